What follows belongs to an exercise in optimizing a design on an open flow for small area and a short achievable clock period; a production flow would make more cautious choices.
At most, simulation tests tie the RTL to the original design; equivalence was not proved.
Order is by start time. A run may have started before the one above it ended, and the first run may already hold edits.
Some runs may be left out. An edit can pass the tests and still lose a function that they never use.
For runs 3, 4, 9, 14, 16, 23 and 24, only the layout was checked, not whether the RTL still works.
The clock cells of runs 18 to 28 come from the design's own scripts or RTL, not from TritonCTS.
The flow treats the clock pin as an ideal source. Dropping or thinning the clock tree relies on that and would not hold on a real chip.
Power figures rest on the tool's default switching activity, not on a simulated workload.

**design.v**
```verilog
`timescale 1ns / 1ps
module gen_register( clk, rst, data_in, data_out, write_en  );
	parameter WORD_SIZE = 32 ; 
	input wire clk, rst, write_en;
	input wire [WORD_SIZE-1:0] data_in;
	output reg [WORD_SIZE-1:0] data_out;	
always @ (posedge rst or posedge clk ) begin
	if ( rst ) begin
		data_out <= { WORD_SIZE {1'b0} };
	end else begin
		if(write_en)
			data_out <= data_in;
	end
end
endmodule
`timescale 1ns / 1ps
module fp_adder_stage1#(parameter FP_SIZE = 32,parameter FRAC_SIZE = 23)
		(
		N1,
		N2,
		significand_1,
		shifted_significand_2,
		exponent_1,
		exponent_2,
		exponent_difference,
		sign_bit,
		num_1,
		num_2
    );
	input wire [FP_SIZE-1:0] N1;
	input wire [FP_SIZE-1:0] N2;
	output reg [(FP_SIZE-FRAC_SIZE-1)-1:0] exponent_1;
	output reg [(FP_SIZE-FRAC_SIZE-1)-1:0] exponent_2;
	output reg [(FP_SIZE-FRAC_SIZE-1)-1:0] exponent_difference;
	output reg [FRAC_SIZE:0] significand_1;
	output reg [FRAC_SIZE:0] shifted_significand_2;
	output reg sign_bit;
	output reg [FP_SIZE-1:0] num_1;  
	output reg [FP_SIZE-1:0] num_2;  
	reg [FRAC_SIZE:0] significand_2;
	 always@(*)begin
		significand_2='d0;
		if (N2[30:23] > N1[30:23]) begin
			num_1=N2;
			num_2=N1;
		end else begin
			num_1=N1;
			num_2=N2;
		end
		exponent_1 = num_1[30:23];
		exponent_2 = num_2[30:23];
		significand_1[22:0]=num_1[22:0];
		significand_2[22:0]=num_2[22:0];
		if (exponent_1 == 'd0) begin
			significand_1[23] = 1'b0;
		end else begin
			significand_1[23] = 1'b1;
		end
		if (exponent_2 == 'd0) begin
			significand_2[23] = 1'b0;
		end else begin
			significand_2[23] = 1'b1;
		end
		exponent_difference = $signed(exponent_1) - $signed(exponent_2);
		if(exponent_difference[7]==1'b1)begin
			exponent_difference=~exponent_difference;
			exponent_difference=exponent_difference+8'b00000001;
		end
		shifted_significand_2 = significand_2 >> exponent_difference;
		if (shifted_significand_2>significand_1) begin
			sign_bit=num_2[FP_SIZE-1];
		end else begin
			sign_bit=num_1[FP_SIZE-1];
		end
		if (num_1[FP_SIZE-1] != num_2[FP_SIZE-1]) begin
			shifted_significand_2 = ~ shifted_significand_2;
			shifted_significand_2 = shifted_significand_2 + 'd1;
		end
	 end
endmodule
`timescale 1ns / 1ps
module fp_adder_stage2#(parameter FP_SIZE = 32,parameter FRAC_SIZE = 23)
(
	num_1,
	num_2,
	exponent_1,
	exponent_2,
	significand_1,
	significand_2,
	result_significand,
	carryout);
	input wire [FP_SIZE-1:0] num_1;
	input wire [FP_SIZE-1:0] num_2;
	input wire [(FP_SIZE-FRAC_SIZE-1)-1:0] exponent_1;
	input wire [(FP_SIZE-FRAC_SIZE-1)-1:0] exponent_2;
	input wire [FRAC_SIZE:0] significand_1;
	input wire [FRAC_SIZE:0] significand_2;
	output reg [FRAC_SIZE:0] result_significand;
	output reg carryout;
	always@(*) begin
		carryout='d0;
		{carryout,result_significand} = {1'b0, significand_1} + {1'b0, significand_2};
		if((num_1[FP_SIZE-1] != num_2[FP_SIZE-1]) && result_significand[FRAC_SIZE]==1'b1 && carryout==1'b0) begin
			result_significand=~result_significand;
			result_significand=result_significand+24'd1;
		end
	end
endmodule
`timescale 1ns / 1ps
module fp_adder_stage3#(parameter FP_SIZE = 32,parameter FRAC_SIZE = 23)
(
		num_1,
		num_2,
		carryout,
		sign_bit,
		exponent_1,
		significand,
		result,
		zero
    );
	input wire [FP_SIZE-1:0] num_1;
	input wire [FP_SIZE-1:0] num_2;
	output reg [FP_SIZE-1:0] result;
	input wire [FRAC_SIZE:0] significand;
	input wire [(FP_SIZE-FRAC_SIZE-1)-1:0] exponent_1;
	input wire carryout;
	input wire sign_bit;
	output reg zero;
	integer i; 
	reg [FRAC_SIZE:0] c_significand;
	reg [(FP_SIZE-FRAC_SIZE-1)-1:0] left_shift;
	reg [(FP_SIZE-FRAC_SIZE-1)-1:0] exponent;
	always@(*) begin
		zero=1'b1;  
		left_shift='d0;
		exponent='d0;
		c_significand=significand;
		if ((num_1[FP_SIZE-1]==num_2[FP_SIZE-1]) && carryout==1'b1) begin
			c_significand=c_significand>>1;
			c_significand[FRAC_SIZE]=1'b1;
			left_shift=-'d1;
			zero=1'b0;
		end else begin
			for(i=0;i<=24;i=i+1) begin
				if(c_significand[FRAC_SIZE]!=1'b1) begin 
					c_significand=c_significand<<1;
					left_shift=left_shift+'d1;
				end else begin
					zero=1'b0;
				end
			end
		end
		c_significand[FRAC_SIZE]=sign_bit;  
		if (zero) begin
			exponent='d0;
		end else begin 
			exponent=exponent_1-left_shift;
		end
		if (zero) begin
			result='d0;
		end else begin
			result={c_significand[FRAC_SIZE],exponent,c_significand[FRAC_SIZE-1:0]};
		end
	end
endmodule
`timescale 1ns / 1ps
module FP_Adder 
	#(
		parameter FP_SIZE = 32,
		parameter FRAC_SIZE = 23,
		parameter EXP_SIZE = 8
	)
	(
		input clk,
		input rst,
		input enable,
		input[FP_SIZE-1:0]  N1,
		input[FP_SIZE-1:0]  N2,
		input wire valid,
		output reg[FP_SIZE-1:0] result
	);
	wire [FRAC_SIZE:0] stg1_significand_1;
	wire [FRAC_SIZE:0] stg1_significand_2;
	wire [(FP_SIZE-FRAC_SIZE-1)-1:0] stg1_exponent_1;
	wire [(FP_SIZE-FRAC_SIZE-1)-1:0] stg1_exponent_2;
	wire [(FP_SIZE-FRAC_SIZE-1)-1:0] stg1_exponent_difference;
	wire stg1_sign_bit;
	wire [FP_SIZE-1:0] stg1_num_1;
	wire [FP_SIZE-1:0] stg1_num_2;
	reg [FP_SIZE-1:0] c_N1;
	reg [FP_SIZE-1:0] c_N2;
	wire[FRAC_SIZE:0] stg2_result_significand;
	wire stg2_carryout;
	wire [FP_SIZE-1:0] stg3_result;
	wire stg3_zero;
		wire [23:0] rb11_out;	 
		wire [23:0] rb12_out;	 
		wire [7:0] 	rb13_out;	 
		wire [7:0] 	rb14_out;	 
		wire [7:0] 	rb15_out;	 
		wire [31:0] rb16_out;	 
		wire [31:0] rb17_out;	 
		wire 			rb18_out;	 
		wire [31:0] rb21_out; 	 
		wire [31:0] rb22_out;	 
		wire [23:0] rb23_out;	 
		wire 			rb24_out;	 
		wire 			rb25_out;	 
		wire [7:0] rb26_out;		 
		wire [31:0] rb31_out;	 
		wire 			rb32_out;	 
	always@(*) begin
		if(valid) begin
			c_N1 = N1;
			c_N2 = N2;
		end else begin
			c_N1='d0;
			c_N2='d0;
		end
	end
	fp_adder_stage1 #(FP_SIZE,FRAC_SIZE) stage_1 
		(
		.N1(c_N1),
		.N2(c_N2),
		.significand_1(stg1_significand_1),
		.shifted_significand_2(stg1_significand_2),
		.exponent_1(stg1_exponent_1),
		.exponent_2(stg1_exponent_2),
		.exponent_difference(stg1_exponent_difference),
		.sign_bit(stg1_sign_bit),
		.num_1(stg1_num_1),
		.num_2(stg1_num_2)
    );
	gen_register #(24) rb11 (.clk(clk),
									.rst(rst),
									.write_en(enable),
									.data_in(stg1_significand_1),
									.data_out(rb11_out));
	gen_register #(24) rb12 (.clk(clk),
									.rst(rst),
									.write_en(enable),
									.data_in(stg1_significand_2),
									.data_out(rb12_out));
	gen_register #(8) rb13 (.clk(clk),
									.rst(rst),
									.write_en(enable),
									.data_in(stg1_exponent_1),
									.data_out(rb13_out));
	gen_register #(8) rb14 (.clk(clk),
									.rst(rst),
									.write_en(enable),
									.data_in(stg1_exponent_2),
									.data_out(rb14_out));
	gen_register #(8) rb15 (.clk(clk),
									.rst(rst),
									.write_en(enable),
									.data_in(stg1_exponent_difference),
									.data_out(rb15_out));
	gen_register #(32) rb16 (.clk(clk),
									.rst(rst),
									.write_en(enable),
									.data_in(stg1_num_1),
									.data_out(rb16_out));
	gen_register #(32) rb17 (.clk(clk),
									.rst(rst),
									.write_en(enable),
									.data_in(stg1_num_2),
									.data_out(rb17_out));
	gen_register #(1) rb18 (.clk(clk),
									.rst(rst),
									.write_en(enable),
									.data_in(stg1_sign_bit),
									.data_out(rb18_out));
	 fp_adder_stage2 #(FP_SIZE,FRAC_SIZE) stage_2
	 (
	 .num_1(rb16_out),
		.num_2(rb17_out),
		.exponent_1(rb13_out),
		.exponent_2(rb14_out),
		.significand_1(rb11_out),
		.significand_2(rb12_out),
		.result_significand(stg2_result_significand),
		.carryout(stg2_carryout));
	gen_register #(32) rb21 (.clk(clk),
									.rst(rst),
									.write_en(enable),
									.data_in(rb16_out),
									.data_out(rb21_out));
	gen_register #(32) rb22 (.clk(clk),
									.rst(rst),
									.write_en(enable),
									.data_in(rb17_out),
									.data_out(rb22_out));
	gen_register #(24) rb23 (.clk(clk),
									.rst(rst),
									.write_en(enable),
									.data_in(stg2_result_significand),
									.data_out(rb23_out));
	gen_register #(1) rb24 (.clk(clk),
									.rst(rst),
									.write_en(enable),
									.data_in(rb18_out),
									.data_out(rb24_out));
	gen_register #(1) rb25 (.clk(clk),
									.rst(rst),
									.write_en(enable),
									.data_in(stg2_carryout),
									.data_out(rb25_out));
	gen_register #(8) rb26(.clk(clk),
									.rst(rst),
									.write_en(enable),
									.data_in(rb13_out),
									.data_out(rb26_out));
	fp_adder_stage3 #(FP_SIZE,FRAC_SIZE) stage3
	(
		.num_1(rb21_out),
		.num_2(rb22_out),
		.carryout(rb25_out),
		.sign_bit(rb24_out),
		.exponent_1(rb26_out),
		.significand(rb23_out),
		.result(stg3_result),
		.zero(stg3_zero)
    );
	gen_register #(32) rb31(.clk(clk),
									.rst(rst),
									.write_en(enable),
									.data_in(stg3_result),
									.data_out(rb31_out));
	gen_register #(1) rb32(.clk(clk),
									.rst(rst),
									.write_en(enable),
									.data_in(stg3_zero),
									.data_out(rb32_out));
	always@(posedge clk or posedge rst) begin
		if(rst) begin
			result<='d0;
		end else begin
			result<=rb31_out;
		end
	end
endmodule 
```
**run.sh**
```bash
#!/bin/bash
# synth_recipe.tcl (not shown) runs the flow's synth.tcl, then flattens the netlist and writes it again
# the make line also repeats each setting of config.mk as NAME=value (left out here)
make -C /OpenROAD-flow-scripts/flow DESIGN_CONFIG=/design/flow/config.mk WORK_HOME=/design/flow/orfs CLKGATE_MAP_FILE= SYNTH_SCRIPT=/design/flow/synth_recipe.tcl finish
```
**config.mk**
```make
export PLATFORM = sky130hd
export DESIGN_NAME = FP_Adder
export DESIGN_NICKNAME = FP_Adder
export VERILOG_FILES = /design/flow/design.v
export SDC_FILE = /design/flow/constraint.sdc
export NUM_CORES = 4
export LEC_CHECK = 0
export CAP_MARGIN = 20
export CORE_MARGIN = 2
export CORE_UTILIZATION = 40
export SLEW_MARGIN = 20
```
**constraint.sdc**
```tcl
create_clock -name core_clock -period 16.0 [get_ports {clk}]
set_input_delay 3.2000 -clock core_clock [delete_from_list [all_inputs] [get_ports {clk}]]
set_output_delay 3.2000 -clock core_clock [all_outputs]
set_load 0.01 [all_outputs]
```
==> flow_summary.json, run 1 <==
{
  "outcome": "complete, no violations",
  "path_class": "register to register",
  "portBuffers": 99,
  "tns_ns": 0,
  "crit_slowest_cell": "dfrtp_4",
  "rr_worst_depth": 73,
  "endpoint_kind": "register",
  "drive_gt1_frac": 0.111,
  "finalMaxSlewViolations": 0,
  "n_antenna_cell": 0,
  "via_per_inst": 5.81,
  "gr-total-overflow": 0,
  "cts_root_buf": "clkbuf_16",
  "synth_cells": 2194,
  "max_freq_mhz": 67.4,
  "finalCritPeriodShare": 0.927,
  "reg2reg_slack_ns": 1.17,
  "reg2reg_from": "rb23.data_out[22]",
  "ios": 100,
  "coreArea_um2": 43300,
  "path_max_fanout": 12,
  "grt_start_max_net_pins": 101,
  "hold_viol": 0,
  "totalWireLength_mm": 51.9,
  "setup_viol_count_final": 0,
  "power_leakage_nw": 8.47,
  "insertion_delay_ns": 0.46,
  "initial_core_util": 0.407,
  "cts_tree": "yes",
  "synth_edf_count": 0,
  "synth_area_um2": 17600,
  "die_y_um": 214,
  "ys_async_sr_fraction": 1.00,
  "dpl.hpwl_mm": 39.9,
  "drt_iter0_drc": 1176,
  "max_stage_delay_ns": 0.53,
  "clk_pin_slew_worst_paths_ns": 0.07,
  "period_needed_ns": 14.83,
  "start_kind": "register",
  "grt_pass1_wl_mm": 83.9,
  "vdd_ir_drop_max_uv": 112,
  "yosys_warnings": 8,
  "cp.arrival_ns": 15.13,
  "fill_cells": 4362,
  "std_cell_rows": 76,
  "tightest_slew_ns": 1.04,
  "via_count": 16400,
  "drv_cap": 0,
  "h-tree-depth": 4,
  "wl_per_cell_um": 18.4,
  "antenna_found_initial": 1,
  "syn2layout_area_growth_pct": 12.4,
  "skew_ns": 0.0154,
  "critPathRequiredTime_ns": 16.30,
  "worst_slack_ns": 1.17,
  "cts_buffers": 17,
  "hold_path_class": "register to register",
  "ctsHoldBuffers": 0,
  "numClockSinks": 159,
  "gp_congestion": 0.903,
  "grt_util_all_layers": 0.231,
  "seq_area_frac_synth": 0.226,
  "relSlewSlack": 0.301,
  "synth_flop_cell": "dfrtp_1",
  "critPathCapture": "rb31.data_out[30]",
  "dpl_worst_slack_ns": 0.475,
  "power_density_nw_per_um2": 193,
  "grt_pass1_vias": 15900,
  "ys_types": 107,
  "drc": 0,
  "dieArea_um2": 45700,
  "die_w_um": 214,
  "worst_path_most_repeated_cell": "ha_1",
  "num-nets-final": 2389,
  "reg2reg_to": "rb31.data_out[30]",
  "ys_seq_elements": 159,
  "syn_avg_cell_area_um2": 8.03,
  "rsz0062_at_grt": "no",
  "dr.pass1.iters": 5,
  "crit_start": "rb23.data_out[22]",
  "clk_path_buf_depth": 2,
  "ant_nets": 0
}
==> final cells by class <==
class / instances / area [um2] / area share
clock buffer: 19 / 433 / 0.0219
clock inverter: 13 / 150 / 0.00759
inverter: 109 / 418 / 0.0211
multi-input combinational: 1800 / 12700 / 0.644
sequential: 159 / 3980 / 0.201
tap: 585 / 732 / 0.0370
timing repair buffer: 143 / 1320 / 0.0666
==> where the power goes <==
group          switching, mW  total [mW]  internal (mW)
Clock                  0.185       0.418          0.233
Sequential             0.155       0.710          0.554
Combinational           1.59        2.68           1.09
Total                   1.93        3.81           1.88
==> worst max-delay path: cells and delay by family, from the launching register on <==
| family | cells | cell delay [ns] |
|---|---|---|
| compound gates | 21 | 3.45 |
| mux | 9 | 1.73 |
| buf+inv | 6 | 0.63 |
| simple gates | 13 | 1.09 |
| xor+xnor | 2 | 0.34 |
| flops | 1 | 0.53 |
| fa+ha+maj | 22 | 6.83 |
==> worst min path at each step <==
stage	from	depth (start not counted)	endpoint
global placement	rb31.data_out[9]	0	result[9]
finish	rb31.data_out[11]	0	result[11]
detailed placement	rb31.data_out[11]	0	result[11]
global route	rb31.data_out[11]	0	result[11]
CTS	rb31.data_out[11]	0	result[11]
floorplan	rb31.data_out[12]	0	result[12]
==> synthesized netlist by cell type (all sizes together), types with 32 or more instances <==
library cell  count  area, um2
a21oi           153        773
buf              32        156
clkbuf           94        353
dfrtp           159       3980
ha               89       1110
inv             109        409
mux2             87        983
mux2i           137       1380
nand2           194        728
nand2b           34        213
nand3            64        325
nor2            214        816
nor2b            42        263
nor3             53        313
o211ai           35        263
o21ai           119        596
xnor2            87        893
xor2             51        454
==> cell families (layout without fill, tap and decap cells) <==
family,count (synthesis),after routing,synth area share
buf+inv,235,284,0.0522
simple gates,763,763,0.214
compound gates,564,564,0.210
fa+ha+maj,96,96,0.0684
xor+xnor,145,145,0.0856
flops,159,159,0.226
mux,232,232,0.144
==> repair_timing <==
| action | in CTS | in global routing |
|---|---|---|
| setup buffers | 0 | 14 |
| endpoints found under the hold margin | 0 | 0 |
| resized for setup | 0 | 9 |
| setup endpoints to repair | 0 | 5 |
==> stage by stage <==
| step | total power [mW] | hold WS (ns) | area (um2) | util | std cells |
|---|---|---|---|---|---|
| final | 3.81 | 0.373 | 19800 | 0.457 | 2828 |
| after global routing | 4.13 | 0.380 | 19800 | 0.457 | 2828 |
| after CTS | 3.74 | 0.374 | 19700 | 0.454 | 2814 |
| after detailed placement | 3.30 | 0.360 | 19100 | 0.441 | 2782 |
| after global placement | 3.27 | 0.362 | 19100 | 0.441 | 2782 |
| after floorplan | 2.58 | 0.350 | 17600 | - | 2194 |
==> layer usage <==
metal | up-vias | wire length (um) | global-route usage
met5 | - | 0 | 0
met4 | 0 | 1910 | 0.0967
met3 | 90 | 2280 | 0.0289
met2 | 465 | 24300 | 0.382
met1 | 7860 | 23500 | 0.303
li1 | 8012 | - | -
==> flip-flops by register name, summed over array words and instances, names as in the netlist <==
signal / flops
rb12.data_out: 24
rb17.data_out: 1
rb18.data_out: 1
rb22.data_out: 1
rb21.data_out: 9
rb11.data_out: 24
rb31.data_out: 32
rb25.data_out: 1
rb13.data_out: 7
rb24.data_out: 1
result: 32
rb16.data_out: 2
rb23.data_out: 24
==> cell usage in the layout (no fill, tap or decap), types with 27 or more instances in the layout <==
| cell type | instances |
|---|---|
| nand2b_1 | 34 |
| nor3_1 | 46 |
| o22ai_1 | 28 |
| a21oi_1 | 150 |
| mux2_2 | 84 |
| ha_1 | 89 |
| nand3_1 | 63 |
| mux2i_1 | 135 |
| inv_1 | 105 |
| nor2_1 | 210 |
| o21ai_0 | 111 |
| dfrtp_1 | 157 |
| a31oi_1 | 27 |
| xor2_1 | 50 |
| buf_4 | 44 |
| clkdlybuf4s50_1 | 97 |
| xnor2_1 | 73 |
| o211ai_1 | 35 |
| nor2b_1 | 42 |
| or3_1 | 28 |
| nand2_1 | 194 |
==> inputs of run 2 (changes only) <==
==> design.v (replaced) <==
`timescale 1ns / 1ps
module gen_register( clk, rst, data_in, data_out, write_en  );
	parameter WORD_SIZE = 32 ;
	input wire clk, rst, write_en;
	input wire [WORD_SIZE-1:0] data_in;
	output reg [WORD_SIZE-1:0] data_out;
always @ (posedge rst or posedge clk ) begin
	if ( rst ) begin
		data_out <= { WORD_SIZE {1'b0} };
	end else begin
		if(write_en)
			data_out <= data_in;
	end
end
endmodule
`timescale 1ns / 1ps
module fp_adder_stage1
	(
		input  wire [31:0] n1,
		input  wire [31:0] n2,
		output wire [7:0]  exp_a,
		output wire [23:0] sig_a,
		output wire [23:0] sig_b_sh,
		output wire        sign_a,
		output wire        sign_b
	);
	wire [7:0] e1 = n1[30:23];
	wire [7:0] e2 = n2[30:23];
	wire [23:0] m1 = {|e1, n1[22:0]};
	wire [23:0] m2 = {|e2, n2[22:0]};
	wire [8:0] d12 = {1'b0, e1} - {1'b0, e2};
	wire [7:0] d21 = e2 - e1;
	wire       swap = d12[8];              
	wire [7:0] sh = d12[7] ? d21 : d12[7:0];
	assign exp_a  = swap ? e2 : e1;
	assign sig_a  = swap ? m2 : m1;
	assign sign_a = swap ? n2[31] : n1[31];
	assign sign_b = swap ? n1[31] : n2[31];
	wire [23:0] sig_b = swap ? m1 : m2;
	assign sig_b_sh = sig_b >> sh;
endmodule
`timescale 1ns / 1ps
module fp_adder_stage2
	(
		input  wire [23:0] sig_a,
		input  wire [23:0] sig_b_sh,
		input  wire        sign_a,
		input  wire        sign_b,
		output wire [24:0] mag,
		output wire        sign
	);
	wire sub = sign_a ^ sign_b;
	wire [24:0] s = {1'b0, sig_a} + {1'b0, sig_b_sh};
	wire [24:0] t = {1'b0, sig_a} - {1'b0, sig_b_sh};
	wire borrow = t[24];                   
	wire b_zero = ~|sig_b_sh;
	wire neg = t[23] & (borrow | b_zero);
	wire [23:0] dmag = neg ? (24'd0 - t[23:0]) : t[23:0];
	assign mag  = sub ? {1'b0, dmag} : s;
	assign sign = borrow ? sign_b : sign_a;
endmodule
`timescale 1ns / 1ps
module fp_adder_stage3
	(
		input  wire [24:0] mag,
		input  wire        sign,
		input  wire [7:0]  exp_a,
		input  wire        live,
		output wire [31:0] result
	);
	reg [4:0]  lz;
	reg [24:0] norm;
	integer i;
	always @(*) begin
		lz = 5'd0;
		for (i = 0; i <= 24; i = i + 1)
			if (mag[i]) lz = 5'd24 - i[4:0];
	end
	always @(*) norm = mag << lz;
	wire zero = ~|mag;
	wire [7:0] exp_r = exp_a + 8'd1 - {3'd0, lz};
	assign result = (zero | ~live) ? 32'd0 : {sign, exp_r, norm[23:1]};
endmodule
`timescale 1ns / 1ps
module FP_Adder
	#(
		parameter FP_SIZE = 32,
		parameter FRAC_SIZE = 23,
		parameter EXP_SIZE = 8
	)
	(
		input clk,
		input rst,
		input enable,
		input[FP_SIZE-1:0]  N1,
		input[FP_SIZE-1:0]  N2,
		input wire valid,
		output reg[FP_SIZE-1:0] result
	);
	reg [31:0] r_n1;
	reg [31:0] r_n2;
	reg        r_valid;
	reg        r_en;
	always @(posedge clk) begin
		r_n1    <= N1;
		r_n2    <= N2;
		r_valid <= valid;
	end
	always @(posedge clk or posedge rst) begin
		if (rst) r_en <= 1'b0;
		else     r_en <= enable;
	end
	wire [7:0]  a_exp_d;
	wire [23:0] a_sig_d;
	wire [23:0] a_bsh_d;
	wire        a_sa_d, a_sb_d;
	fp_adder_stage1 stage_1 (
		.n1(r_n1), .n2(r_n2),
		.exp_a(a_exp_d), .sig_a(a_sig_d), .sig_b_sh(a_bsh_d),
		.sign_a(a_sa_d), .sign_b(a_sb_d));
	reg [7:0]  a_exp;
	reg [23:0] a_sig;
	reg [23:0] a_bsh;
	reg        a_sa, a_sb;
	reg        a_live;
	always @(posedge clk) begin
		if (r_en) begin
			a_exp <= a_exp_d;
			a_sig <= a_sig_d;
			a_bsh <= a_bsh_d;
			a_sa  <= a_sa_d;
			a_sb  <= a_sb_d;
		end
	end
	always @(posedge clk or posedge rst) begin
		if (rst)       a_live <= 1'b0;
		else if (r_en) a_live <= r_valid;
	end
	wire [24:0] b_mag_d;
	wire        b_sign_d;
	fp_adder_stage2 stage_2 (
		.sig_a(a_sig), .sig_b_sh(a_bsh), .sign_a(a_sa), .sign_b(a_sb),
		.mag(b_mag_d), .sign(b_sign_d));
	reg [24:0] b_mag;
	reg        b_sign;
	reg [7:0]  b_exp;
	reg        b_live;
	always @(posedge clk) begin
		if (r_en) begin
			b_mag  <= b_mag_d;
			b_sign <= b_sign_d;
			b_exp  <= a_exp;
		end
	end
	always @(posedge clk or posedge rst) begin
		if (rst)       b_live <= 1'b0;
		else if (r_en) b_live <= a_live;
	end
	wire [31:0] c_result;
	fp_adder_stage3 stage3 (
		.mag(b_mag), .sign(b_sign), .exp_a(b_exp), .live(b_live),
		.result(c_result));
	always @(posedge clk or posedge rst) begin
		if (rst)       result <= 'd0;
		else if (r_en) result <= c_result;
	end
endmodule
==> run 2 against run 1 <==
Compared with the run above: still clean; area after synthesis down 22%; die area shrank 21%; wire length decreased by 29%; total power shrank 44%; via count decreased by 31%; design area down 20%; sequential share of layout area is 11 points higher; critical path depth is 72 lower; core utilization grew 0.16 points; non-clock buffer count fell by 30; first-iteration DRC count shrank 31%; setup slack better by 10 ns; critical endpoint is now result[15]; largest cell class unchanged.
==> flow_summary.json, run 2 <==
{
  "die_w_um": 190,
  "period_needed_ns": 4.58,
  "h-tree-depth": 4,
  "finalCritPeriodShare": 0.286,
  "synth_top_area_frac": 0.200,
  "grt.busiest_layer": "met2",
  "synth_most_common_cell": "nand2_1",
  "switching_share": 0.408,
  "drive_gt1_frac": 0.0868,
  "grt_pass1_wl_mm": 58.5,
  "grt_util_all_layers": 0.205,
  "die_y_um": 190,
  "grt_use_met3": 0.0269,
  "pwr-share-comb": 0.474,
  "path_class": "register to output pin",
  "synth_compound_area_frac": 0.205,
  "power_density_nw_per_um2": 135,
  "max_stage_delay_ns": 0.56,
  "clk_path_buf_depth": 2,
  "setup_viol_count_final": 0,
  "grt_start_max_net_pins": 51,
  "cts.repair.resized": 0,
  "rsz0062_at_grt": "no",
  "seq_area_frac_synth": 0.358,
  "synth_commonest_cells": "nand2_1 (111), mux2i_1 (110), nor2_1 (103)",
  "yosys.area.top_type": "edfxtp_1",
  "fin_cells": 1987,
  "ctsHoldBuffers": 0,
  "max_freq_mhz": 219,
  "gr-total-overflow": 0,
  "ant_nets": 0,
  "synth_cells": 1463,
  "dr.pass1.iters": 6,
  "power.internal_mw": 1.26,
  "drc": 0,
  "tightest_slew_ns": 1.10,
  "insertion_delay_ns": 0.44,
  "largestRegisters": "r_n1 x32, r_n2 x32, result x32",
  "yosys_warnings": 2,
  "ios": 100,
  "synth_top_family_by_area": "compound AO/OA/AOI/OAI gates",
  "crit_slowest_cell": "clkdlybuf4s50_1",
  "ys_async_sr_fraction": 0.182,
  "tns_ns": 0,
  "start_kind": "register",
  "syn2layout_area_growth_pct": 13.9,
  "final_util": 0.459,
  "cts_buffers": 17,
  "ys_seq_elements": 192,
  "relSlewSlack": 0.266,
  "grt_util_met2": 0.356,
  "syn_avg_cell_area_um2": 9.44,
  "seqPwrFrac": 0.325,
  "numClockSinks": 192,
  "final_common_cell": "nand2_1",
  "cts_root_buf": "clkbuf_16",
  "outcome": "complete, no violations",
  "via_per_inst": 5.68,
  "path_cells": "clkdlybuf4s50_1",
  "gp_congestion": 0.938,
  "portBuffers": 99,
  "vdd_ir_drop_max_uv": 87.4,
  "cts_tree": "yes",
  "wl_per_cell_um": 18.5,
  "cp.arrival_ns": 1.38,
  "dpl.cell_count": 1955,
  "num-nets-final": 1667,
  "dpl.hpwl_mm": 28.7,
  "grt_pass1_vias": 10900,
  "hold_viol": 0,
  "dieArea_um2": 36000,
  "ys_top_cells_by_area": "edfxtp_1 (20%), dfxtp_1 (9.4%), mux2i_1 (8.0%)",
  "skew_ns": 0.0128,
  "std_cell_rows": 68,
  "clk_pin_slew_worst_paths_ns": 0.07,
  "p_switching_mw": 0.869,
  "initial_core_util": 0.403,
  "cp_top_family": "buffers and inverters",
  "synth_fa_ha_area_frac": 0.0752,
  "via_count": 11300,
  "coreArea_um2": 34300,
  "drv_cap": 0,
  "finalMaxSlewViolations": 0,
  "drt_iter0_drc": 808,
  "layout_common_cells": "nand2_1 (111), mux2i_1 (109), nor2_1 (103), clkdlybuf4s50_1 (99), edfxtp_1 (92)",
  "endpoint_kind": "output pin",
  "synth_area_um2": 13800,
  "critPathRequiredTime_ns": 12.80,
  "synthXorXnorAreaFrac": 0.0331,
  "n_antenna_cell": 0,
  "yosys-mux-area-fraction": 0.119,
  "totalWireLength_mm": 36.8,
  "ys_types": 100,
  "met1_usage": 0.268,
  "crit_buf_inv": 1,
  "reg2reg_slack_ns": 11.43,
  "synth_flop_cell": "edfxtp_1",
  "fill_cells": 3249,
  "synthSimpleGateAreaFrac": 0.158,
  "clock_power_share": 0.202,
  "path_max_fanout": 2,
  "synth_edf_count": 92,
  "hold_path_class": "register to register",
  "post_cts_buffers": 0,
  "antenna_found_initial": 0,
  "power_leakage_nw": 6.29
}
run 2: cell types whose count changed after synthesis, moves of 32 or more:
cell / delta
dfrtp_1: -124
xnor2_1: -38
edfxtp_1: +92
o21ai_0: -59
xor2_1: -37
mux2_2: -41
nand2_1: -83
a21oi_1: -73
dfxtp_1: +65
clkbuf_1: -56
nor2b_1: -32
nor2_1: -108
run 2: final timing paths:
check,start,to,cells after the start
worst max-delay path,result[15],result[15],1
worst min-delay path,a_exp[1],b_exp[1],0
worst max register to register,r_n1[27],a_bsh[8],12
worst min register to register,a_exp[1],b_exp[1],0
max in group asynchronous,rst,r_en,3
min in group asynchronous,rst,r_en,3
run 2: metrics by stage:
| step | instance area (um2) | total power, mW | setup slack, ns | hold WS (ns) |
|---|---|---|---|---|
| 6_report | 15700 | 2.13 | 11.42 | 0.420 |
| 5_1_grt | 15700 | 2.27 | 11.17 | 0.428 |
| 4_1_cts | 15700 | 2.13 | 11.40 | 0.423 |
| 3_5_place_dp | 15100 | 1.70 | 11.50 | 0.405 |
| 3_3_place_gp | 15100 | 1.69 | 11.60 | 0.404 |
| 2_1_floorplan | 13800 | 1.41 | 12.02 | 0.400 |
run 2: power by group through the flow:
stage / Combinational (mW) / Sequential, mW / Clock [mW]
after floorplan: 0.715 / 0.693 / 0
after global placement: 0.991 / 0.702 / 0
after detailed placement: 0.998 / 0.704 / 0
after CTS: 1.00 / 0.693 / 0.440
after global routing: 1.11 / 0.704 / 0.460
final: 1.01 / 0.692 / 0.430
run 2: cells by family (layout without fill, tap and decap cells):
logic type | after synthesis | count (layout)
flip-flops | 192 | 192
adder cells (fa/ha/maj) | 80 | 80
multiplexers | 156 | 156
AND/OR/NAND/NOR | 436 | 436
XOR/XNOR | 50 | 50
AO/OA/AOI/OAI | 384 | 384
buffers and inverters | 165 | 234
run 2: cell type report:
type / count / area, um2 / share of cell area
Clock buffer: 18 / 429 / 0.0273
Clock inverter: 14 / 168 / 0.0107
Inverter: 89 / 334 / 0.0212
Multi-Input combinational cell: 1106 / 8190 / 0.521
Sequential cell: 192 / 4940 / 0.314
Tap cell: 455 / 569 / 0.0362
Timing Repair Buffer: 113 / 1100 / 0.0697
run 2: per-layer routing:
metal  routed length (um)  share of wire  up-vias
met5                    0              0        -
met4                  615          0.017        0
met3                 1460          0.040       36
met2                18000           0.49      317
met1                16700           0.45     5351
li1                     -              -     5587
run 2: worst reg2reg max path, stage by stage (launching register included):
cell and delay [ns]:
dfxtp_1 0.38, inv_1 0.06, ha_1 0.53, a21o_1 0.29
a221oi_4 0.11, o31ai_4 0.58, buf_4 0.66, mux2i_1 0.53
mux2i_1 0.13, nor3b_1 0.19, mux2_2 0.37, a22o_1 0.27
a32o_1 0.23
==> inputs of run 3 (changes only) <==
--- a/design.v
+++ b/design.v
@@ -24,3 +24,3 @@
 		output wire        sign_a,
-		output wire        sign_b
+		output wire        sub
 	);
@@ -34,2 +34,3 @@
 	wire [7:0] sh = d12[7] ? d21 : d12[7:0];
+	wire       big = sh[7] | sh[6] | sh[5] | (sh[4] & sh[3]);    
 	assign exp_a  = swap ? e2 : e1;
@@ -37,5 +38,10 @@
 	assign sign_a = swap ? n2[31] : n1[31];
-	assign sign_b = swap ? n1[31] : n2[31];
+	assign sub    = n1[31] ^ n2[31];
 	wire [23:0] sig_b = swap ? m1 : m2;
-	assign sig_b_sh = sig_b >> sh;
+	wire [23:0] s0 = sh[4] ? {16'd0, sig_b[23:16]} : sig_b;
+	wire [23:0] s1 = sh[3] ? {8'd0, s0[23:8]} : s0;
+	wire [23:0] s2 = sh[2] ? {4'd0, s1[23:4]} : s1;
+	wire [23:0] s3 = sh[1] ? {2'd0, s2[23:2]} : s2;
+	wire [23:0] s4 = sh[0] ? {1'd0, s3[23:1]} : s3;
+	assign sig_b_sh = big ? 24'd0 : s4;
 endmodule
@@ -47,3 +53,3 @@
 		input  wire        sign_a,
-		input  wire        sign_b,
+		input  wire        sub,
 		output wire [24:0] mag,
@@ -51,11 +57,34 @@
 	);
-	wire sub = sign_a ^ sign_b;
-	wire [24:0] s = {1'b0, sig_a} + {1'b0, sig_b_sh};
-	wire [24:0] t = {1'b0, sig_a} - {1'b0, sig_b_sh};
-	wire borrow = t[24];                   
-	wire b_zero = ~|sig_b_sh;
-	wire neg = t[23] & (borrow | b_zero);
-	wire [23:0] dmag = neg ? (24'd0 - t[23:0]) : t[23:0];
-	assign mag  = sub ? {1'b0, dmag} : s;
-	assign sign = borrow ? sign_b : sign_a;
+	wire [23:0] b = sig_b_sh ^ {24{sub}};
+	wire [23:0] g0 = sig_a & b;
+	wire [23:0] p0 = sig_a ^ b;
+	wire [24*6-1:0] g;
+	wire [24*6-1:0] p;
+	assign g[23:0] = g0;
+	assign p[23:0] = p0;
+	genvar k, i;
+	generate
+		for (k = 0; k < 5; k = k + 1) begin : lvl
+			for (i = 0; i < 24; i = i + 1) begin : bt
+				if ((i >> k) & 1) begin : node
+					localparam integer J = ((i >> k) << k) - 1;
+					assign g[24*(k+1)+i] = g[24*k+i] | (p[24*k+i] & g[24*k+J]);
+					assign p[24*(k+1)+i] = p[24*k+i] & p[24*k+J];
+				end else begin : pass
+					assign g[24*(k+1)+i] = g[24*k+i];
+					assign p[24*(k+1)+i] = p[24*k+i];
+				end
+			end
+		end
+	endgenerate
+	wire [23:0] G = g[24*5 +: 24];
+	wire [23:0] P = p[24*5 +: 24];
+	wire cout  = G[23];
+	wire force_ = sub & ~|sig_b_sh & sig_a[23];
+	wire cin   = sub & cout & ~force_;
+	wire [23:0] c = {G[22:0], 1'b0} | ({P[22:0], 1'b1} & {24{cin}});
+	wire [23:0] s = p0 ^ c;
+	wire inv = sub & ~cin;
+	assign mag  = {~sub & cout, s ^ {24{inv}}};
+	assign sign = sign_a ^ (sub & ~cout);
 endmodule
@@ -70,14 +99,17 @@
 	);
-	reg [4:0]  lz;
-	reg [24:0] norm;
-	integer i;
-	always @(*) begin
-		lz = 5'd0;
-		for (i = 0; i <= 24; i = i + 1)
-			if (mag[i]) lz = 5'd24 - i[4:0];
-	end
-	always @(*) norm = mag << lz;
-	wire zero = ~|mag;
-	wire [7:0] exp_r = exp_a + 8'd1 - {3'd0, lz};
-	assign result = (zero | ~live) ? 32'd0 : {sign, exp_r, norm[23:1]};
+	wire z16 = ~|mag[24:9];
+	wire [24:0] v1 = z16 ? {mag[8:0], 16'd0} : mag;
+	wire z8 = ~|v1[24:17];
+	wire [24:0] v2 = z8 ? {v1[16:0], 8'd0} : v1;
+	wire z4 = ~|v2[24:21];
+	wire [24:0] v3 = z4 ? {v2[20:0], 4'd0} : v2;
+	wire z2 = ~|v3[24:23];
+	wire [24:0] v4 = z2 ? {v3[22:0], 2'd0} : v3;
+	wire z1 = ~v4[24];
+	wire [24:0] v5 = z1 ? {v4[23:0], 1'd0} : v4;
+	wire [7:0] ed = exp_a + 8'd1 - {3'd0, z16, z8, z4, z2, 1'b0};
+	wire [7:0] ed1 = ed - 8'd1;
+	wire [7:0] exp_r = z1 ? ed1 : ed;
+	wire kill = ~v5[24] | ~live;
+	assign result = kill ? 32'd0 : {sign, exp_r, v5[23:1]};
 endmodule
@@ -115,3 +147,3 @@
 	wire [23:0] a_bsh_d;
-	wire        a_sa_d, a_sb_d;
+	wire        a_sa_d, a_sub_d;
 	fp_adder_stage1 stage_1 (
@@ -119,3 +151,3 @@
 		.exp_a(a_exp_d), .sig_a(a_sig_d), .sig_b_sh(a_bsh_d),
-		.sign_a(a_sa_d), .sign_b(a_sb_d));
+		.sign_a(a_sa_d), .sub(a_sub_d));
 	reg [7:0]  a_exp;
@@ -123,3 +155,3 @@
 	reg [23:0] a_bsh;
-	reg        a_sa, a_sb;
+	reg        a_sa, a_sub;
 	reg        a_live;
@@ -131,3 +163,3 @@
 			a_sa  <= a_sa_d;
-			a_sb  <= a_sb_d;
+			a_sub  <= a_sub_d;
 		end
@@ -141,3 +173,3 @@
 	fp_adder_stage2 stage_2 (
-		.sig_a(a_sig), .sig_b_sh(a_bsh), .sign_a(a_sa), .sign_b(a_sb),
+		.sig_a(a_sig), .sig_b_sh(a_bsh), .sign_a(a_sa), .sub(a_sub),
 		.mag(b_mag_d), .sign(b_sign_d));
==> flow/run.sh (new file) <==
#!/bin/bash
# Own layout flow: the standard synthesis, then ORFS's standard layout steps
# with timing repair aimed below the 16 ns clock (setup margin) and plain
# buffers on the ports.  Each step's full output goes to a log here.
set -uo pipefail
MARGIN=$(cat flow/margin.txt 2>/dev/null || echo 11.8)
bash standard.sh synth > synth.log 2>&1 || { tail -50 synth.log; exit 1; }
export SETUP_SLACK_MARGIN=$MARGIN
export BUFFER_PORTS_ARGS="-buffer_cell sky130_fd_sc_hd__buf_2"
bash standard.sh finish > layout.log 2>&1 || { tail -50 layout.log; exit 1; }
tail -5 layout.log
==> flow/margin.txt (new file) <==
11.8
==> standard.sh (new file) <==
#!/bin/bash
# synth_recipe.tcl (not shown) runs the flow's synth.tcl, then flattens the netlist and writes it again
# the make line also repeats each setting of config.mk as NAME=value (left out here)
make -C /OpenROAD-flow-scripts/flow DESIGN_CONFIG=/design/flow/config.mk WORK_HOME=/design/flow/orfs CLKGATE_MAP_FILE= SYNTH_SCRIPT=/design/flow/synth_recipe.tcl "${@:-finish}"
removed: run.sh
==> run 3 against run 2 <==
Compared with the run above: combinational power is 12% lower; setup slack improved by 0.38 ns; hold slack about the same; core utilization increased by 2.5 points; register-to-register slack improved by 0.51 ns.
==> flow_summary.json, run 3 <==
{
  "rr_worst_depth": 19,
  "insertion_delay_ns": 0.44,
  "min-delay-start": "a_exp[5]",
  "die_w_um": 171,
  "ys_types": 73,
  "drv_cap": 0,
  "outcome": "complete, no violations",
  "fill_cells": 2616,
  "ys_seq_elements": 192,
  "seq_area_frac_synth": 0.442,
  "clk_pin_slew_worst_paths_ns": 0.08,
  "gp_congestion": 0.895,
  "wl_per_cell_um": 17.5,
  "yosys_warnings": 1,
  "crit_buf_inv": 1,
  "num-nets-final": 1322,
  "min_path_cells": 0,
  "reg2reg_to": "result[30]",
  "rsz0062_at_grt": "yes",
  "yosys.area.top_type": "edfxtp_1",
  "synth_flop_cell": "edfxtp_1",
  "h-tree-depth": 4,
  "largestRegisters": "r_n1 x32, r_n2 x32, result x32",
  "synth_cells": 1075,
  "ys_top_cells_by_area": "edfxtp_1 (25%), dfxtp_1 (12%), dfrtp_1 (7.8%)",
  "max_stage_delay_ns": 0.41,
  "drt_iter0_drc": 514,
  "dpl-instance-area_um2": 12100,
  "final_common_cell": "buf_2",
  "cts_buffers": 17,
  "critPathRequiredTime_ns": 12.80,
  "synth_fa_ha_area_frac": 0.0591,
  "synth_area_um2": 11200,
  "ant_nets": 0,
  "synth_top_area_frac": 0.247,
  "portBuffers": 99,
  "fin_area_um2": 13400,
  "power_leakage_nw": 5.56,
  "synthXorXnorAreaFrac": 0.0690,
  "vdd_ir_drop_max_uv": 70.9,
  "initial_core_util": 0.405,
  "hold_path_class": "register to register",
  "path_cells": "buf_2",
  "finalCritPeriodShare": 0.262,
  "grt_util_all_layers": 0.188,
  "tns_ns": 0,
  "cts_tree": "yes",
  "hold-path-endpoint": "b_exp[5]",
  "synth_most_common_cell": "edfxtp_1",
  "total_power_mw": 2.04,
  "drc": 0,
  "gr-total-overflow": 0,
  "antenna_found_initial": 0,
  "coreArea_um2": 27600,
  "path_class": "register to output pin",
  "start_kind": "register",
  "synth_top_family_by_area": "compound AO/OA/AOI/OAI gates",
  "grt_pass1_wl_mm": 43.3,
  "power_density_nw_per_um2": 152,
  "relSlewSlack": 0.392,
  "dieArea_um2": 29300,
  "yosys-mux-area-fraction": 0.116,
  "period_needed_ns": 4.20,
  "cp_top_family": "flip-flops",
  "synth_commonest_cells": "edfxtp_1 (92), nand2_1 (78), mux2i_1 (76)",
  "finalMaxSlewViolations": 0,
  "dpl.hpwl_mm": 20.3,
  "reg2reg_from": "b_mag[7]",
  "skew_ns": 0.0120,
  "reg2reg_slack_ns": 11.94,
  "max_freq_mhz": 238,
  "endpoint_kind": "output pin",
  "synth_compound_area_frac": 0.168,
  "die_y_um": 171,
  "dr.pass1.iters": 5,
  "synthSimpleGateAreaFrac": 0.108,
  "numClockSinks": 192,
  "path_max_fanout": 2,
  "via_count": 8597,
  "drive_gt1_frac": 0.248,
  "cts_root_buf": "clkbuf_16",
  "std_cell_rows": 61,
  "hold_viol": 0,
  "ios": 100,
  "ys_async_sr_fraction": 0.182,
  "synth_edf_count": 92,
  "n_antenna_cell": 0,
  "syn_avg_cell_area_um2": 10.4,
  "cp.arrival_ns": 1.00,
  "tightest_slew_ns": 0.911,
  "syn2layout_area_growth_pct": 19.7,
  "grt_pass1_vias": 8081,
  "totalWireLength_mm": 27.9,
  "clk_path_buf_depth": 2,
  "via_per_inst": 5.39,
  "final_util": 0.484,
  "setup_viol_count_final": 0,
  "crit_slowest_cell": "dfrtp_1",
  "layout_common_cells": "buf_2 (98), edfxtp_1 (92), nand2_1 (75), mux2i_1 (68), nor2_1 (68)",
  "grt_start_max_net_pins": 64
}
-- run 3: cell types whose count changed after synthesis, moves of 15 or more --
cell / change
ha_1: -27
o2bb2ai_1: +22
nor3_1: -16
mux2i_1: -34
inv_1: -44
nor2_1: -34
nand2_1: -33
o21ai_0: -19
xor2_1: +32
a21oi_1: -18
nand2b_1: -15
-- run 3: worst max-delay path by stage --
stage	slack, ns	to	start	cells past startpoint
5_1_grt	11.74	result[29]	b_mag[13]	20
3_5_place_dp	10.90	result[30]	b_mag[11]	19
3_3_place_gp	10.96	result[30]	b_mag[11]	19
4_1_cts	11.79	result[4]	result[4]	1
6_report	11.80	result[4]	result[4]	1
2_1_floorplan	11.77	result[30]	b_mag[18]	20
-- run 3: cell families (layout without fill, tap and decap cells) --
family,Yosys count,in the layout
buffers and inverters,100,238
muxes,121,121
DFF,192,192
adders and majority gates,51,51
xor gates and xnor gates,88,88
and+or+nand+nor,257,259
AOI/OAI and AO/OA,266,267
-- run 3: cell type report --
class	instances	area [um2]	share of cell area
sequential	192	4940	0.369
timing repair buffer	163	1020	0.0765
clock buffer	17	425	0.0318
tap	378	473	0.0354
multi-input combinational	786	6160	0.460
clock inverter	15	189	0.0141
inverter	43	164	0.0123
-- run 3: power by group --
part	total [mW]	switching [mW]	leakage [nW]	internal, mW
combinational	0.893	0.492	3.36	0.401
sequential	0.713	0.0831	1.90	0.630
clock	0.430	0.216	0.298	0.214
total	2.04	0.790	5.56	1.25
-- run 3: through the flow --
stage / std cells / setup slack (ns) / hold WS, ns
after floorplan: 1075 / 11.77 / 0.400
after global placement: 1503 / 10.96 / 0.402
after detailed placement: 1503 / 10.90 / 0.405
after CTS: 1562 / 11.79 / 0.422
after global routing: 1594 / 11.74 / 0.430
final: 1594 / 11.80 / 0.420
-- run 3: routing by layer --
metal,share of wire,vias to the layer above,GRT usage
met4,0.031,0,0.0733
met3,0.041,62,0.0297
met1,0.45,4061,0.245
li1,-,4244,-
met2,0.48,230,0.314
met5,0,-,0
-- run 3: repair_timing --
| action | 4_1_cts | 5_1_grt |
|---|---|---|
| hold endpoints to repair | 0 | 0 |
| cloned | 2 | 2 |
| hold buffers | 0 | 0 |
| pin swaps | 10 | 17 |
| endpoints found under the setup margin | 57 | 65 |
| resized for setup | 16 | 34 |
| buffers inserted | 25 | 30 |
==> inputs of run 4 (changes only) <==
==> flow/margin.txt (replaced) <==
12.3
==> run 4 against run 3 <==
Compared with the run above: clock skew decreased by 0.0014 ns; global-route usage grew 1.1 points; clock power about the same; combinational power up 12%; highest routed layer unchanged; total power is 5.6% higher; fmax increased by 0.19%; still clean; first-iteration DRC count grew 34%; wire length rose by 5.7%; setup slack improved by 0.0080 ns; largest power group unchanged; non-clock buffer count up 45.
==> flow_summary.json, run 4 <==
{
  "synth_edf_count": 92,
  "initial_core_util": 0.405,
  "insertion_delay_ns": 0.44,
  "largestRegisters": "r_n1 x32, r_n2 x32, result x32",
  "wl_per_cell_um": 18.0,
  "ys_async_sr_fraction": 0.182,
  "dieArea_um2": 29300,
  "synth_commonest_cells": "edfxtp_1 (92), nand2_1 (78), mux2i_1 (76)",
  "endpoint_kind": "output pin",
  "clk_pin_slew_worst_paths_ns": 0.07,
  "crit_buf_inv": 1,
  "setup_viol_count_final": 0,
  "synth_top_area_frac": 0.247,
  "via_count": 8927,
  "grt_pass1_vias": 8406,
  "finalCritPeriodShare": 0.262,
  "path_max_fanout": 2,
  "synth_fa_ha_area_frac": 0.0591,
  "grt_util_all_layers": 0.199,
  "gp_congestion": 0.911,
  "drive_gt1_frac": 0.321,
  "synthSimpleGateAreaFrac": 0.108,
  "yosys_warnings": 1,
  "std_cell_rows": 61,
  "cp_top_family": "flip-flops",
  "skew_ns": 0.0106,
  "dpl.cell_count": 1503,
  "synth_top_family_by_area": "compound AO/OA/AOI/OAI gates",
  "ant_nets": 0,
  "synth_area_um2": 11200,
  "max_freq_mhz": 239,
  "numClockSinks": 192,
  "ys_types": 73,
  "path_cells": "buf_2",
  "portBuffers": 99,
  "crit_slowest_cell": "dfrtp_1",
  "drc": 0,
  "cp.arrival_ns": 0.99,
  "critPathRequiredTime_ns": 12.80,
  "yosys-mux-area-fraction": 0.116,
  "final_common_cell": "buf_2",
  "n_antenna_cell": 0,
  "synthXorXnorAreaFrac": 0.0690,
  "relSlewSlack": 0.385,
  "gr-total-overflow": 0,
  "synth_most_common_cell": "edfxtp_1",
  "antenna_found_initial": 0,
  "fin_cells": 1641,
  "drv_cap": 0,
  "num-nets-final": 1369,
  "start_kind": "register",
  "tightest_slew_ns": 0.922,
  "ys_seq_elements": 192,
  "outcome": "complete, no violations",
  "syn_avg_cell_area_um2": 10.4,
  "grt_start_max_net_pins": 55,
  "rsz0062_at_grt": "yes",
  "hold_path_class": "register to register",
  "dr.pass1.iters": 5,
  "yosys.area.top_type": "edfxtp_1",
  "h-tree-depth": 4,
  "die_w_um": 171,
  "ios": 100,
  "synth_cells": 1075,
  "fill_cells": 2524,
  "dpl.hpwl_mm": 20.4,
  "power_leakage_nw": 5.85,
  "totalWireLength_mm": 29.5,
  "die_y_um": 171,
  "hold_viol": 0,
  "seq_area_frac_synth": 0.442,
  "cts_buffers": 17,
  "finalMaxSlewViolations": 0,
  "period_needed_ns": 4.19,
  "max_stage_delay_ns": 0.40,
  "layout_common_cells": "buf_2 (99), buf_4 (97), edfxtp_1 (92), nand2_1 (71), nor2_1 (67)",
  "clk_path_buf_depth": 2,
  "ys_top_cells_by_area": "edfxtp_1 (25%), dfxtp_1 (12%), dfrtp_1 (7.8%)",
  "path_class": "register to output pin",
  "via_per_inst": 5.44,
  "syn2layout_area_growth_pct": 27.1,
  "final_util": 0.514,
  "drt_iter0_drc": 691,
  "grt_pass1_wl_mm": 45.4,
  "synth_flop_cell": "edfxtp_1",
  "power_density_nw_per_um2": 151,
  "vdd_ir_drop_max_uv": 83.4,
  "cts_root_buf": "clkbuf_16",
  "tns_ns": 0,
  "coreArea_um2": 27600,
  "cts_tree": "yes",
  "synth_compound_area_frac": 0.168
}
[run 4: cell counts after synthesis]
Identical to the previous run, type by type.
[run 4: cell families (layout without fill, tap and decap cells)]
| group | after synthesis | after routing |
|---|---|---|
| mux | 121 | 121 |
| xor+xnor | 88 | 88 |
| simple gates | 257 | 260 |
| compound gates | 266 | 268 |
| buf+inv | 100 | 283 |
| fa+ha+maj | 51 | 51 |
| flops | 192 | 192 |
[run 4: through the flow]
step	hold slack, ns	power [mW]	cell area (um2)	setup slack (ns)
floorplan	0.400	1.31	11300	11.77
global placement	0.402	1.53	12100	10.87
detailed placement	0.405	1.53	12100	10.85
CTS	0.423	2.08	13600	11.79
global route	0.427	2.27	14200	11.78
finish	0.421	2.15	14200	11.81
[run 4: cell type report]
type | instances | area (um2) | area share
timing repair buffer | 208 | 1450 | 0.102
tap | 378 | 473 | 0.0333
multi-input combinational | 788 | 6560 | 0.462
clock inverter | 14 | 166 | 0.0117
sequential | 192 | 4950 | 0.349
inverter | 43 | 174 | 0.0122
clock buffer | 18 | 429 | 0.0302
[run 4: path summary, 6_finish.rpt]
kind	from	to	slack [ns]	cells past startpoint
max in group asynchronous	rst	r_en	12.65	2
max	result[27]	result[27]	11.81	1
min reg2reg	a_exp[5]	b_exp[5]	0.42	0
min in group asynchronous	rst	result[10]	2.87	2
min	a_exp[5]	b_exp[5]	0.42	0
max reg2reg	b_mag[12]	result[29]	12.01	20
[run 4: routing by layer]
metal,vias up,share of wire,track usage
met4,0,0.038,0.0958
met5,-,0,0
met2,309,0.49,0.338
li1,4346,-,-
met1,4198,0.43,0.249
met3,74,0.043,0.0315
[run 4: timing repair]
item | 4_1_cts | 5_1_grt
gates cloned | 8 | 1
resized for setup | 83 | 58
buffers inserted | 62 | 35
pin swaps | 22 | 22
endpoints found under the setup margin | 110 | 80
hold buffers | 0 | 0
[run 4: where the power goes]
group	internal (mW)	leakage [nW]	switching, mW
registers	0.630	1.90	0.0874
logic	0.472	3.66	0.529
clock network	0.224	0.285	0.208
==> inputs of run 5 (changes only) <==
--- a/design.v
+++ b/design.v
@@ -95,3 +95,3 @@
 		input  wire        sign,
-		input  wire [7:0]  exp_a,
+		input  wire [7:0]  exp_a1,
 		input  wire        live,
@@ -99,17 +99,40 @@
 	);
-	wire z16 = ~|mag[24:9];
-	wire [24:0] v1 = z16 ? {mag[8:0], 16'd0} : mag;
-	wire z8 = ~|v1[24:17];
-	wire [24:0] v2 = z8 ? {v1[16:0], 8'd0} : v1;
-	wire z4 = ~|v2[24:21];
-	wire [24:0] v3 = z4 ? {v2[20:0], 4'd0} : v2;
-	wire z2 = ~|v3[24:23];
-	wire [24:0] v4 = z2 ? {v3[22:0], 2'd0} : v3;
-	wire z1 = ~v4[24];
-	wire [24:0] v5 = z1 ? {v4[23:0], 1'd0} : v4;
-	wire [7:0] ed = exp_a + 8'd1 - {3'd0, z16, z8, z4, z2, 1'b0};
-	wire [7:0] ed1 = ed - 8'd1;
-	wire [7:0] exp_r = z1 ? ed1 : ed;
-	wire kill = ~v5[24] | ~live;
-	assign result = kill ? 32'd0 : {sign, exp_r, v5[23:1]};
+	wire [31:0] x = {mag, 7'd0};
+	wire [15:0] v0;
+	wire [15:0] c0;
+	wire [7:0]  v1;
+	wire [15:0] c1;
+	wire [3:0]  v2;
+	wire [11:0] c2;
+	wire [1:0]  v3;
+	wire [7:0]  c3;
+	genvar j;
+	generate
+		for (j = 0; j < 16; j = j + 1) begin : l0
+			assign v0[j] = x[2*j+1] | x[2*j];
+			assign c0[j] = ~x[2*j+1];
+		end
+		for (j = 0; j < 8; j = j + 1) begin : l1
+			assign v1[j] = v0[2*j+1] | v0[2*j];
+			assign c1[2*j +: 2] = v0[2*j+1] ? {1'b0, c0[2*j+1]} : {1'b1, c0[2*j]};
+		end
+		for (j = 0; j < 4; j = j + 1) begin : l2
+			assign v2[j] = v1[2*j+1] | v1[2*j];
+			assign c2[3*j +: 3] = v1[2*j+1] ? {1'b0, c1[2*(2*j+1) +: 2]} : {1'b1, c1[2*(2*j) +: 2]};
+		end
+		for (j = 0; j < 2; j = j + 1) begin : l3
+			assign v3[j] = v2[2*j+1] | v2[2*j];
+			assign c3[4*j +: 4] = v2[2*j+1] ? {1'b0, c2[3*(2*j+1) +: 3]} : {1'b1, c2[3*(2*j) +: 3]};
+		end
+	endgenerate
+	wire       nz = v3[1] | v3[0];
+	wire [4:0] lz = v3[1] ? {1'b0, c3[7:4]} : {1'b1, c3[3:0]};
+	wire [24:0] n1 = lz[4] ? {mag[8:0], 16'd0} : mag;
+	wire [24:0] n2 = lz[3] ? {n1[16:0], 8'd0} : n1;
+	wire [24:0] n3 = lz[2] ? {n2[20:0], 4'd0} : n2;
+	wire [24:0] n4 = lz[1] ? {n3[22:0], 2'd0} : n3;
+	wire [24:0] n5 = lz[0] ? {n4[23:0], 1'd0} : n4;
+	wire [7:0] exp_r = exp_a1 - {3'd0, lz};
+	wire kill = ~nz | ~live;
+	assign result = kill ? 32'd0 : {sign, exp_r, n5[23:1]};
 endmodule
@@ -177,3 +200,3 @@
 	reg        b_sign;
-	reg [7:0]  b_exp;
+	reg [7:0]  b_exp;       
 	reg        b_live;
@@ -183,3 +206,3 @@
 			b_sign <= b_sign_d;
-			b_exp  <= a_exp;
+			b_exp  <= a_exp + 8'd1;
 		end
@@ -192,3 +215,3 @@
 	fp_adder_stage3 stage3 (
-		.mag(b_mag), .sign(b_sign), .exp_a(b_exp), .live(b_live),
+		.mag(b_mag), .sign(b_sign), .exp_a1(b_exp), .live(b_live),
 		.result(c_result));
==> flow/margin.txt (replaced) <==
12.0
==> run 5 against run 4 <==
Compared with the run above: hold slack improved by 0.052 ns; register-to-register slack barely moved; first-iteration DRC count fell by 12%; critical path type unchanged; fmax fell by 0.79%; global-route usage fell by 1.5 points; still clean on timing, DRC and antenna.
==> flow_summary.json, run 5 <==
{
  "dpl.hpwl_mm": 19.5,
  "dpl.cell_count": 1568,
  "crit_slowest_cell": "dfrtp_1",
  "hold_path_class": "register to register",
  "reg2reg_to": "a_bsh[6]",
  "via_per_inst": 5.31,
  "endpoint_kind": "output pin",
  "path_cells": "buf_2",
  "gr-total-overflow": 0,
  "ys_async_sr_fraction": 0.182,
  "grt_pass1_wl_mm": 42.0,
  "synth_top_area_frac": 0.249,
  "drc": 0,
  "yosys_warnings": 1,
  "num-nets-final": 1375,
  "cts_root_buf": "clkbuf_16",
  "numClockSinks": 192,
  "max_freq_mhz": 237,
  "max_stage_delay_ns": 0.42,
  "die_w_um": 171,
  "initial_core_util": 0.410,
  "crit_buf_inv": 1,
  "n_antenna_cell": 0,
  "cts_buffers": 17,
  "synth_top_family_by_area": "compound AO/OA/AOI/OAI gates",
  "drive_gt1_frac": 0.204,
  "cp_top_family": "flip-flops",
  "drv_cap": 0,
  "ios": 100,
  "layout_common_cells": "nand2_1 (153), buf_2 (97), edfxtp_1 (92), inv_1 (70)",
  "totalWireLength_mm": 27.0,
  "insertion_delay_ns": 0.45,
  "grt_start_max_net_pins": 70,
  "dr.pass1.iters": 5,
  "ys_seq_elements": 192,
  "synth_fa_ha_area_frac": 0.0561,
  "finalMaxSlewViolations": 0,
  "std_cell_rows": 60,
  "cts_tree": "yes",
  "min-delay-start": "r_valid",
  "ctsHoldBuffers": 0,
  "grt_pass1_vias": 8020,
  "portBuffers": 99,
  "h-tree-depth": 4,
  "vdd_ir_drop_max_uv": 60.3,
  "synth_most_common_cell": "nand2_1",
  "relSlewSlack": 0.480,
  "fin_cells": 1644,
  "cp.arrival_ns": 1.02,
  "synth_cells": 1153,
  "period_needed_ns": 4.22,
  "ant_nets": 0,
  "synth_compound_area_frac": 0.171,
  "wl_per_cell_um": 16.4,
  "largestRegisters": "r_n1 x32, r_n2 x32, result x32",
  "dieArea_um2": 29100,
  "synth_commonest_cells": "nand2_1 (156), edfxtp_1 (92), inv_1 (72)",
  "synthXorXnorAreaFrac": 0.0679,
  "syn_avg_cell_area_um2": 9.63,
  "yosys-mux-area-fraction": 0.0777,
  "syn2layout_area_growth_pct": 18.9,
  "antenna_found_initial": 0,
  "start_kind": "register",
  "synth_area_um2": 11100,
  "path_max_fanout": 2,
  "synth_edf_count": 92,
  "synth_flop_cell": "edfxtp_1",
  "hold_viol": 0,
  "rr_worst_depth": 12,
  "yosys.area.top_type": "edfxtp_1",
  "ys_types": 73,
  "via_count": 8729,
  "tightest_slew_ns": 0.779,
  "critPathRequiredTime_ns": 12.80,
  "power_density_nw_per_um2": 154,
  "min_path_cells": 1,
  "grt_util_all_layers": 0.184,
  "die_y_um": 171,
  "path_class": "register to output pin",
  "finalCritPeriodShare": 0.264,
  "gp_congestion": 0.896,
  "setup_viol_count_final": 0,
  "hold-path-endpoint": "a_live",
  "reg2reg_from": "r_n1[24]",
  "synthSimpleGateAreaFrac": 0.132,
  "drt_iter0_drc": 607,
  "tns_ns": 0,
  "rsz0062_at_grt": "yes",
  "seq_area_frac_synth": 0.445,
  "total_power_mw": 2.03,
  "power_leakage_nw": 5.58,
  "ys_top_cells_by_area": "edfxtp_1 (25%), dfxtp_1 (12%), dfrtp_1 (7.9%)",
  "reg2reg_slack_ns": 12.00,
  "coreArea_um2": 27100,
  "clk_pin_slew_worst_paths_ns": 0.08,
  "outcome": "complete, no violations",
  "skew_ns": 0.0145,
  "clk_path_buf_depth": 2,
  "final_common_cell": "nand2_1"
}
[run 5: cell count changes after synthesis, moves of 19 or more]
cell and delta:
o2bb2ai_1 -21, clkbuf_1 +19, nand2_1 +78, o22ai_1 +25
inv_1 +30, mux2_2 -25
[run 5: report_power, final]
| part | internal, mW | total [mW] | switching [mW] | leakage (nW) |
|---|---|---|---|---|
| Combinational | 0.400 | 0.864 | 0.464 | 3.39 |
| Sequential | 0.634 | 0.738 | 0.105 | 1.90 |
| Clock | 0.220 | 0.433 | 0.213 | 0.299 |
| Total | 1.25 | 2.03 | 0.782 | 5.58 |
[run 5: cells by family after synthesis]
| kind of cell | after synthesis |
|---|---|
| flip-flops | 192 |
| XOR/XNOR | 86 |
| multiplexers | 84 |
| AO/OA/AOI/OAI | 277 |
| adder cells (fa/ha/maj) | 48 |
| buffers and inverters | 140 |
| AND/OR/NAND/NOR | 326 |
[run 5: cell type report]
| class | instances | area (um2) |
|---|---|---|
| Fill cell | 2521 | 13900 |
| Multi-Input combinational cell | 822 | 5910 |
| Sequential cell | 192 | 4960 |
| Timing Repair Buffer | 153 | 978 |
| Tap cell | 372 | 465 |
| Clock buffer | 18 | 450 |
| Inverter | 73 | 278 |
| Clock inverter | 14 | 158 |
[run 5: how the worst max path moves through the flow]
stage | depth (start not counted) | slack, ns | from | to
floorplan | 1 | 12.02 | rst | a_live
global placement | 12 | 11.22 | b_mag[23] | result[30]
detailed placement | 12 | 11.24 | b_mag[23] | result[30]
CTS | 1 | 11.77 | result[2] | result[2]
global route | 1 | 11.77 | result[2] | result[2]
finish | 1 | 11.78 | result[2] | result[2]
[run 5: metal layers]
| metal | part of all wire | global-route usage | up-vias |
|---|---|---|---|
| met5 | 0 | 0 | - |
| met4 | 0.032 | 0.0713 | 0 |
| met3 | 0.049 | 0.0296 | 66 |
| met2 | 0.47 | 0.303 | 282 |
| met1 | 0.45 | 0.243 | 4037 |
| li1 | - | - | 4344 |
[run 5: stage by stage]
| stage | hold slack (ns) | util | cell area (um2) | worst slack [ns] |
|---|---|---|---|---|
| finish | 0.473 | 0.487 | 13200 | 11.78 |
| global route | 0.498 | 0.487 | 13200 | 11.77 |
| CTS | 0.473 | 0.469 | 12700 | 11.77 |
| detailed placement | 0.453 | 0.440 | 11900 | 11.24 |
| global placement | 0.448 | 0.440 | 11900 | 11.22 |
| floorplan | 0.439 | - | 11100 | 12.02 |
[run 5: timing repair]
item / in CTS / in global routing
cloned: 0 / 2
buffers inserted: 7 / 35
pin swaps: 0 / 11
setup endpoints to repair: 102 / 69
gates resized for setup: 29 / 40
==> inputs of run 6 (changes only) <==
==> flow/run.sh (replaced) <==
#!/bin/bash
# Own layout flow: the standard synthesis, then ORFS's standard layout steps
# with timing repair aimed below the 16 ns clock (setup margin), plain
# buffers on the ports, and resizing free to change cell footprints.  Each
# step's full output goes to a log file here.
set -uo pipefail
MARGIN=$(cat flow/margin.txt 2>/dev/null || echo 11.8)
bash standard.sh synth > synth.log 2>&1 || { tail -50 synth.log; exit 1; }
export SETUP_SLACK_MARGIN=$MARGIN
export BUFFER_PORTS_ARGS="-buffer_cell sky130_fd_sc_hd__buf_2"
export MATCH_CELL_FOOTPRINT=0
bash standard.sh finish > layout.log 2>&1 || { tail -50 layout.log; exit 1; }
tail -5 layout.log
==> flow/margin.txt (replaced) <==
11.95
--- a/config.mk
+++ b/config.mk
@@ -9,3 +9,3 @@
 export CORE_MARGIN = 2
-export CORE_UTILIZATION = 40
+export CORE_UTILIZATION = 65
 export SLEW_MARGIN = 20
==> run 6 against run 5 <==
Compared with the run above: critical path depth is the same; non-clock buffer count shrank 14; via count grew 2.6%; die area shrank 38%; critical path type unchanged; design area shrank 2.9%; hold slack gained 0.017 ns; setup slack gained 0.011 ns.
==> flow_summary.json, run 6 <==
{
  "die_w_um": 135,
  "yosys_warnings": 1,
  "ys_top_cells_by_area": "edfxtp_1 (25%), dfxtp_1 (12%), dfrtp_1 (7.9%)",
  "ios": 100,
  "grt_util_all_layers": 0.302,
  "antenna_found_initial": 0,
  "totalWireLength_mm": 27.7,
  "n_antenna_cell": 0,
  "drt_iter0_drc": 782,
  "setup_viol_count_final": 0,
  "period_needed_ns": 4.21,
  "max_stage_delay_ns": 0.42,
  "cp.arrival_ns": 1.01,
  "syn_avg_cell_area_um2": 9.63,
  "relSlewSlack": 0.298,
  "synth_area_um2": 11100,
  "gp_congestion": 0.963,
  "dpl-instance-area_um2": 11700,
  "path_class": "register to output pin",
  "path_max_fanout": 2,
  "crit_buf_inv": 1,
  "drc": 0,
  "clk_pin_slew_worst_paths_ns": 0.08,
  "portBuffers": 99,
  "finalCritPeriodShare": 0.263,
  "via_count": 8956,
  "min-delay-start": "r_valid",
  "initial_core_util": 0.667,
  "start_kind": "register",
  "std_cell_rows": 47,
  "grt_start_max_net_pins": 90,
  "hold_viol": 0,
  "layout_common_cells": "nand2_1 (154), buf_2 (98), edfxtp_1 (92), inv_1 (71), dfxtp_1 (64)",
  "tightest_slew_ns": 1.05,
  "synth_commonest_cells": "nand2_1 (156), edfxtp_1 (92), inv_1 (72)",
  "ys_types": 73,
  "cp_top_family": "flip-flops",
  "wl_per_cell_um": 18.7,
  "die_y_um": 135,
  "path_cells": "buf_2",
  "ctsHoldBuffers": 0,
  "power_leakage_nw": 5.48,
  "largestRegisters": "r_n1 x32, r_n2 x32, result x32",
  "power_density_nw_per_um2": 159,
  "coreArea_um2": 16600,
  "crit_slowest_cell": "dfrtp_1",
  "yosys.area.top_type": "edfxtp_1",
  "fin_area_um2": 12800,
  "cts_root_buf": "clkbuf_16",
  "ys_seq_elements": 192,
  "dpl.hpwl_mm": 19.5,
  "grt_pass1_vias": 8398,
  "dpl_worst_slack_ns": 11.41,
  "switching_share": 0.390,
  "h-tree-depth": 4,
  "synth_flop_cell": "edfxtp_1",
  "outcome": "complete, no violations",
  "ant_nets": 0,
  "ys_async_sr_fraction": 0.182,
  "synth_edf_count": 92,
  "numClockSinks": 192,
  "skew_ns": 0.0123,
  "grt_pass1_wl_mm": 42.8,
  "cts_buffers": 17,
  "gr-total-overflow": 0,
  "critPathRequiredTime_ns": 12.80,
  "finalMaxSlewViolations": 0,
  "reg2reg_from": "r_n1[24]",
  "p_switching_mw": 0.793,
  "via_per_inst": 6.06,
  "hold_path_class": "register to register",
  "pwr-share-comb": 0.426,
  "synth_most_common_cell": "nand2_1",
  "num-nets-final": 1360,
  "power.internal_mw": 1.24,
  "dieArea_um2": 18100,
  "dr.pass1.iters": 5,
  "final_util": 0.770,
  "clk_path_buf_depth": 2,
  "tns_ns": 0,
  "vdd_ir_drop_max_uv": 98.3,
  "syn2layout_area_growth_pct": 15.4,
  "endpoint_kind": "output pin",
  "insertion_delay_ns": 0.44,
  "final_common_cell": "nand2_1",
  "synth_top_area_frac": 0.249,
  "clock_power_share": 0.210,
  "rsz0062_at_grt": "yes",
  "worst_slack_ns": 11.79,
  "drive_gt1_frac": 0.191,
  "seq_area_frac_synth": 0.445,
  "seqPwrFrac": 0.364,
  "max_freq_mhz": 238,
  "drv_cap": 0,
  "synth_cells": 1153,
  "crit_start": "result[24]",
  "cts_tree": "yes"
}
## run 6: cell count changes in the layout (fill, tap and decap cells not counted), sizes merged
| cell | change |
|---|---|
| buf | -14 |
| clkinv | -1 |
| clkbuf | -1 |
| and2 | -1 |
| bufinv | +1 |
| clkinvlp | +2 |
| inv | -1 |
## run 6: cell type report
cell class,count,area (um2)
timing repair buffer,139,847
clock buffer,17,425
fill,1116,3830
inverter,73,278
multi-input combinational,821,5870
tap,220,275
sequential,192,4950
clock inverter,15,168
## run 6: repair_timing
item	4_1_cts	5_1_grt
resized for setup	20	36
endpoints found under the setup margin	77	58
cloned	0	1
pin swaps	0	6
buffers inserted	6	23
## run 6: power by group through the flow
stage                     logic [mW]  registers (mW)  clock network, mW
after global routing           0.939           0.748              0.447
after floorplan                0.596           0.708                  0
after global placement         0.771           0.737                  0
after detailed placement       0.782           0.738                  0
final                          0.867           0.739              0.427
after CTS                      0.802           0.731              0.431
## run 6: layer usage
layer / GRT usage / part of all wire
met5: 0 / 0
met4: 0.0977 / 0.026
met3: 0.0405 / 0.065
met2: 0.514 / 0.49
met1: 0.401 / 0.42
## run 6: per-stage QoR
step	instances	power, mW	hold slack, ns
2_1_floorplan	1153	1.30	0.439
3_3_place_gp	1415	1.51	0.450
3_5_place_dp	1415	1.52	0.464
4_1_cts	1453	1.96	0.481
5_1_grt	1477	2.13	0.519
6_report	1477	2.03	0.490
## run 6: final timing paths
check / endpoint / slack (ns) / depth (start not counted)
max: result[24] / 11.79 / 1
min: a_live / 0.49 / 1
max reg2reg: a_bsh[6] / 12.04 / 13
min reg2reg: a_live / 0.49 / 1
max in group asynchronous: r_en / 12.81 / 3
min in group asynchronous: result[18] / 2.84 / 3
## run 6: cell families (layout without fill, tap and decap cells)
kind of cell    Yosys count  after routing  synth area share
simple gates            326            326             0.132
fa+ha+maj                48             48            0.0561
buf+inv                 140            244            0.0506
xor+xnor                 86             86            0.0679
compound gates          277            277             0.171
mux                      84             84            0.0777
flops                   192            192             0.445
==> inputs of run 7 (changes only) <==
--- a/config.mk
+++ b/config.mk
@@ -9,3 +9,3 @@
 export CORE_MARGIN = 2
-export CORE_UTILIZATION = 65
+export CORE_UTILIZATION = 40
 export SLEW_MARGIN = 20
==> run 7 against run 6 <==
Compared with the run above: clock skew rose by 0.0024 ns; via count fell by 4.4%; total power fell by 0.31%; design area rose by 2.2%; largest power group unchanged; highest routed layer unchanged.
==> flow_summary.json, run 7 <==
{
  "outcome": "complete, no violations",
  "num-nets-final": 1366,
  "path_max_fanout": 2,
  "via_count": 8566,
  "coreArea_um2": 27100,
  "clk_pin_slew_worst_paths_ns": 0.08,
  "cts_buffers": 17,
  "fin_hold_ws_ns": 0.473,
  "ys_types": 73,
  "endpoint_kind": "output pin",
  "period_needed_ns": 4.21,
  "grt_pass1_wl_mm": 41.8,
  "largestRegisters": "r_n1 x32, r_n2 x32, result x32",
  "seq_area_frac_synth": 0.445,
  "drive_gt1_frac": 0.196,
  "synth_fa_ha_area_frac": 0.0561,
  "synth_commonest_cells": "nand2_1 (156), edfxtp_1 (92), inv_1 (72)",
  "drv_cap": 0,
  "std_cell_rows": 60,
  "insertion_delay_ns": 0.45,
  "totalWireLength_mm": 26.6,
  "critPathRequiredTime_ns": 12.80,
  "setup_viol_count_final": 0,
  "ys_top_cells_by_area": "edfxtp_1 (25%), dfxtp_1 (12%), dfrtp_1 (7.9%)",
  "clk_path_buf_depth": 2,
  "synth_edf_count": 92,
  "synth_top_family_by_area": "compound AO/OA/AOI/OAI gates",
  "syn_avg_cell_area_um2": 9.63,
  "final_common_cell": "nand2_1",
  "die_y_um": 171,
  "syn2layout_area_growth_pct": 17.9,
  "grt_start_max_net_pins": 70,
  "finalMaxSlewViolations": 0,
  "multi_input_area_um2": 5860,
  "tightest_slew_ns": 0.777,
  "gr-total-overflow": 0,
  "relSlewSlack": 0.482,
  "skew_ns": 0.0147,
  "power_leakage_nw": 5.53,
  "yosys.area.top_type": "edfxtp_1",
  "wl_per_cell_um": 16.3,
  "via_per_inst": 5.24,
  "synth_cells": 1153,
  "finalCritPeriodShare": 0.263,
  "antenna_found_initial": 0,
  "initial_core_util": 0.410,
  "reg2reg_slack_ns": 12.07,
  "grt_util_all_layers": 0.184,
  "start_kind": "register",
  "yosys-mux-area-fraction": 0.0777,
  "seqCellArea_um2": 4950,
  "grt_pass1_vias": 7982,
  "path_class": "register to output pin",
  "ios": 100,
  "rsz0062_at_grt": "yes",
  "layout_common_cells": "nand2_1 (153), buf_2 (96), edfxtp_1 (92), inv_1 (70)",
  "dr.pass1.iters": 5,
  "crit_buf_inv": 1,
  "ant_nets": 0,
  "synth_area_um2": 11100,
  "portBuffers": 99,
  "ys_async_sr_fraction": 0.182,
  "max_freq_mhz": 237,
  "tns_ns": 0,
  "max_stage_delay_ns": 0.42,
  "die_w_um": 171,
  "dpl.hpwl_mm": 19.5,
  "power_density_nw_per_um2": 155,
  "dpl-instance-area_um2": 11900,
  "ctsHoldBuffers": 0,
  "path_cells": "buf_2",
  "yosys_warnings": 1,
  "ys_seq_elements": 192,
  "final_util": 0.483,
  "synth_compound_area_frac": 0.171,
  "synth_flop_cell": "edfxtp_1",
  "cp.arrival_ns": 1.01,
  "hold_path_class": "register to register",
  "cts_tree": "yes",
  "gp_congestion": 0.896,
  "synth_most_common_cell": "nand2_1",
  "fill_cells": 2544,
  "n_antenna_cell": 0,
  "h-tree-depth": 4,
  "crit_slowest_cell": "dfrtp_1",
  "synthSimpleGateAreaFrac": 0.132,
  "dieArea_um2": 29100,
  "numClockSinks": 192,
  "vdd_ir_drop_max_uv": 60.5,
  "drt_iter0_drc": 544,
  "drc": 0,
  "synthXorXnorAreaFrac": 0.0679,
  "cts_root_buf": "clkbuf_16",
  "fin_area_um2": 13100,
  "synth_top_area_frac": 0.249,
  "hold_viol": 0,
  "cp_top_family": "flip-flops"
}
-- run 7: cell counts after synthesis --
No cell type changed its count.
-- run 7: layout make-up --
type | instances | share of cell area
flip-flops and latches | 192 | 0.378
inverters | 73 | 0.0212
well taps | 372 | 0.0356
multi-input cells | 821 | 0.447
clock buffers | 18 | 0.0344
repair buffers | 145 | 0.0711
clock inverters | 14 | 0.0120
-- run 7: what timing repair did --
item	in CTS	in global routing
setup buffers	7	26
gates resized for setup	24	34
endpoints found under the setup margin	101	60
endpoints found under the hold margin	0	0
gates cloned	0	2
pin swaps	0	9
-- run 7: final timing paths --
| check | startpoint | to | depth (start not counted) |
|---|---|---|---|
| setup / recovery | result[2] | result[2] | 1 |
| hold reg to reg | r_valid | a_live | 1 |
| min in group asynchronous | rst | result[5] | 3 |
| setup reg to reg | r_n1[23] | a_bsh[0] | 15 |
| max in group asynchronous | rst | r_en | 3 |
| hold / removal | r_valid | a_live | 1 |
-- run 7: power breakdown --
part           total (mW)  switching, mW  internal [mW]
logic               0.858          0.461          0.397
clock network       0.433          0.214          0.220
registers           0.736          0.102          0.634
total                2.03          0.777           1.25
-- run 7: cell families after synthesis --
kind of cell / after synthesis
flops: 192
buf+inv: 140
xor+xnor: 86
compound gates: 277
mux: 84
simple gates: 326
fa+ha+maj: 48
-- run 7: layer usage --
metal	vias up	global-route usage	part of all wire
li1	4316	-	-
met1	3977	0.243	0.46
met2	223	0.302	0.47
met3	50	0.0296	0.037
met4	0	0.0713	0.029
met5	-	0	0
-- run 7: through the flow --
step / setup WS, ns / std cells / power (mW)
after floorplan: 12.02 / 1153 / 1.30
after global placement: 11.22 / 1568 / 1.51
after detailed placement: 11.24 / 1568 / 1.52
after CTS: 11.77 / 1607 / 1.97
after global routing: 11.77 / 1635 / 2.15
final: 11.79 / 1635 / 2.03
==> inputs of run 8 (changes only) <==
==> flow/run.sh (replaced) <==
#!/bin/bash
# Own layout flow: the standard synthesis (standard.sh synth, unchanged),
# then ORFS's standard layout steps with
#  - timing repair aimed below the 16 ns clock (setup margin in margin.txt),
#  - resizing free to change cell footprints (drive strengths),
#  - plain buffers (not delay cells) on the ports.
# Each step's full output goes to a log file in this folder.
set -uo pipefail
MARGIN=$(cat flow/margin.txt 2>/dev/null || echo 11.8)
bash standard.sh synth > synth.log 2>&1 || { tail -50 synth.log; exit 1; }
bash standard.sh SETUP_SLACK_MARGIN=$MARGIN MATCH_CELL_FOOTPRINT=0 \
  "BUFFER_PORTS_ARGS=-buffer_cell sky130_fd_sc_hd__buf_2" finish > layout.log 2>&1 \
  || { tail -50 layout.log; exit 1; }
tail -5 layout.log
==> flow/margin.txt (replaced) <==
11.9
--- a/config.mk
+++ b/config.mk
@@ -10,2 +10,4 @@
 export CORE_UTILIZATION = 40
+export CTS_CLUSTER_DIAMETER = 150
+export CTS_CLUSTER_SIZE = 50
 export SLEW_MARGIN = 20
==> run 8 against run 7 <==
Compared with the run above: synthesized cell count is the same; total power shrank 1.1%; clock-buffer cell count is the same; area after synthesis is the same; critical path depth is the same; first-iteration DRC count grew 2.4%; die area is the same; fmax shrank 1.1%; critical endpoint unchanged; highest routed layer unchanged; still clean; critical path type unchanged; via count shrank 1.7%; clock skew grew 0.014 ns.
==> flow_summary.json, run 8 <==
{
  "outcome": "complete, no violations",
  "period_needed_ns": 4.26,
  "clk_pin_slew_worst_paths_ns": 0.08,
  "dpl.hpwl_mm": 19.4,
  "syn_avg_cell_area_um2": 9.63,
  "n_antenna_cell": 0,
  "cts_buffers": 17,
  "start_kind": "register",
  "clk_path_buf_depth": 2,
  "path_class": "register to output pin",
  "yosys_warnings": 1,
  "std_cell_rows": 60,
  "synth_edf_count": 92,
  "synth_most_common_cell": "nand2_1",
  "gr-total-overflow": 0,
  "portBuffers": 99,
  "drv_cap": 0,
  "finalCritPeriodShare": 0.266,
  "synth_top_family_by_area": "compound AO/OA/AOI/OAI gates",
  "yosys.area.top_type": "edfxtp_1",
  "h-tree-depth": 4,
  "hold_viol": 0,
  "cp.arrival_ns": 1.06,
  "gp_congestion": 0.898,
  "drive_gt1_frac": 0.180,
  "insertion_delay_ns": 0.47,
  "grt_pass1_wl_mm": 42.0,
  "cts_tree": "yes",
  "reg2reg_to": "a_bsh[3]",
  "numClockSinks": 192,
  "reg2reg_slack_ns": 12.11,
  "fin_cells": 1619,
  "tightest_slew_ns": 0.775,
  "max_stage_delay_ns": 0.44,
  "dr.pass1.iters": 6,
  "via_per_inst": 5.20,
  "crit_start": "result[2]",
  "yosys-mux-area-fraction": 0.0777,
  "seqCellArea_um2": 4950,
  "synth_top_area_frac": 0.249,
  "ys_async_sr_fraction": 0.182,
  "dpl.cell_count": 1568,
  "endpoint_kind": "output pin",
  "die_w_um": 171,
  "synthSimpleGateAreaFrac": 0.132,
  "rr_worst_depth": 13,
  "via_count": 8419,
  "max_freq_mhz": 235,
  "drt_iter0_drc": 557,
  "crit_buf_inv": 1,
  "largestRegisters": "r_n1 x32, r_n2 x32, result x32",
  "multi_input_area_um2": 5810,
  "cp_top_family": "flip-flops",
  "synth_flop_cell": "edfxtp_1",
  "synth_fa_ha_area_frac": 0.0561,
  "skew_ns": 0.0286,
  "worstSetupPathDepth": 1,
  "rsz0062_at_grt": "yes",
  "antenna_found_initial": 0,
  "ctsHoldBuffers": 0,
  "reg2reg_from": "r_n1[27]",
  "tns_ns": 0,
  "critPathCapture": "result[2]",
  "ys_seq_elements": 192,
  "hold_path_class": "register to register",
  "path_max_fanout": 2,
  "ios": 100,
  "cts_root_buf": "clkbuf_16",
  "power_density_nw_per_um2": 155,
  "synth_commonest_cells": "nand2_1 (156), edfxtp_1 (92), inv_1 (72)",
  "ys_top_cells_by_area": "edfxtp_1 (25%), dfxtp_1 (12%), dfrtp_1 (7.9%)",
  "initial_core_util": 0.410,
  "critPathRequiredTime_ns": 12.80,
  "path_cells": "buf_2",
  "power_leakage_nw": 5.44,
  "vdd_ir_drop_max_uv": 65.5,
  "crit_slowest_cell": "dfrtp_1",
  "synth_compound_area_frac": 0.171,
  "layout_common_cells": "nand2_1 (153), buf_2 (97), edfxtp_1 (92), inv_1 (71)",
  "fin_hold_ws_ns": 0.467,
  "grt_pass1_vias": 8014,
  "grt_start_max_net_pins": 70,
  "finalMaxSlewViolations": 0,
  "synth_area_um2": 11100,
  "drc": 0,
  "final_common_cell": "nand2_1",
  "setup_viol_count_final": 0,
  "seq_area_frac_synth": 0.445,
  "grt_util_all_layers": 0.183,
  "synthXorXnorAreaFrac": 0.0679,
  "syn2layout_area_growth_pct": 16.2,
  "dieArea_um2": 29100,
  "ant_nets": 0,
  "die_y_um": 171,
  "synth_cells": 1153,
  "wl_per_cell_um": 16.1,
  "num-nets-final": 1350,
  "fill_cells": 2574,
  "ys_types": 73,
  "coreArea_um2": 27100,
  "relSlewSlack": 0.483,
  "totalWireLength_mm": 26.1
}
## run 8: cell counts after synthesis
Identical to the previous run, type by type.
## run 8: per-layer routing
layer	GRT usage	routed length, um
met1	0.244	12000
met2	0.304	12500
met3	0.0285	1050
met5	0	0
met4	0.0639	580
## run 8: cell families after synthesis
group           after synthesis
flops                       192
simple gates                326
fa+ha+maj                    48
buf+inv                     140
mux                          84
xor+xnor                     86
compound gates              277
## run 8: how the worst min path moves through the flow
stage                         to    start  cells past startpoint  slack [ns]
after global routing      a_live  r_valid                      1        0.49
after floorplan           a_live  r_valid                      1        0.44
final                     a_live  r_valid                      1        0.47
after CTS                 a_live  r_valid                      1        0.47
after global placement    a_live  r_valid                      1        0.45
after detailed placement  a_live  r_valid                      1        0.45
## run 8: layout make-up
class / instances / share of cell area
tap: 372 / 0.0361
clock inverter: 14 / 0.0153
timing repair buffer: 129 / 0.0587
clock buffer: 18 / 0.0349
inverter: 73 / 0.0215
multi-input combinational: 821 / 0.450
sequential: 192 / 0.383
## run 8: power by group
group | switching (mW) | internal, mW
clock network | 0.227 | 0.227
logic | 0.447 | 0.367
registers | 0.102 | 0.633
## run 8: worst register-to-register path, cell delays in order (launching register included)
cell and delay (ns):
dfxtp_1 0.39, inv_1 0.06, ha_2 0.35, a21o_1 0.28, a22o_1 0.28, a221o_2 0.38
o31ai_4 0.25, xor2_2 0.24, buf_12 0.21, mux2i_1 0.21, mux2i_1 0.13, a221o_1 0.35
mux2_2 0.29, a2bb2o_4 0.21
## run 8: repair_timing
action | 4_1_cts | 5_1_grt
endpoints found under the setup margin | 98 | 79
gates resized for setup | 19 | 25
pin swaps | 0 | 4
buffers inserted | 5 | 14
## run 8: stage by stage
step / worst slack (ns) / cell area [um2] / util / total power [mW]
finish: 11.74 / 12900 / 0.476 / 2.00
floorplan: 12.00 / 11100 / - / 1.30
global placement: 11.15 / 11900 / 0.440 / 1.51
CTS: 11.75 / 12700 / 0.468 / 1.98
detailed placement: 11.16 / 11900 / 0.440 / 1.51
global route: 11.74 / 12900 / 0.476 / 2.13
==> inputs of run 9 (changes only) <==
--- a/design.v
+++ b/design.v
@@ -21,4 +21,6 @@
 		output wire [7:0]  exp_a,
-		output wire [23:0] sig_a,
-		output wire [23:0] sig_b_sh,
+		output wire [22:0] frac_a,
+		output wire [23:0] sig_b,
+		output wire [4:0]  sh,
+		output wire        big,
 		output wire        sign_a,
@@ -28,20 +30,47 @@
 	wire [7:0] e2 = n2[30:23];
-	wire [23:0] m1 = {|e1, n1[22:0]};
-	wire [23:0] m2 = {|e2, n2[22:0]};
-	wire [8:0] d12 = {1'b0, e1} - {1'b0, e2};
-	wire [7:0] d21 = e2 - e1;
-	wire       swap = d12[8];              
-	wire [7:0] sh = d12[7] ? d21 : d12[7:0];
-	wire       big = sh[7] | sh[6] | sh[5] | (sh[4] & sh[3]);    
+	wire [7:0] d12, d21;
+	wire       ge12, ge21;
+	fpa_sub8 sub12 (.a(e1), .b(e2), .d(d12), .ge(ge12));
+	fpa_sub8 sub21 (.a(e2), .b(e1), .d(d21), .ge(ge21));
+	wire       swap = ~ge12;               
+	wire [7:0] s = d12[7] ? d21 : d12;
+	assign sh     = s[4:0];
+	assign big    = s[7] | s[6] | s[5] | (s[4] & s[3]);    
 	assign exp_a  = swap ? e2 : e1;
-	assign sig_a  = swap ? m2 : m1;
+	assign frac_a = swap ? n2[22:0] : n1[22:0];
+	assign sig_b  = swap ? {|e1, n1[22:0]} : {|e2, n2[22:0]};
 	assign sign_a = swap ? n2[31] : n1[31];
 	assign sub    = n1[31] ^ n2[31];
-	wire [23:0] sig_b = swap ? m1 : m2;
-	wire [23:0] s0 = sh[4] ? {16'd0, sig_b[23:16]} : sig_b;
-	wire [23:0] s1 = sh[3] ? {8'd0, s0[23:8]} : s0;
-	wire [23:0] s2 = sh[2] ? {4'd0, s1[23:4]} : s1;
-	wire [23:0] s3 = sh[1] ? {2'd0, s2[23:2]} : s2;
-	wire [23:0] s4 = sh[0] ? {1'd0, s3[23:1]} : s3;
-	assign sig_b_sh = big ? 24'd0 : s4;
+endmodule
+module fpa_sub8
+	(
+		input  wire [7:0] a,
+		input  wire [7:0] b,
+		output wire [7:0] d,
+		output wire       ge
+	);
+	wire [7:0] p = a ^ ~b;
+	wire [7:0] g = a & ~b;
+	wire [8*4-1:0] gg;
+	wire [8*4-1:0] pp;
+	assign gg[7:0] = g;
+	assign pp[7:0] = p;
+	genvar k, i;
+	generate
+		for (k = 0; k < 3; k = k + 1) begin : lvl
+			for (i = 0; i < 8; i = i + 1) begin : bt
+				if ((i >> k) & 1) begin : node
+					localparam integer J = ((i >> k) << k) - 1;
+					assign gg[8*(k+1)+i] = gg[8*k+i] | (pp[8*k+i] & gg[8*k+J]);
+					assign pp[8*(k+1)+i] = pp[8*k+i] & pp[8*k+J];
+				end else begin : pass
+					assign gg[8*(k+1)+i] = gg[8*k+i];
+					assign pp[8*(k+1)+i] = pp[8*k+i];
+				end
+			end
+		end
+	endgenerate
+	wire [7:0] c = gg[8*3 +: 8] | pp[8*3 +: 8];
+	assign d  = p ^ {c[6:0], 1'b1};
+	assign ge = c[7];
 endmodule
@@ -51,3 +80,5 @@
 		input  wire [23:0] sig_a,
-		input  wire [23:0] sig_b_sh,
+		input  wire [23:0] sig_b,
+		input  wire [4:0]  sh,
+		input  wire        big,
 		input  wire        sign_a,
@@ -57,3 +88,9 @@
 	);
-	wire [23:0] b = sig_b_sh ^ {24{sub}};
+	wire [23:0] s0 = big   ? 24'd0 :
+	                 sh[4] ? {16'd0, sig_b[23:16]} : sig_b;
+	wire [23:0] s1 = sh[3] ? {8'd0, s0[23:8]} : s0;
+	wire [23:0] s2 = sh[2] ? {4'd0, s1[23:4]} : s1;
+	wire [23:0] s3 = sh[1] ? {2'd0, s2[23:2]} : s2;
+	wire [23:0] bs = sh[0] ? {1'd0, s3[23:1]} : s3;
+	wire [23:0] b = bs ^ {24{sub}};
 	wire [23:0] g0 = sig_a & b;
@@ -81,9 +118,9 @@
 	wire [23:0] P = p[24*5 +: 24];
-	wire cout  = G[23];
-	wire force_ = sub & ~|sig_b_sh & sig_a[23];
-	wire cin   = sub & cout & ~force_;
+	wire cout   = G[23];
+	wire force_ = sub & ~|bs & sig_a[23];
+	wire cin    = sub & cout & ~force_;
 	wire [23:0] c = {G[22:0], 1'b0} | ({P[22:0], 1'b1} & {24{cin}});
-	wire [23:0] s = p0 ^ c;
+	wire [23:0] sm = p0 ^ c;
 	wire inv = sub & ~cin;
-	assign mag  = {~sub & cout, s ^ {24{inv}}};
+	assign mag  = {~sub & cout, sm ^ {24{inv}}};
 	assign sign = sign_a ^ (sub & ~cout);
@@ -96,4 +133,4 @@
 		input  wire [7:0]  exp_a1,
-		input  wire        live,
-		output wire [31:0] result
+		output wire [31:0] result,
+		output wire        nonzero
 	);
@@ -127,4 +164,4 @@
 	endgenerate
-	wire       nz = v3[1] | v3[0];
 	wire [4:0] lz = v3[1] ? {1'b0, c3[7:4]} : {1'b1, c3[3:0]};
+	assign nonzero = v3[1] | v3[0];
 	wire [24:0] n1 = lz[4] ? {mag[8:0], 16'd0} : mag;
@@ -134,5 +171,6 @@
 	wire [24:0] n5 = lz[0] ? {n4[23:0], 1'd0} : n4;
-	wire [7:0] exp_r = exp_a1 - {3'd0, lz};
-	wire kill = ~nz | ~live;
-	assign result = kill ? 32'd0 : {sign, exp_r, n5[23:1]};
+	wire [7:0] exp_r;
+	wire       exp_ge;
+	fpa_sub8 esub (.a(exp_a1), .b({3'd0, lz}), .d(exp_r), .ge(exp_ge));
+	assign result = {sign, exp_r, n5[23:1]};
 endmodule
@@ -154,4 +192,16 @@
 	);
-	reg [31:0] r_n1;
-	reg [31:0] r_n2;
+	wire [7:0]  o_exp;
+	wire [22:0] o_fra;
+	wire [23:0] o_sigb;
+	wire [4:0]  o_sh;
+	wire        o_big, o_sa, o_sub;
+	fp_adder_stage1 stage_1 (
+		.n1(N1), .n2(N2),
+		.exp_a(o_exp), .frac_a(o_fra), .sig_b(o_sigb),
+		.sh(o_sh), .big(o_big), .sign_a(o_sa), .sub(o_sub));
+	reg [7:0]  r_exp;
+	reg [22:0] r_fra;
+	reg [23:0] r_sigb;
+	reg [4:0]  r_sh;
+	reg        r_big, r_sa, r_sub;
 	reg        r_valid;
@@ -159,4 +209,9 @@
 	always @(posedge clk) begin
-		r_n1    <= N1;
-		r_n2    <= N2;
+		r_exp   <= o_exp;
+		r_fra   <= o_fra;
+		r_sigb  <= o_sigb;
+		r_sh    <= o_sh;
+		r_big   <= o_big;
+		r_sa    <= o_sa;
+		r_sub   <= o_sub;
 		r_valid <= valid;
@@ -167,14 +222,11 @@
 	end
-	wire [7:0]  a_exp_d;
-	wire [23:0] a_sig_d;
-	wire [23:0] a_bsh_d;
-	wire        a_sa_d, a_sub_d;
-	fp_adder_stage1 stage_1 (
-		.n1(r_n1), .n2(r_n2),
-		.exp_a(a_exp_d), .sig_a(a_sig_d), .sig_b_sh(a_bsh_d),
-		.sign_a(a_sa_d), .sub(a_sub_d));
-	reg [7:0]  a_exp;
-	reg [23:0] a_sig;
-	reg [23:0] a_bsh;
-	reg        a_sa, a_sub;
+	wire [24:0] a_mag_d;
+	wire        a_sign_d;
+	fp_adder_stage2 stage_2 (
+		.sig_a({|r_exp, r_fra}), .sig_b(r_sigb), .sh(r_sh), .big(r_big),
+		.sign_a(r_sa), .sub(r_sub),
+		.mag(a_mag_d), .sign(a_sign_d));
+	reg [24:0] a_mag;
+	reg        a_sign;
+	reg [7:0]  a_exp1;      
 	reg        a_live;
@@ -182,7 +234,5 @@
 		if (r_en) begin
-			a_exp <= a_exp_d;
-			a_sig <= a_sig_d;
-			a_bsh <= a_bsh_d;
-			a_sa  <= a_sa_d;
-			a_sub  <= a_sub_d;
+			a_mag  <= a_mag_d;
+			a_sign <= a_sign_d;
+			a_exp1 <= r_exp + 8'd1;
 		end
@@ -193,30 +243,20 @@
 	end
-	wire [24:0] b_mag_d;
-	wire        b_sign_d;
-	fp_adder_stage2 stage_2 (
-		.sig_a(a_sig), .sig_b_sh(a_bsh), .sign_a(a_sa), .sub(a_sub),
-		.mag(b_mag_d), .sign(b_sign_d));
-	reg [24:0] b_mag;
-	reg        b_sign;
-	reg [7:0]  b_exp;       
-	reg        b_live;
+	wire [31:0] b_res_d;
+	wire        b_nz_d;
+	fp_adder_stage3 stage3 (
+		.mag(a_mag), .sign(a_sign), .exp_a1(a_exp1),
+		.result(b_res_d), .nonzero(b_nz_d));
+	reg [31:0] b_res;
+	reg        b_ok;        
 	always @(posedge clk) begin
-		if (r_en) begin
-			b_mag  <= b_mag_d;
-			b_sign <= b_sign_d;
-			b_exp  <= a_exp + 8'd1;
-		end
-	end
-	always @(posedge clk or posedge rst) begin
-		if (rst)       b_live <= 1'b0;
-		else if (r_en) b_live <= a_live;
-	end
-	wire [31:0] c_result;
-	fp_adder_stage3 stage3 (
-		.mag(b_mag), .sign(b_sign), .exp_a1(b_exp), .live(b_live),
-		.result(c_result));
+		if (r_en) b_res <= b_res_d;
+	end
+	always @(posedge clk or posedge rst) begin
+		if (rst)       b_ok <= 1'b0;
+		else if (r_en) b_ok <= a_live & b_nz_d;
+	end
 	always @(posedge clk or posedge rst) begin
 		if (rst)       result <= 'd0;
-		else if (r_en) result <= c_result;
-	end
-endmodule
+		else if (r_en) result <= b_ok ? b_res : 32'd0;
+	end
+endmodule
--- a/config.mk
+++ b/config.mk
@@ -9,5 +9,3 @@
 export CORE_MARGIN = 2
-export CORE_UTILIZATION = 40
-export CTS_CLUSTER_DIAMETER = 150
-export CTS_CLUSTER_SIZE = 50
+export CORE_UTILIZATION = 65
 export SLEW_MARGIN = 20
==> run 9 against run 8 <==
Compared with the run above: critical path type is now primary input to register; critical endpoint is now r_big; clock-buffer cell count shrank 1; fmax down 22%; largest cell class unchanged; highest routed layer unchanged; area after synthesis increased by 2.8%; sequential share of layout area down 8.1 points; first-iteration DRC count is 25% higher.
==> flow_summary.json, run 9 <==
{
  "cp.arrival_ns": 5.81,
  "reg2reg_slack_ns": 11.17,
  "final_util": 0.796,
  "die_w_um": 136,
  "dieArea_um2": 18600,
  "drt_iter0_drc": 695,
  "setup_viol_count_final": 0,
  "period_needed_ns": 5.50,
  "clk_pin_slew_worst_paths_ns": 0.07,
  "synth_flop_cell": "edfxtp_1",
  "outcome": "complete, no violations",
  "rr_worst_depth": 17,
  "die_y_um": 136,
  "power_leakage_nw": 5.82,
  "insertion_delay_ns": 0.44,
  "grt_util_all_layers": 0.312,
  "grt_pass1_wl_mm": 46.1,
  "crit_slowest_cell": "mux2_4",
  "ys_types": 84,
  "dpl.hpwl_mm": 19.9,
  "fill_cells": 1124,
  "synthXorXnorAreaFrac": 0.0491,
  "vdd_ir_drop_max_uv": 85.8,
  "finalMaxSlewViolations": 0,
  "drv_cap": 0,
  "totalWireLength_mm": 30.0,
  "num-nets-final": 1463,
  "path_cells": "buf_12 -> inv_8 -> ha_4 -> inv_2 -> fa_2 -> a21bo_4 -> a21oi_4 -> nor2_1 -> o21a_1 -> o41ai_4 -> xnor2_2 -> mux2_4 -> xor2_1 -> a221o_1",
  "drc": 0,
  "ios": 100,
  "ys_top_cells_by_area": "edfxtp_1 (17%), dfxtp_1 (11%), dfrtp_1 (7.7%)",
  "synthSimpleGateAreaFrac": 0.156,
  "start_kind": "primary input",
  "critPathCapture": "r_big",
  "numClockSinks": 165,
  "synth_area_um2": 11400,
  "crit_buf_inv": 3,
  "tns_ns": 0,
  "max_stage_delay_ns": 0.36,
  "initial_core_util": 0.662,
  "finalCritPeriodShare": 0.344,
  "ant_nets": 0,
  "syn_avg_cell_area_um2": 9.17,
  "reg2reg_to": "a_mag[19]",
  "clk_path_buf_depth": 2,
  "tightest_slew_ns": 0.931,
  "synth_fa_ha_area_frac": 0.0539,
  "ys_async_sr_fraction": 0.212,
  "dpl.cell_count": 1505,
  "synth_top_area_frac": 0.174,
  "coreArea_um2": 17200,
  "via_per_inst": 6.27,
  "yosys-mux-area-fraction": 0.129,
  "power_density_nw_per_um2": 165,
  "crit_start": "N2[23]",
  "drive_gt1_frac": 0.251,
  "final_common_cell": "nand2_1",
  "seqCellArea_um2": 4150,
  "ctsHoldBuffers": 0,
  "std_cell_rows": 48,
  "reg2reg_from": "r_sh[3]",
  "gr-total-overflow": 0,
  "synth_cells": 1245,
  "cts_buffers": 17,
  "synth_commonest_cells": "nand2_1 (131), nor2_1 (89), o21ai_0 (87)",
  "cts_root_buf": "clkbuf_16",
  "critPathRequiredTime_ns": 16.31,
  "h-tree-depth": 4,
  "hold_path_class": "register to register",
  "gp_congestion": 0.966,
  "yosys.area.top_type": "edfxtp_1",
  "cp_top_family": "compound AO/OA/AOI/OAI gates",
  "grt_start_max_net_pins": 57,
  "layout_common_cells": "nand2_1 (129), buf_2 (91), nor2_1 (87), o21ai_0 (78)",
  "skew_ns": 0.0150,
  "endpoint_kind": "register",
  "yosys_warnings": 1,
  "via_count": 9938,
  "synth_most_common_cell": "nand2_1",
  "relSlewSlack": 0.379,
  "grt_pass1_vias": 9107,
  "wl_per_cell_um": 18.9,
  "synth_edf_count": 66,
  "path_class": "primary input to register",
  "hold_viol": 0,
  "largestRegisters": "b_res x32, result x32, a_mag x25",
  "dr.pass1.iters": 5,
  "worstSetupPathDepth": 14,
  "portBuffers": 99,
  "max_freq_mhz": 182,
  "cts_tree": "yes",
  "ys_seq_elements": 165,
  "synth_compound_area_frac": 0.192,
  "syn2layout_area_growth_pct": 20.2,
  "rsz0062_at_grt": "yes",
  "synth_top_family_by_area": "compound AO/OA/AOI/OAI gates",
  "fin_cells": 1586,
  "multi_input_area_um2": 7120,
  "path_max_fanout": 4,
  "antenna_found_initial": 1,
  "seq_area_frac_synth": 0.363
}
## run 9: worst min path at each step
| stage | startpoint | endpoint | slack (ns) | cells after the start |
|---|---|---|---|---|
| floorplan | a_sign | b_res[31] | 0.40 | 0 |
| global placement | a_sign | b_res[31] | 0.40 | 0 |
| detailed placement | a_sign | b_res[31] | 0.41 | 0 |
| CTS | a_sign | b_res[31] | 0.43 | 0 |
| global route | a_sign | b_res[31] | 0.45 | 0 |
| finish | a_sign | b_res[31] | 0.43 | 0 |
## run 9: through the flow
step | hold WS (ns) | area (um2) | setup WS [ns] | power [mW]
floorplan | 0.400 | 11700 | 10.35 | 1.52
global placement | 0.403 | 12200 | 9.35 | 1.72
CTS | 0.427 | 13400 | 10.67 | 2.22
detailed placement | 0.408 | 12200 | 9.26 | 1.75
global route | 0.446 | 13700 | 10.35 | 2.40
finish | 0.425 | 13700 | 10.50 | 2.27
## run 9: logic make-up (layout without fill, tap and decap cells)
kind of cell               after synthesis  after routing
adders and majority gates               48             48
buffers and inverters                  157            271
DFF                                    165            165
and+or+nand+nor                        375            375
other                                    0              1
xor gates and xnor gates                64             64
muxes                                  136            136
AOI/OAI and AO/OA                      300            301
## run 9: per-layer routing
layer,global-route usage,vias up,part of all wire
li1,-,4714,-
met1,0.383,4723,0.40
met2,0.552,420,0.51
met3,0.0496,81,0.054
met4,0.111,0,0.032
met5,0,-,0
## run 9: timing repair
item / CTS / global route
buffers inserted: 21 / 18
cloned: 8 / 1
setup endpoints to repair: 132 / 121
pin swaps: 9 / 4
hold endpoints to repair: 0 / 0
gates resized for setup: 60 / 34
## run 9: layout make-up
class | count | share of cell area
Clock inverter | 15 | 0.0144
Sequential cell | 165 | 0.302
Antenna cell | 1 | 0.000182
Multi-Input combinational cell | 924 | 0.519
Timing Repair Buffer | 160 | 0.0900
Inverter | 79 | 0.0224
Tap cell | 225 | 0.0205
Clock buffer | 17 | 0.0310
## run 9: power breakdown
group | switching [mW] | internal (mW) | leakage, nW
logic | 0.646 | 0.493 | 3.88
clock network | 0.204 | 0.215 | 0.299
registers | 0.113 | 0.599 | 1.64
total | 0.963 | 1.31 | 5.82
==> inputs of run 10 (changes only) <==
==> design.v: back to that of run 5 <==
==> flow/run.sh (replaced) <==
#!/bin/bash
# Own layout flow: the standard synthesis (standard.sh synth, unchanged),
# then ORFS's standard layout steps with
#  - timing repair aimed below the 16 ns clock (setup margin in margin.txt),
#  - resizing free to change cell footprints (drive strengths),
#  - plain buffers on the ports: buf_2 on the outputs (out_buffers.tcl,
#    run before global placement), buf_1 on the inputs,
#  - the output register's flip-flops at drive strength 4 (before CTS).
# Each step's full output goes to a log file in this folder.
set -uo pipefail
HERE=$(pwd)
MARGIN=$(cat flow/margin.txt 2>/dev/null || echo 11.9)
bash standard.sh synth > synth.log 2>&1 || { tail -50 synth.log; exit 1; }
export PRE_GLOBAL_PLACE_TCL=$HERE/flow/out_buffers.tcl
export PRE_CTS_TCL=$HERE/flow/out_flops.tcl
bash standard.sh SETUP_SLACK_MARGIN=$MARGIN MATCH_CELL_FOOTPRINT=0 \
  "BUFFER_PORTS_ARGS=-inputs -buffer_cell sky130_fd_sc_hd__buf_1" finish > layout.log 2>&1 \
  || { tail -50 layout.log; exit 1; }
tail -5 layout.log
==> flow/margin.txt (replaced) <==
11.95
==> flow/out_buffers.tcl (new file) <==
# buffer the output ports with buf_2 (the inputs get buf_1 from ORFS's own call)
buffer_ports -outputs -buffer_cell sky130_fd_sc_hd__buf_2
==> flow/out_flops.tcl (new file) <==
# the output register drives the output buffers: use its strongest size
foreach inst [get_cells -quiet {result*}] {
  if {[get_property $inst ref_name] eq "sky130_fd_sc_hd__dfrtp_1"} {
    replace_cell $inst sky130_fd_sc_hd__dfrtp_4
  }
}
--- a/config.mk
+++ b/config.mk
@@ -10,2 +10,3 @@
 export CORE_UTILIZATION = 65
+export CTS_BUF_LIST = sky130_fd_sc_hd__clkbuf_8
 export SLEW_MARGIN = 20
==> run 10 against run 9 <==
Compared with the run above: largest cell class unchanged; sequential power grew about 10%; cell count decreased by 9.6%; register-to-register slack better by 0.88 ns; total power fell by 17%; sequential share of layout area grew 11 points; still clean; via count decreased by 12%; non-clock buffer count shrank 65; first-iteration DRC count up 8.5%; clock power decreased by 24%; setup slack improved by 1.3 ns; clock-buffer cell count unchanged.
==> flow_summary.json, run 10 <==
{
  "outcome": "complete, no violations",
  "synth_top_area_frac": 0.249,
  "reg2reg_to": "a_bsh[22]",
  "critPathRequiredTime_ns": 12.80,
  "initial_core_util": 0.667,
  "wl_per_cell_um": 18.8,
  "skew_ns": 0.0199,
  "grt_util_all_layers": 0.299,
  "period_needed_ns": 4.21,
  "drive_gt1_frac": 0.129,
  "start_kind": "register",
  "drt_iter0_drc": 754,
  "max_freq_mhz": 237,
  "min-delay-start": "r_valid",
  "dpl.hpwl_mm": 19.4,
  "cp.arrival_ns": 1.01,
  "dieArea_um2": 18100,
  "insertion_delay_ns": 0.50,
  "synth_cells": 1153,
  "antenna_found_initial": 0,
  "coreArea_um2": 16600,
  "hold-path-endpoint": "a_live",
  "synth_commonest_cells": "nand2_1 (156), edfxtp_1 (92), inv_1 (72)",
  "synth_flop_cell": "edfxtp_1",
  "seq_area_frac_synth": 0.445,
  "rr_worst_depth": 12,
  "power_leakage_nw": 4.94,
  "path_max_fanout": 2,
  "ys_types": 73,
  "reg2reg_from": "r_n1[24]",
  "tightest_slew_ns": 0.822,
  "layout_common_cells": "nand2_1 (154), edfxtp_1 (92), inv_1 (71), buf_1 (67)",
  "drv_cap": 0,
  "hold_viol": 0,
  "vdd_ir_drop_max_uv": 83.8,
  "largestRegisters": "r_n1 x32, r_n2 x32, result x32",
  "synth_area_um2": 11100,
  "setup_viol_count_final": 0,
  "reg2reg_slack_ns": 12.05,
  "totalWireLength_mm": 27.0,
  "die_y_um": 135,
  "syn2layout_area_growth_pct": 11.4,
  "cts_tree": "yes",
  "synth_most_common_cell": "nand2_1",
  "synth_edf_count": 92,
  "via_count": 8713,
  "ios": 100,
  "finalCritPeriodShare": 0.263,
  "path_class": "register to output pin",
  "yosys.area.top_type": "edfxtp_1",
  "min_path_cells": 1,
  "dpl.cell_count": 1383,
  "clk_pin_slew_worst_paths_ns": 0.11,
  "via_per_inst": 6.08,
  "ys_seq_elements": 192,
  "ys_top_cells_by_area": "edfxtp_1 (25%), dfxtp_1 (12%), dfrtp_1 (7.9%)",
  "die_w_um": 135,
  "finalMaxSlewViolations": 0,
  "numClockSinks": 192,
  "endpoint_kind": "output pin",
  "yosys_warnings": 1,
  "gp_congestion": 0.945,
  "hold_path_class": "register to register",
  "rsz0062_at_grt": "yes",
  "n_antenna_cell": 0,
  "dr.pass1.iters": 6,
  "power_density_nw_per_um2": 153,
  "grt_pass1_vias": 8131,
  "syn_avg_cell_area_um2": 9.63,
  "cts_buffers": 17,
  "fin_cells": 1433,
  "drc": 0,
  "ant_nets": 0,
  "grt_start_max_net_pins": 70,
  "std_cell_rows": 47,
  "tns_ns": 0,
  "gr-total-overflow": 0,
  "num-nets-final": 1316,
  "relSlewSlack": 0.452,
  "ys_async_sr_fraction": 0.182,
  "final_common_cell": "nand2_1",
  "portBuffers": 99,
  "total_power_mw": 1.89,
  "grt_pass1_wl_mm": 42.4
}
## run 10: cell types whose count changed in the layout (fill, tap and decap cells not counted), moves of 33 or more
cell and delta:
buf_2 -91, buf_1 +67, mux2_4 -48, o22ai_1 +39, o21ai_0 -33
## run 10: area by class of cell
| class | instances | area (um2) |
|---|---|---|
| Fill cell | 1241 | 4280 |
| Clock inverter | 15 | 148 |
| Timing Repair Buffer | 95 | 507 |
| Multi-Input combinational cell | 821 | 5850 |
| Sequential cell | 192 | 5070 |
| Clock buffer | 17 | 234 |
| Tap cell | 220 | 275 |
| Inverter | 73 | 278 |
## run 10: worst max path at each step
stage,startpoint,end,slack (ns),cells past startpoint
after floorplan,a_sub,b_mag[4],12.00,16
after global placement,a_sub,b_mag[4],11.53,11
after detailed placement,a_sub,b_mag[4],11.29,11
after CTS,result[13],result[13],11.78,0
after global routing,result[23],result[23],11.78,0
final,result[13],result[13],11.79,0
## run 10: kinds of logic (layout without fill, tap and decap cells)
group	Yosys count	in the layout	share of synthesized area
flops	192	192	0.445
fa+ha+maj	48	48	0.0561
simple gates	326	326	0.132
xor+xnor	86	86	0.0679
buf+inv	140	200	0.0506
mux	84	84	0.0777
compound gates	277	277	0.171
## run 10: repair_timing
action                                  CTS  global route
pin swaps                                 1             8
gates cloned                              0             1
setup buffers                             0            17
hold endpoints to repair                  0             0
hold buffers                              0             0
endpoints found under the setup margin   89            73
gates resized for setup                  26            25
## run 10: metrics by stage
stage | setup slack [ns] | utilization | instance area, um2 | hold slack, ns
finish | 11.79 | 0.743 | 12400 | 0.489
global route | 11.78 | 0.743 | 12400 | 0.511
CTS | 11.78 | 0.726 | 12100 | 0.489
detailed placement | 11.29 | 0.689 | 11500 | 0.459
global placement | 11.53 | 0.689 | 11500 | 0.446
floorplan | 12.00 | - | 11100 | 0.439
## run 10: metal layers
metal,global-route usage,up-vias,wire length [um]
met3,0.0345,57,1510
met4,0.104,0,601
met1,0.411,4087,11800
met2,0.495,342,13100
met5,0,-,0
li1,-,4227,-
## run 10: power breakdown
group,leakage [nW],switching [mW],internal (mW)
logic,2.90,0.438,0.344
registers,1.85,0.131,0.655
clock network,0.196,0.191,0.128
==> inputs of run 11 (changes only) <==
==> flow/run.sh (replaced) <==
#!/bin/bash
# Own layout flow: the standard synthesis (standard.sh synth, unchanged),
# then ORFS's standard layout steps with
#  - timing repair aimed below the 16 ns clock (setup margin in margin.txt),
#  - resizing free to change cell footprints (drive strengths),
#  - plain buffers (not delay cells) on the ports.
# Each step's full output goes to a log file in this folder.
set -uo pipefail
MARGIN=$(cat flow/margin.txt 2>/dev/null || echo 11.8)
bash standard.sh synth > synth.log 2>&1 || { tail -50 synth.log; exit 1; }
bash standard.sh SETUP_SLACK_MARGIN=$MARGIN MATCH_CELL_FOOTPRINT=0 \
  "BUFFER_PORTS_ARGS=-buffer_cell sky130_fd_sc_hd__buf_2" finish > layout.log 2>&1 \
  || { tail -50 layout.log; exit 1; }
tail -5 layout.log
==> flow/margin.txt (replaced) <==
11.9
--- a/config.mk
+++ b/config.mk
@@ -7,2 +7,3 @@
 export LEC_CHECK = 0
+export ABC_AREA = 1
 export CAP_MARGIN = 20
@@ -10,3 +11,2 @@
 export CORE_UTILIZATION = 65
-export CTS_BUF_LIST = sky130_fd_sc_hd__clkbuf_8
 export SLEW_MARGIN = 20
removed: flow/out_buffers.tcl
removed: flow/out_flops.tcl
==> run 11 against run 10 <==
Compared with the run above: die area rose by 8.8%; sequential cell count did not move; area after synthesis rose by 9.1%; combinational power rose by 0.5%; non-clock buffer count rose by 26; global-route usage fell by 0.13 points; total power fell by 0.88%; clock-buffer cell count rose by 4; register-to-register slack improved by 0.26 ns; critical path type unchanged.
==> flow_summary.json, run 11 <==
{
  "grt_pass1_vias": 9849,
  "largestRegisters": "r_n1 x32, r_n2 x32, result x32",
  "rr_worst_depth": 18,
  "syn_avg_cell_area_um2": 7.63,
  "wl_per_cell_um": 15.5,
  "cts_buffers": 17,
  "grt_util_all_layers": 0.298,
  "reg2reg_from": "r_n1[23]",
  "power_density_nw_per_um2": 141,
  "fill_cells": 1457,
  "total_power_mw": 1.87,
  "totalWireLength_mm": 29.5,
  "ys_async_sr_fraction": 0.182,
  "finalMaxSlewViolations": 0,
  "drt_iter0_drc": 1250,
  "ys_seq_elements": 192,
  "yosys_warnings": 1,
  "dieArea_um2": 19700,
  "hold_viol": 0,
  "synth_most_common_cell": "nand2_1",
  "max_freq_mhz": 239,
  "synth_area_um2": 12100,
  "min_path_cells": 2,
  "ios": 100,
  "path_cells": "buf_2",
  "die_y_um": 140,
  "outcome": "complete, no violations",
  "path_max_fanout": 2,
  "reg2reg_to": "a_bsh[2]",
  "seq_area_frac_synth": 0.408,
  "setup_viol_count_final": 0,
  "finalCritPeriodShare": 0.262,
  "tns_ns": 0,
  "grt_start_max_net_pins": 69,
  "dpl.hpwl_mm": 21.9,
  "hold_path_class": "register to register",
  "synth_cells": 1588,
  "via_count": 10800,
  "yosys.area.top_type": "edfxtp_1",
  "cp_top_family": "flip-flops",
  "final_common_cell": "nand2_1",
  "rsz0062_at_grt": "yes",
  "power_leakage_nw": 6.52,
  "syn2layout_area_growth_pct": 9.31,
  "via_per_inst": 5.69,
  "crit_buf_inv": 1,
  "period_needed_ns": 4.19,
  "cts_tree": "yes",
  "reg2reg_slack_ns": 12.31,
  "hold-path-endpoint": "a_live",
  "num-nets-final": 1778,
  "crit_slowest_cell": "dfrtp_1",
  "fin_hold_ws_ns": 0.425,
  "path_class": "register to output pin",
  "synth_edf_count": 92,
  "drive_gt1_frac": 0.134,
  "skew_ns": 0.0169,
  "ys_types": 53,
  "insertion_delay_ns": 0.44,
  "cp.arrival_ns": 0.99,
  "synth_flop_cell": "edfxtp_1",
  "gr-total-overflow": 0,
  "antenna_found_initial": 0,
  "ys_top_cells_by_area": "edfxtp_1 (23%), nand2_1 (15%), nand3_1 (12%)",
  "synth_commonest_cells": "nand2_1 (469), nand3_1 (292), inv_1 (142)",
  "endpoint_kind": "output pin",
  "die_w_um": 140,
  "clk_pin_slew_worst_paths_ns": 0.07,
  "start_kind": "register",
  "ant_nets": 0,
  "numClockSinks": 192,
  "vdd_ir_drop_max_uv": 78.6,
  "dr.pass1.iters": 5,
  "relSlewSlack": 0.303,
  "cts_root_buf": "clkbuf_16",
  "tightest_slew_ns": 1.05,
  "std_cell_rows": 49,
  "n_antenna_cell": 0,
  "portBuffers": 99,
  "coreArea_um2": 18100,
  "max_stage_delay_ns": 0.41,
  "layout_common_cells": "nand2_1 (468), nand3_1 (292), inv_1 (142), buf_2 (93), edfxtp_1 (92)",
  "h-tree-depth": 4,
  "min-delay-start": "r_valid",
  "drv_cap": 0,
  "gp_congestion": 0.941,
  "grt_pass1_wl_mm": 47.3,
  "drc": 0,
  "clk_path_buf_depth": 2,
  "critPathRequiredTime_ns": 12.80,
  "ctsHoldBuffers": 0,
  "synth_top_area_frac": 0.228,
  "initial_core_util": 0.667
}
## run 11: changes by cell type in the layout (fill, tap and decap cells not counted), moves of 17 or more
cell	previous run	this run
o22ai_1	45	2
dfrtp_4	33	1
a21o_1	26	4
buf_1	67	0
dfrtp_1	2	34
inv_1	71	142
nand2_1	154	468
buf_2	0	93
clkbuf_16	1	18
mux2i_1	63	0
nand3_1	20	292
xnor2_1	50	7
mux2_2	17	0
nand2_2	1	18
## run 11: logic make-up (layout without fill, tap and decap cells)
group	after synthesis	after routing	share of synthesized area
fa+ha+maj	48	48	0.0515
flops	192	192	0.408
xor+xnor	45	45	0.0325
buf+inv	217	304	0.0834
simple gates	913	913	0.340
compound gates	173	173	0.0849
## run 11: area by class of cell
type                       instances  area (um2)  share of cell area
timing repair buffer             121         702              0.0530
clock inverter                    11        98.8             0.00747
inverter                         151         572              0.0432
sequential                       192        4940               0.373
multi-input combinational       1179        6160               0.466
tap                              229         287              0.0216
clock buffer                      21         472              0.0356
## run 11: what timing repair did
item | in CTS | in global routing
buffers inserted | 5 | 12
gates cloned | 0 | 0
setup endpoints to repair | 32 | 35
gates resized for setup | 1 | 6
endpoints found under the hold margin | 0 | 0
## run 11: power breakdown
group          internal [mW]  total [mW]  switching (mW)
sequential             0.613       0.674          0.0610
clock                  0.218       0.411           0.193
combinational          0.270       0.786           0.516
total                   1.10        1.87           0.770
## run 11: worst max path at each step
stage / end / cells after the start / startpoint / slack (ns)
global placement: result[12] / 1 / result[12] / 12.31
detailed placement: result[24] / 1 / result[24] / 12.29
finish: result[5] / 1 / result[5] / 11.81
CTS: result[14] / 1 / result[14] / 11.83
floorplan: a_live / 1 / rst / 12.02
global route: result[5] / 1 / result[5] / 11.80
## run 11: metal layers
metal	vias up	wire, um	GRT usage
li1	5427	-	-
met1	4895	12500	0.404
met2	437	14200	0.497
met3	70	1900	0.0451
met4	0	790	0.0937
met5	-	0	0
## run 11: metrics by stage
| step | instance area (um2) | std cells | setup slack (ns) | util |
|---|---|---|---|---|
| finish | 13200 | 1904 | 11.81 | 0.729 |
| global route | 13200 | 1904 | 11.80 | 0.729 |
| CTS | 13100 | 1892 | 11.83 | 0.723 |
| detailed placement | 12500 | 1855 | 12.29 | 0.689 |
| global placement | 12500 | 1855 | 12.31 | 0.689 |
| floorplan | 12100 | 1588 | 12.02 | - |
==> inputs of run 12 (changes only) <==
==> flow/run.sh (replaced) <==
#!/bin/bash
# Own layout flow: the standard synthesis (standard.sh synth, unchanged),
# then ORFS's standard layout steps with
#  - timing repair aimed below the 16 ns clock (setup margin in margin.txt),
#  - resizing free to change cell footprints (drive strengths),
#  - plain buf_1 buffers (not delay cells) on all the ports.
# Each step's full output goes to a log file in this folder.
set -uo pipefail
MARGIN=$(cat flow/margin.txt 2>/dev/null || echo 11.9)
bash standard.sh synth > synth.log 2>&1 || { tail -50 synth.log; exit 1; }
bash standard.sh SETUP_SLACK_MARGIN=$MARGIN MATCH_CELL_FOOTPRINT=0 \
  "BUFFER_PORTS_ARGS=-buffer_cell sky130_fd_sc_hd__buf_1" finish > layout.log 2>&1 \
  || { tail -50 layout.log; exit 1; }
tail -5 layout.log
--- a/config.mk
+++ b/config.mk
@@ -7,3 +7,2 @@
 export LEC_CHECK = 0
-export ABC_AREA = 1
 export CAP_MARGIN = 20
@@ -11,2 +10,3 @@
 export CORE_UTILIZATION = 65
+export CTS_BUF_LIST = sky130_fd_sc_hd__clkbuf_8
 export SLEW_MARGIN = 20
==> run 12 against run 11 <==
Compared with the run above: still clean; first-iteration DRC count is 42% lower; clock power is 22% lower; combinational power is 7.4% higher; sequential cell count stayed put; clock-buffer cell count is 4 lower; area after synthesis is 8.4% lower; die area is 8.1% lower; global-route usage is 0.46 points lower; core utilization is 1.9 points higher.
==> flow_summary.json, run 12 <==
{
  "path_class": "register to output pin",
  "std_cell_rows": 47,
  "crit_start": "result[28]",
  "cts_root_buf": "clkbuf_8",
  "path_max_fanout": 2,
  "ys_types": 73,
  "grt_start_max_net_pins": 71,
  "numClockSinks": 192,
  "largestRegisters": "r_n1 x32, r_n2 x32, result x32",
  "cts_buffers": 17,
  "n_antenna_cell": 0,
  "max_freq_mhz": 237,
  "drive_gt1_frac": 0.126,
  "ys_async_sr_fraction": 0.182,
  "rr_worst_depth": 13,
  "wl_met3_mm": 1.36,
  "ant_nets": 0,
  "dpl.hpwl_mm": 19.2,
  "portBuffers": 99,
  "synth_edf_count": 92,
  "fin_hold_ws_ns": 0.474,
  "drt_iter0_drc": 725,
  "power_density_nw_per_um2": 153,
  "dr.pass1.iters": 6,
  "synth_area_um2": 11100,
  "final_common_cell": "nand2_1",
  "grt_util_all_layers": 0.293,
  "critPathRequiredTime_ns": 12.80,
  "max_stage_delay_ns": 0.42,
  "yosys_warnings": 1,
  "setup_viol_count_final": 0,
  "rsz0062_at_grt": "yes",
  "synth_cells": 1153,
  "synth_flop_cell": "edfxtp_1",
  "outcome": "complete, no violations",
  "yosys.area.top_type": "edfxtp_1",
  "wl_per_cell_um": 18.1,
  "seq_area_frac_synth": 0.445,
  "relSlewSlack": 0.462,
  "ios": 100,
  "hold-path-endpoint": "a_live",
  "min_path_cells": 1,
  "grt_pass1_vias": 8292,
  "reg2reg_from": "r_n1[24]",
  "reg2reg_to": "a_bsh[3]",
  "syn_avg_cell_area_um2": 9.63,
  "ctsHoldBuffers": 0,
  "clk_pin_slew_worst_paths_ns": 0.11,
  "topRoutingLayerUsed": "met4",
  "antenna_found_initial": 0,
  "finalCritPeriodShare": 0.264,
  "initial_core_util": 0.667,
  "drc": 0,
  "ys_top_cells_by_area": "edfxtp_1 (25%), dfxtp_1 (12%), dfrtp_1 (7.9%)",
  "tns_ns": 0,
  "endpoint_kind": "output pin",
  "period_needed_ns": 4.23,
  "crit_slowest_cell": "dfrtp_1",
  "hold_viol": 0,
  "wl_met1_mm": 11.8,
  "totalWireLength_mm": 26.6,
  "num-nets-final": 1353,
  "tightest_slew_ns": 0.807,
  "synth_most_common_cell": "nand2_1",
  "power_leakage_nw": 5.16,
  "h-tree-depth": 4,
  "grt_pass1_wl_mm": 41.7,
  "clk_path_buf_depth": 2,
  "start_kind": "register",
  "drv_cap": 0,
  "synth_top_area_frac": 0.249,
  "insertion_delay_ns": 0.47,
  "synth_commonest_cells": "nand2_1 (156), edfxtp_1 (92), inv_1 (72)",
  "cp.arrival_ns": 1.03,
  "path_cells": "buf_6",
  "reg2reg_slack_ns": 12.05,
  "die_y_um": 135,
  "skew_ns": 0.0196,
  "via_count": 8836,
  "min-delay-start": "r_valid",
  "coreArea_um2": 16600,
  "syn2layout_area_growth_pct": 12.2,
  "finalMaxSlewViolations": 0,
  "hold_path_class": "register to register",
  "vdd_ir_drop_max_uv": 77.3,
  "dieArea_um2": 18100,
  "gp_congestion": 0.962,
  "cp_top_family": "flip-flops",
  "die_w_um": 135,
  "gr-total-overflow": 0,
  "layout_common_cells": "nand2_1 (154), edfxtp_1 (92), inv_1 (73), buf_1 (68)",
  "dr_wl_met2_mm": 12.8,
  "via_per_inst": 6.01,
  "ys_seq_elements": 192,
  "crit_buf_inv": 1,
  "cts_tree": "yes"
}
[run 12: cell count changes in the layout (fill, tap and decap cells not counted), moves of 17 or more]
cell,before,now
xnor2_1,7,50
nand2_1,468,154
inv_1,142,73
nand2_2,18,1
mux2_2,0,17
buf_1,0,68
a21o_1,4,26
clkbuf_2,0,29
nand3_1,292,20
clkbuf_16,18,1
o22ai_1,2,45
buf_2,93,0
mux2i_1,0,63
[run 12: where the power goes]
part / switching [mW] / leakage, nW / internal, mW
Clock: 0.179 / 0.203 / 0.142
Sequential: 0.107 / 1.90 / 0.633
Combinational: 0.467 / 3.06 / 0.378
[run 12: final cells by class]
cell class                 count  area (um2)
fill                        1213        4190
timing repair buffer         132         716
clock inverter                15         161
tap                          220         275
sequential                   192        4950
inverter                      73         278
multi-input combinational    821        5840
clock buffer                  17         234
[run 12: cell families (layout without fill, tap and decap cells)]
kind of cell,after synthesis,count (layout),share of synthesized area
AOI/OAI and AO/OA,277,277,0.171
xor gates and xnor gates,86,86,0.0679
adders and majority gates,48,48,0.0561
buffers and inverters,140,237,0.0506
DFF,192,192,0.445
muxes,84,84,0.0777
and+or+nand+nor,326,326,0.132
[run 12: routing by layer]
layer,global-route usage,up-vias
li1,-,4293
met3,0.0432,60
met5,0,-
met1,0.400,4158
met4,0.0982,0
met2,0.483,325
[run 12: how the worst max path moves through the flow]
stage,endpoint,slack (ns),cells after the start
after floorplan,b_mag[4],12.00,16
after global placement,b_mag[4],11.54,11
after detailed placement,b_mag[4],11.31,11
after CTS,result[24],11.75,1
after global routing,result[24],11.73,1
final,result[28],11.77,1
[run 12: metrics by stage]
stage               cell area, um2  utilization  setup WS, ns  power, mW  cells
floorplan                    11100            -         12.00       1.30   1153
global placement             11600        0.697         11.54       1.49   1415
detailed placement           11600        0.697         11.31       1.51   1415
CTS                          12200        0.731         11.75       1.85   1454
global route                 12400        0.748         11.73       2.01   1470
finish                       12400        0.748         11.77       1.91   1470
[run 12: what timing repair did]
action                                  in CTS  in global routing
setup buffers                                7                 15
gates resized for setup                     43                 38
endpoints found under the setup margin      84                 71
pin swaps                                    0                  4
cloned                                       0                  1
==> inputs of run 13 (changes only) <==
--- a/config.mk
+++ b/config.mk
@@ -9,3 +9,3 @@
 export CORE_MARGIN = 2
-export CORE_UTILIZATION = 65
+export CORE_UTILIZATION = 80
 export CTS_BUF_LIST = sky130_fd_sc_hd__clkbuf_8
==> run 13 against run 12 <==
Compared with the run above: die area down 18%; cell count down 1.9%; core utilization up 17 points; global-route usage up 13 points; critical path type unchanged; sequential power up 0.7%; still clean; first-iteration DRC count rose to 2.5 times the previous value.
==> flow_summary.json, run 13 <==
{
  "outcome": "complete, no violations",
  "clk_pin_slew_worst_paths_ns": 0.11,
  "endpoint_kind": "output pin",
  "gp_congestion": 0.976,
  "largestRegisters": "r_n1 x32, r_n2 x32, result x32",
  "cts_root_buf": "clkbuf_8",
  "grt_pass1_vias": 9149,
  "drt_iter0_drc": 1831,
  "wl_per_cell_um": 24.1,
  "cp_top_family": "flip-flops",
  "ys_seq_elements": 192,
  "max_freq_mhz": 234,
  "max_stage_delay_ns": 0.44,
  "fill_cells": 532,
  "reg2reg_from": "a_sub",
  "insertion_delay_ns": 0.50,
  "dpl.hpwl_mm": 20.6,
  "synth_compound_area_frac": 0.171,
  "path_max_fanout": 2,
  "critPathRequiredTime_ns": 12.80,
  "relSlewSlack": 0.412,
  "crit_slowest_cell": "dfrtp_1",
  "synth_cells": 1153,
  "synth_top_area_frac": 0.249,
  "cts_tree": "yes",
  "synth_top_family_by_area": "compound AO/OA/AOI/OAI gates",
  "power_density_nw_per_um2": 164,
  "layout_common_cells": "nand2_1 (153), edfxtp_1 (92), inv_1 (73), buf_1 (67)",
  "grt_util_all_layers": 0.426,
  "ant_nets": 0,
  "finalCritPeriodShare": 0.268,
  "gr-total-overflow": 0,
  "portBuffers": 99,
  "numClockSinks": 192,
  "grt_pass1_wl_mm": 47.9,
  "h-tree-depth": 4,
  "synth_most_common_cell": "nand2_1",
  "rsz0062_at_grt": "yes",
  "skew_ns": 0.0143,
  "hold-path-endpoint": "a_live",
  "drv_cap": 0,
  "dr_wl_met2_mm": 16.1,
  "dieArea_um2": 14800,
  "setup_viol_count_final": 0,
  "coreArea_um2": 13700,
  "antenna_found_initial": 0,
  "synth_fa_ha_area_frac": 0.0561,
  "final_common_cell": "nand2_1",
  "cts_buffers": 17,
  "total_power_mw": 2.05,
  "yosys.area.top_type": "edfxtp_1",
  "die_w_um": 122,
  "crit_start": "result[2]",
  "tns_ns": 0,
  "ys_types": 73,
  "via_per_inst": 7.24,
  "ys_async_sr_fraction": 0.182,
  "start_kind": "register",
  "hold_path_class": "register to register",
  "num-nets-final": 1364,
  "worst_slack_ns": 11.72,
  "synth_edf_count": 92,
  "synthXorXnorAreaFrac": 0.0679,
  "dpl_worst_slack_ns": 11.40,
  "initial_core_util": 0.809,
  "grt_start_max_net_pins": 70,
  "cp.arrival_ns": 1.08,
  "die_y_um": 122,
  "synth_area_um2": 11100,
  "wl_met1_mm": 11.4,
  "vdd_ir_drop_max_uv": 139,
  "syn2layout_area_growth_pct": 13.0,
  "period_needed_ns": 4.28,
  "ys_top_cells_by_area": "edfxtp_1 (25%), dfxtp_1 (12%), dfrtp_1 (7.9%)",
  "path_cells": "clkbuf_2",
  "reg2reg_to": "b_mag[22]",
  "reg2reg_slack_ns": 11.72,
  "rr_worst_depth": 14,
  "yosys-mux-area-fraction": 0.0777,
  "min-delay-start": "r_valid",
  "syn_avg_cell_area_um2": 9.63,
  "yosys_warnings": 1,
  "seq_area_frac_synth": 0.445,
  "ios": 100,
  "synth_commonest_cells": "nand2_1 (156), edfxtp_1 (92), inv_1 (72)",
  "dr.pass1.iters": 13,
  "synthSimpleGateAreaFrac": 0.132,
  "totalWireLength_mm": 34.7,
  "wl_met3_mm": 4.11,
  "min_path_cells": 1,
  "ctsHoldBuffers": 0,
  "power_leakage_nw": 5.25,
  "clk_path_buf_depth": 2,
  "hold_viol": 0,
  "synth_flop_cell": "edfxtp_1",
  "std_cell_rows": 43,
  "finalMaxSlewViolations": 0,
  "topRoutingLayerUsed": "met4",
  "via_count": 10400,
  "tightest_slew_ns": 0.873,
  "path_class": "register to output pin",
  "drc": 0,
  "crit_buf_inv": 1,
  "drive_gt1_frac": 0.136
}
## run 13: power by group
group	switching (mW)	internal (mW)
Combinational	0.567	0.400
Clock	0.194	0.145
Sequential	0.112	0.633
## run 13: cell type report
cell class | instances | area [um2] | area share
tap | 180 | 225 | 0.0180
clock inverter | 15 | 173 | 0.0138
clock buffer | 17 | 234 | 0.0187
inverter | 73 | 278 | 0.0221
timing repair buffer | 143 | 851 | 0.0678
multi-input combinational | 821 | 5830 | 0.465
sequential | 192 | 4950 | 0.394
antenna | 1 | 2.50 | 0.000200
## run 13: cell families (layout without fill, tap and decap cells)
logic type,Yosys count,count (layout)
buffers and inverters,140,248
other,0,1
xor gates and xnor gates,86,86
AOI/OAI and AO/OA,277,277
DFF,192,192
muxes,84,84
and+or+nand+nor,326,326
adders and majority gates,48,48
## run 13: metrics by stage
stage	instances	util	instance area, um2	hold slack (ns)
floorplan	1153	-	11100	0.439
global placement	1376	0.842	11600	0.446
detailed placement	1376	0.842	11600	0.471
CTS	1416	0.884	12100	0.481
global route	1441	0.914	12500	0.499
finish	1442	0.914	12500	0.502
## run 13: worst max path at each step
stage | end | slack, ns | depth (start not counted)
2_1_floorplan | b_mag[4] | 12.00 | 16
3_3_place_gp | result[30] | 11.59 | 12
3_5_place_dp | result[29] | 11.40 | 15
4_1_cts | result[2] | 11.75 | 1
5_1_grt | result[29] | 11.63 | 15
6_report | result[2] | 11.72 | 1
## run 13: what timing repair did
action / 4_1_cts / 5_1_grt
endpoints found under the setup margin: 83 / 81
cloned: 0 / 2
resized for setup: 43 / 55
pin swaps: 0 / 7
setup buffers: 8 / 23
## run 13: metal layers
metal	vias to the layer above	track usage
li1	4325	-
met1	4687	0.510
met2	1062	0.704
met3	367	0.0988
met4	0	0.251
met5	-	0
==> inputs of run 14 (changes only) <==
--- a/design.v
+++ b/design.v
@@ -16,2 +16,13 @@
 `timescale 1ns / 1ps
+module fp_adder_prep
+	(
+		input  wire [7:0] e1,
+		input  wire [7:0] e2,
+		output wire [7:0] d12,
+		output wire       swap,
+		output wire       h2
+	);
+	assign {swap, d12} = {1'b0, e1} - {1'b0, e2};
+	assign h2 = |e2;
+endmodule
 module fp_adder_stage1
@@ -19,6 +30,11 @@
 		input  wire [31:0] n1,
-		input  wire [31:0] n2,
+		input  wire [22:0] f2,
+		input  wire        s2,
+		input  wire        h2,
+		input  wire [7:0]  d12,
+		input  wire        swap,
 		output wire [7:0]  exp_a,
-		output wire [23:0] sig_a,
-		output wire [23:0] sig_b_sh,
+		output wire [23:0] p,
+		output wire [23:0] g,
+		output wire        b_zero,
 		output wire        sign_a,
@@ -26,15 +42,12 @@
 	);
-	wire [7:0] e1 = n1[30:23];
-	wire [7:0] e2 = n2[30:23];
+	wire [7:0]  e1 = n1[30:23];
 	wire [23:0] m1 = {|e1, n1[22:0]};
-	wire [23:0] m2 = {|e2, n2[22:0]};
-	wire [8:0] d12 = {1'b0, e1} - {1'b0, e2};
-	wire [7:0] d21 = e2 - e1;
-	wire       swap = d12[8];              
-	wire [7:0] sh = d12[7] ? d21 : d12[7:0];
-	wire       big = sh[7] | sh[6] | sh[5] | (sh[4] & sh[3]);    
-	assign exp_a  = swap ? e2 : e1;
-	assign sig_a  = swap ? m2 : m1;
-	assign sign_a = swap ? n2[31] : n1[31];
-	assign sub    = n1[31] ^ n2[31];
+	wire [23:0] m2 = {h2, f2};
+	wire [4:0] nd = 5'd0 - d12[4:0];
+	wire [4:0] sh = d12[7] ? nd : d12[4:0];
+	wire       big = d12[7] ? (d12 <= 8'd232) : (d12 >= 8'd24);
+	assign exp_a  = swap ? (e1 - d12) : e1;
+	assign sign_a = swap ? s2 : n1[31];
+	assign sub    = n1[31] ^ s2;
+	wire [23:0] sig_a = swap ? m2 : m1;
 	wire [23:0] sig_b = swap ? m1 : m2;
@@ -42,6 +55,10 @@
 	wire [23:0] s1 = sh[3] ? {8'd0, s0[23:8]} : s0;
-	wire [23:0] s2 = sh[2] ? {4'd0, s1[23:4]} : s1;
-	wire [23:0] s3 = sh[1] ? {2'd0, s2[23:2]} : s2;
+	wire [23:0] s2_ = sh[2] ? {4'd0, s1[23:4]} : s1;
+	wire [23:0] s3 = sh[1] ? {2'd0, s2_[23:2]} : s2_;
 	wire [23:0] s4 = sh[0] ? {1'd0, s3[23:1]} : s3;
-	assign sig_b_sh = big ? 24'd0 : s4;
+	wire [23:0] bs = big ? 24'd0 : s4;
+	assign b_zero = ~|bs;
+	wire [23:0] b = bs ^ {24{sub}};
+	assign p = sig_a ^ b;
+	assign g = sig_a & b;
 endmodule
@@ -50,4 +67,6 @@
 	(
-		input  wire [23:0] sig_a,
-		input  wire [23:0] sig_b_sh,
+		input  wire [23:0] p0,
+		input  wire [23:0] g0,
+		input  wire        b_zero,
+		input  wire        hid_a,
 		input  wire        sign_a,
@@ -57,5 +76,2 @@
 	);
-	wire [23:0] b = sig_b_sh ^ {24{sub}};
-	wire [23:0] g0 = sig_a & b;
-	wire [23:0] p0 = sig_a ^ b;
 	wire [24*6-1:0] g;
@@ -81,5 +97,5 @@
 	wire [23:0] P = p[24*5 +: 24];
-	wire cout  = G[23];
-	wire force_ = sub & ~|sig_b_sh & sig_a[23];
-	wire cin   = sub & cout & ~force_;
+	wire cout   = G[23];
+	wire force_ = sub & b_zero & hid_a;
+	wire cin    = sub & cout & ~force_;
 	wire [23:0] c = {G[22:0], 1'b0} | ({P[22:0], 1'b1} & {24{cin}});
@@ -154,4 +170,13 @@
 	);
+	wire [7:0] i_d12;
+	wire       i_swap, i_h2;
+	fp_adder_prep prep (
+		.e1(N1[30:23]), .e2(N2[30:23]),
+		.d12(i_d12), .swap(i_swap), .h2(i_h2));
 	reg [31:0] r_n1;
-	reg [31:0] r_n2;
+	reg [22:0] r_f2;
+	reg        r_s2;
+	reg [7:0]  r_d12;       
+	reg        r_swap;      
+	reg        r_h2;        
 	reg        r_valid;
@@ -160,3 +185,7 @@
 		r_n1    <= N1;
-		r_n2    <= N2;
+		r_f2    <= N2[22:0];
+		r_s2    <= N2[31];
+		r_d12   <= i_d12;
+		r_swap  <= i_swap;
+		r_h2    <= i_h2;
 		r_valid <= valid;
@@ -168,13 +197,12 @@
 	wire [7:0]  a_exp_d;
-	wire [23:0] a_sig_d;
-	wire [23:0] a_bsh_d;
-	wire        a_sa_d, a_sub_d;
+	wire [23:0] a_p_d, a_g_d;
+	wire        a_bz_d, a_sa_d, a_sub_d;
 	fp_adder_stage1 stage_1 (
-		.n1(r_n1), .n2(r_n2),
-		.exp_a(a_exp_d), .sig_a(a_sig_d), .sig_b_sh(a_bsh_d),
+		.n1(r_n1), .f2(r_f2), .s2(r_s2), .h2(r_h2), .d12(r_d12), .swap(r_swap),
+		.exp_a(a_exp_d), .p(a_p_d), .g(a_g_d), .b_zero(a_bz_d),
 		.sign_a(a_sa_d), .sub(a_sub_d));
 	reg [7:0]  a_exp;
-	reg [23:0] a_sig;
-	reg [23:0] a_bsh;
-	reg        a_sa, a_sub;
+	reg [23:0] a_p;
+	reg [23:0] a_g;
+	reg        a_bz, a_sa, a_sub;
 	reg        a_live;
@@ -183,6 +211,7 @@
 			a_exp <= a_exp_d;
-			a_sig <= a_sig_d;
-			a_bsh <= a_bsh_d;
+			a_p   <= a_p_d;
+			a_g   <= a_g_d;
+			a_bz  <= a_bz_d;
 			a_sa  <= a_sa_d;
-			a_sub  <= a_sub_d;
+			a_sub <= a_sub_d;
 		end
@@ -196,3 +225,4 @@
 	fp_adder_stage2 stage_2 (
-		.sig_a(a_sig), .sig_b_sh(a_bsh), .sign_a(a_sa), .sub(a_sub),
+		.p0(a_p), .g0(a_g), .b_zero(a_bz), .hid_a(|a_exp),
+		.sign_a(a_sa), .sub(a_sub),
 		.mag(b_mag_d), .sign(b_sign_d));
==> flow/margin.txt (replaced) <==
11.8
--- a/config.mk
+++ b/config.mk
@@ -9,3 +9,3 @@
 export CORE_MARGIN = 2
-export CORE_UTILIZATION = 80
+export CORE_UTILIZATION = 65
 export CTS_BUF_LIST = sky130_fd_sc_hd__clkbuf_8
==> run 14 against run 13 <==
Compared with the run above: via count down 15%; still clean on timing, DRC and antenna; clock skew grew 0.0014 ns; highest routed layer unchanged; clock-buffer cell count increased by 1.
==> flow_summary.json, run 14 <==
{
  "grt_pass1_vias": 8344,
  "insertion_delay_ns": 0.48,
  "crit_slowest_cell": "ha_4",
  "clk_path_buf_depth": 2,
  "synth_edf_count": 93,
  "max_freq_mhz": 234,
  "finalMaxSlewViolations": 0,
  "num-nets-final": 1331,
  "path_class": "primary input to register",
  "wl_per_cell_um": 18.3,
  "power_leakage_nw": 5.16,
  "synth_most_common_cell": "edfxtp_1",
  "n_antenna_cell": 0,
  "drt_iter0_drc": 683,
  "hold_path_class": "register to register",
  "syn2layout_area_growth_pct": 12.0,
  "clk_pin_slew_worst_paths_ns": 0.10,
  "layout_common_cells": "edfxtp_1 (93), nor2_1 (79), inv_1 (72), dfxtp_1 (66), buf_1 (63)",
  "synth_commonest_cells": "edfxtp_1 (93), nor2_1 (80), inv_1 (74)",
  "setup_viol_count_final": 0,
  "skew_ns": 0.0156,
  "vdd_ir_drop_max_uv": 97.8,
  "grt_util_all_layers": 0.290,
  "ys_types": 73,
  "path_max_fanout": 3,
  "synth_cells": 1108,
  "drv_cap": 0,
  "die_y_um": 136,
  "initial_core_util": 0.660,
  "dr.pass1.iters": 5,
  "gr-total-overflow": 0,
  "grt_start_max_net_pins": 73,
  "tns_ns": 0,
  "coreArea_um2": 17100,
  "final_common_cell": "edfxtp_1",
  "ctsHoldBuffers": 0,
  "endpoint_kind": "register",
  "die_w_um": 136,
  "crit_buf_inv": 1,
  "cts_tree": "yes",
  "ios": 100,
  "via_per_inst": 6.15,
  "rsz0062_at_grt": "yes",
  "drive_gt1_frac": 0.150,
  "synth_area_um2": 11300,
  "numClockSinks": 195,
  "dpl.hpwl_mm": 19.5,
  "period_needed_ns": 4.27,
  "via_count": 8918,
  "tightest_slew_ns": 0.850,
  "syn_avg_cell_area_um2": 10.2,
  "power_density_nw_per_um2": 152,
  "hold_viol": 0,
  "finalCritPeriodShare": 0.267,
  "antenna_found_initial": 0,
  "cts_buffers": 17,
  "yosys.area.top_type": "edfxtp_1",
  "std_cell_rows": 48,
  "h-tree-depth": 4,
  "grt_pass1_wl_mm": 41.6,
  "ys_async_sr_fraction": 0.179,
  "portBuffers": 99,
  "cts_root_buf": "clkbuf_8",
  "cp_top_family": "compound AO/OA/AOI/OAI gates",
  "relSlewSlack": 0.431,
  "dieArea_um2": 18400,
  "worst_path_most_repeated_cell": "a21o_1",
  "ant_nets": 0,
  "yosys_warnings": 1,
  "gp_congestion": 0.941,
  "max_stage_delay_ns": 0.22,
  "ys_top_cells_by_area": "edfxtp_1 (25%), dfxtp_1 (12%), dfrtp_1 (7.8%)",
  "totalWireLength_mm": 26.5,
  "seq_area_frac_synth": 0.444,
  "start_kind": "primary input",
  "fin_hold_ws_ns": 0.528,
  "largestRegisters": "r_n1 x32, result x32, b_mag x25",
  "drc": 0,
  "synth_top_area_frac": 0.247,
  "ys_seq_elements": 195,
  "outcome": "complete, no violations",
  "synth_flop_cell": "edfxtp_1",
  "cp.arrival_ns": 4.67,
  "path_cells": "buf_8 -> ha_4 -> nor2b_1 -> o21ai_1 -> nand2b_1 -> a21o_1 -> a21o_1 -> a21o_1 -> a21oi_2 -> xnor2_1",
  "critPathRequiredTime_ns": 16.40
}
## run 14: changes by cell type after synthesis, moves of 10 or more
cell	change
nand2_1	-109
o21ai_0	+10
nand2b_1	+12
buf_2	-11
nor2_1	+17
mux2i_1	-11
mux2_2	+29
a22oi_1	+11
## run 14: worst reg2reg max path, stage by stage (launching register included)
cell,delay (ns)
dfxtp_1,0.45
inv_1,0.24
ha_1,0.22
or3b_2,0.48
a211o_1,0.53
nand2_1,0.23
o22ai_1,0.11
o22a_1,0.27
or3_1,0.40
nor4b_2,0.26
o2111ai_1,0.12
nor4bb_1,0.46
## run 14: power by group
group	internal (mW)	total [mW]	switching [mW]
clock network	0.148	0.328	0.180
registers	0.660	0.779	0.119
logic	0.359	0.820	0.461
## run 14: timing repair
action,4_1_cts,5_1_grt
endpoints found under the setup margin,32,41
pin swaps,3,9
buffers inserted,11,13
gates cloned,0,1
gates resized for setup,28,31
## run 14: final timing paths
check / from / to / slack, ns / cells after the start
setup / recovery: N1[24] / r_d12[7] / 11.73 / 10
setup reg to reg: r_d12[0] / a_bz / 11.97 / 11
max in group asynchronous: rst / r_en / 12.87 / 3
hold reg to reg: a_live / b_live / 0.53 / 1
min in group asynchronous: rst / result[22] / 2.79 / 3
hold / removal: a_live / b_live / 0.53 / 1
## run 14: kinds of logic (layout without fill, tap and decap cells)
logic type / Yosys count / count (layout) / synth area share
xor+xnor: 93 / 93 / 0.0721
buf+inv: 128 / 245 / 0.0449
mux: 106 / 106 / 0.103
simple gates: 245 / 246 / 0.106
compound gates: 291 / 291 / 0.173
fa+ha+maj: 50 / 50 / 0.0574
flops: 195 / 195 / 0.444
## run 14: per-layer routing
metal  vias up  share of wire  track usage
met5         -              0            0
met4         0          0.031        0.115
met3        68          0.055       0.0385
li1       4308              -            -
met1      4220           0.42        0.381
met2       322           0.50        0.490
## run 14: final cells by class
cell class / instances / area, um2
clock buffer: 18 / 248
inverter: 76 / 305
timing repair buffer: 137 / 751
tap: 225 / 282
multi-input combinational: 786 / 5880
sequential: 195 / 5010
fill: 1277 / 4470
clock inverter: 14 / 165
## run 14: stage by stage
stage               cell area [um2]  std cells  power, mW  setup slack, ns   util
floorplan                     11300       1108       1.34            11.48      -
global placement              11900       1394       1.54            11.11  0.696
detailed placement            11900       1394       1.56            11.03  0.696
CTS                           12400       1437       1.90            11.76  0.727
global route                  12600       1451       2.05            11.68  0.739
finish                        12600       1451       1.93            11.73  0.739
==> inputs of run 15 (changes only) <==
==> design.v: back to that of run 5 <==
==> run 15 against run 14 <==
Compared with the run above: non-clock buffer count is 8 lower; global-route usage is 0.98 points higher; first-iteration DRC count is 39% higher; combinational power is 2.6% higher; clock-buffer cell count is 1 higher; critical endpoint is now result[2]; cell count is 1.1% higher; synthesized cell count is 4.1% higher.
==> flow_summary.json, run 15 <==
{
  "outcome": "complete, no violations",
  "dpl_worst_slack_ns": 11.28,
  "dpl.cell_count": 1414,
  "die_w_um": 135,
  "yosys.area.top_type": "edfxtp_1",
  "grt_start_max_net_pins": 70,
  "num-nets-final": 1350,
  "dieArea_um2": 18100,
  "tns_ns": 0,
  "finalCritPeriodShare": 0.264,
  "synth_cells": 1153,
  "final_util": 0.741,
  "ctsHoldBuffers": 0,
  "seqPwrFrac": 0.390,
  "portBuffers": 99,
  "path_class": "register to output pin",
  "crit_buf_inv": 1,
  "switching_share": 0.399,
  "initial_core_util": 0.667,
  "drive_gt1_frac": 0.119,
  "period_needed_ns": 4.22,
  "reg2reg_to": "a_bsh[22]",
  "skew_ns": 0.0175,
  "clk_pin_slew_worst_paths_ns": 0.10,
  "min-delay-start": "r_valid",
  "seq_area_frac_synth": 0.445,
  "ys_types": 73,
  "synth_flop_cell": "edfxtp_1",
  "tightest_slew_ns": 0.780,
  "ys_seq_elements": 192,
  "rr_worst_depth": 11,
  "cts_tree": "yes",
  "hold_path_class": "register to register",
  "synth_commonest_cells": "nand2_1 (156), edfxtp_1 (92), inv_1 (72)",
  "fin_area_um2": 12300,
  "dpl.hpwl_mm": 19.6,
  "power.internal_mw": 1.14,
  "rsz0062_at_grt": "yes",
  "path_cells": "clkbuf_2",
  "h-tree-depth": 4,
  "grt_pass1_vias": 8304,
  "cts_buffers": 17,
  "grt_util_all_layers": 0.300,
  "syn2layout_area_growth_pct": 11.2,
  "endpoint_kind": "output pin",
  "power_leakage_nw": 5.12,
  "relSlewSlack": 0.480,
  "coreArea_um2": 16600,
  "finalMaxSlewViolations": 0,
  "numClockSinks": 192,
  "dr.pass1.iters": 6,
  "antenna_found_initial": 0,
  "ios": 100,
  "reg2reg_slack_ns": 11.94,
  "syn_avg_cell_area_um2": 9.63,
  "vdd_ir_drop_max_uv": 88.7,
  "die_y_um": 135,
  "pwr-share-comb": 0.444,
  "synth_area_um2": 11100,
  "cts_root_buf": "clkbuf_8",
  "synth_top_area_frac": 0.249,
  "wl_per_cell_um": 18.3,
  "drc": 0,
  "cp_top_family": "flip-flops",
  "insertion_delay_ns": 0.47,
  "fin_hold_ws_ns": 0.490,
  "fin_cells": 1467,
  "layout_common_cells": "nand2_1 (154), edfxtp_1 (92), inv_1 (72), buf_1 (71)",
  "drv_cap": 0,
  "crit_slowest_cell": "dfrtp_1",
  "worst_slack_ns": 11.78,
  "via_per_inst": 6.08,
  "path_max_fanout": 2,
  "p_switching_mw": 0.756,
  "ys_top_cells_by_area": "edfxtp_1 (25%), dfxtp_1 (12%), dfrtp_1 (7.9%)",
  "critPathRequiredTime_ns": 12.80,
  "largestRegisters": "r_n1 x32, r_n2 x32, result x32",
  "via_count": 8921,
  "final_common_cell": "nand2_1",
  "min_path_cells": 1,
  "start_kind": "register",
  "std_cell_rows": 47,
  "synth_most_common_cell": "nand2_1",
  "reg2reg_from": "r_n1[28]",
  "total_power_mw": 1.89,
  "clock_power_share": 0.166,
  "grt_pass1_wl_mm": 42.7,
  "max_freq_mhz": 237,
  "ant_nets": 0,
  "dpl-instance-area_um2": 11600,
  "synth_edf_count": 92,
  "gp_congestion": 0.988,
  "power_density_nw_per_um2": 154,
  "totalWireLength_mm": 26.9,
  "n_antenna_cell": 0,
  "cp.arrival_ns": 1.02,
  "yosys_warnings": 1,
  "gr-total-overflow": 0,
  "drt_iter0_drc": 952,
  "ys_async_sr_fraction": 0.182,
  "hold_viol": 0,
  "max_stage_delay_ns": 0.42,
  "clk_path_buf_depth": 2,
  "hold-path-endpoint": "a_live",
  "setup_viol_count_final": 0
}
run 15: cell count changes after synthesis, sizes merged, moves of 11 or more:
cell and delta:
o21ai -11, nor2 -17, buf +11, nand2 +109
nand2b -12, mux2 -29, a22oi -11
run 15: final cells by class:
| class | count | area, um2 |
|---|---|---|
| repair buffers | 129 | 656 |
| clock inverters | 13 | 126 |
| flip-flops and latches | 192 | 4940 |
| fillers | 1226 | 4310 |
| clock buffers | 19 | 262 |
| well taps | 220 | 275 |
| inverters | 73 | 278 |
| multi-input cells | 821 | 5800 |
run 15: timing repair:
action                                 in CTS  in global routing
resized for setup                          28                 38
setup endpoints to repair                  68                 81
endpoints found under the hold margin       0                  0
pin swaps                                   0                  3
buffers inserted                            8                 13
run 15: power by group through the flow:
stage | combinational (mW) | sequential, mW | clock [mW]
3_3_place_gp | 0.749 | 0.743 | 0
4_1_cts | 0.794 | 0.732 | 0.319
6_report | 0.841 | 0.739 | 0.315
3_5_place_dp | 0.766 | 0.743 | 0
5_1_grt | 0.919 | 0.747 | 0.336
2_1_floorplan | 0.596 | 0.708 | 0
run 15: cells by family after synthesis:
group                    synth area share
AO/OA/AOI/OAI                       0.171
XOR/XNOR                           0.0679
adder cells (fa/ha/maj)            0.0561
buffers and inverters              0.0506
flip-flops                          0.445
multiplexers                       0.0777
AND/OR/NAND/NOR                     0.132
run 15: layer usage:
metal / vias up / global-route usage / routed length (um)
met1: 4206 / 0.405 / 11600
met5: - / 0 / 0
met3: 65 / 0.0484 / 1580
li1: 4297 / - / -
met2: 353 / 0.493 / 13000
met4: 0 / 0.107 / 637
run 15: worst max-delay path by stage:
stage | cells after the start | to | slack (ns) | startpoint
2_1_floorplan | 16 | b_mag[4] | 11.84 | a_sub
3_5_place_dp | 11 | b_mag[4] | 11.28 | a_sub
6_report | 1 | result[2] | 11.78 | result[2]
5_1_grt | 1 | result[20] | 11.75 | result[20]
3_3_place_gp | 12 | result[30] | 11.53 | b_mag[23]
4_1_cts | 1 | result[2] | 11.76 | result[2]
==> inputs of run 16 (changes only) <==
--- a/design.v
+++ b/design.v
@@ -55,2 +55,3 @@
 		output wire [24:0] mag,
+		output wire        inv,
 		output wire        sign
@@ -86,4 +87,4 @@
 	wire [23:0] s = p0 ^ c;
-	wire inv = sub & ~cin;
-	assign mag  = {~sub & cout, s ^ {24{inv}}};
+	assign inv = sub & ~cin;
+	assign mag  = {~sub & cout, s};
 	assign sign = sign_a ^ (sub & ~cout);
@@ -93,3 +94,4 @@
 	(
-		input  wire [24:0] mag,
+		input  wire [24:0] mag_x,
+		input  wire        inv,
 		input  wire        sign,
@@ -99,2 +101,3 @@
 	);
+	wire [24:0] mag = {mag_x[24], mag_x[23:0] ^ {24{inv}}};
 	wire [31:0] x = {mag, 7'd0};
@@ -176,3 +179,3 @@
 	reg [7:0]  a_exp;
-	reg [23:0] a_sig;
+	reg [22:0] a_sig;       
 	reg [23:0] a_bsh;
@@ -183,3 +186,3 @@
 			a_exp <= a_exp_d;
-			a_sig <= a_sig_d;
+			a_sig <= a_sig_d[22:0];
 			a_bsh <= a_bsh_d;
@@ -195,6 +198,8 @@
 	wire        b_sign_d;
+	wire        b_inv_d;
 	fp_adder_stage2 stage_2 (
-		.sig_a(a_sig), .sig_b_sh(a_bsh), .sign_a(a_sa), .sub(a_sub),
-		.mag(b_mag_d), .sign(b_sign_d));
-	reg [24:0] b_mag;
+		.sig_a({|a_exp, a_sig}), .sig_b_sh(a_bsh), .sign_a(a_sa), .sub(a_sub),
+		.mag(b_mag_d), .inv(b_inv_d), .sign(b_sign_d));
+	reg [24:0] b_mag;       
+	reg        b_inv;
 	reg        b_sign;
@@ -205,2 +210,3 @@
 			b_mag  <= b_mag_d;
+			b_inv  <= b_inv_d;
 			b_sign <= b_sign_d;
@@ -215,3 +221,3 @@
 	fp_adder_stage3 stage3 (
-		.mag(b_mag), .sign(b_sign), .exp_a1(b_exp), .live(b_live),
+		.mag_x(b_mag), .inv(b_inv), .sign(b_sign), .exp_a1(b_exp), .live(b_live),
 		.result(c_result));
==> run 16 against run 15 <==
Compared with the run above: synthesized cell count is 15% higher; still clean; largest cell class unchanged; clock skew is 0.0067 ns higher; highest routed layer unchanged; sequential share of layout area is 3.3 points lower.
==> flow_summary.json, run 16 <==
{
  "gp_congestion": 0.986,
  "yosys.area.top_type": "edfxtp_1",
  "seq_area_frac_synth": 0.404,
  "switching_share": 0.419,
  "crit_slowest_cell": "dfrtp_1",
  "cts_buffers": 17,
  "critPathCapture": "result[18]",
  "power_leakage_nw": 5.61,
  "worstSetupPathDepth": 1,
  "path_class": "register to output pin",
  "grt_use_met3": 0.0428,
  "power.internal_mw": 1.09,
  "hold_viol": 0,
  "antenna_found_initial": 0,
  "crit_start": "result[18]",
  "via_count": 10300,
  "drt_iter0_drc": 739,
  "die_w_um": 141,
  "critPathRequiredTime_ns": 12.80,
  "dr.pass1.iters": 6,
  "drc": 0,
  "fin_cells": 1651,
  "grt_util_met2": 0.539,
  "gr-total-overflow": 0,
  "syn2layout_area_growth_pct": 9.89,
  "total_power_mw": 1.87,
  "pwr-share-comb": 0.452,
  "dpl.hpwl_mm": 22.9,
  "fill_cells": 1448,
  "num-nets-final": 1521,
  "via_per_inst": 6.23,
  "coreArea_um2": 18600,
  "met1_usage": 0.380,
  "vdd_ir_drop_max_uv": 82.9,
  "grt_pass1_vias": 9512,
  "relSlewSlack": 0.480,
  "numClockSinks": 192,
  "hold_path_class": "register to register",
  "grt.busiest_layer": "met2",
  "finalCritPeriodShare": 0.265,
  "ys_types": 95,
  "rsz0062_at_grt": "yes",
  "synth_flop_cell": "edfxtp_1",
  "clk_path_buf_depth": 2,
  "start_kind": "register",
  "clock_power_share": 0.162,
  "synth_cells": 1323,
  "grt_start_max_net_pins": 73,
  "insertion_delay_ns": 0.49,
  "cp.arrival_ns": 1.04,
  "wl_per_cell_um": 18.7,
  "ys_seq_elements": 192,
  "grt_util_all_layers": 0.310,
  "layout_common_cells": "nand2_1 (176), edfxtp_1 (92), inv_1 (80), nor2_1 (72), buf_1 (69)",
  "drv_cap": 0,
  "reg2reg_from": "b_inv",
  "dpl-instance-area_um2": 12600,
  "yosys_warnings": 1,
  "setup_viol_count_final": 0,
  "reg2reg_to": "result[30]",
  "rr_worst_depth": 18,
  "period_needed_ns": 4.24,
  "ios": 100,
  "p_switching_mw": 0.782,
  "portBuffers": 99,
  "endpoint_kind": "output pin",
  "clk_pin_slew_worst_paths_ns": 0.11,
  "die_y_um": 141,
  "outcome": "complete, no violations",
  "tightest_slew_ns": 0.781,
  "max_stage_delay_ns": 0.42,
  "ant_nets": 0,
  "ctsHoldBuffers": 0,
  "initial_core_util": 0.657,
  "syn_avg_cell_area_um2": 9.23,
  "synth_edf_count": 92,
  "h-tree-depth": 4,
  "synth_area_um2": 12200,
  "path_max_fanout": 2,
  "fin_area_um2": 13400,
  "power_density_nw_per_um2": 139,
  "cts_root_buf": "clkbuf_8",
  "path_cells": "clkbuf_2",
  "grt_pass1_wl_mm": 48.7,
  "seqPwrFrac": 0.386,
  "reg2reg_slack_ns": 11.93,
  "final_common_cell": "nand2_1",
  "drive_gt1_frac": 0.121,
  "finalMaxSlewViolations": 0,
  "synth_top_area_frac": 0.226,
  "ys_top_cells_by_area": "edfxtp_1 (23%), dfxtp_1 (11%), dfrtp_1 (7.2%)",
  "tns_ns": 0,
  "final_util": 0.722,
  "synth_commonest_cells": "nand2_1 (178), edfxtp_1 (92), inv_1 (79)",
  "totalWireLength_mm": 30.9,
  "min_path_cells": 1,
  "std_cell_rows": 50,
  "crit_buf_inv": 1,
  "synth_most_common_cell": "nand2_1",
  "max_freq_mhz": 236,
  "ys_async_sr_fraction": 0.182,
  "cp_top_family": "flip-flops",
  "cts_tree": "yes",
  "largestRegisters": "r_n1 x32, r_n2 x32, result x32",
  "dieArea_um2": 19900,
  "dpl.cell_count": 1590,
  "skew_ns": 0.0242
}
==> run 16: cell count changes after synthesis, moves of 11 or more <==
cell      previous run  this run
buf_2               14        28
a22oi_1              3        14
nand2_1            156       178
o22ai_1             45        32
a211oi_1             8        23
mux2i_1             67        51
==> run 16: kinds of logic after synthesis <==
| family | count (synthesis) | synth area share |
|---|---|---|
| AND/OR/NAND/NOR | 406 | 0.156 |
| multiplexers | 66 | 0.0586 |
| adder cells (fa/ha/maj) | 50 | 0.0537 |
| AO/OA/AOI/OAI | 356 | 0.204 |
| buffers and inverters | 166 | 0.0587 |
| flip-flops | 192 | 0.404 |
| XOR/XNOR | 87 | 0.0645 |
==> run 16: final cells by class <==
type,instances,area [um2],area share
Antenna cell,1,2.50,0.000186
Clock buffer,18,248,0.0185
Clock inverter,14,123,0.00913
Inverter,83,327,0.0243
Multi-Input combinational cell,966,6720,0.500
Sequential cell,192,4940,0.368
Tap cell,234,293,0.0218
Timing Repair Buffer,143,772,0.0575
==> run 16: what timing repair did <==
action,4_1_cts,5_1_grt
pin swaps,1,2
resized for setup,28,44
buffers inserted,6,20
setup endpoints to repair,42,58
cloned,1,1
==> run 16: worst min path at each step <==
stage,slack [ns],to,startpoint
floorplan,0.44,a_live,r_valid
global placement,0.44,a_live,r_valid
detailed placement,0.46,a_live,r_valid
CTS,0.48,a_live,r_valid
global route,0.49,a_live,r_valid
finish,0.48,a_live,r_valid
==> run 16: stage by stage <==
| step | hold slack (ns) | worst slack (ns) |
|---|---|---|
| finish | 0.479 | 11.76 |
| detailed placement | 0.458 | 11.36 |
| CTS | 0.485 | 11.73 |
| floorplan | 0.439 | 12.02 |
| global route | 0.489 | 11.72 |
| global placement | 0.444 | 11.43 |
==> run 16: power by group through the flow <==
| stage | Combinational (mW) | Clock [mW] | Sequential, mW |
|---|---|---|---|
| after global placement | 0.771 | 0 | 0.728 |
| after CTS | 0.798 | 0.308 | 0.717 |
| after global routing | 0.923 | 0.324 | 0.731 |
| final | 0.844 | 0.302 | 0.721 |
| after detailed placement | 0.779 | 0 | 0.728 |
| after floorplan | 0.605 | 0 | 0.697 |
==> run 16: layer usage <==
layer / share of wire / wire length (um)
met5: 0 / 0
met3: 0.049 / 1510
met4: 0.047 / 1470
met1: 0.40 / 12400
met2: 0.50 / 15500
==> inputs of run 17 (changes only) <==
--- a/design.v
+++ b/design.v
@@ -55,3 +55,2 @@
 		output wire [24:0] mag,
-		output wire        inv,
 		output wire        sign
@@ -87,4 +86,4 @@
 	wire [23:0] s = p0 ^ c;
-	assign inv = sub & ~cin;
-	assign mag  = {~sub & cout, s};
+	wire inv = sub & ~cin;
+	assign mag  = {~sub & cout, s ^ {24{inv}}};
 	assign sign = sign_a ^ (sub & ~cout);
@@ -94,4 +93,3 @@
 	(
-		input  wire [24:0] mag_x,
-		input  wire        inv,
+		input  wire [24:0] mag,
 		input  wire        sign,
@@ -101,3 +99,2 @@
 	);
-	wire [24:0] mag = {mag_x[24], mag_x[23:0] ^ {24{inv}}};
 	wire [31:0] x = {mag, 7'd0};
@@ -179,3 +176,3 @@
 	reg [7:0]  a_exp;
-	reg [22:0] a_sig;       
+	reg [23:0] a_sig;
 	reg [23:0] a_bsh;
@@ -186,3 +183,3 @@
 			a_exp <= a_exp_d;
-			a_sig <= a_sig_d[22:0];
+			a_sig <= a_sig_d;
 			a_bsh <= a_bsh_d;
@@ -198,8 +195,6 @@
 	wire        b_sign_d;
-	wire        b_inv_d;
 	fp_adder_stage2 stage_2 (
-		.sig_a({|a_exp, a_sig}), .sig_b_sh(a_bsh), .sign_a(a_sa), .sub(a_sub),
-		.mag(b_mag_d), .inv(b_inv_d), .sign(b_sign_d));
-	reg [24:0] b_mag;       
-	reg        b_inv;
+		.sig_a(a_sig), .sig_b_sh(a_bsh), .sign_a(a_sa), .sub(a_sub),
+		.mag(b_mag_d), .sign(b_sign_d));
+	reg [24:0] b_mag;
 	reg        b_sign;
@@ -210,3 +205,2 @@
 			b_mag  <= b_mag_d;
-			b_inv  <= b_inv_d;
 			b_sign <= b_sign_d;
@@ -221,3 +215,3 @@
 	fp_adder_stage3 stage3 (
-		.mag_x(b_mag), .inv(b_inv), .sign(b_sign), .exp_a1(b_exp), .live(b_live),
+		.mag(b_mag), .sign(b_sign), .exp_a1(b_exp), .live(b_live),
 		.result(c_result));
==> flow/margin.txt (replaced) <==
11.7
==> run 17 against run 16 <==
Compared with the run above: still clean on timing, DRC and antenna; sequential share of layout area up 4.0 points; global-route usage shrank 1.3 points; clock-buffer cell count increased by 1; critical path type unchanged; hold slack improved by 0.0085 ns; largest power group unchanged; first-iteration DRC count up 14%.
==> flow_summary.json, run 17 <==
{
  "outcome": "complete, no violations",
  "yosys.area.top_type": "edfxtp_1",
  "seq_area_frac_synth": 0.445,
  "ys_types": 73,
  "syn_avg_cell_area_um2": 9.63,
  "totalWireLength_mm": 26.6,
  "yosys_warnings": 1,
  "gr-total-overflow": 0,
  "cts.repair.resized": 9,
  "synth_cells": 1153,
  "antenna_found_initial": 0,
  "vdd_ir_drop_max_uv": 82.9,
  "grt_start_max_net_pins": 70,
  "hold_viol": 0,
  "yosys-mux-area-fraction": 0.0777,
  "rsz0062_at_grt": "yes",
  "ctsHoldBuffers": 0,
  "period_needed_ns": 4.23,
  "drt_iter0_drc": 845,
  "dpl.hpwl_mm": 19.6,
  "synth_most_common_cell": "nand2_1",
  "path_max_fanout": 2,
  "drc": 0,
  "synth_fa_ha_area_frac": 0.0561,
  "rr_worst_depth": 11,
  "ys_async_sr_fraction": 0.182,
  "power_leakage_nw": 4.92,
  "final_util": 0.728,
  "ys_top_cells_by_area": "edfxtp_1 (25%), dfxtp_1 (12%), dfrtp_1 (7.9%)",
  "portBuffers": 99,
  "fin_area_um2": 12100,
  "finalCritPeriodShare": 0.264,
  "ys_seq_elements": 192,
  "crit_buf_inv": 1,
  "post_cts_buffers": 0,
  "largestRegisters": "r_n1 x32, r_n2 x32, result x32",
  "dpl-instance-area_um2": 11600,
  "layout_common_cells": "nand2_1 (153), buf_1 (99), edfxtp_1 (92), inv_1 (73)",
  "via_per_inst": 6.08,
  "drv_cap": 0,
  "fin_hold_ws_ns": 0.488,
  "wl_per_cell_um": 18.4,
  "multi_input_area_um2": 5770,
  "synth_compound_area_frac": 0.171,
  "start_kind": "register",
  "synth_top_area_frac": 0.249,
  "synth_flop_cell": "edfxtp_1",
  "grt_util_all_layers": 0.298,
  "critPathRequiredTime_ns": 12.80,
  "synth_area_um2": 11100,
  "tns_ns": 0,
  "tightest_slew_ns": 0.788,
  "dr.pass1.iters": 6,
  "power_density_nw_per_um2": 153,
  "ant_nets": 0,
  "setup_viol_count_final": 0,
  "cts_root_buf": "clkbuf_8",
  "synthXorXnorAreaFrac": 0.0679,
  "synth_top_family_by_area": "compound AO/OA/AOI/OAI gates",
  "max_stage_delay_ns": 0.40,
  "dieArea_um2": 18100,
  "clk_path_buf_depth": 2,
  "min_path_cells": 1,
  "cp_top_family": "flip-flops",
  "die_w_um": 135,
  "insertion_delay_ns": 0.47,
  "synthSimpleGateAreaFrac": 0.132,
  "worstSetupPathDepth": 1,
  "path_cells": "buf_1",
  "via_count": 8796,
  "cts_buffers": 17,
  "grt_pass1_wl_mm": 42.4,
  "drive_gt1_frac": 0.0767,
  "endpoint_kind": "output pin",
  "ios": 100,
  "hold_path_class": "register to register",
  "gp_congestion": 0.988,
  "cp.arrival_ns": 1.03,
  "clk_pin_slew_worst_paths_ns": 0.10,
  "initial_core_util": 0.667,
  "synth_edf_count": 92,
  "finalMaxSlewViolations": 0,
  "max_freq_mhz": 237,
  "relSlewSlack": 0.475,
  "crit_slowest_cell": "dfrtp_1",
  "numClockSinks": 192,
  "synth_commonest_cells": "nand2_1 (156), edfxtp_1 (92), inv_1 (72)",
  "grt_pass1_vias": 8241,
  "num-nets-final": 1329,
  "std_cell_rows": 47,
  "h-tree-depth": 4,
  "seqCellArea_um2": 4940,
  "n_antenna_cell": 0,
  "syn2layout_area_growth_pct": 9.12,
  "fill_cells": 1277,
  "cts_tree": "yes",
  "path_class": "register to output pin",
  "coreArea_um2": 16600,
  "die_y_um": 135,
  "skew_ns": 0.0201,
  "final_common_cell": "nand2_1"
}
[run 17: changes by cell type after synthesis, sizes merged, moves of 11 or more]
cell    change
a211oi     -18
o21ai      -12
nor2       -12
a22oi      -11
mux2i      +14
buf        -23
o22ai      +12
nand2      -25
[run 17: worst paths after layout]
kind	start	slack, ns	end
min in group asynchronous	rst	2.80	result[0]
max in group asynchronous	rst	12.85	r_en
worst min-delay path	r_valid	0.49	a_live
worst min register to register	r_valid	0.49	a_live
worst max register to register	r_n1[29]	11.81	a_bsh[22]
worst max-delay path	result[2]	11.77	result[2]
[run 17: area by class of cell]
class | instances | area share
multi-input combinational | 821 | 0.477
sequential | 192 | 0.408
timing repair buffer | 108 | 0.0378
tap | 220 | 0.0227
inverter | 73 | 0.0226
clock buffer | 19 | 0.0216
clock inverter | 13 | 0.0104
[run 17: routing by layer]
| metal | wire length, um | global-route usage | part of all wire | up-vias |
|---|---|---|---|---|
| met1 | 11600 | 0.404 | 0.44 | 4141 |
| met2 | 12800 | 0.487 | 0.48 | 339 |
| met4 | 665 | 0.105 | 0.025 | 0 |
| met5 | 0 | 0 | 0 | - |
| li1 | - | - | - | 4253 |
| met3 | 1550 | 0.0480 | 0.058 | 63 |
[run 17: power breakdown]
group	total, mW	switching [mW]	internal, mW	leakage [nW]
registers	0.739	0.106	0.633	1.90
logic	0.794	0.458	0.336	2.83
clock network	0.316	0.180	0.135	0.198
[run 17: metrics by stage]
step / total power, mW / setup WS, ns / std cells
2_1_floorplan: 1.30 / 11.84 / 1153
3_3_place_gp: 1.49 / 11.53 / 1414
3_5_place_dp: 1.51 / 11.28 / 1414
4_1_cts: 1.83 / 11.72 / 1446
5_1_grt: 1.95 / 11.62 / 1446
6_report: 1.85 / 11.77 / 1446
[run 17: cells by family after synthesis]
group,after synthesis
simple gates,326
xor+xnor,86
flops,192
compound gates,277
buf+inv,140
fa+ha+maj,48
mux,84
==> inputs of run 18 (changes only) <==
==> flow/run.sh (replaced) <==
#!/bin/bash
# Own layout flow: the standard synthesis (standard.sh synth, unchanged),
# then ORFS's standard layout steps, except that the clock tree is built by
# flow/cts.tcl (a balanced two-level tree: the clock port drives 4 buffers,
# each drives 2 leaf buffers, each leaf drives 1/8 of the flip-flops), and
# with
#  - timing repair aimed below the 16 ns clock (setup margin in margin.txt),
#  - resizing free to change cell footprints (drive strengths),
#  - plain buf_1 buffers (not delay cells) on all the ports.
# Each step's full output goes to a log file in this folder.
set -uo pipefail
HERE=$(pwd)
MARGIN=$(cat flow/margin.txt 2>/dev/null || echo 11.9)
VARS=(SETUP_SLACK_MARGIN=$MARGIN MATCH_CELL_FOOTPRINT=0
      "BUFFER_PORTS_ARGS=-buffer_cell sky130_fd_sc_hd__buf_1")
bash standard.sh synth > synth.log 2>&1 || { tail -50 synth.log; exit 1; }
bash standard.sh "${VARS[@]}" place > place.log 2>&1 || { tail -50 place.log; exit 1; }
export RESULTS_DIR=$HERE/orfs/results/sky130hd/FP_Adder/base
export PLATFORM_DIR=$FLOW_HOME/platforms/sky130hd
export LIB_FILE=$PLATFORM_DIR/lib/sky130_fd_sc_hd__tt_025C_1v80.lib
export MARGIN CTS_LEAVES=8
openroad -no_init -exit flow/cts.tcl > cts.log 2>&1 || { tail -50 cts.log; exit 1; }
cp $RESULTS_DIR/4_1_cts.odb $RESULTS_DIR/4_cts.odb
touch $RESULTS_DIR/4_cts.sdc
bash standard.sh "${VARS[@]}" finish > layout.log 2>&1 || { tail -50 layout.log; exit 1; }
tail -5 layout.log
==> flow/cts.tcl (new file) <==
# Clock tree step, in place of ORFS's CTS: a two-level tree built by hand.
# The clock port drives M level-1 buffers; each drives the leaf buffers
# nearest it; each leaf buffer drives one cluster of flip-flops (balanced
# k-means on the placed positions, so every leaf has the same number of
# flip-flops and every flip-flop goes through the same two buffers).
# Then, as ORFS's CTS step does: legalise, repair setup and hold timing,
# legalise, and write 4_1_cts.odb and 4_cts.sdc.
set R $::env(RESULTS_DIR)
read_db $R/3_place.odb
read_liberty $::env(LIB_FILE)
read_sdc $R/3_place.sdc
source $::env(PLATFORM_DIR)/setRC.tcl
set_dont_use [get_lib_cells {sky130_fd_sc_hd__probe_p_8 sky130_fd_sc_hd__probec_p_8 sky130_fd_sc_hd__lpflow_*}]

proc bkmeans { pts K } {
  set n [llength $pts]
  set xs [lsort -real [lmap s $pts {lindex $s 1}]]
  set ys [lsort -real [lmap s $pts {lindex $s 2}]]
  set mx [expr {([lindex $xs 0] + [lindex $xs end]) / 2.0}]
  set my [expr {([lindex $ys 0] + [lindex $ys end]) / 2.0}]
  set rx [expr {([lindex $xs end] - [lindex $xs 0]) / 4.0}]
  set ry [expr {([lindex $ys end] - [lindex $ys 0]) / 4.0}]
  set cx {}; set cy {}
  for {set k 0} {$k < $K} {incr k} {
    set ang [expr {2 * 3.14159265 * ($k + 0.5) / $K}]
    lappend cx [expr {$mx + $rx * cos($ang)}]
    lappend cy [expr {$my + $ry * sin($ang)}]
  }
  set cap [expr {int(ceil(double($n) / $K))}]
  for {set iter 0} {$iter < 30} {incr iter} {
    set pairs {}
    set i 0
    foreach s $pts {
      for {set k 0} {$k < $K} {incr k} {
        lappend pairs [list [expr {abs([lindex $s 1] - [lindex $cx $k]) + abs([lindex $s 2] - [lindex $cy $k])}] $i $k]
      }
      incr i
    }
    set pairs [lsort -real -index 0 $pairs]
    set assign [lrepeat $n -1]
    set cnt [lrepeat $K 0]
    foreach p $pairs {
      lassign $p d i k
      if {[lindex $assign $i] >= 0 || [lindex $cnt $k] >= $cap} continue
      lset assign $i $k
      lset cnt $k [expr {[lindex $cnt $k] + 1}]
    }
    set sx [lrepeat $K 0.0]; set sy [lrepeat $K 0.0]
    set i 0
    foreach s $pts {
      set k [lindex $assign $i]
      lset sx $k [expr {[lindex $sx $k] + [lindex $s 1]}]
      lset sy $k [expr {[lindex $sy $k] + [lindex $s 2]}]
      incr i
    }
    for {set k 0} {$k < $K} {incr k} {
      if {[lindex $cnt $k] > 0} {
        lset cx $k [expr {[lindex $sx $k] / [lindex $cnt $k]}]
        lset cy $k [expr {[lindex $sy $k] / [lindex $cnt $k]}]
      }
    }
  }
  return [list $assign $cx $cy $cnt]
}

# two-level tree: the clock port drives M level-1 buffers, each driving
# K/M leaf buffers near it, each driving one cluster of flip-flops
proc build_clock_tree2 { K M leafcell l1cell } {
  set block [ord::get_db_block]
  set db [ord::get_db]
  set clk_net [$block findNet clk]
  set sinks {}
  foreach it [$clk_net getITerms] {
    set bb [[$it getInst] getBBox]
    lappend sinks [list $it [expr {([$bb xMin] + [$bb xMax]) / 2.0}] [expr {([$bb yMin] + [$bb yMax]) / 2.0}]]
  }
  lassign [bkmeans $sinks $K] assign cx cy cnt
  puts "clock tree: [llength $sinks] sinks in $K clusters: $cnt"
  set leaves {}
  for {set k 0} {$k < $K} {incr k} { lappend leaves [list $k [lindex $cx $k] [lindex $cy $k]] }
  lassign [bkmeans $leaves $M] lassign_ lx ly lcnt
  puts "level 1: $M buffers over leaves: $lcnt"
  set l1nets {}
  for {set m 0} {$m < $M} {incr m} {
    set inst [odb::dbInst_create $block [$db findMaster $l1cell] "clkbuf_l1_$m"]
    $inst setLocation [expr {int([lindex $lx $m])}] [expr {int([lindex $ly $m])}]
    $inst setPlacementStatus PLACED
    set net [odb::dbNet_create $block "clknet_l1_$m"]
    $net setSigType CLOCK
    [$inst findITerm A] connect $clk_net
    [$inst findITerm X] connect $net
    lappend l1nets $net
  }
  for {set k 0} {$k < $K} {incr k} {
    set inst [odb::dbInst_create $block [$db findMaster $leafcell] "clkbuf_leaf_$k"]
    $inst setLocation [expr {int([lindex $cx $k])}] [expr {int([lindex $cy $k])}]
    $inst setPlacementStatus PLACED
    set net [odb::dbNet_create $block "clknet_leaf_$k"]
    $net setSigType CLOCK
    [$inst findITerm A] connect [lindex $l1nets [lindex $lassign_ $k]]
    [$inst findITerm X] connect $net
    set i 0
    foreach s $sinks {
      if {[lindex $assign $i] == $k} {
        set it [lindex $s 0]
        $it disconnect
        $it connect $net
      }
      incr i
    }
  }
}

build_clock_tree2 $::env(CTS_LEAVES) 4 sky130_fd_sc_hd__clkbuf_16 sky130_fd_sc_hd__clkbuf_8
global_connect
set_placement_padding -global -left 0 -right 0
detailed_placement
set_propagated_clock [all_clocks]
estimate_parasitics -placement
report_clock_skew
report_clock_latency
repair_timing -setup_margin $::env(MARGIN) -hold_margin 0 -repair_tns 100 -verbose
detailed_placement
check_placement -verbose
estimate_parasitics -placement
report_worst_slack -max
report_worst_slack -min
write_db $R/4_1_cts.odb
write_sdc -no_timestamp $R/4_cts.sdc
==> flow/margin.txt (replaced) <==
11.8
--- a/config.mk
+++ b/config.mk
@@ -10,3 +10,2 @@
 export CORE_UTILIZATION = 65
-export CTS_BUF_LIST = sky130_fd_sc_hd__clkbuf_8
 export SLEW_MARGIN = 20
==> run 18 against run 17 <==
Compared with the run above: still clean on timing, DRC and antenna; sequential power barely moved; clock power fell by 19%; total power down 3.0%; design area is 0.74% lower; core utilization is 0.54 points lower; sequential cell count unchanged; global-route usage fell by 1.3 points; critical path depth unchanged; highest routed layer unchanged.
==> flow_summary.json, run 18 <==
{
  "outcome": "complete, no violations",
  "coreArea_um2": 16600,
  "met1_usage": 0.398,
  "syn2layout_area_growth_pct": 8.31,
  "dpl-instance-area_um2": 11600,
  "period_needed_ns": 4.07,
  "insertion_delay_ns": 0.32,
  "synth_top_area_frac": 0.249,
  "layout_common_cells": "nand2_1 (154), buf_1 (99), edfxtp_1 (92), inv_1 (71), mux2i_1 (65)",
  "n_antenna_cell": 0,
  "multi_input_area_um2": 5780,
  "synth_commonest_cells": "nand2_1 (156), edfxtp_1 (92), inv_1 (72)",
  "grt.busiest_layer": "met2",
  "path_cells": "buf_1",
  "via_per_inst": 6.08,
  "drv_cap": 0,
  "grt_start_max_net_pins": 70,
  "wl_per_cell_um": 18.4,
  "fin_area_um2": 12000,
  "final_util": 0.722,
  "gr-total-overflow": 0,
  "num-nets-final": 1327,
  "finalMaxSlewViolations": 0,
  "worst_slack_ns": 11.93,
  "synth_cells": 1153,
  "ys_top_cells_by_area": "edfxtp_1 (25%), dfxtp_1 (12%), dfrtp_1 (7.9%)",
  "clk_pin_slew_worst_paths_ns": 0.09,
  "std_cell_rows": 47,
  "grt_pass1_wl_mm": 41.9,
  "hold_path_class": "register to register",
  "ios": 100,
  "yosys_warnings": 1,
  "synth_edf_count": 92,
  "relSlewSlack": 0.480,
  "grt_pass1_vias": 8095,
  "antenna_found_initial": 0,
  "fin_cells": 1429,
  "tightest_slew_ns": 0.779,
  "skew_ns": 0.0217,
  "hold_viol": 0,
  "ys_types": 73,
  "power_leakage_nw": 4.86,
  "dpl_worst_slack_ns": 11.28,
  "crit_buf_inv": 1,
  "rsz0062_at_grt": "no",
  "setup_viol_count_final": 0,
  "drive_gt1_frac": 0.0695,
  "totalWireLength_mm": 26.3,
  "vdd_ir_drop_max_uv": 115,
  "synth_flop_cell": "edfxtp_1",
  "grt_use_met3": 0.0199,
  "worstSetupPathDepth": 1,
  "yosys.area.top_type": "edfxtp_1",
  "finalCritPeriodShare": 0.254,
  "die_w_um": 135,
  "cp_top_family": "flip-flops",
  "min_path_cells": 1,
  "crit_slowest_cell": "dfrtp_1",
  "synth_area_um2": 11100,
  "ys_seq_elements": 192,
  "path_max_fanout": 2,
  "synth_most_common_cell": "nand2_1",
  "critPathRequiredTime_ns": 12.80,
  "dpl.hpwl_mm": 19.6,
  "max_stage_delay_ns": 0.40,
  "ys_async_sr_fraction": 0.182,
  "portBuffers": 99,
  "initial_core_util": 0.667,
  "tns_ns": 0,
  "ant_nets": 0,
  "largestRegisters": "r_n1 x32, r_n2 x32, result x32",
  "cp.arrival_ns": 0.87,
  "die_y_um": 135,
  "drc": 0,
  "drt_iter0_drc": 805,
  "grt_util_met2": 0.487,
  "start_kind": "register",
  "dr.pass1.iters": 5,
  "endpoint_kind": "output pin",
  "fill_cells": 1284,
  "grt_util_all_layers": 0.285,
  "dieArea_um2": 18100,
  "power_density_nw_per_um2": 149,
  "dpl.cell_count": 1414,
  "final_common_cell": "nand2_1",
  "via_count": 8693,
  "seqCellArea_um2": 4940,
  "seq_area_frac_synth": 0.445,
  "path_class": "register to output pin",
  "max_freq_mhz": 246,
  "syn_avg_cell_area_um2": 9.63,
  "rr_worst_depth": 11,
  "gp_congestion": 0.988
}
[run 18: cell type report]
type                    instances  area share
plain buffers                  12      0.0212
inverters                      73      0.0231
multi-input cells             821       0.481
flip-flops and latches        192       0.411
well taps                     220      0.0229
repair buffers                111      0.0404
[run 18: where the power goes]
group | internal [mW] | leakage (nW) | switching (mW) | total, mW
Sequential | 0.633 | 1.90 | 0.105 | 0.738
Combinational | 0.339 | 2.84 | 0.459 | 0.798
Clock | 0.113 | 0.127 | 0.143 | 0.257
[run 18: worst register-to-register path, delay by kind of cell, from the launching register on]
kind                       cells  cell delay [ns]
and+or+nand+nor                3             1.37
adders and majority gates      1             0.36
AOI/OAI and AO/OA              6             1.63
buffers and inverters          1             0.07
DFF                            1             0.40
[run 18: logic make-up after synthesis]
kind of cell / Yosys count / share of synthesized area
adders and majority gates: 48 / 0.0561
buffers and inverters: 140 / 0.0506
xor gates and xnor gates: 86 / 0.0679
DFF: 192 / 0.445
and+or+nand+nor: 326 / 0.132
muxes: 84 / 0.0777
AOI/OAI and AO/OA: 277 / 0.171
[run 18: per-stage QoR]
stage          hold WS [ns]  power [mW]
2_1_floorplan         0.439        1.30
3_3_place_gp          0.444        1.49
3_5_place_dp          0.463        1.51
5_1_grt               0.508        1.89
6_report              0.489        1.79
[run 18: final timing paths]
path	from	to	slack (ns)
worst max-delay path	result[2]	result[2]	11.93
worst min-delay path	r_valid	a_live	0.49
worst max register to register	r_n1[29]	a_bsh[22]	12.00
worst min register to register	r_valid	a_live	0.49
max in group asynchronous	rst	r_en	12.70
min in group asynchronous	rst	result[22]	2.95
[run 18: routing by layer]
layer	wire [um]	up-vias
met2	12700	306
met1	11500	4098
met4	631	0
met5	0	-
met3	1400	50
li1	-	4239
==> inputs of run 19 (changes only) <==
==> flow/margin.txt (replaced) <==
12.0
==> run 19 against run 18 <==
Compared with the run above: still clean; sequential share of layout area decreased by 1.8 points; hold slack about the same; combinational power is about 10% higher; global-route usage rose by 0.17 points.
==> flow_summary.json, run 19 <==
{
  "outcome": "complete, no violations",
  "critPathRequiredTime_ns": 12.80,
  "synthXorXnorAreaFrac": 0.0679,
  "switching_share": 0.386,
  "crit_buf_inv": 1,
  "ys_types": 73,
  "gp_congestion": 0.924,
  "totalWireLength_mm": 26.6,
  "setup_viol_count_final": 0,
  "drc": 0,
  "syn2layout_area_growth_pct": 13.3,
  "grt_pass1_vias": 8308,
  "antenna_found_initial": 0,
  "rsz0062_at_grt": "yes",
  "fill_cells": 1182,
  "path_max_fanout": 2,
  "path_cells": "clkbuf_2",
  "path_class": "register to output pin",
  "wl_per_cell_um": 18.1,
  "grt_start_max_net_pins": 70,
  "dieArea_um2": 18100,
  "n_antenna_cell": 0,
  "drv_cap": 0,
  "power_density_nw_per_um2": 149,
  "gr-total-overflow": 0,
  "worstSetupPathDepth": 1,
  "finalCritPeriodShare": 0.254,
  "cp.arrival_ns": 0.86,
  "ios": 100,
  "synth_top_family_by_area": "compound AO/OA/AOI/OAI gates",
  "die_y_um": 135,
  "dpl.hpwl_mm": 19.3,
  "via_count": 8850,
  "pwr-share-comb": 0.470,
  "seqPwrFrac": 0.394,
  "synth_area_um2": 11100,
  "layout_common_cells": "nand2_1 (153), edfxtp_1 (92), inv_1 (71), buf_1 (68), nor2_1 (63)",
  "ys_async_sr_fraction": 0.182,
  "synthSimpleGateAreaFrac": 0.132,
  "grt_util_all_layers": 0.287,
  "ant_nets": 0,
  "num-nets-final": 1368,
  "seqCellArea_um2": 4950,
  "drt_iter0_drc": 655,
  "synth_fa_ha_area_frac": 0.0561,
  "initial_core_util": 0.667,
  "cp_top_family": "flip-flops",
  "max_stage_delay_ns": 0.41,
  "synth_edf_count": 92,
  "period_needed_ns": 4.06,
  "std_cell_rows": 47,
  "grt_pass1_wl_mm": 42.2,
  "die_w_um": 135,
  "yosys.area.top_type": "edfxtp_1",
  "syn_avg_cell_area_um2": 9.63,
  "power_leakage_nw": 5.21,
  "final_common_cell": "nand2_1",
  "coreArea_um2": 16600,
  "vdd_ir_drop_max_uv": 104,
  "synth_cells": 1153,
  "fin_cells": 1470,
  "insertion_delay_ns": 0.32,
  "finalMaxSlewViolations": 0,
  "synth_compound_area_frac": 0.171,
  "crit_slowest_cell": "dfrtp_1",
  "dr.pass1.iters": 5,
  "drive_gt1_frac": 0.138,
  "relSlewSlack": 0.470,
  "start_kind": "register",
  "max_freq_mhz": 246,
  "seq_area_frac_synth": 0.445,
  "portBuffers": 99,
  "min_path_cells": 1,
  "synth_top_area_frac": 0.249,
  "clock_power_share": 0.136,
  "endpoint_kind": "output pin",
  "tns_ns": 0,
  "ys_top_cells_by_area": "edfxtp_1 (25%), dfxtp_1 (12%), dfrtp_1 (7.9%)",
  "yosys_warnings": 1,
  "tightest_slew_ns": 0.796,
  "ys_seq_elements": 192,
  "synth_most_common_cell": "nand2_1",
  "hold_path_class": "register to register",
  "yosys-mux-area-fraction": 0.0777,
  "synth_flop_cell": "edfxtp_1",
  "clk_pin_slew_worst_paths_ns": 0.10,
  "skew_ns": 0.0232,
  "p_switching_mw": 0.723,
  "power.internal_mw": 1.15,
  "via_per_inst": 6.02,
  "hold_viol": 0,
  "synth_commonest_cells": "nand2_1 (156), edfxtp_1 (92), inv_1 (72)",
  "dpl.cell_count": 1416,
  "multi_input_area_um2": 5930,
  "rr_worst_depth": 13,
  "largestRegisters": "r_n1 x32, r_n2 x32, result x32"
}
## run 19: cell counts after synthesis
Identical to the previous run, type by type.
## run 19: stage by stage
stage                     hold WS [ns]  total power, mW  setup WS, ns   util  area, um2
after global placement           0.452             1.50         11.50  0.698      11600
final                            0.489             1.87         11.94  0.755      12600
after floorplan                  0.439             1.31         12.02      -      11100
after detailed placement         0.466             1.51         11.39  0.698      11600
after global routing             0.510             1.98         11.91  0.755      12600
## run 19: path summary, 6_finish.rpt
path                            startpoint         end  slack (ns)
worst min-delay path               r_valid      a_live        0.49
worst max-delay path            result[27]  result[27]       11.94
max in group asynchronous              rst        r_en       12.70
worst max register to register    r_n1[25]    a_bsh[3]       12.09
min in group asynchronous              rst  result[27]        2.95
worst min register to register     r_valid      a_live        0.49
## run 19: area by class of cell
class,instances,area share
plain buffers,12,0.0203
inverters,73,0.0221
multi-input cells,821,0.472
flip-flops and latches,192,0.394
well taps,220,0.0219
repair buffers,152,0.0703
## run 19: kinds of logic after synthesis
kind of cell	Yosys count
and+or+nand+nor	326
AOI/OAI and AO/OA	277
DFF	192
buffers and inverters	140
xor gates and xnor gates	86
muxes	84
adders and majority gates	48
## run 19: worst reg2reg max path, delay by kind of cell, from the launching register on
family / cells / cell delay, ns
AO/OA/AOI/OAI: 6 / 1.82
buffers and inverters: 2 / 0.21
adder cells (fa/ha/maj): 1 / 0.38
flip-flops: 1 / 0.39
multiplexers: 3 / 0.63
XOR/XNOR: 1 / 0.24
## run 19: power by group through the flow
stage	clock (mW)	combinational, mW	sequential (mW)
3_5_place_dp	0	0.768	0.740
6_report	0.255	0.878	0.737
5_1_grt	0.274	0.959	0.746
2_1_floorplan	0	0.597	0.708
3_3_place_gp	0	0.757	0.739
## run 19: layer usage
metal,vias to the layer above,track usage,routed length [um],share of wire
met2,307,0.492,13000,0.49
met4,0,0.0637,651,0.024
met5,-,0,0,0
met3,64,0.0233,1370,0.052
li1,4314,-,-,-
met1,4165,0.401,11700,0.44
==> inputs of run 20 (changes only) <==
==> flow/margin.txt (replaced) <==
11.7
==> run 20 against run 19 <==
Compared with the run above: setup slack worse by 0.049 ns; sequential cell count is the same; core utilization fell by 3.5 points; critical path depth up 12; largest power group unchanged; highest routed layer unchanged; combinational power decreased by 9.6%; total power is 4.4% lower; global-route usage shrank 0.19 points; cell count is 3.0% lower; synthesized cell count is the same.
==> flow_summary.json, run 20 <==
{
  "gp_congestion": 0.988,
  "num-nets-final": 1324,
  "syn_avg_cell_area_um2": 9.63,
  "ys_async_sr_fraction": 0.182,
  "endpoint_kind": "register",
  "crit_slowest_cell": "ha_1",
  "synth_commonest_cells": "nand2_1 (156), edfxtp_1 (92), inv_1 (72)",
  "antenna_found_initial": 0,
  "rsz0062_at_grt": "no",
  "min-delay-start": "r_valid",
  "tightest_slew_ns": 0.785,
  "setup_viol_count_final": 0,
  "fin_cells": 1426,
  "drive_gt1_frac": 0.0647,
  "synth_flop_cell": "edfxtp_1",
  "drv_cap": 0,
  "die_y_um": 135,
  "yosys_warnings": 1,
  "drc": 0,
  "hold_path_class": "register to register",
  "max_stage_delay_ns": 0.43,
  "path_class": "register to register",
  "via_per_inst": 6.09,
  "vdd_ir_drop_max_uv": 115,
  "ys_seq_elements": 192,
  "fill_cells": 1283,
  "ant_nets": 0,
  "synth_edf_count": 92,
  "largestRegisters": "r_n1 x32, r_n2 x32, result x32",
  "yosys.area.top_type": "edfxtp_1",
  "seq_area_frac_synth": 0.445,
  "coreArea_um2": 16600,
  "layout_common_cells": "nand2_1 (154), buf_1 (99), edfxtp_1 (92), inv_1 (72), mux2i_1 (65)",
  "synth_most_common_cell": "nand2_1",
  "dieArea_um2": 18100,
  "crit_start": "r_n1[29]",
  "relSlewSlack": 0.477,
  "grt_pass1_vias": 8089,
  "dpl.cell_count": 1414,
  "crit_buf_inv": 2,
  "via_count": 8682,
  "outcome": "complete, no violations",
  "portBuffers": 99,
  "totalWireLength_mm": 26.2,
  "max_freq_mhz": 243,
  "grt_start_max_net_pins": 70,
  "finalMaxSlewViolations": 0,
  "wl_per_cell_um": 18.4,
  "cp_top_family": "compound AO/OA/AOI/OAI gates",
  "synth_area_um2": 11100,
  "path_max_fanout": 28,
  "n_antenna_cell": 0,
  "path_cells": "inv_1 -> ha_1 -> a21o_4 -> a22o_1 -> a221o_1 -> o31ai_4 -> xor2_2 -> buf_8 -> mux2i_1 -> mux2i_1 -> a221o_1 -> mux2_2 -> a2bb2o_4",
  "skew_ns": 0.0197,
  "grt_util_all_layers": 0.285,
  "synth_cells": 1153,
  "syn2layout_area_growth_pct": 7.98,
  "dpl.hpwl_mm": 19.6,
  "synth_top_area_frac": 0.249,
  "power_density_nw_per_um2": 149,
  "power_leakage_nw": 4.85,
  "hold_viol": 0,
  "ys_top_cells_by_area": "edfxtp_1 (25%), dfxtp_1 (12%), dfrtp_1 (7.9%)",
  "start_kind": "register",
  "std_cell_rows": 47,
  "insertion_delay_ns": 0.31,
  "die_w_um": 135,
  "reg2reg_from": "r_n1[29]",
  "dr.pass1.iters": 6,
  "ios": 100,
  "finalCritPeriodShare": 0.257,
  "critPathRequiredTime_ns": 16.09,
  "gr-total-overflow": 0,
  "clk_pin_slew_worst_paths_ns": 0.11,
  "grt_pass1_wl_mm": 41.8,
  "tns_ns": 0,
  "ys_types": 73,
  "final_common_cell": "nand2_1",
  "period_needed_ns": 4.11,
  "cp.arrival_ns": 4.20,
  "initial_core_util": 0.667,
  "drt_iter0_drc": 763
}
[run 20: cell counts after synthesis]
Identical to the previous run, type by type.
[run 20: worst paths after layout]
| kind | slack [ns] | to | depth (start not counted) |
|---|---|---|---|
| max in group asynchronous | 12.70 | r_en | 3 |
| worst min register to register | 0.49 | a_live | 1 |
| min in group asynchronous | 2.95 | result[23] | 3 |
| worst max register to register | 11.89 | a_bsh[3] | 13 |
| worst max-delay path | 11.89 | a_bsh[3] | 13 |
| worst min-delay path | 0.49 | a_live | 1 |
[run 20: through the flow]
step / area [um2] / utilization / worst slack, ns / total power [mW] / hold slack [ns]
after floorplan: 11100 / - / 11.84 / 1.30 / 0.439
after global placement: 11600 / 0.696 / 11.53 / 1.49 / 0.444
after detailed placement: 11600 / 0.696 / 11.28 / 1.51 / 0.463
after global routing: 12000 / 0.720 / 11.69 / 1.89 / 0.508
final: 12000 / 0.720 / 11.89 / 1.79 / 0.488
[run 20: kinds of logic (layout without fill, tap and decap cells)]
kind of cell / Yosys count / count (layout) / share of synthesized area
and+or+nand+nor: 326 / 326 / 0.132
muxes: 84 / 84 / 0.0777
adders and majority gates: 48 / 48 / 0.0561
DFF: 192 / 192 / 0.445
buffers and inverters: 140 / 193 / 0.0506
xor gates and xnor gates: 86 / 86 / 0.0679
AOI/OAI and AO/OA: 277 / 277 / 0.171
[run 20: layer usage]
| layer | routed length [um] | share of wire | global-route usage |
|---|---|---|---|
| met1 | 11500 | 0.44 | 0.398 |
| met5 | 0 | 0 | 0 |
| met2 | 12600 | 0.48 | 0.486 |
| met4 | 703 | 0.027 | 0.0743 |
| met3 | 1400 | 0.053 | 0.0199 |
[run 20: cell type report]
cell class / instances / area [um2] / share of cell area
timing repair buffer: 108 / 458 / 0.0382
multi-input combinational: 821 / 5780 / 0.482
inverter: 73 / 274 / 0.0229
buffer: 12 / 255 / 0.0213
tap: 220 / 275 / 0.0230
sequential: 192 / 4940 / 0.413
[run 20: where the power goes]
group	switching, mW	internal (mW)
clock network	0.143	0.113
logic	0.458	0.336
registers	0.105	0.633
==> inputs of run 21 (changes only) <==
==> flow/margin.txt (replaced) <==
11.8
--- a/config.mk
+++ b/config.mk
@@ -9,3 +9,3 @@
 export CORE_MARGIN = 2
-export CORE_UTILIZATION = 65
+export CORE_UTILIZATION = 72
 export SLEW_MARGIN = 20
==> run 21 against run 20 <==
Compared with the run above: setup slack improved by 0.023 ns; fmax is 0.56% higher; first-iteration DRC count decreased by 2.5%; area after synthesis is the same; combinational power is 2% higher; still clean; sequential power barely moved; synthesized cell count stayed put.
==> flow_summary.json, run 21 <==
{
  "antenna_found_initial": 0,
  "grt_start_max_net_pins": 71,
  "layout_common_cells": "nand2_1 (155), buf_1 (99), edfxtp_1 (92), inv_1 (72), mux2i_1 (64)",
  "synth_top_area_frac": 0.249,
  "pwr-share-comb": 0.451,
  "total_power_mw": 1.80,
  "num-nets-final": 1331,
  "dpl_worst_slack_ns": 11.37,
  "finalCritPeriodShare": 0.256,
  "portBuffers": 99,
  "start_kind": "register",
  "syn_avg_cell_area_um2": 9.63,
  "wl_per_cell_um": 18.8,
  "die_w_um": 128,
  "seq_area_frac_synth": 0.445,
  "n_antenna_cell": 0,
  "p_switching_mw": 0.705,
  "synth_compound_area_frac": 0.171,
  "coreArea_um2": 15100,
  "cp.arrival_ns": 4.16,
  "ant_nets": 0,
  "period_needed_ns": 4.09,
  "dpl-instance-area_um2": 11600,
  "seqPwrFrac": 0.409,
  "synth_flop_cell": "edfxtp_1",
  "dr.pass1.iters": 6,
  "vdd_ir_drop_max_uv": 117,
  "drive_gt1_frac": 0.0709,
  "relSlewSlack": 0.465,
  "ys_types": 73,
  "power_leakage_nw": 4.89,
  "synth_top_family_by_area": "compound AO/OA/AOI/OAI gates",
  "largestRegisters": "r_n1 x32, r_n2 x32, result x32",
  "tightest_slew_ns": 0.803,
  "synth_commonest_cells": "nand2_1 (156), edfxtp_1 (92), inv_1 (72)",
  "synth_most_common_cell": "nand2_1",
  "path_class": "register to register",
  "power_density_nw_per_um2": 149,
  "gp_congestion": 0.932,
  "grt_pass1_wl_mm": 40.8,
  "skew_ns": 0.0263,
  "outcome": "complete, no violations",
  "ys_async_sr_fraction": 0.182,
  "hold_path_class": "register to register",
  "rsz0062_at_grt": "yes",
  "power.internal_mw": 1.09,
  "final_common_cell": "nand2_1",
  "gr-total-overflow": 0,
  "drc": 0,
  "synth_area_um2": 11100,
  "setup_viol_count_final": 0,
  "tns_ns": 0,
  "dpl.hpwl_mm": 19.5,
  "clk_pin_slew_worst_paths_ns": 0.09,
  "totalWireLength_mm": 26.4,
  "synthXorXnorAreaFrac": 0.0679,
  "grt_util_all_layers": 0.311,
  "hold_viol": 0,
  "worst_slack_ns": 11.91,
  "yosys_warnings": 1,
  "via_per_inst": 6.37,
  "synthSimpleGateAreaFrac": 0.132,
  "endpoint_kind": "register",
  "die_y_um": 128,
  "drt_iter0_drc": 744,
  "ys_seq_elements": 192,
  "drv_cap": 0,
  "synth_edf_count": 92,
  "finalMaxSlewViolations": 0,
  "max_freq_mhz": 245,
  "dieArea_um2": 16400,
  "yosys-mux-area-fraction": 0.0777,
  "insertion_delay_ns": 0.31,
  "ys_top_cells_by_area": "edfxtp_1 (25%), dfxtp_1 (12%), dfrtp_1 (7.9%)",
  "fin_area_um2": 12000,
  "clock_power_share": 0.140,
  "initial_core_util": 0.733,
  "synth_fa_ha_area_frac": 0.0561,
  "grt_pass1_vias": 8080,
  "std_cell_rows": 45,
  "via_count": 8927,
  "path_max_fanout": 50,
  "yosys.area.top_type": "edfxtp_1",
  "critPathRequiredTime_ns": 16.07,
  "switching_share": 0.392,
  "synth_cells": 1153,
  "syn2layout_area_growth_pct": 8.34,
  "ios": 100
}
[run 21: cell counts after synthesis]
Identical to the previous run, type by type.
[run 21: per-stage QoR]
| step | std cells | utilization | hold slack [ns] |
|---|---|---|---|
| 2_1_floorplan | 1153 | - | 0.439 |
| 3_3_place_gp | 1384 | 0.763 | 0.481 |
| 3_5_place_dp | 1384 | 0.763 | 0.454 |
| 5_1_grt | 1401 | 0.794 | 0.500 |
| 6_report | 1401 | 0.794 | 0.485 |
[run 21: area by class of cell]
| class | instances | area [um2] |
|---|---|---|
| multi-input combinational | 822 | 5790 |
| inverter | 73 | 274 |
| buffer | 12 | 255 |
| sequential | 192 | 4950 |
| timing repair buffer | 114 | 526 |
| tap | 188 | 235 |
| fill | 1036 | 3120 |
[run 21: path summary, 6_finish.rpt]
kind	start	to	slack, ns	cells after the start
min in group asynchronous	rst	result[22]	2.95	3
min	r_valid	a_live	0.48	1
max	r_n1[23]	a_bsh[3]	11.91	14
max reg2reg	r_n1[23]	a_bsh[3]	11.91	14
min reg2reg	r_valid	a_live	0.48	1
max in group asynchronous	rst	r_en	12.70	3
[run 21: kinds of logic after synthesis]
kind of cell	count (synthesis)
compound gates	277
xor+xnor	86
fa+ha+maj	48
buf+inv	140
flops	192
mux	84
simple gates	326
[run 21: power by group through the flow]
stage	clock [mW]	sequential, mW	combinational, mW
6_report	0.252	0.735	0.809
5_1_grt	0.272	0.746	0.881
3_5_place_dp	0	0.742	0.766
3_3_place_gp	0	0.739	0.745
2_1_floorplan	0	0.708	0.596
[run 21: routing by layer]
| metal | track usage | up-vias | routed length [um] |
|---|---|---|---|
| li1 | - | 4256 | - |
| met1 | 0.408 | 4198 | 10600 |
| met2 | 0.554 | 390 | 13200 |
| met3 | 0.0309 | 83 | 1610 |
| met4 | 0.0853 | 0 | 942 |
| met5 | 0 | - | 0 |
[run 21: worst max-delay path, stage by stage (launching register included)]
cell	delay, ns
dfxtp_1	0.35
inv_1	0.07
ha_1	0.16
inv_1	0.06
fa_1	0.39
a21o_1	0.20
a221oi_2	0.58
a21oi_4	0.22
buf_6	0.27
mux2i_2	0.37
mux2i_1	0.17
and3_1	0.21
a221o_1	0.28
mux2_2	0.30
a2bb2o_4	0.21
==> inputs of run 22 (changes only) <==
--- a/flow/run.sh
+++ b/flow/run.sh
@@ -13,3 +13,3 @@
 MARGIN=$(cat flow/margin.txt 2>/dev/null || echo 11.9)
-VARS=(SETUP_SLACK_MARGIN=$MARGIN MATCH_CELL_FOOTPRINT=0
+VARS=(SETUP_SLACK_MARGIN=$MARGIN MATCH_CELL_FOOTPRINT=0 REMOVE_ABC_BUFFERS=1
       "BUFFER_PORTS_ARGS=-buffer_cell sky130_fd_sc_hd__buf_1")
--- a/config.mk
+++ b/config.mk
@@ -9,3 +9,3 @@
 export CORE_MARGIN = 2
-export CORE_UTILIZATION = 72
+export CORE_UTILIZATION = 65
 export SLEW_MARGIN = 20
==> run 22 against run 21 <==
Compared with the run above: die area increased by 10%; still clean; design area decreased by 0.44%; first-iteration DRC count decreased by 7.7%; via count decreased by 3.5%; sequential share of layout area increased by 0.17 points; clock skew increased by 0.0018 ns; area after synthesis unchanged; core utilization decreased by 7.5 points; total power decreased by 0.93%; largest cell class unchanged; hold slack improved by 0.025 ns.
==> flow_summary.json, run 22 <==
{
  "die_y_um": 135,
  "drt_iter0_drc": 687,
  "portBuffers": 99,
  "gp_congestion": 0.949,
  "endpoint_kind": "output pin",
  "synth_top_area_frac": 0.249,
  "ys_types": 73,
  "critPathCapture": "result[20]",
  "rr_worst_depth": 12,
  "pwr-share-comb": 0.443,
  "drive_gt1_frac": 0.0653,
  "layout_common_cells": "nand2_1 (154), buf_1 (99), edfxtp_1 (92), inv_1 (72), mux2i_1 (65)",
  "gr-total-overflow": 0,
  "drv_cap": 0,
  "final_common_cell": "nand2_1",
  "ys_async_sr_fraction": 0.182,
  "insertion_delay_ns": 0.32,
  "std_cell_rows": 47,
  "finalCritPeriodShare": 0.255,
  "yosys.area.top_type": "edfxtp_1",
  "rsz0062_at_grt": "yes",
  "synth_area_um2": 11100,
  "dr.pass1.iters": 8,
  "tightest_slew_ns": 1.05,
  "initial_core_util": 0.667,
  "worst_slack_ns": 11.92,
  "fill_cells": 1299,
  "ant_nets": 0,
  "synth_most_common_cell": "nand2_1",
  "dieArea_um2": 18100,
  "grt_pass1_vias": 8166,
  "totalWireLength_mm": 26.3,
  "path_class": "register to output pin",
  "dpl.hpwl_mm": 19.3,
  "coreArea_um2": 16600,
  "setup_viol_count_final": 0,
  "crit_slowest_cell": "dfrtp_1",
  "reg2reg_from": "b_mag[23]",
  "seq_area_frac_synth": 0.445,
  "ios": 100,
  "grt_start_max_net_pins": 87,
  "antenna_found_initial": 0,
  "yosys_warnings": 1,
  "clk_pin_slew_worst_paths_ns": 0.12,
  "drc": 0,
  "grt_pass1_wl_mm": 42.1,
  "skew_ns": 0.0281,
  "path_max_fanout": 2,
  "hold_viol": 0,
  "seqPwrFrac": 0.411,
  "num-nets-final": 1328,
  "via_count": 8619,
  "power_density_nw_per_um2": 149,
  "wl_per_cell_um": 18.4,
  "outcome": "complete, no violations",
  "hold_path_class": "register to register",
  "worstSetupPathDepth": 1,
  "die_w_um": 135,
  "synth_edf_count": 92,
  "via_per_inst": 6.03,
  "power_leakage_nw": 4.86,
  "syn_avg_cell_area_um2": 9.63,
  "fin_hold_ws_ns": 0.509,
  "path_cells": "buf_1",
  "ys_seq_elements": 192,
  "switching_share": 0.391,
  "cp.arrival_ns": 0.88,
  "max_stage_delay_ns": 0.40,
  "clock_power_share": 0.146,
  "tns_ns": 0,
  "power.internal_mw": 1.08,
  "grt_util_all_layers": 0.286,
  "ys_top_cells_by_area": "edfxtp_1 (25%), dfxtp_1 (12%), dfrtp_1 (7.9%)",
  "vdd_ir_drop_max_uv": 103,
  "p_switching_mw": 0.696,
  "largestRegisters": "r_n1 x32, r_n2 x32, result x32",
  "finalMaxSlewViolations": 0,
  "period_needed_ns": 4.08,
  "reg2reg_to": "result[30]",
  "dpl_worst_slack_ns": 11.38,
  "max_freq_mhz": 245,
  "start_kind": "register",
  "n_antenna_cell": 0,
  "synth_cells": 1153,
  "critPathRequiredTime_ns": 12.80,
  "synth_commonest_cells": "nand2_1 (156), edfxtp_1 (92), inv_1 (72)",
  "syn2layout_area_growth_pct": 7.87,
  "relSlewSlack": 0.303,
  "reg2reg_slack_ns": 11.95,
  "crit_start": "result[20]",
  "cp_top_family": "flip-flops",
  "crit_buf_inv": 1,
  "synth_flop_cell": "edfxtp_1"
}
-- run 22: per-layer routing --
layer / part of all wire / vias up / routed length, um / GRT usage
li1: - / 4233 / - / -
met2: 0.50 / 287 / 13000 / 0.497
met4: 0.016 / 0 / 408 / 0.0503
met3: 0.053 / 47 / 1390 / 0.0199
met1: 0.44 / 4052 / 11500 / 0.402
met5: 0 / - / 0 / 0
-- run 22: how the worst min path moves through the flow --
stage / slack (ns) / end / from / cells past startpoint
floorplan: 0.44 / a_live / r_valid / 1
finish: 0.51 / a_live / r_valid / 1
detailed placement: 0.49 / a_live / a_live / 1
global route: 0.51 / a_live / r_valid / 1
global placement: 0.49 / b_live / a_live / 1
-- run 22: power groups by stage --
| stage | sequential, mW | clock, mW | combinational, mW |
|---|---|---|---|
| 6_report | 0.732 | 0.259 | 0.788 |
| 5_1_grt | 0.744 | 0.278 | 0.867 |
| 3_5_place_dp | 0.738 | 0 | 0.767 |
| 3_3_place_gp | 0.738 | 0 | 0.747 |
| 2_1_floorplan | 0.725 | 0 | 0.564 |
-- run 22: cell type report --
| cell class | count | area [um2] | share of cell area |
|---|---|---|---|
| tap | 220 | 275 | 0.0230 |
| buffer | 12 | 255 | 0.0213 |
| inverter | 73 | 274 | 0.0229 |
| sequential | 192 | 4940 | 0.413 |
| timing repair buffer | 112 | 488 | 0.0408 |
| multi-input combinational | 821 | 5730 | 0.479 |
-- run 22: kinds of logic after synthesis --
group,after synthesis,share of synthesized area
muxes,84,0.0777
xor gates and xnor gates,86,0.0679
DFF,192,0.445
AOI/OAI and AO/OA,277,0.171
buffers and inverters,140,0.0506
adders and majority gates,48,0.0561
and+or+nand+nor,326,0.132
-- run 22: metrics by stage --
step	util	cells	cell area, um2	total power [mW]
final	0.719	1430	12000	1.78
after global routing	0.719	1430	12000	1.89
after detailed placement	0.698	1418	11600	1.50
after global placement	0.698	1418	11600	1.49
after floorplan	-	1086	10800	1.29
==> inputs of run 23 (changes only) <==
--- a/design.v
+++ b/design.v
@@ -81,9 +81,10 @@
 	wire [23:0] P = p[24*5 +: 24];
-	wire cout  = G[23];
+	wire cout   = G[23];
 	wire force_ = sub & ~|sig_b_sh & sig_a[23];
-	wire cin   = sub & cout & ~force_;
-	wire [23:0] c = {G[22:0], 1'b0} | ({P[22:0], 1'b1} & {24{cin}});
-	wire [23:0] s = p0 ^ c;
-	wire inv = sub & ~cin;
-	assign mag  = {~sub & cout, s ^ {24{inv}}};
+	wire cin    = sub & cout & ~force_;
+	wire [23:0] c0 = {G[22:0], 1'b0};
+	wire [23:0] c1 = {G[22:0] | P[22:0], 1'b1};
+	wire [23:0] cx = cin ? c1 : (c0 ^ {24{sub}});
+	wire [23:0] mg = p0 ^ cx;
+	assign mag  = {~sub & cout, mg};
 	assign sign = sign_a ^ (sub & ~cout);
--- a/flow/run.sh
+++ b/flow/run.sh
@@ -13,3 +13,3 @@
 MARGIN=$(cat flow/margin.txt 2>/dev/null || echo 11.9)
-VARS=(SETUP_SLACK_MARGIN=$MARGIN MATCH_CELL_FOOTPRINT=0 REMOVE_ABC_BUFFERS=1
+VARS=(SETUP_SLACK_MARGIN=$MARGIN MATCH_CELL_FOOTPRINT=0
       "BUFFER_PORTS_ARGS=-buffer_cell sky130_fd_sc_hd__buf_1")
==> run 23 against run 22 <==
Compared with the run above: wire length is 18% higher; clock skew is 0.00061 ns higher; setup slack worse by 0.025 ns; register-to-register slack worse by 0.05 ns; sequential power is 3% lower; combinational power is 0.9% lower; highest routed layer unchanged; via count is 19% higher; total power is 1.4% lower; still clean; design area is 7.9% higher; fmax is 0.62% lower; cell count is 11% higher; sequential share of layout area is 3.0 points lower.
==> flow_summary.json, run 23 <==
{
  "power.internal_mw": 1.05,
  "synth_commonest_cells": "nand2_1 (168), edfxtp_1 (92), inv_1 (76)",
  "initial_core_util": 0.668,
  "endpoint_kind": "register",
  "yosys.area.top_type": "edfxtp_1",
  "largestRegisters": "r_n1 x32, r_n2 x32, result x32",
  "synth_flop_cell": "edfxtp_1",
  "power_density_nw_per_um2": 136,
  "hold_viol": 0,
  "total_power_mw": 1.75,
  "cp.arrival_ns": 4.24,
  "drive_gt1_frac": 0.0666,
  "synth_cells": 1299,
  "drt_iter0_drc": 1031,
  "relSlewSlack": 0.300,
  "insertion_delay_ns": 0.32,
  "synth_edf_count": 92,
  "yosys_warnings": 1,
  "critPathRequiredTime_ns": 16.13,
  "layout_common_cells": "nand2_1 (166), buf_1 (99), edfxtp_1 (92), inv_1 (76), mux2i_1 (69)",
  "setup_viol_count_final": 0,
  "pwr-share-comb": 0.445,
  "portBuffers": 99,
  "antenna_found_initial": 1,
  "period_needed_ns": 4.11,
  "dpl.hpwl_mm": 22.6,
  "drv_cap": 0,
  "seq_area_frac_synth": 0.409,
  "syn2layout_area_growth_pct": 6.92,
  "clock_power_share": 0.148,
  "grt_pass1_vias": 9336,
  "switching_share": 0.402,
  "drc": 0,
  "p_switching_mw": 0.706,
  "dr.pass1.iters": 7,
  "wl_per_cell_um": 19.6,
  "die_w_um": 140,
  "via_count": 10200,
  "vdd_ir_drop_max_uv": 105,
  "std_cell_rows": 49,
  "via_per_inst": 6.47,
  "max_freq_mhz": 244,
  "gr-total-overflow": 0,
  "tns_ns": 0,
  "coreArea_um2": 18100,
  "num-nets-final": 1470,
  "dpl.cell_count": 1561,
  "seqPwrFrac": 0.407,
  "synth_area_um2": 12100,
  "ant_nets": 0,
  "gp_congestion": 0.962,
  "ys_types": 92,
  "start_kind": "register",
  "outcome": "complete, no violations",
  "totalWireLength_mm": 30.9,
  "ys_top_cells_by_area": "edfxtp_1 (23%), dfxtp_1 (11%), dfrtp_1 (7.3%)",
  "skew_ns": 0.0287,
  "synth_most_common_cell": "nand2_1",
  "grt_util_all_layers": 0.301,
  "dieArea_um2": 19700,
  "finalCritPeriodShare": 0.257,
  "path_max_fanout": 12,
  "power_leakage_nw": 5.20,
  "final_common_cell": "nand2_1",
  "grt_pass1_wl_mm": 48.4,
  "rsz0062_at_grt": "yes",
  "path_class": "register to register",
  "final_util": 0.714,
  "synth_top_area_frac": 0.229,
  "syn_avg_cell_area_um2": 9.30,
  "clk_pin_slew_worst_paths_ns": 0.10,
  "die_y_um": 140,
  "grt_start_max_net_pins": 88,
  "finalMaxSlewViolations": 0,
  "fin_cells": 1581,
  "ys_seq_elements": 192,
  "ios": 100,
  "hold_path_class": "register to register",
  "tightest_slew_ns": 1.05,
  "ys_async_sr_fraction": 0.182
}
-- run 23: cell types whose count changed after synthesis, moves of 12 or more --
cell,change
nand2_1,+12
o21ai_0,+15
xnor2_1,-32
nand3_1,+27
-- run 23: path summary, 6_finish.rpt --
| check | start | end | slack [ns] | cells after the start |
|---|---|---|---|---|
| max | r_n1[29] | a_bsh[4] | 11.90 | 11 |
| min | r_valid | a_live | 0.52 | 1 |
| max reg2reg | r_n1[29] | a_bsh[4] | 11.90 | 11 |
| min reg2reg | r_valid | a_live | 0.52 | 1 |
| max in group asynchronous | rst | r_en | 12.71 | 3 |
| min in group asynchronous | rst | result[20] | 2.93 | 3 |
-- run 23: logic make-up after synthesis --
family,Yosys count,synth area share
muxes,90,0.0778
adders and majority gates,49,0.0526
xor gates and xnor gates,64,0.0464
and+or+nand+nor,408,0.161
AOI/OAI and AO/OA,338,0.196
buffers and inverters,158,0.0576
DFF,192,0.409
-- run 23: metal layers --
| metal | global-route usage | routed length [um] | up-vias |
|---|---|---|---|
| met5 | 0 | 0 | - |
| met4 | 0.0877 | 1020 | 0 |
| met3 | 0.0421 | 2250 | 77 |
| met2 | 0.497 | 14800 | 442 |
| met1 | 0.418 | 12900 | 4833 |
| li1 | - | - | 4881 |
-- run 23: worst max-delay path: stages (launching register included) --
cell	delay [ns]
dfxtp_1	0.37
inv_1	0.10
ha_1	0.46
a21o_1	0.35
a31o_1	0.31
or3_4	0.40
a41oi_4	0.42
nor2_4	0.16
a221o_1	0.38
nor2_2	0.28
nand2_1	0.33
o32ai_1	0.37
-- run 23: stage by stage --
step / hold WS, ns / setup slack (ns) / area [um2]
3_5_place_dp: 0.516 / 11.63 / 12500
5_1_grt: 0.538 / 11.74 / 12900
2_1_floorplan: 0.439 / 12.02 / 12100
3_3_place_gp: 0.487 / 11.67 / 12500
6_report: 0.515 / 11.90 / 12900
-- run 23: layout make-up --
class,count,area [um2]
Antenna cell,1,2.50
Buffer,12,255
Fill cell,1413,5170
Inverter,80,300
Multi-Input combinational cell,951,6620
Sequential cell,192,4940
Tap cell,229,287
Timing Repair Buffer,116,510
-- run 23: power groups by stage --
| stage | sequential (mW) | combinational [mW] | clock, mW |
|---|---|---|---|
| global route | 0.721 | 0.860 | 0.282 |
| finish | 0.713 | 0.781 | 0.260 |
| floorplan | 0.694 | 0.586 | 0 |
| global placement | 0.718 | 0.731 | 0 |
| detailed placement | 0.719 | 0.747 | 0 |
==> inputs of run 24 (changes only) <==
--- a/design.v
+++ b/design.v
@@ -55,2 +55,3 @@
 		output wire [24:0] mag,
+		output wire        inv,
 		output wire        sign
@@ -81,10 +82,9 @@
 	wire [23:0] P = p[24*5 +: 24];
-	wire cout   = G[23];
+	wire cout  = G[23];
 	wire force_ = sub & ~|sig_b_sh & sig_a[23];
-	wire cin    = sub & cout & ~force_;
-	wire [23:0] c0 = {G[22:0], 1'b0};
-	wire [23:0] c1 = {G[22:0] | P[22:0], 1'b1};
-	wire [23:0] cx = cin ? c1 : (c0 ^ {24{sub}});
-	wire [23:0] mg = p0 ^ cx;
-	assign mag  = {~sub & cout, mg};
+	wire cin   = sub & cout & ~force_;
+	wire [23:0] c = {G[22:0], 1'b0} | ({P[22:0], 1'b1} & {24{cin}});
+	wire [23:0] s = p0 ^ c;
+	assign inv = sub & ~cin;
+	assign mag  = {~sub & cout, s};
 	assign sign = sign_a ^ (sub & ~cout);
@@ -94,3 +94,4 @@
 	(
-		input  wire [24:0] mag,
+		input  wire [24:0] mag_x,
+		input  wire        inv,
 		input  wire        sign,
@@ -100,2 +101,3 @@
 	);
+	wire [24:0] mag = {mag_x[24], mag_x[23:0] ^ {24{inv}}};
 	wire [31:0] x = {mag, 7'd0};
@@ -177,3 +179,3 @@
 	reg [7:0]  a_exp;
-	reg [23:0] a_sig;
+	reg [22:0] a_sig;       
 	reg [23:0] a_bsh;
@@ -184,3 +186,3 @@
 			a_exp <= a_exp_d;
-			a_sig <= a_sig_d;
+			a_sig <= a_sig_d[22:0];
 			a_bsh <= a_bsh_d;
@@ -196,6 +198,8 @@
 	wire        b_sign_d;
+	wire        b_inv_d;
 	fp_adder_stage2 stage_2 (
-		.sig_a(a_sig), .sig_b_sh(a_bsh), .sign_a(a_sa), .sub(a_sub),
-		.mag(b_mag_d), .sign(b_sign_d));
-	reg [24:0] b_mag;
+		.sig_a({|a_exp, a_sig}), .sig_b_sh(a_bsh), .sign_a(a_sa), .sub(a_sub),
+		.mag(b_mag_d), .inv(b_inv_d), .sign(b_sign_d));
+	reg [24:0] b_mag;       
+	reg        b_inv;
 	reg        b_sign;
@@ -206,2 +210,3 @@
 			b_mag  <= b_mag_d;
+			b_inv  <= b_inv_d;
 			b_sign <= b_sign_d;
@@ -216,3 +221,3 @@
 	fp_adder_stage3 stage3 (
-		.mag(b_mag), .sign(b_sign), .exp_a1(b_exp), .live(b_live),
+		.mag_x(b_mag), .inv(b_inv), .sign(b_sign), .exp_a1(b_exp), .live(b_live),
 		.result(c_result));
==> run 24 against run 23 <==
Compared with the run above: still clean on timing, DRC and antenna; critical path depth decreased by 10; setup slack improved by 0.026 ns; sequential power rose by 1%; cell count up 2.3%; clock power fell by 2%; sequential cell count stayed put; die area up 1.1%; core utilization shrank 0.57 points; clock skew decreased by 0.0073 ns; wire length shrank 0.55%; synthesized cell count rose by 1.8%; critical path type is now register to output pin; largest power group unchanged.
==> flow_summary.json, run 24 <==
{
  "finalMaxSlewViolations": 0,
  "drv_cap": 0,
  "initial_core_util": 0.657,
  "totalWireLength_mm": 30.8,
  "gp_congestion": 0.986,
  "cp.arrival_ns": 0.88,
  "synth_commonest_cells": "nand2_1 (178), edfxtp_1 (92), inv_1 (79)",
  "total_power_mw": 1.79,
  "cp_top_family": "flip-flops",
  "grt_util_all_layers": 0.300,
  "ios": 100,
  "hold_path_class": "register to register",
  "die_w_um": 141,
  "path_class": "register to output pin",
  "ys_top_cells_by_area": "edfxtp_1 (23%), dfxtp_1 (11%), dfrtp_1 (7.2%)",
  "start_kind": "register",
  "drt_iter0_drc": 701,
  "num-nets-final": 1504,
  "layout_common_cells": "nand2_1 (176), buf_1 (99), edfxtp_1 (92), inv_1 (79), nor2_1 (72)",
  "crit_buf_inv": 1,
  "fin_cells": 1618,
  "std_cell_rows": 50,
  "crit_slowest_cell": "dfrtp_1",
  "ys_async_sr_fraction": 0.182,
  "grt_start_max_net_pins": 73,
  "dpl_worst_slack_ns": 11.36,
  "clk_pin_slew_worst_paths_ns": 0.10,
  "n_antenna_cell": 0,
  "max_freq_mhz": 245,
  "synth_area_um2": 12200,
  "drive_gt1_frac": 0.0766,
  "via_count": 10200,
  "portBuffers": 99,
  "period_needed_ns": 4.08,
  "switching_share": 0.409,
  "path_cells": "buf_1",
  "outcome": "complete, no violations",
  "min-delay-start": "r_valid",
  "synth_most_common_cell": "nand2_1",
  "grt_pass1_wl_mm": 48.3,
  "path_max_fanout": 2,
  "yosys.area.top_type": "edfxtp_1",
  "yosys_warnings": 1,
  "gr-total-overflow": 0,
  "synth_top_area_frac": 0.226,
  "reg2reg_from": "r_n1[24]",
  "final_common_cell": "nand2_1",
  "tns_ns": 0,
  "fill_cells": 1496,
  "synth_edf_count": 92,
  "rr_worst_depth": 12,
  "skew_ns": 0.0214,
  "power.internal_mw": 1.06,
  "seq_area_frac_synth": 0.404,
  "p_switching_mw": 0.733,
  "coreArea_um2": 18600,
  "syn_avg_cell_area_um2": 9.23,
  "critPathRequiredTime_ns": 12.80,
  "max_stage_delay_ns": 0.41,
  "finalCritPeriodShare": 0.255,
  "reg2reg_slack_ns": 11.96,
  "clock_power_share": 0.142,
  "reg2reg_to": "a_bsh[3]",
  "wl_per_cell_um": 19.0,
  "dr.pass1.iters": 5,
  "relSlewSlack": 0.469,
  "dpl.cell_count": 1590,
  "dieArea_um2": 19900,
  "pwr-share-comb": 0.456,
  "hold-path-endpoint": "a_live",
  "min_path_cells": 1,
  "die_y_um": 141,
  "ys_types": 95,
  "largestRegisters": "r_n1 x32, r_n2 x32, result x32",
  "synth_cells": 1323,
  "grt_pass1_vias": 9422,
  "power_leakage_nw": 5.38,
  "tightest_slew_ns": 0.797,
  "crit_start": "result[30]",
  "dpl.hpwl_mm": 22.9,
  "synth_flop_cell": "edfxtp_1",
  "rsz0062_at_grt": "yes",
  "power_density_nw_per_um2": 136,
  "drc": 0,
  "antenna_found_initial": 1,
  "syn2layout_area_growth_pct": 7.74,
  "insertion_delay_ns": 0.31,
  "via_per_inst": 6.28,
  "hold_viol": 0,
  "seqPwrFrac": 0.402,
  "setup_viol_count_final": 0,
  "worst_slack_ns": 11.92,
  "vdd_ir_drop_max_uv": 101,
  "ant_nets": 0,
  "ys_seq_elements": 192,
  "endpoint_kind": "output pin"
}
run 24: cell types whose count changed in the layout (fill, tap and decap cells not counted), moves of 10 or more:
cell | previous run | this run
a21o_1 | 19 | 29
a21oi_1 | 53 | 65
a221oi_1 | 2 | 16
a41oi_1 | 12 | 2
buf_4 | 14 | 27
mux2i_1 | 69 | 50
nand2_1 | 166 | 176
nand3_1 | 46 | 24
nor2b_1 | 20 | 8
nor3_1 | 18 | 31
o22ai_1 | 45 | 31
xnor2_1 | 19 | 43
run 24: routing by layer:
layer	track usage	routed length [um]	up-vias
met2	0.529	15000	387
li1	-	-	4920
met1	0.373	12300	4744
met5	0	13	-
met4	0.140	1670	2
met3	0.0292	1720	101
run 24: area by class of cell:
cell class,instances,area [um2],share of cell area
Buffer,12,255,0.0194
Inverter,83,332,0.0252
Multi-Input combinational cell,966,6680,0.508
Sequential cell,192,4940,0.376
Tap cell,234,293,0.0222
Timing Repair Buffer,131,657,0.0499
run 24: how the worst max path moves through the flow:
stage	endpoint	slack (ns)	cells past startpoint
detailed placement	result[30]	11.36	18
floorplan	a_live	12.02	1
global placement	result[30]	11.43	18
finish	result[30]	11.92	1
global route	a_bsh[3]	11.67	12
run 24: kinds of logic after synthesis:
logic type                 after synthesis  synth area share
AOI/OAI and AO/OA                      356             0.204
xor gates and xnor gates                87            0.0645
DFF                                    192             0.404
and+or+nand+nor                        406             0.156
buffers and inverters                  166            0.0587
adders and majority gates               50            0.0537
muxes                                   66            0.0586
run 24: through the flow:
step                area [um2]  hold slack, ns   util
floorplan                12200           0.439      -
global placement         12600           0.444  0.680
detailed placement       12600           0.458  0.680
global route             13200           0.485  0.708
finish                   13200           0.477  0.708
run 24: power groups by stage:
stage	registers (mW)	logic, mW	clock network (mW)
after detailed placement	0.728	0.779	0
after global placement	0.728	0.771	0
after global routing	0.732	0.895	0.275
after floorplan	0.697	0.605	0
final	0.720	0.817	0.255
==> inputs of run 25 (changes only) <==
--- a/design.v
+++ b/design.v
@@ -55,3 +55,2 @@
 		output wire [24:0] mag,
-		output wire        inv,
 		output wire        sign
@@ -87,4 +86,4 @@
 	wire [23:0] s = p0 ^ c;
-	assign inv = sub & ~cin;
-	assign mag  = {~sub & cout, s};
+	wire inv = sub & ~cin;
+	assign mag  = {~sub & cout, s ^ {24{inv}}};
 	assign sign = sign_a ^ (sub & ~cout);
@@ -94,4 +93,3 @@
 	(
-		input  wire [24:0] mag_x,
-		input  wire        inv,
+		input  wire [24:0] mag,
 		input  wire        sign,
@@ -101,3 +99,2 @@
 	);
-	wire [24:0] mag = {mag_x[24], mag_x[23:0] ^ {24{inv}}};
 	wire [31:0] x = {mag, 7'd0};
@@ -179,3 +176,3 @@
 	reg [7:0]  a_exp;
-	reg [22:0] a_sig;       
+	reg [23:0] a_sig;
 	reg [23:0] a_bsh;
@@ -186,3 +183,3 @@
 			a_exp <= a_exp_d;
-			a_sig <= a_sig_d[22:0];
+			a_sig <= a_sig_d;
 			a_bsh <= a_bsh_d;
@@ -198,8 +195,6 @@
 	wire        b_sign_d;
-	wire        b_inv_d;
 	fp_adder_stage2 stage_2 (
-		.sig_a({|a_exp, a_sig}), .sig_b_sh(a_bsh), .sign_a(a_sa), .sub(a_sub),
-		.mag(b_mag_d), .inv(b_inv_d), .sign(b_sign_d));
-	reg [24:0] b_mag;       
-	reg        b_inv;
+		.sig_a(a_sig), .sig_b_sh(a_bsh), .sign_a(a_sa), .sub(a_sub),
+		.mag(b_mag_d), .sign(b_sign_d));
+	reg [24:0] b_mag;
 	reg        b_sign;
@@ -210,3 +205,2 @@
 			b_mag  <= b_mag_d;
-			b_inv  <= b_inv_d;
 			b_sign <= b_sign_d;
@@ -221,3 +215,3 @@
 	fp_adder_stage3 stage3 (
-		.mag_x(b_mag), .inv(b_inv), .sign(b_sign), .exp_a1(b_exp), .live(b_live),
+		.mag(b_mag), .sign(b_sign), .exp_a1(b_exp), .live(b_live),
 		.result(c_result));
--- a/config.mk
+++ b/config.mk
@@ -10,2 +10,3 @@
 export CORE_UTILIZATION = 65
+export PLACE_DENSITY = 0.8
 export SLEW_MARGIN = 20
==> run 25 against run 24 <==
Compared with the run above: still clean on timing, DRC and antenna; die area decreased by 8.9%; sequential cell count is the same; clock power barely moved; synthesized cell count shrank 13%; global-route usage is 2.1 points lower; fmax down 0.56%; design area is 8.6% lower; total power fell by 0.48%; combinational power is 2.8% lower; hold slack better by 0.025 ns; largest cell class unchanged; highest routed layer is now met4.
==> flow_summary.json, run 25 <==
{
  "outcome": "complete, no violations",
  "power_density_nw_per_um2": 148,
  "synth_commonest_cells": "nand2_1 (156), edfxtp_1 (92), inv_1 (72)",
  "fin_cells": 1431,
  "via_count": 8599,
  "grt_util_all_layers": 0.279,
  "ant_nets": 0,
  "fin_hold_ws_ns": 0.501,
  "dpl.cell_count": 1416,
  "hold_path_class": "register to register",
  "drc": 0,
  "worst_slack_ns": 11.90,
  "crit_slowest_cell": "dfxtp_1",
  "setup_viol_count_final": 0,
  "start_kind": "register",
  "relSlewSlack": 0.306,
  "synth_most_common_cell": "nand2_1",
  "reg2reg_from": "r_n1[29]",
  "grt_pass1_vias": 8127,
  "seq_area_frac_synth": 0.445,
  "antenna_found_initial": 0,
  "grt_pass1_wl_mm": 40.9,
  "std_cell_rows": 47,
  "wl_per_cell_um": 18.0,
  "die_y_um": 135,
  "period_needed_ns": 4.10,
  "vdd_ir_drop_max_uv": 107,
  "dieArea_um2": 18100,
  "max_freq_mhz": 244,
  "synth_cells": 1153,
  "finalMaxSlewViolations": 0,
  "drv_cap": 0,
  "die_w_um": 135,
  "gr-total-overflow": 0,
  "fin_area_um2": 12000,
  "power_leakage_nw": 4.87,
  "max_stage_delay_ns": 0.41,
  "ys_top_cells_by_area": "edfxtp_1 (25%), dfxtp_1 (12%), dfrtp_1 (7.9%)",
  "gp_congestion": 1.02,
  "final_common_cell": "nand2_1",
  "ys_types": 73,
  "totalWireLength_mm": 25.7,
  "hold_viol": 0,
  "tns_ns": 0,
  "dpl-instance-area_um2": 11600,
  "initial_core_util": 0.667,
  "synth_top_area_frac": 0.249,
  "ys_async_sr_fraction": 0.182,
  "fill_cells": 1249,
  "num-nets-final": 1329,
  "largestRegisters": "r_n1 x32, r_n2 x32, result x32",
  "cp.arrival_ns": 4.16,
  "yosys_warnings": 1,
  "coreArea_um2": 16600,
  "dpl_worst_slack_ns": 11.28,
  "total_power_mw": 1.78,
  "min-delay-start": "r_valid",
  "ios": 100,
  "cp_top_family": "compound AO/OA/AOI/OAI gates",
  "endpoint_kind": "register",
  "synth_edf_count": 92,
  "syn2layout_area_growth_pct": 8.39,
  "layout_common_cells": "nand2_1 (153), buf_1 (99), edfxtp_1 (92), inv_1 (71)",
  "drive_gt1_frac": 0.0702,
  "yosys.area.top_type": "edfxtp_1",
  "finalCritPeriodShare": 0.256,
  "path_max_fanout": 29,
  "insertion_delay_ns": 0.31,
  "ys_seq_elements": 192,
  "crit_buf_inv": 2,
  "clk_pin_slew_worst_paths_ns": 0.10,
  "final_util": 0.723,
  "portBuffers": 99,
  "rsz0062_at_grt": "no",
  "dpl.hpwl_mm": 19.0,
  "skew_ns": 0.0255,
  "grt_start_max_net_pins": 87,
  "n_antenna_cell": 0,
  "syn_avg_cell_area_um2": 9.63,
  "path_class": "register to register",
  "dr.pass1.iters": 5,
  "crit_start": "r_n1[29]",
  "critPathRequiredTime_ns": 16.06,
  "tightest_slew_ns": 1.04,
  "synth_flop_cell": "edfxtp_1",
  "drt_iter0_drc": 614,
  "via_per_inst": 6.01,
  "synth_area_um2": 11100,
  "path_cells": "inv_1 -> ha_2 -> a21o_4 -> a22o_1 -> a221o_1 -> o31ai_4 -> xor2_2 -> buf_12 -> mux2i_1 -> mux2i_1 -> a221o_1 -> mux2_2 -> a2bb2o_4"
}
## run 25: cell count changes in the layout (fill, tap and decap cells not counted), sizes merged, moves of 9 or more
cell and change:
a211oi -18, a21oi -10, a221oi -9, a22oi -11
buf -17, mux2i +14, nand2 -26, nand2b -10
nand4 -10, nor2 -12, nor3 -10, o21ai -12
o22ai +12
## run 25: area by class of cell
| class | instances | area [um2] | area share |
|---|---|---|---|
| Inverter | 73 | 278 | 0.0231 |
| Multi-Input combinational cell | 821 | 5780 | 0.480 |
| Sequential cell | 192 | 4940 | 0.411 |
| Timing Repair Buffer | 113 | 497 | 0.0413 |
| Buffer | 12 | 255 | 0.0212 |
| Tap cell | 220 | 275 | 0.0229 |
## run 25: final timing paths
kind	end	slack (ns)	depth (start not counted)
max	a_bsh[3]	11.90	13
min	a_live	0.50	1
max reg2reg	a_bsh[3]	11.90	13
min reg2reg	a_live	0.50	1
max in group asynchronous	r_en	12.69	3
min in group asynchronous	result[9]	2.95	3
## run 25: cell families (layout without fill, tap and decap cells)
kind of cell             after synthesis  count (layout)  share of synthesized area
multiplexers                          84              84                     0.0777
buffers and inverters                140             198                     0.0506
AND/OR/NAND/NOR                      326             326                      0.132
flip-flops                           192             192                      0.445
XOR/XNOR                              86              86                     0.0679
adder cells (fa/ha/maj)               48              48                     0.0561
AO/OA/AOI/OAI                        277             277                      0.171
## run 25: routing by layer
metal | GRT usage | vias up | share of wire
li1 | - | 4232 | -
met1 | 0.369 | 4002 | 0.42
met2 | 0.485 | 305 | 0.49
met3 | 0.0360 | 60 | 0.060
met4 | 0.0766 | 0 | 0.029
met5 | 0 | - | 0
## run 25: where the power goes
group / internal, mW / leakage, nW / switching [mW]
Combinational: 0.340 / 2.85 / 0.454
Clock: 0.113 / 0.127 / 0.140
Sequential: 0.633 / 1.90 / 0.104
Total: 1.09 / 4.87 / 0.698
==> inputs of run 26 (changes only) <==
--- a/flow/cts.tcl
+++ b/flow/cts.tcl
@@ -113,3 +113,3 @@
 
-build_clock_tree2 $::env(CTS_LEAVES) 4 sky130_fd_sc_hd__clkbuf_16 sky130_fd_sc_hd__clkbuf_8
+build_clock_tree2 $::env(CTS_LEAVES) 4 sky130_fd_sc_hd__clkbuf_16 sky130_fd_sc_hd__clkbuf_16
 global_connect
--- a/config.mk
+++ b/config.mk
@@ -10,3 +10,2 @@
 export CORE_UTILIZATION = 65
-export PLACE_DENSITY = 0.8
 export SLEW_MARGIN = 20
==> run 26 against run 25 <==
Compared with the run above: critical path type is now register to output pin; register-to-register slack better by 0.09 ns; core utilization increased by 0.13 points; total power increased by 1.6%; global-route usage increased by 0.66 points; synthesized cell count unchanged; critical endpoint is now result[2].
==> flow_summary.json, run 26 <==
{
  "outcome": "complete, no violations",
  "initial_core_util": 0.667,
  "dpl.cell_count": 1414,
  "wl_met1_mm": 11.5,
  "path_class": "register to output pin",
  "ys_top_cells_by_area": "edfxtp_1 (25%), dfxtp_1 (12%), dfrtp_1 (7.9%)",
  "synth_compound_area_frac": 0.171,
  "synth_area_um2": 11100,
  "fin_cells": 1427,
  "largestRegisters": "r_n1 x32, r_n2 x32, result x32",
  "min-delay-start": "r_valid",
  "num-nets-final": 1325,
  "cp.arrival_ns": 0.85,
  "endpoint_kind": "output pin",
  "synth_edf_count": 92,
  "synth_top_area_frac": 0.249,
  "std_cell_rows": 47,
  "wl_met3_mm": 1.42,
  "final_common_cell": "nand2_1",
  "grt_pass1_vias": 8095,
  "relSlewSlack": 0.482,
  "grt_util_all_layers": 0.285,
  "synth_most_common_cell": "nand2_1",
  "n_antenna_cell": 0,
  "crit_buf_inv": 1,
  "finalMaxSlewViolations": 0,
  "dpl-instance-area_um2": 11600,
  "max_freq_mhz": 247,
  "dpl.hpwl_mm": 19.6,
  "fill_cells": 1275,
  "finalCritPeriodShare": 0.253,
  "gr-total-overflow": 0,
  "hold_viol": 0,
  "wl_per_cell_um": 18.4,
  "dpl_worst_slack_ns": 11.28,
  "yosys-mux-area-fraction": 0.0777,
  "cp_top_family": "flip-flops",
  "ys_types": 73,
  "drv_cap": 0,
  "ys_seq_elements": 192,
  "yosys.area.top_type": "edfxtp_1",
  "layout_common_cells": "nand2_1 (154), buf_1 (99), edfxtp_1 (92), inv_1 (71), mux2i_1 (65)",
  "die_w_um": 135,
  "synth_fa_ha_area_frac": 0.0561,
  "portBuffers": 99,
  "crit_slowest_cell": "dfrtp_1",
  "dr_wl_met2_mm": 12.7,
  "synth_top_family_by_area": "compound AO/OA/AOI/OAI gates",
  "antenna_found_initial": 0,
  "insertion_delay_ns": 0.30,
  "max_stage_delay_ns": 0.40,
  "totalWireLength_mm": 26.2,
  "tightest_slew_ns": 0.777,
  "synthSimpleGateAreaFrac": 0.132,
  "reg2reg_from": "r_n1[29]",
  "syn2layout_area_growth_pct": 8.58,
  "synth_commonest_cells": "nand2_1 (156), edfxtp_1 (92), inv_1 (72)",
  "yosys_warnings": 1,
  "crit_start": "result[2]",
  "dr.pass1.iters": 5,
  "ios": 100,
  "rsz0062_at_grt": "no",
  "grt_pass1_wl_mm": 41.9,
  "seqCellArea_um2": 4940,
  "drc": 0,
  "tns_ns": 0,
  "synthXorXnorAreaFrac": 0.0679,
  "vdd_ir_drop_max_uv": 115,
  "via_count": 8635,
  "setup_viol_count_final": 0,
  "fin_area_um2": 12100,
  "gp_congestion": 0.988,
  "drt_iter0_drc": 784,
  "start_kind": "register",
  "power_leakage_nw": 4.87,
  "synth_cells": 1153,
  "ant_nets": 0,
  "ys_async_sr_fraction": 0.182,
  "syn_avg_cell_area_um2": 9.63,
  "topRoutingLayerUsed": "met4",
  "path_max_fanout": 2,
  "clk_pin_slew_worst_paths_ns": 0.09,
  "synth_flop_cell": "edfxtp_1",
  "grt_start_max_net_pins": 70,
  "die_y_um": 135,
  "hold_path_class": "register to register",
  "critPathRequiredTime_ns": 12.80,
  "skew_ns": 0.0202,
  "via_per_inst": 6.05,
  "dieArea_um2": 18100,
  "worst_slack_ns": 11.95,
  "coreArea_um2": 16600,
  "drive_gt1_frac": 0.0679,
  "multi_input_area_um2": 5780,
  "period_needed_ns": 4.05,
  "path_cells": "buf_1",
  "power_density_nw_per_um2": 150,
  "seq_area_frac_synth": 0.445
}
-- run 26: cell counts after synthesis --
No cell type changed its count.
-- run 26: path summary, 6_finish.rpt --
path	depth (start not counted)	endpoint	slack, ns
setup reg to reg	11	a_bsh[22]	11.99
setup / recovery	1	result[2]	11.95
max in group asynchronous	3	r_en	12.68
hold / removal	1	a_live	0.49
min in group asynchronous	3	result[22]	2.96
hold reg to reg	1	a_live	0.49
-- run 26: where the power goes --
group | switching [mW] | internal (mW) | total (mW) | leakage, nW
clock network | 0.143 | 0.135 | 0.278 | 0.148
logic | 0.458 | 0.338 | 0.797 | 2.83
registers | 0.105 | 0.633 | 0.739 | 1.90
-- run 26: final cells by class --
| cell class | count | share of cell area |
|---|---|---|
| inverter | 73 | 0.0231 |
| multi-input combinational | 821 | 0.480 |
| sequential | 192 | 0.410 |
| tap | 220 | 0.0228 |
| buffer | 12 | 0.0249 |
| timing repair buffer | 109 | 0.0390 |
-- run 26: logic make-up after synthesis --
| group | count (synthesis) |
|---|---|
| multiplexers | 84 |
| XOR/XNOR | 86 |
| buffers and inverters | 140 |
| flip-flops | 192 |
| AND/OR/NAND/NOR | 326 |
| AO/OA/AOI/OAI | 277 |
| adder cells (fa/ha/maj) | 48 |
-- run 26: per-layer routing --
layer  up-vias  track usage
met3        55       0.0206
met1      4050        0.397
met4         0       0.0713
met2       300        0.489
li1       4230            -
met5         -            0
-- run 26: through the flow --
step           power (mW)  hold WS [ns]  utilization
5_1_grt              1.92         0.508        0.724
2_1_floorplan        1.30         0.439            -
6_report             1.81         0.488        0.724
3_5_place_dp         1.51         0.463        0.696
3_3_place_gp         1.49         0.444        0.696
==> inputs of run 27 (changes only) <==
--- a/flow/cts.tcl
+++ b/flow/cts.tcl
@@ -113,3 +113,3 @@
 
-build_clock_tree2 $::env(CTS_LEAVES) 4 sky130_fd_sc_hd__clkbuf_16 sky130_fd_sc_hd__clkbuf_16
+build_clock_tree2 $::env(CTS_LEAVES) 4 sky130_fd_sc_hd__clkbuf_16 sky130_fd_sc_hd__clkbuf_8
 global_connect
--- a/config.mk
+++ b/config.mk
@@ -10,2 +10,3 @@
 export CORE_UTILIZATION = 65
+export GPL_TIMING_DRIVEN = 0
 export SLEW_MARGIN = 20
==> run 27 against run 26 <==
Compared with the run above: still clean on timing, DRC and antenna; synthesized cell count did not move; clock skew up 0.018 ns; global-route usage is 2.8 points higher.
==> flow_summary.json, run 27 <==
{
  "portBuffers": 99,
  "totalWireLength_mm": 28.8,
  "relSlewSlack": 0.334,
  "gp_congestion": 0.991,
  "initial_core_util": 0.667,
  "grt_pass1_vias": 8741,
  "yosys_warnings": 1,
  "cp.arrival_ns": 4.11,
  "outcome": "complete, no violations",
  "insertion_delay_ns": 0.33,
  "dr.pass1.iters": 5,
  "via_count": 9146,
  "period_needed_ns": 4.08,
  "gr-total-overflow": 0,
  "die_w_um": 135,
  "drc": 0,
  "antenna_found_initial": 1,
  "die_y_um": 135,
  "grt_util_all_layers": 0.314,
  "drt_iter0_drc": 817,
  "yosys.area.top_type": "edfxtp_1",
  "fill_cells": 1226,
  "max_freq_mhz": 245,
  "ys_top_cells_by_area": "edfxtp_1 (25%), dfxtp_1 (12%), dfrtp_1 (7.9%)",
  "crit_start": "r_n2[23]",
  "finalCritPeriodShare": 0.255,
  "synth_top_area_frac": 0.249,
  "rsz0062_at_grt": "yes",
  "dpl.cell_count": 1473,
  "wl_per_cell_um": 19.2,
  "start_kind": "register",
  "std_cell_rows": 47,
  "critPathRequiredTime_ns": 16.03,
  "final_common_cell": "nand2_1",
  "coreArea_um2": 16600,
  "ys_async_sr_fraction": 0.182,
  "tightest_slew_ns": 0.971,
  "drv_cap": 0,
  "critPathCapture": "a_bsh[0]",
  "fin_cells": 1497,
  "rr_worst_depth": 12,
  "num-nets-final": 1395,
  "hold_viol": 0,
  "synth_flop_cell": "edfxtp_1",
  "largestRegisters": "r_n1 x32, r_n2 x32, result x32",
  "finalMaxSlewViolations": 0,
  "path_class": "register to register",
  "tns_ns": 0,
  "reg2reg_to": "a_bsh[0]",
  "ant_nets": 0,
  "vdd_ir_drop_max_uv": 93.8,
  "endpoint_kind": "register",
  "ys_seq_elements": 192,
  "drive_gt1_frac": 0.0830,
  "power_leakage_nw": 5.03,
  "ys_types": 73,
  "seq_area_frac_synth": 0.445,
  "grt_pass1_wl_mm": 45.4,
  "skew_ns": 0.0379,
  "syn2layout_area_growth_pct": 10.9,
  "reg2reg_from": "r_n2[23]",
  "path_max_fanout": 6,
  "syn_avg_cell_area_um2": 9.63,
  "power_density_nw_per_um2": 150,
  "synth_cells": 1153,
  "ios": 100,
  "dieArea_um2": 18100,
  "clk_pin_slew_worst_paths_ns": 0.09,
  "final_util": 0.739,
  "hold_path_class": "register to register",
  "n_antenna_cell": 0,
  "dpl.hpwl_mm": 22.2,
  "synth_commonest_cells": "nand2_1 (156), edfxtp_1 (92), inv_1 (72)",
  "grt_start_max_net_pins": 53,
  "synth_edf_count": 92,
  "synth_most_common_cell": "nand2_1",
  "via_per_inst": 6.11,
  "synth_area_um2": 11100,
  "min_path_cells": 1,
  "reg2reg_slack_ns": 11.92,
  "setup_viol_count_final": 0,
  "layout_common_cells": "nand2_1 (154), buf_1 (103), edfxtp_1 (92), inv_1 (71), mux2i_1 (67)"
}
==> run 27: cell counts after synthesis <==
No cell type changed its count.
==> run 27: how the worst min path moves through the flow <==
stage | from | endpoint
2_1_floorplan | r_valid | a_live
6_report | r_valid | a_live
5_1_grt | r_valid | a_live
3_3_place_gp | r_valid | a_live
3_5_place_dp | r_valid | a_live
==> run 27: power by group <==
group | leakage, nW | internal, mW | switching [mW]
clock | 0.127 | 0.113 | 0.143
sequential | 1.90 | 0.632 | 0.0761
combinational | 3.01 | 0.360 | 0.517
==> run 27: logic make-up (layout without fill, tap and decap cells) <==
logic type	after synthesis	in the layout	share of synthesized area
xor gates and xnor gates	86	86	0.0679
and+or+nand+nor	326	326	0.132
AOI/OAI and AO/OA	277	277	0.171
DFF	192	192	0.445
adders and majority gates	48	48	0.0561
muxes	84	84	0.0777
buffers and inverters	140	264	0.0506
==> run 27: area by class of cell <==
| cell class | instances | area (um2) | area share |
|---|---|---|---|
| Inverter | 73 | 274 | 0.0223 |
| Buffer | 79 | 587 | 0.0477 |
| Timing Repair Buffer | 112 | 489 | 0.0398 |
| Sequential cell | 192 | 4940 | 0.402 |
| Multi-Input combinational cell | 821 | 5740 | 0.466 |
| Tap cell | 220 | 275 | 0.0224 |
==> run 27: metal layers <==
layer | vias to the layer above | part of all wire | GRT usage
met3 | 91 | 0.060 | 0.0285
met4 | 0 | 0.043 | 0.127
met2 | 417 | 0.50 | 0.554
li1 | 4366 | - | -
met5 | - | 0 | 0
met1 | 4272 | 0.40 | 0.398
==> run 27: stage by stage <==
step	total power [mW]	setup WS (ns)	hold slack (ns)	instance area, um2
2_1_floorplan	1.30	11.84	0.439	11100
3_3_place_gp	1.51	10.68	0.450	11700
3_5_place_dp	1.54	10.60	0.456	11800
5_1_grt	1.94	11.72	0.501	12300
6_report	1.84	11.92	0.478	12300
==> run 27: worst max-delay path, stage by stage (launching register included) <==
cell and delay [ns]:
dfxtp_1 0.42, ha_1 0.21, inv_1 0.06, fa_1 0.41
a21o_1 0.21, a221oi_2 0.42, a21oi_2 0.24, mux2i_1 0.80
mux2i_1 0.19, and2_1 0.22, o21ai_0 0.26, a2bb2oi_1 0.24
o22ai_1 0.13
==> inputs of run 28 (changes only) <==
--- a/config.mk
+++ b/config.mk
@@ -9,4 +9,3 @@
 export CORE_MARGIN = 2
-export CORE_UTILIZATION = 65
-export GPL_TIMING_DRIVEN = 0
+export CORE_UTILIZATION = 60
 export SLEW_MARGIN = 20
==> run 28 against run 27 <==
Compared with the run above: still clean; sequential cell count is the same; clock skew fell by 0.013 ns; design area shrank 2.6%; cell count shrank 3.9%; first-iteration DRC count fell by 25%; area after synthesis is the same; critical path depth down 11; synthesized cell count unchanged; critical path type is now register to output pin; critical endpoint is now result[29]; largest cell class unchanged.
==> flow_summary.json, run 28 <==
{
  "antenna_found_initial": 0,
  "cp_top_family": "flip-flops",
  "grt_start_max_net_pins": 79,
  "seq_area_frac_synth": 0.445,
  "dpl-instance-area_um2": 11600,
  "synth_commonest_cells": "nand2_1 (156), edfxtp_1 (92), inv_1 (72)",
  "drv_cap": 0,
  "dieArea_um2": 19600,
  "via_per_inst": 5.86,
  "grt_util_all_layers": 0.258,
  "yosys.area.top_type": "edfxtp_1",
  "wl_per_cell_um": 17.9,
  "setup_viol_count_final": 0,
  "path_max_fanout": 2,
  "dr.pass1.iters": 22,
  "num-nets-final": 1328,
  "power_density_nw_per_um2": 148,
  "gr-total-overflow": 0,
  "multi_input_area_um2": 5740,
  "cp.arrival_ns": 0.86,
  "tns_ns": 0,
  "coreArea_um2": 18100,
  "ys_seq_elements": 192,
  "fin_hold_ws_ns": 0.479,
  "grt.busiest_layer": "met2",
  "ys_async_sr_fraction": 0.182,
  "hold_viol": 0,
  "final_common_cell": "nand2_1",
  "synth_area_um2": 11100,
  "fin_area_um2": 12000,
  "hold_path_class": "register to register",
  "ys_types": 73,
  "grt_pass1_vias": 7893,
  "die_y_um": 140,
  "n_antenna_cell": 0,
  "critPathRequiredTime_ns": 12.80,
  "start_kind": "register",
  "crit_slowest_cell": "dfrtp_1",
  "layout_common_cells": "nand2_1 (154), buf_1 (99), edfxtp_1 (92), inv_1 (71)",
  "crit_buf_inv": 1,
  "drt_iter0_drc": 610,
  "met1_usage": 0.369,
  "yosys_warnings": 1,
  "grt_use_met3": 0.0181,
  "endpoint_kind": "output pin",
  "initial_core_util": 0.614,
  "vdd_ir_drop_max_uv": 110,
  "finalCritPeriodShare": 0.254,
  "path_class": "register to output pin",
  "synth_edf_count": 92,
  "drc": 0,
  "tightest_slew_ns": 0.904,
  "ios": 100,
  "seqCellArea_um2": 4940,
  "largestRegisters": "r_n1 x32, r_n2 x32, result x32",
  "max_stage_delay_ns": 0.39,
  "relSlewSlack": 0.397,
  "gp_congestion": 0.894,
  "grt_pass1_wl_mm": 41.5,
  "dpl.hpwl_mm": 19.2,
  "max_freq_mhz": 246,
  "synth_most_common_cell": "nand2_1",
  "drive_gt1_frac": 0.0678,
  "die_w_um": 140,
  "clk_pin_slew_worst_paths_ns": 0.10,
  "path_cells": "buf_1",
  "outcome": "complete, no violations",
  "fill_cells": 1466,
  "period_needed_ns": 4.06,
  "synth_top_area_frac": 0.249,
  "ys_top_cells_by_area": "edfxtp_1 (25%), dfxtp_1 (12%), dfrtp_1 (7.9%)",
  "via_count": 8431,
  "fin_cells": 1439,
  "syn_avg_cell_area_um2": 9.63,
  "insertion_delay_ns": 0.32,
  "finalMaxSlewViolations": 0,
  "dpl.cell_count": 1426,
  "grt_util_met2": 0.430,
  "power_leakage_nw": 4.86,
  "std_cell_rows": 49,
  "rsz0062_at_grt": "no",
  "totalWireLength_mm": 25.8,
  "synth_flop_cell": "edfxtp_1",
  "synth_cells": 1153,
  "ant_nets": 0,
  "syn2layout_area_growth_pct": 8.05,
  "portBuffers": 99,
  "skew_ns": 0.0252
}
run 28: cell counts after synthesis:
No cell type changed its count.
run 28: where the power goes:
group          switching (mW)  total, mW  internal (mW)
clock                   0.144      0.257          0.113
combinational           0.449      0.784          0.335
sequential              0.101      0.734          0.633
total                   0.693       1.78           1.08
run 28: area by class of cell:
cell class | instances | area share
inverter | 73 | 0.0232
sequential | 192 | 0.412
tap | 229 | 0.0239
multi-input combinational | 821 | 0.479
buffer | 12 | 0.0213
timing repair buffer | 112 | 0.0407
run 28: routing by layer:
metal	routed length (um)	part of all wire
met3	1080	0.042
met1	11800	0.46
met5	0	0
met4	780	0.030
met2	12100	0.47
run 28: worst paths after layout:
path                            depth (start not counted)       start  slack, ns          to
worst max-delay path                                    1  result[29]      11.94  result[29]
worst min-delay path                                    1     r_valid       0.48      a_live
worst max register to register                         13    r_n1[28]      11.95    a_bsh[3]
worst min register to register                          1     r_valid       0.48      a_live
max in group asynchronous                               3         rst      12.68        r_en
min in group asynchronous                               3         rst       2.93  result[26]
run 28: cells by family (layout without fill, tap and decap cells):
group,after synthesis,in the layout,share of synthesized area
mux,84,84,0.0777
simple gates,326,326,0.132
buf+inv,140,197,0.0506
xor+xnor,86,86,0.0679
flops,192,192,0.445
fa+ha+maj,48,48,0.0561
compound gates,277,277,0.171
run 28: stage by stage:
stage	worst slack [ns]	util	total power, mW
floorplan	11.84	-	1.30
detailed placement	11.32	0.643	1.51
global placement	11.41	0.643	1.51
global route	11.81	0.663	1.89
finish	11.94	0.663	1.78
run 28: worst reg2reg max path, cell delays in order (launching register included):
cell and delay [ns]:
dfxtp_1 0.41, inv_1 0.07, ha_1 0.41, and3_1 0.26
a22o_1 0.23, a221o_1 0.36, o31ai_4 0.33, xor2_2 0.23
buf_8 0.24, o21ai_1 0.15, a2111oi_1 0.43, nor3_1 0.18
mux2_2 0.33, a2bb2o_4 0.22

-- separate check: timing with driven ports --
How much do the figures lean on ideal ports? The routed layouts below were timed once more, with nothing changed but the port constraints. Step 1, drivers: a clkbuf_16 drives clk and a buf_2 each remaining input, both assumed. Step 2 adds t to the input delays and takes it off the output delays; t is the mean of the earliest and latest rising clock arrival at the registers after step 1. Input paths then give back, and output paths get back, about the clock's delay inside the block. Three values: ideal ports, drivers, drivers and shift; two values: the first two.
run	t, ns	setup slack, ns	clock arrival spread, ns
run 1	0.511	1.168 / 1.168 / 1.168	0.015 / 0.016
run 2	0.493	11.424 / 11.369 / 11.425	0.013 / 0.013
run 3	0.483	11.804 / 11.752 / 11.939	0.013 / 0.014
run 4	0.490	11.812 / 11.761 / 12.006	0.012 / 0.012
run 5	0.493	11.778 / 11.730 / 12.004	0.016 / 0.016
run 6	0.483	11.790 / 11.745 / 12.036	0.012 / 0.013
run 7	0.495	11.787 / 11.739 / 12.070	0.019 / 0.019
run 8	0.500	11.739 / 11.691 / 12.113	0.029 / 0.028
run 9	0.479	10.503 / 10.487 / 10.008	0.016 / 0.016
run 10	0.530	11.788 / 11.744 / 12.054	0.021 / 0.021
run 11	0.474	11.814 / 11.767 / 12.240	0.017 / 0.017
run 12	0.506	11.773 / 11.733 / 12.050	0.021 / 0.021
run 13	0.540	11.718 / 11.674 / 11.724	0.014 / 0.015
run 14	0.505	11.731 / 11.707 / 11.202	0.015 / 0.016
run 15	0.502	11.782 / 11.740 / 11.940	0.017 / 0.018
run 16	0.515	11.760 / 11.719 / 11.934	0.024 / 0.024
run 17	0.502	11.773 / 11.731 / 11.812	0.020 / 0.020
run 18	0.388	11.932 / 11.850 / 12.001	0.024 / 0.025
run 19	0.383	11.938 / 11.858 / 12.094	0.024 / 0.024
run 20	0.386	11.889 / 11.848 / 11.889	0.020 / 0.021
run 21	0.383	11.912 / 11.851 / 11.912	0.026 / 0.026
run 22	0.382	11.920 / 11.844 / 11.953	0.031 / 0.032
run 23	0.386	11.895 / 11.852 / 11.895	0.030 / 0.030
run 24	0.385	11.921 / 11.836 / 11.964	0.023 / 0.023
run 25	0.378	11.898 / 11.838 / 11.898	0.032 / 0.032
run 26	0.386	11.947 / 11.853 / 11.994	0.024 / 0.024
run 27	0.384	11.921 / 11.853 / 11.921	0.038 / 0.038
run 28	0.392	11.936 / 11.849 / 11.948	0.029 / 0.029
After both steps setup and hold are still met in every run listed. For run 14, which loses most, drivers alone change the setup slack by -0.024 ns; drivers and shift together by -0.529 ns.
